Background: an optimization exercise with open tools, aiming at small area, a short achievable clock period and few clock cycles per item. Do not read the settings as production practice. Only simulation tests tie the RTL to the original design; equivalence was not proved. The runs stand in the order in which they began. Some may have run side by side, so a run need not build on the results above it, and the first need not be the original design. The series may have gaps, and a smaller design here may also do less where the tests do not look. Power and IR drop assume default switching activity.

### flow/run.sh
#!/bin/bash
# synth_recipe.tcl (not shown) runs the flow's synth.tcl, then flattens the netlist and writes it again
# the make line also repeats each setting of config.mk as NAME=value (left out here)
make -C /OpenROAD-flow-scripts/flow DESIGN_CONFIG=/design/flow/config.mk WORK_HOME=/design/flow/orfs CLKGATE_MAP_FILE= SYNTH_SCRIPT=/design/flow/synth_recipe.tcl finish
### flow/config.mk
export PLATFORM = sky130hd
export DESIGN_NAME = fpadd
export DESIGN_NICKNAME = fpadd
export VERILOG_FILES = /design/flow/design.v
export SDC_FILE = /design/flow/constraint.sdc
export NUM_CORES = 4
export LEC_CHECK = 0
export CAP_MARGIN = 20
export CORE_MARGIN = 2
export CORE_UTILIZATION = 40
export PLACE_DENSITY = 0.6
export SLEW_MARGIN = 20
### flow/constraint.sdc
create_clock -name core_clock -period 8.0 [get_ports {clk}]
set_input_delay 1.6000 -clock core_clock [delete_from_list [all_inputs] [get_ports {clk}]]
set_output_delay 1.6000 -clock core_clock [all_outputs]
set_load 0.01 [all_outputs]
### flow/design.v
module fpadd (
    clk, reset, start,
    a, b,
    sum,
    done
);
    input clk, reset, start;
    input [31:0] a, b;
    output [31:0] sum;
    output done;
    reg        done;
    reg [31:0] sum;
    wire [31:0] res;
    fpadd_comb u_comb (.a(a), .b(b), .y(res));
    always @(posedge clk) begin
        if (reset)
            done <= 1'b0;
        else if (start)
            done <= 1'b1;
        if (start)
            sum <= res;
    end
endmodule
module fpadd_comb (
    input  [31:0] a,
    input  [31:0] b,
    output [31:0] y
);
    wire [7:0]  ea = a[30:23];
    wire [7:0]  eb = b[30:23];
    wire        a_inf  = &ea;
    wire        b_inf  = &eb;
    wire        a_zero = ~|a[30:0];
    wire        b_zero = ~|b[30:0];
    wire        a_ge = a[30:0] >= b[30:0];
    wire [31:0] L = a_ge ? a : b;
    wire [31:0] S = a_ge ? b : a;
    wire [7:0]  d  = L[30:23] - S[30:23];
    wire [4:0]  sh = (|d[7:5]) ? 5'd31 : d[4:0];
    wire [23:0] Ml = {1'b1, L[22:0]};
    wire [23:0] Ms = {1'b1, S[22:0]};
    wire [23:0] F  = Ms >> sh;
    wire [23:0] lost_mask = ~(24'hffffff << sh);
    wire        sticky = |(Ms & lost_mask);
    wire        sub = L[31] ^ S[31];
    wire        c   = S[31] & sticky;
    wire [24:0] Fx  = sub ? ~{1'b0, F} : {1'b0, F};
    wire [24:0] R   = {1'b0, Ml} + Fx + {24'd0, sub ^ c};
    reg  [4:0]  lz;
    integer i;
    always @* begin
        lz = 5'd0;
        for (i = 0; i <= 23; i = i + 1)
            if (R[i]) lz = 5'd23 - i[4:0];
    end
    wire [23:0] Rn = R[23:0] << lz;
    wire        r_zero = ~|R;
    wire [7:0]  e_n = R[24] ? L[30:23] + 8'd1 : L[30:23] - {3'd0, lz};
    wire [22:0] m_n = R[24] ? R[23:1] : Rn[22:0];
    wire [31:0] norm = r_zero ? 32'd0 : {L[31], e_n, m_n};
    assign y = a_inf  ? a :
               b_inf  ? b :
               b_zero ? a :
               a_zero ? b : norm;
endmodule
==> run notes, run 1 <==
SETUP PATH
------------------------------------------------------------------------------------------
Critical path endpoint category                                                       flop
Critical register-to-register path startpoint                                         done
Path type of the worst setup path                                                in -> reg
Crit path arrival time                                                            11.65 ns
Largest fanout on the critical path                                                      4
Required time at the endpoint of the critical path                                 8.13 ns
Depth of the worst register-to-register path                                             2
Maximum cell stage delay along the critical path                                   0.53 ns
Startpoint Class                                                                input port
Worst reg2reg setup slack                                                          7.38 ns
Reg-to-Reg End                                                                        done
Slowest stage cell, crit path                                                 sky130_fd_sc_hd__mux4_2

PLACED DESIGN
------------------------------------------------------------------------------------------
Cell count after placement                                                            2313
Dpl ws                                                                           -3.994 ns
Number of port buffers                                                                  99
HPWL after DPL                                                                    45710 µm
Placer congestion estimate                                                           1.069

STA
------------------------------------------------------------------------------------------
Post-route fraction of the period consumed by the critical path                      1.439
Slew Limit Fails                                                                         0
Actual slew at the worst max-slew pin                                            0.9757 ns
FMAX                                                                             86.85 MHz
Final setup slack of the worst path                                              -3.514 ns
Setup repair after global routing missed its margin                                   true
Setup clock skew after layout                                                         0 ns
Number of setup violations in the final report                                          32
Tightest slew margin relative to the limit                                          0.3427
Total count of hold-check failures in the final report                                   0
Fin Setup TNS                                                                    -91.20 ns
Final Critical Period                                                             11.51 ns

GLOBAL ROUTE
------------------------------------------------------------------------------------------
Number of global-route vias before repair                                           14.53k
Overall global routing resource usage                                               0.4232
Largest net degree at the start of global routing                                       45
Wire length of the first global-routing pass                                      86190 µm
Remaining global-route overflow                                                          0
Number of antenna violations at the first check in global routing                        2

YOSYS
------------------------------------------------------------------------------------------
Synthesis-stage register bit count                                                      33
Nets in the synthesized netlist                                                       1577
Syn Std Cell Area                                                                10130 µm²
Post-synth cell types                                                                   97
Sequential-to-total area share from yosys stat                                     0.09680
Share of synthesized flip-flops with an asynchronous set or reset                        0
Number of synthesized flops with an enable pin                                          32
Mean area per synthesized cell                                                   7.013 µm²
Predominant post-synthesis flop cell                                          sky130_fd_sc_hd__edfxtp_1
Synth warnings                                                                           2
Number of cells produced by synthesis                                                 1445

CLOCK TREE
------------------------------------------------------------------------------------------
# clock sinks                                                                           33
Number of buffers added by the clock tree synthesis step                                 5
Level count of the clock H-tree                                                          2
Clock tree buffer depth                                                                  2
Clock latency on the worst-skew pair                                               0.28 ns
Clock edge transition at the registers on the reported setup and hold paths        0.05 ns
Clock tree from TritonCTS                                                            built
Root Driver                                                                   sky130_fd_sc_hd__clkbuf_16
Number of buffers inserted for hold repair after clock tree synthesis                    0

FLOORPLANNING
------------------------------------------------------------------------------------------
Placeable core area                                                              25040 µm²
Die area                                                                         26620 µm²
Row count                                                                               58
Boundary pin count                                                                     100
Die X                                                                             163.2 µm
Die Y-Extent                                                                      163.2 µm
Effective utilization at floorplan                                                  0.4047

PWR
------------------------------------------------------------------------------------------
Cell Int Power                                                                    3.137 mW
Flop pwr share                                                                       0.059
Maximum resistive drop on vdd                                                  0.0002380 V
Post-route total power                                                            6.032 mW
Switching Power                                                                   2.895 mW
Clock network fraction of total power                                                0.041
Leakage power                                                                     7.969 nW
Power density over cell area                                                  330.4 nW/µm²
Switching Fraction                                                                  0.4800
Share of power burned in combinational logic                                         0.901

WORST HOLD PATH
------------------------------------------------------------------------------------------
Depth of the worst hold-timing path                                                      2
Class of the worst hold path                                                    reg -> reg
Hold Path Origin                                                                      done
Hold Crit Endpoint                                                                    done

FINAL LAYOUT
------------------------------------------------------------------------------------------
Filler Cells Inserted                                                                 1957
Number of nets in the layout                                                          2216
Count of non-filler cells in the finished layout                                      2417
Most common library cell in the layout ignoring fill and taps                 sky130_fd_sc_hd__buf_4
Commonest cells after routing, fill and taps aside                            sky130_fd_sc_hd__buf_4 (563), sky130_fd_sc_hd__nand2_1 (129), sky130_fd_sc_hd__nor2_1 (117)
Layout cell share with drive strength beyond 1                                      0.4916
Area grow syn2layout                                                                80.16%

DETAILED ROUTING
------------------------------------------------------------------------------------------
Detailed-route DRC error count                                                           0
Post-detailed-route wirelength per cell                                           24.89 µm
DRT Pass-1 Iters                                                                         7
Wirelength, routed                                                                60150 µm
Routed vias                                                                         15.57k
Drt first-iter violations                                                             2099
Number of antenna-violating nets in the routed design                                    0
DR vias/cell                                                                         6.441

OUTCOME
------------------------------------------------------------------------------------------
Failing Checks                                                                negative setup slack
Outcome                                                                       complete, but fails checks

FLOW RUN
------------------------------------------------------------------------------------------
Max-Cap Viols                                                                            0

-- area by class of cell --
class                   instances  area (µm²)  area share
inverters                      59       262.8     0.01439
clock buffers                   5       125.1    0.006854
flip-flops and latches         33       980.9     0.05373
repair buffers                724        5914      0.3240
well taps                     330       412.9     0.02262
multi-input cells            1261       10490      0.5746
diodes                          2       5.005   0.0002741
clock inverters                 3       65.06    0.003564
-- cells in the mapped netlist (all sizes together) (36+ instances only) --
library cell  instances  area, µm²
inv                  59      221.5
ha                   62      775.7
nor2                135      511.7
mux2i                74      740.7
a211oi               36      282.8
nor4                 36      225.2
xnor2                39      364.1
nand3                36      180.2
nand2               142      533.0
clkbuf               59      221.5
o21ai               120      604.3
a21oi               106      534.3
nor3                 45      267.8
-- how the worst max path moves through the flow --
stage	start	to	slack, ns	cells after the start
after floorplan	b[11]	sum[30]	-3.84	50
after global placement	b[8]	sum[30]	-3.88	48
after detailed placement	b[8]	sum[30]	-3.99	51
after CTS	b[11]	sum[29]	-3.02	48
after global routing	b[29]	sum[30]	-3.84	51
final	a[29]	sum[30]	-3.51	50
-- stage by stage --
step	instance area (µm²)	hold WS, ns	utilization
3_5_place_dp	15650	0.4813	0.6251
5_1_grt	18250	0.5686	0.7291
4_1_cts	17480	0.5422	0.6982
2_1_floorplan	10730	0.5028	-
3_3_place_gp	15650	0.4620	0.6250
6_report	18260	0.5310	0.7292
-- layer usage --
metal,up-vias,GRT usage,part of all wire
met3,270,0.07136,0.10
met4,0,0.1963,0.063
met1,7290,0.5558,0.39
met5,-,0,0
met2,1135,0.6759,0.44
li1,6874,-,-
-- sequential cells by signal (all words and copies together) (netlist names) --
| register | count |
|---|---|
| sum | 32 |
| done | 1 |
-- kinds of logic after synthesis --
group                      share of synthesized area
adders and majority gates                    0.08347
xor gates and xnor gates                     0.04630
muxes                                         0.1064
AOI/OAI and AO/OA                             0.3500
buffers and inverters                        0.06223
and+or+nand+nor                               0.2547
DFF                                          0.09680
-- critical path: cells and delay by family --
| kind | cells | cell delay [ns] |
|---|---|---|
| AO/OA/AOI/OAI | 17 | 3.16 |
| AND/OR/NAND/NOR | 16 | 2.79 |
| adder cells (fa/ha/maj) | 6 | 1.67 |
| XOR/XNOR | 2 | 0.35 |
| multiplexers | 4 | 1.17 |
| buffers and inverters | 5 | 0.88 |
-- what timing repair did --
action	CTS	global route
buffers inserted	69	45
pin swaps	86	113
cloned	5	0
gates resized for setup	370	182
setup endpoints to repair	32	32
-- power by group through the flow --
stage	clock network (mW)	logic, mW	registers [mW]
2_1_floorplan	0	2.12	0.405
3_3_place_gp	0	4.16	0.356
3_5_place_dp	0	4.18	0.359
4_1_cts	0.245	4.85	0.356
5_1_grt	0.254	5.65	0.360
6_report	0.245	5.43	0.354
Testbench counts, summed over its fixed seeds: cycles 2,408, items 2,400.
==> run 2: changes to the inputs <==
==> flow/design.v (replaced) <==
module fpadd (
    clk, reset, start,
    a, b,
    sum,
    done
);
    input clk, reset, start;
    input [31:0] a, b;
    output [31:0] sum;
    output done;
    reg        done;
    reg [31:0] sum;
    wire [31:0] res;
    fpadd_comb u_comb (.a(a), .b(b), .y(res));
    always @(posedge clk) begin
        if (reset)
            done <= 1'b0;
        else if (start)
            done <= 1'b1;
        if (start)
            sum <= res;
    end
endmodule
module pfx_add #(parameter W = 24) (
    input  [W-1:0] x,
    input  [W-1:0] y,
    input          cin,
    output [W-1:0] s,
    output         cout
);
    localparam L = (W >= 32) ? 6 : (W >= 16) ? 5 : (W >= 8) ? 4 : (W >= 4) ? 3 : (W >= 2) ? 2 : 1;
    wire [W:0] g [0:L];
    wire [W:0] p [0:L];
    assign g[0] = {x & y, cin};
    assign p[0] = {x ^ y, 1'b0};
    genvar l, i;
    generate
        for (l = 0; l < L; l = l + 1) begin : lev
            for (i = 0; i <= W; i = i + 1) begin : bt
                if ((i >> l) & 1) begin : comb
                    localparam integer J = ((i >> l) << l) - 1;
                    assign g[l+1][i] = g[l][i] | (p[l][i] & g[l][J]);
                    assign p[l+1][i] = p[l][i] & p[l][J];
                end else begin : pass
                    assign g[l+1][i] = g[l][i];
                    assign p[l+1][i] = p[l][i];
                end
            end
        end
    endgenerate
    assign s    = p[0][W:1] ^ g[L][W-1:0];
    assign cout = g[L][W];
endmodule
module fpadd_comb (
    input  [31:0] a,
    input  [31:0] b,
    output [31:0] y
);
    wire [7:0]  ea = a[30:23];
    wire [7:0]  eb = b[30:23];
    wire        sa = a[31];
    wire        sb = b[31];
    wire        sub = sa ^ sb;
    wire        a_inf  = &ea;
    wire        b_inf  = &eb;
    wire        a_zero = ~|a[30:0];
    wire        b_zero = ~|b[30:0];
    wire [7:0]  dab, dba;
    wire        a_ge, b_ge;
    pfx_add #(8) u_dab (.x(ea), .y(~eb), .cin(1'b1), .s(dab), .cout(a_ge));
    pfx_add #(8) u_dba (.x(eb), .y(~ea), .cin(1'b1), .s(dba), .cout(b_ge));
    wire        e_eq = (ea == eb);
    wire [22:0] m_unused;
    wire        m_age;
    pfx_add #(23) u_mcmp (.x(a[22:0]), .y(~b[22:0]), .cin(1'b1), .s(m_unused), .cout(m_age));
    wire        swap = e_eq ? ~m_age : ~a_ge;      
    wire [7:0]  d    = a_ge ? dab : dba;
    wire        near = sub & ~|d[7:1];
    wire [23:0] Ml = swap ? {1'b1, b[22:0]} : {1'b1, a[22:0]};
    wire [23:0] Ms = swap ? {1'b1, a[22:0]} : {1'b1, b[22:0]};
    wire        sL = swap ? sb : sa;
    wire        sS = swap ? sa : sb;
    wire [7:0]  eL = swap ? eb : ea;
    wire [4:0]  sh  = (|d[7:5]) ? 5'd31 : d[4:0];
    wire [23:0] F   = Ms >> sh;
    wire [23:0] lost_mask = ~(24'hffffff << sh);
    wire        sticky = |(Ms & lost_mask);
    wire        fc  = sS & sticky;
    wire [24:0] Fx  = sub ? ~{1'b0, F} : {1'b0, F};
    wire [24:0] Rf;
    wire        Rf_co;
    pfx_add #(25) u_far (.x({1'b0, Ml}), .y(Fx), .cin(sub ^ fc), .s(Rf), .cout(Rf_co));
    wire [7:0]  eL_p = eL + 8'd1;
    wire [7:0]  eL_m = eL - 8'd1;
    wire [7:0]  fe  = Rf[24] ? eL_p : Rf[23] ? eL : eL_m;
    wire [22:0] fm  = Rf[24] ? Rf[23:1] : Rf[23] ? Rf[22:0] : {Rf[21:0], 1'b0};
    wire        n_d1 = ea[0] ^ eb[0];              
    wire [23:0] nF  = n_d1 ? {1'b0, Ms[23:1]} : Ms;
    wire        nc  = n_d1 & sS & Ms[0];
    wire [23:0] Rn;
    wire        Rn_co;
    pfx_add #(24) u_near (.x(Ml), .y(~nF), .cin(~nc), .s(Rn), .cout(Rn_co));
    wire        z16 = ~|Rn[23:8];
    wire [23:0] s1  = z16 ? {Rn[7:0], 16'd0} : Rn;
    wire        z8  = ~|s1[23:16];
    wire [23:0] s2  = z8 ? {s1[15:0], 8'd0} : s1;
    wire        z4  = ~|s2[23:20];
    wire [23:0] s3  = z4 ? {s2[19:0], 4'd0} : s2;
    wire        z2  = ~|s3[23:22];
    wire [23:0] s4  = z2 ? {s3[21:0], 2'd0} : s3;
    wire        z1  = ~s4[23];
    wire [22:0] nm  = z1 ? {s4[21:0], 1'b0} : s4[22:0];
    wire [4:0]  lz  = {z16, z8, z4, z2, z1};
    wire        n_zero = ~|Rn;
    wire [7:0]  ne  = eL - {3'd0, lz};
    wire [30:0] norm = near ? {ne, nm} : {fe, fm};
    wire        sel_a = a_inf | (~b_inf & b_zero);
    wire        sel_b = ~a_inf & (b_inf | (~b_zero & a_zero));
    wire        sel_n = ~sel_a & ~sel_b & ~(near & n_zero);
    assign y = ({32{sel_a}} & a) | ({32{sel_b}} & b) | ({32{sel_n}} & {sL, norm});
endmodule
==> flow/flow/run.sh (new file) <==
#!/bin/bash
# The standard layout, with Yosys's full/half-adder extraction turned off
# (ADDER_MAP_FILE empty) so that ABC maps the adders and comparators as plain
# gates. Synthesis is otherwise the standard one, so the registers keep the
# standard synthesis's names and cell types.
set -euo pipefail
bash standard.sh ADDER_MAP_FILE= finish > make_finish.log 2>&1
==> flow/standard.sh (new file) <==
#!/bin/bash
# synth_recipe.tcl (not shown) runs the flow's synth.tcl, then flattens the netlist and writes it again
# the make line also repeats each setting of config.mk as NAME=value (left out here)
make -C /OpenROAD-flow-scripts/flow DESIGN_CONFIG=/design/flow/config.mk WORK_HOME=/design/flow/orfs CLKGATE_MAP_FILE= SYNTH_SCRIPT=/design/flow/synth_recipe.tcl "${@:-finish}"
--- a/flow/config.mk
+++ b/flow/config.mk
@@ -6,4 +6,5 @@
 export NUM_CORES = 4
 export LEC_CHECK = 0
+export ABC_AREA = 1
 export CAP_MARGIN = 20
 export CORE_MARGIN = 2
removed: flow/run.sh
==> run notes, run 2 <==
OUTCOME
------------------------------------------------------------------------------------------
Outcome                                                           timing/DRC/antenna clean

FINAL LAYOUT
------------------------------------------------------------------------------------------
Number of antenna cells inserted                                                         0   -2
Most common library cell in the layout ignoring fill and taps                 sky130_fd_sc_hd__nand2_1
Most flop-heavy register                                                               sum
Count of non-filler cells in the finished layout                                      2624   +8.6%
Number of nets in the layout                                                          2355   +6.3%
Layout cell share with drive strength beyond 1                                      0.1699   -0.3217
Max reg flops                                                                           32   unchanged
Final core utilization                                                              0.5243   -0.2049
Registers with the most flip-flops                                            sum (32), done (1)
Commonest cells after routing, fill and taps aside                            sky130_fd_sc_hd__nand2_1 (789), sky130_fd_sc_hd__nand3_1 (209), sky130_fd_sc_hd__inv_1 (204)
Area grow syn2layout                                                                29.54%

DETAILED ROUTING
------------------------------------------------------------------------------------------
Post-detailed-route wirelength per cell                                           19.31 µm   -22%
DR vias/cell                                                                         5.551   -14%
Detailed-route DRC error count                                                           0   unchanged
Routed wire length on met2                                                        22740 µm   -15%
Wire length on met3                                                                3905 µm   -38%
DRT Pass-1 Iters                                                                        12   +5
Number of antenna-violating nets in the routed design                                    0   unchanged
Routed vias                                                                         14.57k   -6.4%
Drt first-iter violations                                                             1584   -25%
Wirelength, routed                                                                50670 µm   -16%
Routed length on met1                                                             21340 µm   -9.2%
Uppermost layer routed                                                                met4

STA
------------------------------------------------------------------------------------------
Fin Setup TNS                                                                         0 ns   +91.20 ns
Total count of hold-check failures in the final report                                   0   unchanged
Setup clock skew after layout                                                         0 ns   unchanged
Post-route fraction of the period consumed by the critical path                     0.9533   -0.4860
Final Critical Period                                                             7.626 ns   -3.888 ns
Tightest slew margin relative to the limit                                          0.4025   +0.05986
Actual slew at the worst max-slew pin                                            0.8868 ns   -0.08885 ns
Number of setup violations in the final report                                           0   -100%
FMAX                                                                             131.1 MHz   +51%
Slew Limit Fails                                                                         0   unchanged
Final hold slack                                                                 0.4708 ns   -0.06021 ns

GLOBAL ROUTE
------------------------------------------------------------------------------------------
Remaining global-route overflow                                                          0   unchanged
Wire length of the first global-routing pass                                      75220 µm   -13%
Number of antenna violations at the first check in global routing                        0   -2
Overall global routing resource usage                                               0.3477   -0.07546
Largest net degree at the start of global routing                                       53   +18%
Number of global-route vias before repair                                           13.09k   -9.9%

YOSYS
------------------------------------------------------------------------------------------
Nets in the synthesized netlist                                                       2132   +35%
Synth warnings                                                                           5   +3
Syn Std Cell Area                                                                10490 µm²   +3.5%
Post-synth cell types                                                                   55   -43%
Predominant post-synthesis flop cell                                          sky130_fd_sc_hd__edfxtp_1
Area share of the leading cell type in the synthesized netlist                      0.2899   +0.1951
Share of synthesized flip-flops with an asynchronous set or reset                        0   unchanged
Most numerous cell types in the synthesized netlist                           sky130_fd_sc_hd__nand2_1 (810), sky130_fd_sc_hd__nand3_1 (216), sky130_fd_sc_hd__inv_1 (204)
Ranking of synthesized cells by area                                          sky130_fd_sc_hd__nand2_1 (29%), sky130_fd_sc_hd__nand3_1 (10%), sky130_fd_sc_hd__edfxtp_1 (9.2%)
Sequential-to-total area share from yosys stat                                     0.09353   -0.003268
Number of synthesized flops with an enable pin                                          32   unchanged
Number of cells produced by synthesis                                                 2065   +43%
Synthesis-stage register bit count                                                      33   unchanged
Mean area per synthesized cell                                                   5.079 µm²   -28%
Cell taking the most area after synthesis                                     sky130_fd_sc_hd__nand2_1
Top-count cell post-synth                                                     sky130_fd_sc_hd__nand2_1

FLOORPLANNING
------------------------------------------------------------------------------------------
Die X                                                                             165.9 µm   +1.7%
Row count                                                                               59   +1.7%
Die Y-Extent                                                                      165.9 µm   +1.7%
Boundary pin count                                                                     100   unchanged
Effective utilization at floorplan                                                  0.4048   about the same
Placeable core area                                                              25910 µm²   +3.5%
Die area                                                                         27530 µm²   +3.4%

CLOCK TREE
------------------------------------------------------------------------------------------
Clock latency on the worst-skew pair                                               0.28 ns   about the same
Clock tree buffer depth                                                                  2   unchanged
Level count of the clock H-tree                                                          2   unchanged
Clock tree from TritonCTS                                                            built
# clock sinks                                                                           33   unchanged
Number of buffers added by the clock tree synthesis step                                 5   unchanged
Clock edge transition at the registers on the reported setup and hold paths        0.06 ns   about the same
Root Driver                                                                   sky130_fd_sc_hd__clkbuf_16

SETUP PATH
------------------------------------------------------------------------------------------
Path type of the worst setup path                                                in -> reg
Slowest stage cell, crit path                                                 sky130_fd_sc_hd__clkdlybuf4s50_1
Crit path launch                                                                     b[28]
Largest fanout on the critical path                                                     13   +9
Top cell by count, worst path                                                 sky130_fd_sc_hd__nand2_1
Crit path arrival time                                                             7.63 ns   -4.02 ns
Critical path endpoint category                                                       flop
Startpoint Class                                                                input port
Maximum cell stage delay along the critical path                                   0.55 ns   +0.02 ns
Critical register-to-register path startpoint                                         done
Required time at the endpoint of the critical path                                 8.00 ns   -0.13 ns

PLACED DESIGN
------------------------------------------------------------------------------------------
Cell count after placement                                                            2604   +13%
Number of port buffers                                                                  99   unchanged
HPWL after DPL                                                                    41840 µm   -8.5%
Placer congestion estimate                                                          0.9823   -8.1%

PWR
------------------------------------------------------------------------------------------
Leakage power                                                                     7.064 nW   -11%
Maximum resistive drop on vdd                                                  0.0001339 V   -44%
Power density over cell area                                                  205.4 nW/µm²   -38%

WORST HOLD PATH
------------------------------------------------------------------------------------------
Hold Path Origin                                                                      done
Class of the worst hold path                                                    reg -> reg

FLOW RUN
------------------------------------------------------------------------------------------
Max-Cap Viols                                                                            0   unchanged

run 2: cell types whose count changed in the layout (fill, tap and decap cells not counted), moves of 33 or more:
cell,change
sky130_fd_sc_hd__nand2_2,+34
sky130_fd_sc_hd__clkdlybuf4s50_1,+57
sky130_fd_sc_hd__o21ai_1,+42
sky130_fd_sc_hd__buf_4,-391
sky130_fd_sc_hd__buf_6,-53
sky130_fd_sc_hd__inv_1,+180
sky130_fd_sc_hd__nand3_1,+181
sky130_fd_sc_hd__mux2i_1,-57
sky130_fd_sc_hd__ha_4,-33
sky130_fd_sc_hd__nand2_1,+660
run 2: cell families (layout without fill, tap and decap cells):
logic type | Yosys count | in the layout | share of synthesized area
muxes | 10 | 10 | 0.009545
buffers and inverters | 326 | 549 | 0.1328
DFF | 33 | 33 | 0.09353
and+or+nand+nor | 1306 | 1307 | 0.5339
AOI/OAI and AO/OA | 345 | 345 | 0.1927
xor gates and xnor gates | 45 | 45 | 0.03758
run 2: layer usage:
metal	track usage	vias to the layer above
li1	-	7150
met1	0.4583	6584
met2	0.5742	695
met3	0.03241	137
met4	0.1629	0
met5	0	-
run 2: worst max-delay path: cells and delay by family:
kind / cells / cell delay, ns
AOI/OAI and AO/OA: 4 / 0.64
buffers and inverters: 9 / 1.56
and+or+nand+nor: 34 / 3.78
run 2: path summary, 6_finish.rpt:
| path | endpoint | slack [ns] | cells after the start |
|---|---|---|---|
| max reg2reg | done | 7.45 | 2 |
| min | done | 0.47 | 2 |
| max | sum[6] | 0.37 | 47 |
| min reg2reg | done | 0.47 | 2 |
run 2: what timing repair did:
item / in CTS / in global routing
setup buffers: 0 / 6
gates resized for setup: 0 / 97
setup endpoints to repair: 0 / 31
hold buffers: 0 / 0
run 2: metrics by stage:
stage	total power, mW	cell area, µm²	setup WS (ns)
final	2.790	13590	0.3739
after global routing	3.007	13590	-0.01328
after CTS	2.663	13070	0.1577
after detailed placement	2.469	12930	-0.1301
after global placement	2.469	12930	-0.06976
after floorplan	1.603	10490	1.869
run 2: cell type report:
cell class,count,area [µm²]
Clock buffer,6,128.9
Clock inverter,2,10.01
Fill cell,2816,12330
Inverter,251,942.2
Multi-Input combinational cell,1707,8433
Sequential cell,33,980.9
Tap cell,335,419.2
Timing Repair Buffer,290,2671
run 2: power by group:
part | total (mW) | leakage (nW) | internal (mW) | switching (mW)
sequential | 0.286 | 0.322 | 0.264 | 0.0215
clock | 0.188 | 0.0706 | 0.114 | 0.0736
combinational | 2.32 | 6.67 | 0.867 | 1.45
total | 2.79 | 7.06 | 1.25 | 1.54
Testbench counts for the RTL of run 2, summed over its fixed seeds: cycles 2,408, items 2,400.
==> run 3: changes to the inputs <==
--- a/flow/config.mk
+++ b/flow/config.mk
@@ -9,5 +9,5 @@
 export CAP_MARGIN = 20
 export CORE_MARGIN = 2
-export CORE_UTILIZATION = 40
-export PLACE_DENSITY = 0.6
+export CORE_UTILIZATION = 65
+export PLACE_DENSITY = 0.8
 export SLEW_MARGIN = 20
==> run notes, run 3 <==
OUTCOME
------------------------------------------------------------------------------------------
Outcome                                                           timing/DRC/antenna clean

STA
------------------------------------------------------------------------------------------
Final setup slack of the worst path                                              0.2383 ns   -0.1356 ns
Post-route fraction of the period consumed by the critical path                     0.9702   +0.01695
Final Critical Period                                                             7.762 ns   +0.1356 ns
Fin Setup TNS                                                                         0 ns   unchanged
Total count of hold-check failures in the final report                                   0   unchanged
Number of setup violations in the final report                                           0   unchanged
Actual slew at the worst max-slew pin                                             1.032 ns   +0.1453 ns
Tightest slew margin relative to the limit                                          0.3046   -0.09789
FMAX                                                                             128.8 MHz   -1.7%
Slew Limit Fails                                                                         0   unchanged
Setup clock skew after layout                                                         0 ns   unchanged

GLOBAL ROUTE
------------------------------------------------------------------------------------------
Met2 Track Usage GR                                                                 0.7208   +0.1466
Overall global routing resource usage                                               0.4791   +0.1314
Wire length of the first global-routing pass                                      64100 µm   -15%
Number of global-route vias before repair                                           12.14k   -7.3%
Grt met3 use                                                                        0.1336   +0.1011
GR Util met1                                                                        0.6138   +0.1554
Layer carrying the most global-route usage                                            met2
Number of antenna violations at the first check in global routing                        0   unchanged
Remaining global-route overflow                                                          0   unchanged
Largest net degree at the start of global routing                                       71   +34%

YOSYS
------------------------------------------------------------------------------------------
Number of cells produced by synthesis                                                 2065   unchanged
Number of synthesized flops with an enable pin                                          32   unchanged
Synth warnings                                                                           5   unchanged
Cell taking the most area after synthesis                                     sky130_fd_sc_hd__nand2_1
Area share of the leading cell type in the synthesized netlist                      0.2899   unchanged
Ranking of synthesized cells by area                                          sky130_fd_sc_hd__nand2_1 (29%), sky130_fd_sc_hd__nand3_1 (10%), sky130_fd_sc_hd__edfxtp_1 (9.2%)
Syn Std Cell Area                                                                10490 µm²   unchanged
Most numerous cell types in the synthesized netlist                           sky130_fd_sc_hd__nand2_1 (810), sky130_fd_sc_hd__nand3_1 (216), sky130_fd_sc_hd__inv_1 (204)
Predominant post-synthesis flop cell                                          sky130_fd_sc_hd__edfxtp_1
Share of synthesized flip-flops with an asynchronous set or reset                        0   unchanged
Post-synth cell types                                                                   55   unchanged
Mean area per synthesized cell                                                   5.079 µm²   unchanged
Top-count cell post-synth                                                     sky130_fd_sc_hd__nand2_1
Sequential-to-total area share from yosys stat                                     0.09353   unchanged
Synthesis-stage register bit count                                                      33   unchanged
Nets in the synthesized netlist                                                       2132   unchanged

CLOCK TREE
------------------------------------------------------------------------------------------
# clock sinks                                                                           33   unchanged
Clock edge transition at the registers on the reported setup and hold paths        0.05 ns   about the same
Clock tree from TritonCTS                                                            built
Level count of the clock H-tree                                                          2   unchanged
Root Driver                                                                   sky130_fd_sc_hd__clkbuf_16
Clock latency on the worst-skew pair                                               0.28 ns   about the same
Number of buffers inserted for hold repair after clock tree synthesis                    0   unchanged
Clock tree buffer depth                                                                  2   unchanged
Number of buffers added by the clock tree synthesis step                                 5   unchanged

PWR
------------------------------------------------------------------------------------------
Maximum resistive drop on vdd                                                  0.0001117 V   -17%
Leakage power                                                                     6.490 nW   -8.1%
Power density over cell area                                                  209.8 nW/µm²   +2.2%
Post-route total power                                                            2.580 mW   -7.5%

SETUP PATH
------------------------------------------------------------------------------------------
Maximum cell stage delay along the critical path                                   0.53 ns   -0.02 ns
Path type of the worst setup path                                                in -> reg
Crit path launch                                                                     b[24]
Startpoint Class                                                                input port
Largest fanout on the critical path                                                     16   +3
Slowest stage cell, crit path                                                 sky130_fd_sc_hd__clkdlybuf4s50_1
Required time at the endpoint of the critical path                                 7.99 ns   about the same
Critical path endpoint category                                                       flop
Top cell by count, worst path                                                 sky130_fd_sc_hd__nand2_1
Crit path arrival time                                                             7.75 ns   +0.12 ns
Critical register-to-register path startpoint                                         done

FLOORPLANNING
------------------------------------------------------------------------------------------
Die X                                                                             131.0 µm   -21%
Placeable core area                                                              15830 µm²   -39%
Effective utilization at floorplan                                                  0.6626   +0.2579
Boundary pin count                                                                     100   unchanged
Die Y-Extent                                                                      131.0 µm   -21%
Row count                                                                               46   -22%
Die area                                                                         17170 µm²   -38%

DETAILED ROUTING
------------------------------------------------------------------------------------------
DR vias/cell                                                                         6.225   +12%
Post-detailed-route wirelength per cell                                           18.23 µm   -5.6%
Wirelength, routed                                                                43400 µm   -14%
Detailed-route DRC error count                                                           0   unchanged
Routed vias                                                                         14.82k   +1.8%
Number of antenna-violating nets in the routed design                                    0   unchanged
DRT Pass-1 Iters                                                                        10   -2
Drt first-iter violations                                                             2341   +48%

PLACED DESIGN
------------------------------------------------------------------------------------------
Post-placement cell area                                                         11750 µm²   -9.2%
Placer congestion estimate                                                           1.181   +20%
HPWL after DPL                                                                    33380 µm   -20%
Dpl ws                                                                          0.01518 ns   +0.1452 ns
Number of port buffers                                                                  99   unchanged

FINAL LAYOUT
------------------------------------------------------------------------------------------
Most flop-heavy register                                                               sum
Area grow syn2layout                                                                17.28%
Commonest cells after routing, fill and taps aside                            sky130_fd_sc_hd__nand2_1 (801), sky130_fd_sc_hd__nand3_1 (212), sky130_fd_sc_hd__inv_1 (202)
Number of nets in the layout                                                          2231   -5.3%
Fin area                                                                         12300 µm²   -9.5%
Most common library cell in the layout ignoring fill and taps                 sky130_fd_sc_hd__nand2_1
Registers with the most flip-flops                                            sum (32), done (1)
Max reg flops                                                                           32   unchanged
Layout cell share with drive strength beyond 1                                      0.1085   -0.06140
Number of antenna cells inserted                                                         0   unchanged
Final core utilization                                                              0.7771   +0.2528

WORST HOLD PATH
------------------------------------------------------------------------------------------
Hold Path Origin                                                                      done
Class of the worst hold path                                                    reg -> reg

FLOW RUN
------------------------------------------------------------------------------------------
Max-Cap Viols                                                                            0   unchanged

==> run 3: cell counts after synthesis <==
No cell type changed its count.
==> run 3: final timing paths <==
| path | to | slack, ns | depth (start not counted) |
|---|---|---|---|
| max | sum[8] | 0.24 | 43 |
| min | done | 0.48 | 2 |
| max reg2reg | done | 7.45 | 2 |
| min reg2reg | done | 0.48 | 2 |
==> run 3: per-stage QoR <==
| step | hold WS (ns) | instances |
|---|---|---|
| after global routing | 0.5118 | 2381 |
| after floorplan | 0.5028 | 2065 |
| final | 0.4798 | 2381 |
| after CTS | 0.4942 | 2365 |
| after detailed placement | 0.4818 | 2357 |
| after global placement | 0.4576 | 2357 |
==> run 3: power by group <==
| part | internal, mW | switching (mW) | total, mW |
|---|---|---|---|
| Sequential | 0.264 | 0.0207 | 0.285 |
| Clock | 0.146 | 0.0726 | 0.219 |
| Combinational | 0.702 | 1.37 | 2.08 |
==> run 3: cell type report <==
type	count	area (µm²)
well taps	216	270.3
flip-flops and latches	33	980.9
clock inverters	2	33.78
fillers	1357	3528
repair buffers	166	1653
multi-input cells	1707	8278
clock buffers	6	128.9
inverters	251	954.7
==> run 3: critical path: cells and delay by family <==
family | cells | cell delay (ns)
AND/OR/NAND/NOR | 34 | 4.02
buffers and inverters | 5 | 1.10
AO/OA/AOI/OAI | 4 | 1.00
==> run 3: repair_timing <==
action	in CTS	in global routing
resized for setup	0	70
setup endpoints to repair	0	31
setup buffers	0	13
==> run 3: kinds of logic (layout without fill, tap and decap cells) <==
logic type | count (synthesis) | in the layout | synth area share
compound gates | 345 | 345 | 0.1927
xor+xnor | 45 | 45 | 0.03758
buf+inv | 326 | 425 | 0.1328
flops | 33 | 33 | 0.09353
mux | 10 | 10 | 0.009545
simple gates | 1306 | 1307 | 0.5339
==> run 3: routing by layer <==
| metal | wire length [µm] | up-vias |
|---|---|---|
| met5 | 0 | - |
| met4 | 3289 | 0 |
| met3 | 6827 | 271 |
| met2 | 17820 | 1316 |
| met1 | 15460 | 6331 |
| li1 | - | 6903 |
==> run 4: changes to the inputs <==
==> flow/flow/run.sh (replaced) <==
#!/bin/bash
# The standard layout, with two changes:
# - Yosys's full/half-adder extraction is turned off (ADDER_MAP_FILE empty) so
#   that ABC maps the adders and comparators as plain gates. Synthesis is
#   otherwise the standard one, so the registers keep the standard
#   synthesis's names and cell types.
# - every input and output port still gets a buffer, but a plain buf_2 rather
#   than the default pick (a slow delay buffer).
set -euo pipefail
bash standard.sh ADDER_MAP_FILE= "BUFFER_PORTS_ARGS=-buffer_cell sky130_fd_sc_hd__buf_2" finish > make_finish.log 2>&1
==> run notes, run 4 <==
DETAILED ROUTING
------------------------------------------------------------------------------------------
Wirelength, routed                                                                41460 µm   -4.4%
Routed vias                                                                         14.74k   -0.55%
Number of antenna-violating nets in the routed design                                    0   unchanged
Drt first-iter violations                                                             2242   -4.2%
Detailed-route DRC error count                                                           0   unchanged
DR vias/cell                                                                         6.251   +0.42%
DRT Pass-1 Iters                                                                        14   +4
Post-detailed-route wirelength per cell                                           17.58 µm   -3.5%

FINAL LAYOUT
------------------------------------------------------------------------------------------
Commonest cells after routing, fill and taps aside                            sky130_fd_sc_hd__nand2_1 (808), sky130_fd_sc_hd__nand3_1 (214), sky130_fd_sc_hd__inv_1 (201)
Filler Cells Inserted                                                                 1443   +6.3%
Most flop-heavy register                                                               sum
Registers with the most flip-flops                                            sum (32), done (1)
Max reg flops                                                                           32   unchanged
Number of nets in the layout                                                          2208   -1.0%
Most common library cell in the layout ignoring fill and taps                 sky130_fd_sc_hd__nand2_1
Layout cell share with drive strength beyond 1                                      0.1391   +0.03058
Area grow syn2layout                                                                9.366%
Final core utilization                                                              0.7247   -0.05241
Number of antenna cells inserted                                                         0   unchanged

YOSYS
------------------------------------------------------------------------------------------
Share of synthesized flip-flops with an asynchronous set or reset                        0   unchanged
Nets in the synthesized netlist                                                       2132   unchanged
Mean area per synthesized cell                                                   5.079 µm²   unchanged
Ranking of synthesized cells by area                                          sky130_fd_sc_hd__nand2_1 (29%), sky130_fd_sc_hd__nand3_1 (10%), sky130_fd_sc_hd__edfxtp_1 (9.2%)
Sequential-to-total area share from yosys stat                                     0.09353   unchanged
Most numerous cell types in the synthesized netlist                           sky130_fd_sc_hd__nand2_1 (810), sky130_fd_sc_hd__nand3_1 (216), sky130_fd_sc_hd__inv_1 (204)
Number of cells produced by synthesis                                                 2065   unchanged
Top-count cell post-synth                                                     sky130_fd_sc_hd__nand2_1
Syn Std Cell Area                                                                10490 µm²   unchanged
Cell taking the most area after synthesis                                     sky130_fd_sc_hd__nand2_1
Synthesis-stage register bit count                                                      33   unchanged
Predominant post-synthesis flop cell                                          sky130_fd_sc_hd__edfxtp_1
Post-synth cell types                                                                   55   unchanged
Number of synthesized flops with an enable pin                                          32   unchanged
Area share of the leading cell type in the synthesized netlist                      0.2899   unchanged
Synth warnings                                                                           5   unchanged

GLOBAL ROUTE
------------------------------------------------------------------------------------------
Remaining global-route overflow                                                          0   unchanged
Number of global-route vias before repair                                           12.21k   +0.61%
Wire length of the first global-routing pass                                      62530 µm   -2.4%
Number of antenna violations at the first check in global routing                        0   unchanged
Largest net degree at the start of global routing                                       44   -38%
Overall global routing resource usage                                               0.4701   -0.008998

PLACED DESIGN
------------------------------------------------------------------------------------------
HPWL after DPL                                                                    32730 µm   -1.9%
Number of port buffers                                                                  99   unchanged
Placer congestion estimate                                                           1.149   -2.7%
Dpl ws                                                                          0.08620 ns   +0.07102 ns

FLOORPLANNING
------------------------------------------------------------------------------------------
Placeable core area                                                              15830 µm²   unchanged
Boundary pin count                                                                     100   unchanged
Row count                                                                               46   unchanged
Die area                                                                         17170 µm²   unchanged
Die Y-Extent                                                                      131.0 µm   unchanged
Die X                                                                             131.0 µm   unchanged
Effective utilization at floorplan                                                  0.6626   unchanged

WORST HOLD PATH
------------------------------------------------------------------------------------------
Class of the worst hold path                                                    reg -> reg

PWR
------------------------------------------------------------------------------------------
Leakage power                                                                     6.213 nW   -4.3%
Maximum resistive drop on vdd                                                  0.0001316 V   +18%
Post-route total power                                                            2.448 mW   -5.1%
Power density over cell area                                                  213.4 nW/µm²   +1.7%

STA
------------------------------------------------------------------------------------------
Number of setup violations in the final report                                           0   unchanged
Setup clock skew after layout                                                         0 ns   unchanged
Total count of hold-check failures in the final report                                   0   unchanged
Final setup slack of the worst path                                              0.3626 ns   +0.1244 ns
Slew Limit Fails                                                                         0   unchanged
Tightest slew margin relative to the limit                                          0.1472   -0.1575
Actual slew at the worst max-slew pin                                             1.271 ns   +0.2386 ns
Final Critical Period                                                             7.637 ns   -0.1244 ns
FMAX                                                                             130.9 MHz   +1.6%
Post-route fraction of the period consumed by the critical path                     0.9547   -0.01555

SETUP PATH
------------------------------------------------------------------------------------------
Required time at the endpoint of the critical path                                 8.00 ns   about the same
Startpoint Class                                                                input port
Largest fanout on the critical path                                                     16   unchanged
Crit path arrival time                                                             7.64 ns   -0.11 ns
Path type of the worst setup path                                                in -> reg
Top cell by count, worst path                                                 sky130_fd_sc_hd__nand2_1
Maximum cell stage delay along the critical path                                   0.33 ns   -0.20 ns
Critical path endpoint category                                                       flop
Slowest stage cell, crit path                                                 sky130_fd_sc_hd__a21oi_1

CLOCK TREE
------------------------------------------------------------------------------------------
Number of buffers added by the clock tree synthesis step                                 5   unchanged
Clock tree buffer depth                                                                  2   unchanged
Number of buffers inserted for hold repair after clock tree synthesis                    0   unchanged
Root Driver                                                                   sky130_fd_sc_hd__clkbuf_16
Clock latency on the worst-skew pair                                               0.28 ns   about the same
Clock edge transition at the registers on the reported setup and hold paths        0.05 ns   about the same
Clock tree from TritonCTS                                                            built
Level count of the clock H-tree                                                          2   unchanged
# clock sinks                                                                           33   unchanged

OUTCOME
------------------------------------------------------------------------------------------
Outcome                                                           timing/DRC/antenna clean

FLOW RUN
------------------------------------------------------------------------------------------
Max-Cap Viols                                                                            0   unchanged

[run 4: changes by cell type in the layout (fill, tap and decap cells not counted), sizes merged]
cell / change
clkinvlp: +2
buf: +79
bufinv: -1
inv: -1
dlymetal6s2s: -15
clkdlybuf4s50: -84
clkbuf: -3
[run 4: layout make-up]
type | instances | area (µm²) | area share
Clock inverter | 2 | 10.01 | 0.0008727
Inverter | 251 | 960.9 | 0.08378
Clock buffer | 6 | 128.9 | 0.01124
Timing Repair Buffer | 143 | 870.8 | 0.07592
Sequential cell | 33 | 980.9 | 0.08552
Multi-Input combinational cell | 1707 | 8248 | 0.7191
Tap cell | 216 | 270.3 | 0.02356
[run 4: stage by stage]
stage	TNS [ns]	hold WS, ns	std cells	cell area (µm²)
after floorplan	0	0.5028	2065	10490
after global placement	0	0.4549	2333	11040
after detailed placement	0	0.4689	2333	11040
after CTS	0	0.4821	2341	11170
after global routing	-0.1403	0.5209	2358	11470
final	0	0.4700	2358	11470
[run 4: power breakdown]
part           internal, mW  switching [mW]  total (mW)
logic                 0.608            1.38        1.98
registers             0.264          0.0147       0.278
clock network         0.114          0.0717       0.186
total                 0.986            1.46        2.45
[run 4: path summary, 6_finish.rpt]
path / start / endpoint / slack, ns / cells past startpoint
worst max-delay path: b[24] / sum[1] / 0.36 / 47
worst min register to register: done / done / 0.47 / 2
worst min-delay path: done / done / 0.47 / 2
worst max register to register: done / done / 7.44 / 2
[run 4: timing repair]
item / CTS / global route
endpoints found under the hold margin: 0 / 0
resized for setup: 0 / 39
endpoints found under the setup margin: 0 / 31
buffers inserted: 0 / 16
[run 4: per-layer routing]
metal / vias to the layer above / part of all wire / routed length (µm) / track usage
met2: 1243 / 0.40 / 16450 / 0.6925
met5: - / 0 / 0 / 0
li1: 6862 / - / - / -
met1: 6324 / 0.35 / 14470 / 0.5824
met4: 0 / 0.087 / 3589 / 0.3116
met3: 311 / 0.17 / 6950 / 0.1568
[run 4: kinds of logic (layout without fill, tap and decap cells)]
family	after synthesis	after routing	share of synthesized area
AO/OA/AOI/OAI	345	345	0.1927
XOR/XNOR	45	45	0.03758
buffers and inverters	326	402	0.1328
flip-flops	33	33	0.09353
multiplexers	10	10	0.009545
AND/OR/NAND/NOR	1306	1307	0.5339
[run 4: critical path, delay by kind of cell]
kind                      cells  cell delay [ns]
xor gates and xnor gates      1             0.16
buffers and inverters         8             1.01
AOI/OAI and AO/OA             6             1.06
and+or+nand+nor              32             3.77
==> run 5: changes to the inputs <==
--- a/flow/config.mk
+++ b/flow/config.mk
@@ -11,3 +11,4 @@
 export CORE_UTILIZATION = 65
 export PLACE_DENSITY = 0.8
+export SETUP_SLACK_MARGIN = 1.5
 export SLEW_MARGIN = 20
==> run notes, run 5 <==
YOSYS
------------------------------------------------------------------------------------
Area share of the leading cell type in the synthesized netlist                0.2899   unchanged
Predominant post-synthesis flop cell                                    sky130_fd_sc_hd__edfxtp_1
Xor/xnor cell area share of the yosys netlist                                0.03758   unchanged
Ranking of synthesized cells by area                                    sky130_fd_sc_hd__nand2_1 (29%), sky130_fd_sc_hd__nand3_1 (10%), sky130_fd_sc_hd__edfxtp_1 (9.2%)
Syn Std Cell Area                                                          10490 µm²   unchanged
Synthesis-stage register bit count                                                33   unchanged
Simple-gate share of the synthesized area                                     0.5339   unchanged
Number of synthesized flops with an enable pin                                    32   unchanged
Multiplexer share of the synthesized area                                   0.009544   unchanged
Nets in the synthesized netlist                                                 2132   unchanged
Most numerous cell types in the synthesized netlist                     sky130_fd_sc_hd__nand2_1 (810), sky130_fd_sc_hd__nand3_1 (216), sky130_fd_sc_hd__inv_1 (204)
Compound-cell area share of the yosys netlist                                 0.1927   unchanged
Post-Synth Adder-Cell Area                                                         0   unchanged
Mean area per synthesized cell                                             5.079 µm²   unchanged
Top-count cell post-synth                                               sky130_fd_sc_hd__nand2_1
Cell taking the most area after synthesis                               sky130_fd_sc_hd__nand2_1
Synth warnings                                                                     5   unchanged
Share of synthesized flip-flops with an asynchronous set or reset                  0   unchanged
Number of cells produced by synthesis                                           2065   unchanged
Combinational family with the most area after synthesis                 simple AND/OR/NAND/NOR gates
Sequential-to-total area share from yosys stat                               0.09353   unchanged
Post-synth cell types                                                             55   unchanged

PLACED DESIGN
------------------------------------------------------------------------------------
Placer congestion estimate                                                     1.149   unchanged
Number of port buffers                                                            99   unchanged
HPWL after DPL                                                              32730 µm   unchanged
Post-placement cell area                                                   11040 µm²   unchanged

CLOCK TREE
------------------------------------------------------------------------------------
# clock sinks                                                                     33   unchanged
Number of buffers inserted for hold repair after clock tree synthesis              0   unchanged
Level count of the clock H-tree                                                    2   unchanged
Number of buffers added by the clock tree synthesis step                           5   unchanged
Clock tree buffer depth                                                            2   unchanged
Root Driver                                                             sky130_fd_sc_hd__clkbuf_16

STA
------------------------------------------------------------------------------------
Kind of endpoint with the least setup slack                             register input
Last worst endpoint in the global-route repair_timing                   sum[30]$_DFFE_PP_/D

FLOORPLANNING
------------------------------------------------------------------------------------
Row count                                                                         46   unchanged
Effective utilization at floorplan                                            0.6626   unchanged
Die Y-Extent                                                                131.0 µm   unchanged
Boundary pin count                                                               100   unchanged
Die X                                                                       131.0 µm   unchanged

OUTCOME
------------------------------------------------------------------------------------
Outcome                                                                 aborted with a tool error
Step where the flow halted                                                   5_1_grt
Err                                                                     [ERROR GRT-0232] Routing congestion too high. Check the congestion heatmap in the GUI.

GLOBAL ROUTE
------------------------------------------------------------------------------------
Overall global routing resource usage                                         0.9648
Largest net degree at the start of global routing                                 44
Remaining global-route overflow                                                  872

run 5: cell counts after synthesis:
Identical to the previous run, type by type.
run 5: worst max-delay path by stage:
stage / from / endpoint / slack (ns) / cells after the start
CTS: b[24] / sum[30] / 1.25 / 48
detailed placement: b[24] / sum[12] / 0.09 / 47
global placement: a[27] / sum[8] / 0.24 / 43
floorplan: b[24] / sum[9] / 1.87 / 48
run 5: logic make-up after synthesis:
| kind of cell | after synthesis |
|---|---|
| xor gates and xnor gates | 45 |
| buffers and inverters | 326 |
| muxes | 10 |
| and+or+nand+nor | 1306 |
| AOI/OAI and AO/OA | 345 |
| DFF | 33 |
run 5: through the flow:
step	hold WS [ns]	setup slack, ns	std cells	utilization
4_1_cts	0.4821	1.254	2438	0.8253
3_5_place_dp	0.4689	0.08620	2333	0.6972
3_3_place_gp	0.4549	0.2432	2333	0.6972
2_1_floorplan	0.5028	1.869	2065	-
run 5: power groups by stage:
stage               logic (mW)  registers (mW)  clock network (mW)
floorplan                 1.30           0.307                   0
global placement          1.78           0.281                   0
detailed placement        1.81           0.281                   0
CTS                       2.19           0.278               0.185
run 5: what timing repair did:
| item | CTS |
|---|---|
| resized for setup | 270 |
| cloned | 18 |
| setup endpoints to repair | 32 |
| buffers inserted | 79 |
| pin swaps | 85 |
run 5: routing by layer:
| metal | overflow | GRT usage |
|---|---|---|
| met4 | 236 | 1.109 |
| met1 | 17 | 0.8809 |
| met5 | 4 | 0.5912 |
| met2 | 584 | 1.165 |
| met3 | 31 | 0.7928 |
==> run 6: changes to the inputs <==
--- a/flow/design.v
+++ b/flow/design.v
@@ -52,4 +52,45 @@
     assign cout = g[L][W];
 endmodule
+module lzc32 (
+    input  [31:0] x,
+    output [4:0]  cnt,
+    output        nz
+);
+    wire [15:0] v1;
+    wire [15:0] c1;
+    genvar i;
+    generate
+        for (i = 0; i < 16; i = i + 1) begin : l1
+            assign v1[i] = x[2*i+1] | x[2*i];
+            assign c1[i] = ~x[2*i+1];
+        end
+    endgenerate
+    wire [7:0]  v2;
+    wire [15:0] c2;
+    generate
+        for (i = 0; i < 8; i = i + 1) begin : l2
+            assign v2[i] = v1[2*i+1] | v1[2*i];
+            assign c2[2*i+1:2*i] = v1[2*i+1] ? {1'b0, c1[2*i+1]} : {1'b1, c1[2*i]};
+        end
+    endgenerate
+    wire [3:0]  v3;
+    wire [11:0] c3;
+    generate
+        for (i = 0; i < 4; i = i + 1) begin : l3
+            assign v3[i] = v2[2*i+1] | v2[2*i];
+            assign c3[3*i+2:3*i] = v2[2*i+1] ? {1'b0, c2[4*i+3:4*i+2]} : {1'b1, c2[4*i+1:4*i]};
+        end
+    endgenerate
+    wire [1:0]  v4;
+    wire [7:0]  c4;
+    generate
+        for (i = 0; i < 2; i = i + 1) begin : l4
+            assign v4[i] = v3[2*i+1] | v3[2*i];
+            assign c4[4*i+3:4*i] = v3[2*i+1] ? {1'b0, c3[6*i+5:6*i+3]} : {1'b1, c3[6*i+2:6*i]};
+        end
+    endgenerate
+    assign nz  = v4[1] | v4[0];
+    assign cnt = v4[1] ? {1'b0, c4[7:4]} : {1'b1, c4[3:0]};
+endmodule
 module fpadd_comb (
     input  [31:0] a,
@@ -101,16 +142,13 @@
     wire        Rn_co;
     pfx_add #(24) u_near (.x(Ml), .y(~nF), .cin(~nc), .s(Rn), .cout(Rn_co));
-    wire        z16 = ~|Rn[23:8];
-    wire [23:0] s1  = z16 ? {Rn[7:0], 16'd0} : Rn;
-    wire        z8  = ~|s1[23:16];
-    wire [23:0] s2  = z8 ? {s1[15:0], 8'd0} : s1;
-    wire        z4  = ~|s2[23:20];
-    wire [23:0] s3  = z4 ? {s2[19:0], 4'd0} : s2;
-    wire        z2  = ~|s3[23:22];
-    wire [23:0] s4  = z2 ? {s3[21:0], 2'd0} : s3;
-    wire        z1  = ~s4[23];
-    wire [22:0] nm  = z1 ? {s4[21:0], 1'b0} : s4[22:0];
-    wire [4:0]  lz  = {z16, z8, z4, z2, z1};
-    wire        n_zero = ~|Rn;
+    wire [4:0]  lz;
+    wire        n_nz;
+    lzc32 u_lzc (.x({Rn, 8'd0}), .cnt(lz), .nz(n_nz));
+    wire [23:0] s1  = lz[4] ? {Rn[7:0], 16'd0} : Rn;
+    wire [23:0] s2  = lz[3] ? {s1[15:0], 8'd0} : s1;
+    wire [23:0] s3  = lz[2] ? {s2[19:0], 4'd0} : s2;
+    wire [23:0] s4  = lz[1] ? {s3[21:0], 2'd0} : s3;
+    wire [22:0] nm  = lz[0] ? {s4[21:0], 1'b0} : s4[22:0];
+    wire        n_zero = ~n_nz;
     wire [7:0]  ne  = eL - {3'd0, lz};
     wire [30:0] norm = near ? {ne, nm} : {fe, fm};
--- a/flow/config.mk
+++ b/flow/config.mk
@@ -11,4 +11,3 @@
 export CORE_UTILIZATION = 65
 export PLACE_DENSITY = 0.8
-export SETUP_SLACK_MARGIN = 1.5
 export SLEW_MARGIN = 20
==> run notes, run 6 <==
CLOCK TREE
------------------------------------------------------------------------------------------
Number of buffers inserted for hold repair after clock tree synthesis                    0   unchanged
Clock edge transition at the registers on the reported setup and hold paths        0.06 ns
Clock tree from TritonCTS                                                            built
Number of buffers added by the clock tree synthesis step                                 5   unchanged
Clock latency on the worst-skew pair                                               0.28 ns
Root Driver                                                                   sky130_fd_sc_hd__clkbuf_16
# clock sinks                                                                           33   unchanged
Post-cts resize count                                                                    0   -100%
Clock tree buffer depth                                                                  2   unchanged
Post-CTS setup-driven buffer insertion count                                             0   -100%
Level count of the clock H-tree                                                          2   unchanged

FINAL LAYOUT
------------------------------------------------------------------------------------------
Layout cell share with drive strength beyond 1                                      0.1313
Area grow syn2layout                                                                5.558%
Number of nets in the layout                                                          2434
Most common library cell in the layout ignoring fill and taps                 sky130_fd_sc_hd__nand2_1
Commonest cells after routing, fill and taps aside                            sky130_fd_sc_hd__nand2_1 (956), sky130_fd_sc_hd__nand3_1 (330), sky130_fd_sc_hd__inv_1 (225)
Max reg flops                                                                           32
Final core utilization                                                              0.7068
Most flop-heavy register                                                               sum
Registers with the most flip-flops                                            sum (32), done (1)

SETUP PATH
------------------------------------------------------------------------------------------
Depth of the worst register-to-register path                                             2
Crit path arrival time                                                             7.62 ns
Critical path endpoint category                                                       flop
Maximum cell stage delay along the critical path                                   0.43 ns
Path type of the worst setup path                                                in -> reg
Startpoint Class                                                                input port
Largest fanout on the critical path                                                     80
Required time at the endpoint of the critical path                                 8.03 ns
Slowest stage cell, crit path                                                 sky130_fd_sc_hd__nand2_8
Top cell by count, worst path                                                 sky130_fd_sc_hd__nand2_1

PLACED DESIGN
------------------------------------------------------------------------------------------
Placer congestion estimate                                                           1.146   -0.25%
Dpl ws                                                                           0.5517 ns   +0.4655 ns
HPWL after DPL                                                                    38840 µm   +19%
Number of port buffers                                                                  99   unchanged

WORST HOLD PATH
------------------------------------------------------------------------------------------
Class of the worst hold path                                                    reg -> reg
Depth of the worst hold-timing path                                                      2

GLOBAL ROUTE
------------------------------------------------------------------------------------------
Overall global routing resource usage                                               0.5046
Largest net degree at the start of global routing                                       81
Grt met3 use                                                                        0.2131
GR Util met1                                                                        0.5929
Remaining global-route overflow                                                          0
Number of antenna violations at the first check in global routing                        4
Met2 Track Usage GR                                                                 0.7415
Number of global-route vias before repair                                           14.18k
Layer carrying the most global-route usage                                            met2
Wire length of the first global-routing pass                                      74040 µm

PWR
------------------------------------------------------------------------------------------
Post-route total power                                                            2.807 mW
Leakage power                                                                     6.946 nW
Power density over cell area                                                  228.0 nW/µm²
Maximum resistive drop on vdd                                                  0.0001809 V

YOSYS
------------------------------------------------------------------------------------------
Number of cells produced by synthesis                                                 2311   +12%
Ranking of synthesized cells by area                                          sky130_fd_sc_hd__nand2_1 (31%), sky130_fd_sc_hd__nand3_1 (14%), sky130_fd_sc_hd__edfxtp_1 (8.2%)
Share of synthesized flip-flops with an asynchronous set or reset                        0   unchanged
Most numerous cell types in the synthesized netlist                           sky130_fd_sc_hd__nand2_1 (956), sky130_fd_sc_hd__nand3_1 (330), sky130_fd_sc_hd__inv_1 (225)
Area share of the leading cell type in the synthesized netlist                      0.3077   +0.01779
Synth warnings                                                                           5   unchanged
Mean area per synthesized cell                                                   5.046 µm²   -0.63%
Syn Std Cell Area                                                                11660 µm²   +11%
Nets in the synthesized netlist                                                       2378   +12%
Top-count cell post-synth                                                     sky130_fd_sc_hd__nand2_1
Sequential-to-total area share from yosys stat                                     0.08411   -0.009423
Number of synthesized flops with an enable pin                                          32   unchanged
Cell taking the most area after synthesis                                     sky130_fd_sc_hd__nand2_1
Predominant post-synthesis flop cell                                          sky130_fd_sc_hd__edfxtp_1
Post-synth cell types                                                                   54   -1.8%
Synthesis-stage register bit count                                                      33   unchanged

FLOORPLANNING
------------------------------------------------------------------------------------------
Placeable core area                                                              17420 µm²
Row count                                                                               48   +4.3%
Die Y-Extent                                                                      138.0 µm   +5.3%
Effective utilization at floorplan                                                  0.6696   +0.007003
Die area                                                                         19030 µm²
Boundary pin count                                                                     100   unchanged
Die X                                                                             138.0 µm   +5.3%

DETAILED ROUTING
------------------------------------------------------------------------------------------
Detailed-route DRC error count                                                           0
DR vias/cell                                                                         6.350
Number of antenna-violating nets in the routed design                                    0
Routed vias                                                                         16.48k
Post-detailed-route wirelength per cell                                           18.94 µm
Wirelength, routed                                                                49170 µm
DRT Pass-1 Iters                                                                         9
Drt first-iter violations                                                             2388

STA
------------------------------------------------------------------------------------------
Tightest slew margin relative to the limit                                          0.2721
Fin Setup TNS                                                                         0 ns
Final setup slack of the worst path                                              0.4126 ns
Number of setup violations in the final report                                           0
Total count of hold-check failures in the final report                                   0
Slew Limit Fails                                                                         0
FMAX                                                                             131.8 MHz
Setup repair after global routing missed its margin                                  false
Post-route fraction of the period consumed by the critical path                     0.9484
Final Critical Period                                                             7.587 ns
Actual slew at the worst max-slew pin                                             1.091 ns
Setup clock skew after layout                                                         0 ns
Final hold slack                                                                 0.4774 ns

FLOW RUN
------------------------------------------------------------------------------------------
Max-Cap Viols                                                                            0

OUTCOME
------------------------------------------------------------------------------------------
Outcome                                                           timing/DRC/antenna clean

## run 6: cell types whose count changed after synthesis, sizes merged, moves of 7 or more
| cell | change |
|---|---|
| nand2 | +174 |
| nand3 | +122 |
| o21ai | -55 |
| nor2 | +40 |
| inv | +30 |
| or2 | -23 |
| o211ai | -18 |
| o22ai | +12 |
| mux2i | -10 |
| a21oi | -9 |
| nand4 | +9 |
| nor3 | +7 |
| o21a | -7 |
## run 6: stage by stage
step           instance area, µm²  std cells
2_1_floorplan               11660       2311
3_5_place_dp                12100       2584
3_3_place_gp                12100       2584
4_1_cts                     12280       2592
6_report                    12310       2596
5_1_grt                     12300       2593
## run 6: final timing paths
kind	from	end	slack (ns)
setup / recovery	a[27]	sum[15]	0.41
hold / removal	done	done	0.48
setup reg to reg	done	done	7.44
hold reg to reg	done	done	0.48
## run 6: routing by layer
layer,vias to the layer above,wire (µm)
met2,1424,19610
met4,2,4373
li1,7549,-
met5,-,13
met1,7142,16970
met3,367,8200
## run 6: power by group
group | internal (mW) | leakage [nW] | switching (mW) | total, mW
registers | 0.283 | 0.323 | 0.0268 | 0.310
clock network | 0.156 | 0.0841 | 0.0776 | 0.233
logic | 0.650 | 6.54 | 1.61 | 2.26
total | 1.09 | 6.95 | 1.72 | 2.81
## run 6: area by class of cell
type | instances | area [µm²]
fill | 1671 | 5106
sequential | 33 | 980.9
multi-input combinational | 1926 | 9131
clock buffer | 7 | 142.6
tap | 225 | 281.5
timing repair buffer | 121 | 680.7
inverter | 280 | 1056
clock inverter | 1 | 30.03
antenna | 3 | 7.507
## run 6: cells by family (layout without fill, tap and decap cells)
family          Yosys count  count (layout)  share of synthesized area
xor+xnor                 42              42                    0.03154
fa+ha+maj                 1               1                  0.0008583
buf+inv                 352             409                     0.1341
flops                    33              33                    0.08411
other cells               0               3                          0
compound gates          251             251                     0.1264
simple gates           1632            1632                     0.6230
## run 6: critical path: cells and delay by family
kind	cells	cell delay (ns)
AND/OR/NAND/NOR	30	4.93
buffers and inverters	5	0.63
AO/OA/AOI/OAI	1	0.42
Testbench counts for the RTL of run 6, summed over its fixed seeds: cycles 2,408, items 2,400.
==> run 7: changes to the inputs <==
--- a/flow/design.v
+++ b/flow/design.v
@@ -117,5 +117,6 @@
     wire        swap = e_eq ? ~m_age : ~a_ge;      
     wire [7:0]  d    = a_ge ? dab : dba;
-    wire        near = sub & ~|d[7:1];
+    wire        d01  = e_eq | (dab == 8'd1) | (dba == 8'd1);
+    wire        near = sub & d01;
     wire [23:0] Ml = swap ? {1'b1, b[22:0]} : {1'b1, a[22:0]};
     wire [23:0] Ms = swap ? {1'b1, a[22:0]} : {1'b1, b[22:0]};
@@ -123,27 +124,25 @@
     wire        sS = swap ? sa : sb;
     wire [7:0]  eL = swap ? eb : ea;
-    wire [4:0]  sh  = (|d[7:5]) ? 5'd31 : d[4:0];
-    wire [23:0] F   = Ms >> sh;
-    wire [23:0] lost_mask = ~(24'hffffff << sh);
-    wire        sticky = |(Ms & lost_mask);
-    wire        fc  = sS & sticky;
+    wire        big = (|d[7:5]) | (d[4] & d[3]);    
+    wire [23:0] Fs  = Ms >> d[4:0];
+    wire [23:0] lost_mask = ~(24'hffffff << d[4:0]);
+    wire        st_f = big | (|(Ms & lost_mask));
+    wire        n_d1 = ea[0] ^ eb[0];              
+    wire [23:0] nF  = n_d1 ? {1'b0, Ms[23:1]} : Ms;
+    wire        st_n = n_d1 & Ms[0];
+    wire [23:0] F   = near ? nF : (big ? 24'd0 : Fs);
+    wire        c   = sS & (near ? st_n : st_f);
     wire [24:0] Fx  = sub ? ~{1'b0, F} : {1'b0, F};
-    wire [24:0] Rf;
-    wire        Rf_co;
-    pfx_add #(25) u_far (.x({1'b0, Ml}), .y(Fx), .cin(sub ^ fc), .s(Rf), .cout(Rf_co));
+    wire [24:0] R;
+    wire        R_co;
+    pfx_add #(25) u_add (.x({1'b0, Ml}), .y(Fx), .cin(sub ^ c), .s(R), .cout(R_co));
     wire [7:0]  eL_p = eL + 8'd1;
     wire [7:0]  eL_m = eL - 8'd1;
-    wire [7:0]  fe  = Rf[24] ? eL_p : Rf[23] ? eL : eL_m;
-    wire [22:0] fm  = Rf[24] ? Rf[23:1] : Rf[23] ? Rf[22:0] : {Rf[21:0], 1'b0};
-    wire        n_d1 = ea[0] ^ eb[0];              
-    wire [23:0] nF  = n_d1 ? {1'b0, Ms[23:1]} : Ms;
-    wire        nc  = n_d1 & sS & Ms[0];
-    wire [23:0] Rn;
-    wire        Rn_co;
-    pfx_add #(24) u_near (.x(Ml), .y(~nF), .cin(~nc), .s(Rn), .cout(Rn_co));
+    wire [7:0]  fe  = R[24] ? eL_p : R[23] ? eL : eL_m;
+    wire [22:0] fm  = R[24] ? R[23:1] : R[23] ? R[22:0] : {R[21:0], 1'b0};
     wire [4:0]  lz;
     wire        n_nz;
-    lzc32 u_lzc (.x({Rn, 8'd0}), .cnt(lz), .nz(n_nz));
-    wire [23:0] s1  = lz[4] ? {Rn[7:0], 16'd0} : Rn;
+    lzc32 u_lzc (.x({R[23:0], 8'd0}), .cnt(lz), .nz(n_nz));
+    wire [23:0] s1  = lz[4] ? {R[7:0], 16'd0} : R[23:0];
     wire [23:0] s2  = lz[3] ? {s1[15:0], 8'd0} : s1;
     wire [23:0] s3  = lz[2] ? {s2[19:0], 4'd0} : s2;
==> run notes, run 7 <==
FINAL LAYOUT
------------------------------------------------------------------------------------------
Most common library cell in the layout ignoring fill and taps                 sky130_fd_sc_hd__nand2_1
Number of nets in the layout                                                          2009   -17%
Area grow syn2layout                                                                7.969%
Most flop-heavy register                                                               sum
Fin area                                                                         10600 µm²   -14%
Commonest cells after routing, fill and taps aside                            sky130_fd_sc_hd__nand2_1 (706), sky130_fd_sc_hd__nand3_1 (312), sky130_fd_sc_hd__inv_1 (172)
Max reg flops                                                                           32   unchanged
Filler Cells Inserted                                                                 1394   -17%
Registers with the most flip-flops                                            sum (32), done (1)
Layout cell share with drive strength beyond 1                                      0.1395   +0.008141

CLOCK TREE
------------------------------------------------------------------------------------------
Clock tree from TritonCTS                                                            built
Clock edge transition at the registers on the reported setup and hold paths        0.06 ns   about the same
Level count of the clock H-tree                                                          2   unchanged
Clock latency on the worst-skew pair                                               0.28 ns   about the same
Number of buffers inserted for hold repair after clock tree synthesis                    0   unchanged
# clock sinks                                                                           33   unchanged
Root Driver                                                                   sky130_fd_sc_hd__clkbuf_16
Number of buffers added by the clock tree synthesis step                                 5   unchanged
Clock tree buffer depth                                                                  2   unchanged

GLOBAL ROUTE
------------------------------------------------------------------------------------------
Wire length of the first global-routing pass                                      63080 µm   -15%
Overall global routing resource usage                                               0.4924   -0.01224
Largest net degree at the start of global routing                                       59   -27%
Number of antenna violations at the first check in global routing                        3   -1
Number of global-route vias before repair                                           11.93k   -16%
Remaining global-route overflow                                                          0   unchanged

SETUP PATH
------------------------------------------------------------------------------------------
Crit path launch                                                                     b[28]
Startpoint Class                                                                input port
Top cell by count, worst path                                                 sky130_fd_sc_hd__nand2_1
Worst setup path end                                                                sum[3]
Worst reg2reg setup slack                                                          7.42 ns   -0.02 ns
Path type of the worst setup path                                                in -> reg
Slowest stage cell, crit path                                                 sky130_fd_sc_hd__inv_2
Required time at the endpoint of the critical path                                 7.97 ns   -0.06 ns
Reg-to-Reg End                                                                        done
Largest fanout on the critical path                                                     27   -66%
Critical path endpoint category                                                       flop
Critical register-to-register path startpoint                                         done
Depth of the worst register-to-register path                                             2   unchanged
Maximum cell stage delay along the critical path                                   0.37 ns   -0.06 ns
Crit path arrival time                                                             7.42 ns   -0.20 ns

OUTCOME
------------------------------------------------------------------------------------------
Outcome                                                           timing/DRC/antenna clean

YOSYS
------------------------------------------------------------------------------------------
Synth warnings                                                                           4   -1
Number of synthesized flops with an enable pin                                          32   unchanged
Cell taking the most area after synthesis                                     sky130_fd_sc_hd__nand2_1
Syn Std Cell Area                                                                 9813 µm²   -16%
Ranking of synthesized cells by area                                          sky130_fd_sc_hd__nand2_1 (27%), sky130_fd_sc_hd__nand3_1 (16%), sky130_fd_sc_hd__edfxtp_1 (9.8%)
Most numerous cell types in the synthesized netlist                           sky130_fd_sc_hd__nand2_1 (706), sky130_fd_sc_hd__nand3_1 (313), sky130_fd_sc_hd__inv_1 (172)
Top-count cell post-synth                                                     sky130_fd_sc_hd__nand2_1
Sequential-to-total area share from yosys stat                                     0.09996   +0.01585
Predominant post-synthesis flop cell                                          sky130_fd_sc_hd__edfxtp_1
Post-synth cell types                                                                   58   +7.4%
Mean area per synthesized cell                                                   5.234 µm²   +3.7%
Number of cells produced by synthesis                                                 1875   -19%
Share of synthesized flip-flops with an asynchronous set or reset                        0   unchanged
Synthesis-stage register bit count                                                      33   unchanged
Area share of the leading cell type in the synthesized netlist                      0.2700   -0.03764
Nets in the synthesized netlist                                                       1942   -18%

PWR
------------------------------------------------------------------------------------------
Maximum resistive drop on vdd                                                  0.0001363 V   -25%
Cell Int Power                                                                   0.9998 mW   -8.2%
Share of power burned in combinational logic                                         0.794   -0.012
Flop pwr share                                                                       0.115   +0.005
Power density over cell area                                                  234.7 nW/µm²   +2.9%
Leakage power                                                                     5.610 nW   -19%
Switching Power                                                                   1.487 mW   -13%
Clock network fraction of total power                                                0.091   +0.008
Switching Fraction                                                                  0.5979   -0.01406

STA
------------------------------------------------------------------------------------------
Post-route fraction of the period consumed by the critical path                     0.9312   -0.01721
Setup clock skew after layout                                                         0 ns   unchanged
Total count of hold-check failures in the final report                                   0   unchanged
Slew Limit Fails                                                                         0   unchanged
Actual slew at the worst max-slew pin                                             1.036 ns   -0.05463 ns
Number of setup violations in the final report                                           0   unchanged
Final setup slack of the worst path                                              0.5502 ns   +0.1377 ns
Tightest slew margin relative to the limit                                          0.3021   +0.02992
Fin Setup TNS                                                                         0 ns   unchanged
Setup repair after global routing missed its margin                                  false
Final Critical Period                                                             7.450 ns   -0.1377 ns
FMAX                                                                             134.2 MHz   +1.8%

FLOORPLANNING
------------------------------------------------------------------------------------------
Die X                                                                             126.9 µm   -8.0%
Row count                                                                               44   -8.3%
Effective utilization at floorplan                                                  0.6701   about the same
Boundary pin count                                                                     100   unchanged
Die Y-Extent                                                                      126.9 µm   -8.0%
Die area                                                                         16100 µm²   -15%
Placeable core area                                                              14640 µm²   -16%

PLACED DESIGN
------------------------------------------------------------------------------------------
Post-placement cell area                                                         10350 µm²   -15%
Placer congestion estimate                                                           1.146   about the same
HPWL after DPL                                                                    32400 µm   -17%
Dpl ws                                                                           0.4297 ns   -0.1220 ns
Number of port buffers                                                                  99   unchanged

WORST HOLD PATH
------------------------------------------------------------------------------------------
Class of the worst hold path                                                    reg -> reg

DETAILED ROUTING
------------------------------------------------------------------------------------------
Post-detailed-route wirelength per cell                                           19.24 µm   +1.6%
DR vias/cell                                                                         6.486   +2.1%
Routed vias                                                                         13.81k   -16%
Wirelength, routed                                                                40950 µm   -17%
Drt first-iter violations                                                             2759   +16%
Detailed-route DRC error count                                                           0   unchanged
Number of antenna-violating nets in the routed design                                    0   unchanged
DRT Pass-1 Iters                                                                        12   +3

FLOW RUN
------------------------------------------------------------------------------------------
Max-Cap Viols                                                                            0   unchanged

[run 7: cell count changes after synthesis, moves of 12 or more]
cell / previous run / this run
sky130_fd_sc_hd__o22ai_1: 28 / 10
sky130_fd_sc_hd__o21ai_0: 53 / 68
sky130_fd_sc_hd__o21ai_2: 17 / 0
sky130_fd_sc_hd__o21ai_1: 60 / 33
sky130_fd_sc_hd__nand3_1: 330 / 313
sky130_fd_sc_hd__buf_6: 19 / 7
sky130_fd_sc_hd__xor2_1: 33 / 15
sky130_fd_sc_hd__o211ai_1: 10 / 38
sky130_fd_sc_hd__nand2_1: 956 / 706
sky130_fd_sc_hd__inv_2: 50 / 28
sky130_fd_sc_hd__o221ai_1: 2 / 21
sky130_fd_sc_hd__nor2_1: 170 / 100
sky130_fd_sc_hd__inv_1: 225 / 172
[run 7: cell type report]
class	count	area, µm²	share of cell area
inverters	206	783.3	0.07393
clock buffers	5	125.1	0.01181
clock inverters	3	46.29	0.004369
repair buffers	126	705.7	0.06660
well taps	184	230.2	0.02173
diodes	2	5.005	0.0004724
flip-flops and latches	33	980.9	0.09258
multi-input cells	1570	7719	0.7285
[run 7: power by group through the flow]
stage | sequential (mW) | clock, mW | combinational [mW]
2_1_floorplan | 0.314 | 0 | 1.29
3_5_place_dp | 0.288 | 0 | 1.84
4_1_cts | 0.285 | 0.223 | 1.84
5_1_grt | 0.288 | 0.233 | 2.12
3_3_place_gp | 0.286 | 0 | 1.82
6_report | 0.286 | 0.226 | 1.97
[run 7: metrics by stage]
step / hold slack (ns) / total power, mW / std cells / utilization
2_1_floorplan: 0.5028 / 1.601 / 1875 / -
3_3_place_gp: 0.4435 / 2.103 / 2115 / 0.7066
3_5_place_dp: 0.5030 / 2.124 / 2115 / 0.7066
4_1_cts: 0.5105 / 2.353 / 2123 / 0.7183
5_1_grt: 0.5642 / 2.641 / 2129 / 0.7235
6_report: 0.5089 / 2.486 / 2129 / 0.7235
[run 7: worst min-delay path by stage]
| stage | startpoint | endpoint | slack (ns) | cells after the start |
|---|---|---|---|---|
| 3_3_place_gp | done | done | 0.44 | 2 |
| 2_1_floorplan | done | done | 0.50 | 2 |
| 6_report | done | done | 0.51 | 2 |
| 4_1_cts | done | done | 0.51 | 2 |
| 5_1_grt | done | done | 0.56 | 2 |
| 3_5_place_dp | done | done | 0.50 | 2 |
[run 7: repair_timing]
| item | CTS | global route |
|---|---|---|
| hold endpoints to repair | 0 | 0 |
| gates resized for setup | 0 | 11 |
| setup endpoints to repair | 0 | 24 |
| setup buffers | 0 | 3 |
[run 7: cells by family after synthesis]
| family | count (synthesis) | synth area share |
|---|---|---|
| AND/OR/NAND/NOR | 1273 | 0.5854 |
| AO/OA/AOI/OAI | 276 | 0.1788 |
| buffers and inverters | 273 | 0.1181 |
| flip-flops | 33 | 0.09996 |
| XOR/XNOR | 20 | 0.01785 |
[run 7: critical path: cells and delay by family]
| family | cells | cell delay [ns] |
|---|---|---|
| AO/OA/AOI/OAI | 6 | 1.04 |
| buffers and inverters | 5 | 0.98 |
| AND/OR/NAND/NOR | 31 | 3.78 |
[run 7: metal layers]
layer	global-route usage	wire, µm	up-vias
li1	-	-	6376
met1	0.6464	14510	5908
met2	0.7217	16350	1239
met3	0.1295	6477	285
met4	0.2986	3620	0
met5	0	0	-
Testbench counts for the RTL of run 7, summed over its fixed seeds: cycles 2,408, items 2,400.
==> run 8: changes to the inputs <==
--- a/flow/design.v
+++ b/flow/design.v
@@ -112,8 +112,8 @@
     pfx_add #(8) u_dba (.x(eb), .y(~ea), .cin(1'b1), .s(dba), .cout(b_ge));
     wire        e_eq = (ea == eb);
-    wire [22:0] m_unused;
-    wire        m_age;
-    pfx_add #(23) u_mcmp (.x(a[22:0]), .y(~b[22:0]), .cin(1'b1), .s(m_unused), .cout(m_age));
-    wire        swap = e_eq ? ~m_age : ~a_ge;      
+    wire [30:0] c_unused;
+    wire        mag_ge;
+    pfx_add #(31) u_cmp (.x(a[30:0]), .y(~b[30:0]), .cin(1'b1), .s(c_unused), .cout(mag_ge));
+    wire        swap = ~mag_ge;                    
     wire [7:0]  d    = a_ge ? dab : dba;
     wire        d01  = e_eq | (dab == 8'd1) | (dba == 8'd1);
==> flow/flow/run.sh (replaced) <==
#!/bin/bash
# The standard layout, with three changes:
# - Yosys's full/half-adder extraction is turned off (ADDER_MAP_FILE empty) so
#   that ABC maps the adders and comparators as plain gates.
# - ABC maps for area without its own buffering and upsizing (the layout's
#   repair sizes the gates with real wire loads instead). This uses a copy of
#   ORFS's scripts folder in which only abc_area.script differs.
# - every input and output port still gets a buffer, but a plain buf_2 rather
#   than the default pick (a slow delay buffer).
# Synthesis is otherwise the standard one, so the registers keep the standard
# synthesis's names and cell types.
set -euo pipefail
here=$(pwd)
cp -r "$FLOW_HOME/scripts" "$here/scripts_mod"
cp "$here/flow/abc_area.script" "$here/scripts_mod/abc_area.script"
bash standard.sh SCRIPTS_DIR="$here/scripts_mod" ADDER_MAP_FILE= \
  "BUFFER_PORTS_ARGS=-buffer_cell sky130_fd_sc_hd__buf_2" finish > make_finish.log 2>&1
==> flow/flow/abc_area.script (new file) <==
strash
dch
map -B 0.9
topo
stime -c
dnsize -c
==> run notes, run 8 <==
FINAL LAYOUT
------------------------------------------------------------------------------------------
Final core utilization                                                              0.7736   +0.05013
Count of non-filler cells in the finished layout                                      2191   +2.9%
Area grow syn2layout                                                                17.40%
Most flop-heavy register                                                               sum
Registers with the most flip-flops                                            sum (32), done (1)
Number of nets in the layout                                                          2077   +3.4%
Commonest cells after routing, fill and taps aside                            sky130_fd_sc_hd__nand2_1 (729), sky130_fd_sc_hd__nand3_1 (354), sky130_fd_sc_hd__clkinv_1 (208)
Filler Cells Inserted                                                                 1263   -9.4%
Sequential Area                                                                  980.9 µm²   unchanged
Number of antenna cells inserted                                                         0   -2
Multi-input combinational cell area                                               7432 µm²   -3.7%
Layout cell share with drive strength beyond 1                                      0.1094   -0.03008
Max reg flops                                                                           32   unchanged
Most common library cell in the layout ignoring fill and taps                 sky130_fd_sc_hd__nand2_1

SETUP PATH
------------------------------------------------------------------------------------------
Top cell by count, worst path                                                 sky130_fd_sc_hd__nand2_1
Depth of the worst register-to-register path                                             2   unchanged
Slowest stage cell, crit path                                                 sky130_fd_sc_hd__clkinvlp_4
Critical register-to-register path startpoint                                         done
Startpoint Class                                                                input port
Critical path endpoint category                                                       flop
Crit path launch                                                                      b[1]
Reg-to-Reg End                                                                        done
Worst setup path end                                                                sum[6]
Maximum cell stage delay along the critical path                                   0.30 ns   -0.07 ns
Required time at the endpoint of the critical path                                 7.99 ns   +0.02 ns
Path type of the worst setup path                                                in -> reg
Crit path arrival time                                                             7.63 ns   +0.21 ns
Worst reg2reg setup slack                                                          7.43 ns   about the same
Largest fanout on the critical path                                                     25   -7.4%

GLOBAL ROUTE
------------------------------------------------------------------------------------------
Number of global-route vias before repair                                           11.86k   -0.60%
Wire length of the first global-routing pass                                      59620 µm   -5.5%
Largest net degree at the start of global routing                                       52   -12%
Remaining global-route overflow                                                          0   unchanged
Overall global routing resource usage                                               0.5066   +0.01419
Number of antenna violations at the first check in global routing                        0   -3

YOSYS
------------------------------------------------------------------------------------------
Most numerous cell types in the synthesized netlist                           sky130_fd_sc_hd__nand2_1 (748), sky130_fd_sc_hd__nand3_1 (356), sky130_fd_sc_hd__clkinv_1 (216)
Post-Synth Adder-Cell Area                                                               0   unchanged
Xor/xnor cell area share of the yosys netlist                                      0.02034   +0.002493
Post-synth cell types                                                                   27   -53%
Simple-gate share of the synthesized area                                           0.6180   +0.03268
Top-count cell post-synth                                                     sky130_fd_sc_hd__nand2_1
Combinational family with the most area after synthesis                       simple AND/OR/NAND/NOR gates
Synth warnings                                                                           4   unchanged
Area share of the leading cell type in the synthesized netlist                      0.3105   +0.04050
Mean area per synthesized cell                                                   4.914 µm²   -6.1%
Ranking of synthesized cells by area                                          sky130_fd_sc_hd__nand2_1 (31%), sky130_fd_sc_hd__nand3_1 (20%), sky130_fd_sc_hd__edfxtp_1 (11%)
Nets in the synthesized netlist                                                       1907   -1.8%
Number of synthesized flops with an enable pin                                          32   unchanged
Multiplexer share of the synthesized area                                         0.002214   +0.002214
Synthesis-stage register bit count                                                      33   unchanged
Number of cells produced by synthesis                                                 1840   -1.9%
Predominant post-synthesis flop cell                                          sky130_fd_sc_hd__edfxtp_1
Cell taking the most area after synthesis                                     sky130_fd_sc_hd__nand2_1
Syn Std Cell Area                                                                 9041 µm²   -7.9%
Compound-cell area share of the yosys netlist                                       0.1612   -0.01753
Share of synthesized flip-flops with an asynchronous set or reset                        0   unchanged
Sequential-to-total area share from yosys stat                                      0.1085   +0.008535

PLACED DESIGN
------------------------------------------------------------------------------------------
Cell count after placement                                                            2177   +2.9%
HPWL after DPL                                                                    29890 µm   -7.8%
Dpl ws                                                                          -0.1135 ns   -0.5432 ns
Number of port buffers                                                                  99   unchanged
Placer congestion estimate                                                           1.206   +5.2%

STA
------------------------------------------------------------------------------------------
Final setup slack of the worst path                                              0.3516 ns   -0.1986 ns
Slew Limit Fails                                                                         0   unchanged
Final Critical Period                                                             7.648 ns   +0.1986 ns
Actual slew at the worst max-slew pin                                            0.8986 ns   -0.1373 ns
Post-route fraction of the period consumed by the critical path                     0.9560   +0.02483
Setup clock skew after layout                                                         0 ns   unchanged
FMAX                                                                             130.7 MHz   -2.6%
Tightest slew margin relative to the limit                                          0.3946   +0.09252
Total count of hold-check failures in the final report                                   0   unchanged
Final hold slack                                                                 0.4982 ns   -0.01065 ns
Number of setup violations in the final report                                           0   unchanged

FLOORPLANNING
------------------------------------------------------------------------------------------
Die X                                                                             121.9 µm   -3.9%
Row count                                                                               43   -2.3%
Placeable core area                                                              13720 µm²   -6.3%
Die Y-Extent                                                                      121.9 µm   -3.9%
Effective utilization at floorplan                                                  0.6590   -0.01111
Die area                                                                         14870 µm²   -7.6%
Boundary pin count                                                                     100   unchanged

DETAILED ROUTING
------------------------------------------------------------------------------------------
DRT Pass-1 Iters                                                                        12   unchanged
Drt first-iter violations                                                             3001   +8.8%
DR vias/cell                                                                         6.457   -0.44%
Routed vias                                                                         14.15k   +2.5%
Detailed-route DRC error count                                                           0   unchanged
Number of antenna-violating nets in the routed design                                    0   unchanged
Post-detailed-route wirelength per cell                                           17.74 µm   -7.8%
Wirelength, routed                                                                38880 µm   -5.1%

CLOCK TREE
------------------------------------------------------------------------------------------
Clock tree from TritonCTS                                                            built
Number of buffers added by the clock tree synthesis step                                 5   unchanged
Number of buffers inserted for hold repair after clock tree synthesis                    0   unchanged
Clock edge transition at the registers on the reported setup and hold paths        0.06 ns   about the same
# clock sinks                                                                           33   unchanged
Level count of the clock H-tree                                                          2   unchanged
Root Driver                                                                   sky130_fd_sc_hd__clkbuf_16
Clock latency on the worst-skew pair                                               0.29 ns   about the same
Clock tree buffer depth                                                                  2   unchanged

WORST HOLD PATH
------------------------------------------------------------------------------------------
Class of the worst hold path                                                    reg -> reg

OUTCOME
------------------------------------------------------------------------------------------
Outcome                                                           timing/DRC/antenna clean

PWR
------------------------------------------------------------------------------------------
Post-route total power                                                            2.208 mW   -11%
Maximum resistive drop on vdd                                                  0.0001079 V   -21%
Power density over cell area                                                  208.1 nW/µm²   -11%
Leakage power                                                                     4.996 nW   -11%

FLOW RUN
------------------------------------------------------------------------------------------
Max-Cap Viols                                                                            0   unchanged

run 8: cell types whose count changed in the layout (fill, tap and decap cells not counted), sizes merged, moves of 6 or more:
| cell | change |
|---|---|
| o21ai | +7 |
| a22oi | -6 |
| clkinv | +207 |
| nand3 | +32 |
| o211ai | -21 |
| inv | -199 |
| nand2 | -6 |
| nand4 | +6 |
| buf | +34 |
| a31oi | +8 |
run 8: per-layer routing:
metal / track usage / part of all wire / up-vias
met5: 0 / 0 / -
met4: 0.2385 / 0.072 / 0
met3: 0.1742 / 0.17 / 328
met2: 0.7256 / 0.40 / 1283
met1: 0.6796 / 0.36 / 5964
li1: - / - / 6572
run 8: kinds of logic (layout without fill, tap and decap cells):
family / after synthesis / count (layout)
AND/OR/NAND/NOR: 1315 / 1317
AO/OA/AOI/OAI: 253 / 253
flip-flops: 33 / 33
buffers and inverters: 216 / 385
multiplexers: 2 / 2
XOR/XNOR: 21 / 21
run 8: worst min path at each step:
stage	slack, ns	endpoint	cells past startpoint	from
detailed placement	0.49	done	2	done
CTS	0.50	done	2	done
finish	0.50	done	2	done
floorplan	0.50	done	2	done
global route	0.55	done	2	done
global placement	0.46	done	2	done
run 8: power breakdown:
part	leakage, nW	internal [mW]	switching (mW)
combinational	4.60	0.550	1.19
clock	0.0706	0.114	0.0801
sequential	0.322	0.262	0.0160
total	5.00	0.927	1.28
run 8: worst max-delay path, delay by kind of cell:
family / cells / cell delay [ns]
buffers and inverters: 7 / 1.20
AOI/OAI and AO/OA: 5 / 0.93
and+or+nand+nor: 32 / 3.87
run 8: through the flow:
stage	TNS, ns	area (µm²)
after floorplan	0	9095
after global placement	0	10270
after detailed placement	-0.3343	10270
after CTS	0	10410
after global routing	-3.019	10610
final	0	10610
run 8: area by class of cell:
class	instances	area share
clock buffers	6	0.01214
clock inverters	2	0.0009431
repair buffers	160	0.09407
repair inverters	1	0.0007073
flip-flops and latches	33	0.09242
multi-input cells	1593	0.7002
well taps	180	0.02122
inverters	216	0.07827
run 8: what timing repair did:
item / CTS / global route
gates resized for setup: 0 / 44
endpoints found under the setup margin: 0 / 32
setup buffers: 0 / 3
hold endpoints to repair: 0 / 0
Testbench counts for the RTL of run 8, summed over its fixed seeds: cycles 2,408, items 2,400.
==> run 9: changes to the inputs <==
--- a/flow/design.v
+++ b/flow/design.v
@@ -102,9 +102,11 @@
     wire        sa = a[31];
     wire        sb = b[31];
-    wire        sub = sa ^ sb;
     wire        a_inf  = &ea;
     wire        b_inf  = &eb;
     wire        a_zero = ~|a[30:0];
     wire        b_zero = ~|b[30:0];
+    wire        pick_a = a_inf | (~b_inf & b_zero);
+    wire        pick_b = ~a_inf & (b_inf | (~b_zero & a_zero));
+    wire        pick   = pick_a | pick_b;
     wire [7:0]  dab, dba;
     wire        a_ge, b_ge;
@@ -115,6 +117,7 @@
     wire        mag_ge;
     pfx_add #(31) u_cmp (.x(a[30:0]), .y(~b[30:0]), .cin(1'b1), .s(c_unused), .cout(mag_ge));
-    wire        swap = ~mag_ge;                    
+    wire        swap = pick ? pick_b : ~mag_ge;    
     wire [7:0]  d    = a_ge ? dab : dba;
+    wire        sub  = (sa ^ sb) & ~pick;
     wire        d01  = e_eq | (dab == 8'd1) | (dba == 8'd1);
     wire        near = sub & d01;
@@ -125,4 +128,5 @@
     wire [7:0]  eL = swap ? eb : ea;
     wire        big = (|d[7:5]) | (d[4] & d[3]);    
+    wire        kill = big | pick;
     wire [23:0] Fs  = Ms >> d[4:0];
     wire [23:0] lost_mask = ~(24'hffffff << d[4:0]);
@@ -131,6 +135,6 @@
     wire [23:0] nF  = n_d1 ? {1'b0, Ms[23:1]} : Ms;
     wire        st_n = n_d1 & Ms[0];
-    wire [23:0] F   = near ? nF : (big ? 24'd0 : Fs);
-    wire        c   = sS & (near ? st_n : st_f);
+    wire [23:0] F   = near ? nF : (kill ? 24'd0 : Fs);
+    wire        c   = sS & ~pick & (near ? st_n : st_f);
     wire [24:0] Fx  = sub ? ~{1'b0, F} : {1'b0, F};
     wire [24:0] R;
@@ -149,10 +153,5 @@
     wire [23:0] s4  = lz[1] ? {s3[21:0], 2'd0} : s3;
     wire [22:0] nm  = lz[0] ? {s4[21:0], 1'b0} : s4[22:0];
-    wire        n_zero = ~n_nz;
-    wire [7:0]  ne  = eL - {3'd0, lz};
-    wire [30:0] norm = near ? {ne, nm} : {fe, fm};
-    wire        sel_a = a_inf | (~b_inf & b_zero);
-    wire        sel_b = ~a_inf & (b_inf | (~b_zero & a_zero));
-    wire        sel_n = ~sel_a & ~sel_b & ~(near & n_zero);
-    assign y = ({32{sel_a}} & a) | ({32{sel_b}} & b) | ({32{sel_n}} & {sL, norm});
+    wire [7:0]  ne  = n_nz ? eL - {3'd0, lz} : 8'd0;
+    assign y = near ? {sL & n_nz, ne, nm} : {sL, fe, fm};
 endmodule
==> flow/flow/run.sh (replaced) <==
#!/bin/bash
# The standard layout, with two changes:
# - Yosys's full/half-adder extraction is turned off (ADDER_MAP_FILE empty) so
#   that ABC maps the adders and comparators as plain gates. Synthesis is
#   otherwise the standard one, so the registers keep the standard
#   synthesis's names and cell types.
# - every input and output port still gets a buffer, but a plain buf_2 rather
#   than the default pick (a slow delay buffer).
set -euo pipefail
bash standard.sh ADDER_MAP_FILE= "BUFFER_PORTS_ARGS=-buffer_cell sky130_fd_sc_hd__buf_2" finish > make_finish.log 2>&1
removed: flow/flow/abc_area.script
==> run notes, run 9 <==
SETUP PATH
------------------------------------------------------------------------------------------
Crit path launch                                                                     b[30]
Path type of the worst setup path                                                in -> reg
Worst reg2reg setup slack                                                          7.45 ns   +0.02 ns
Critical path endpoint category                                                       flop
Depth of the worst register-to-register path                                             2   unchanged
Largest fanout on the critical path                                                     61   +140%
Top cell by count, worst path                                                 sky130_fd_sc_hd__nand2_1
Crit path arrival time                                                             7.44 ns   -0.19 ns
Startpoint Class                                                                input port
Reg-to-Reg End                                                                        done
Maximum cell stage delay along the critical path                                   0.51 ns   +0.21 ns
Critical register-to-register path startpoint                                         done
Slowest stage cell, crit path                                                 sky130_fd_sc_hd__inv_1
Required time at the endpoint of the critical path                                 8.02 ns   +0.03 ns

YOSYS
------------------------------------------------------------------------------------------
Area share of the leading cell type in the synthesized netlist                      0.2498   -0.06074
Post-synth cell types                                                                   60   +120%
Synth warnings                                                                           4   unchanged
Ranking of synthesized cells by area                                          sky130_fd_sc_hd__nand2_1 (25%), sky130_fd_sc_hd__nand3_1 (17%), sky130_fd_sc_hd__edfxtp_1 (10%)
Share of synthesized flip-flops with an asynchronous set or reset                        0   unchanged
Sequential-to-total area share from yosys stat                                      0.1040   -0.004546
Synthesis-stage register bit count                                                      33   unchanged
Most numerous cell types in the synthesized netlist                           sky130_fd_sc_hd__nand2_1 (628), sky130_fd_sc_hd__nand3_1 (317), sky130_fd_sc_hd__inv_1 (164)
Mean area per synthesized cell                                                   5.248 µm²   +6.8%
Nets in the synthesized netlist                                                       1865   -2.2%
Top-count cell post-synth                                                     sky130_fd_sc_hd__nand2_1
Number of cells produced by synthesis                                                 1798   -2.3%
Syn Std Cell Area                                                                 9437 µm²   +4.4%
Number of synthesized flops with an enable pin                                          32   unchanged
Cell taking the most area after synthesis                                     sky130_fd_sc_hd__nand2_1
Predominant post-synthesis flop cell                                          sky130_fd_sc_hd__edfxtp_1

FINAL LAYOUT
------------------------------------------------------------------------------------------
Registers with the most flip-flops                                            sum (32), done (1)
Layout cell share with drive strength beyond 1                                      0.1381   +0.02870
Filler Cells Inserted                                                                 1332   +5.5%
Max reg flops                                                                           32   unchanged
Number of antenna cells inserted                                                         0   unchanged
Most common library cell in the layout ignoring fill and taps                 sky130_fd_sc_hd__nand2_1
Most flop-heavy register                                                               sum
Count of non-filler cells in the finished layout                                      2045   -6.7%
Number of nets in the layout                                                          1927   -7.2%
Area grow syn2layout                                                                6.497%
Final core utilization                                                              0.6994   -0.07423
Commonest cells after routing, fill and taps aside                            sky130_fd_sc_hd__nand2_1 (628), sky130_fd_sc_hd__nand3_1 (317), sky130_fd_sc_hd__inv_1 (164)

OUTCOME
------------------------------------------------------------------------------------------
Outcome                                                           timing/DRC/antenna clean

PWR
------------------------------------------------------------------------------------------
Leakage power                                                                     5.381 nW   +7.7%
Maximum resistive drop on vdd                                                  0.0001365 V   +26%
Power density over cell area                                                  215.1 nW/µm²   +3.4%
Flop pwr share                                                                       0.128   +0.002
Switching Fraction                                                                  0.5765   -0.003874
Clock network fraction of total power                                                0.105   +0.017
Share of power burned in combinational logic                                         0.767   -0.019
Cell Int Power                                                                   0.9154 mW   -1.2%
Switching Power                                                                   1.246 mW   -2.8%

GLOBAL ROUTE
------------------------------------------------------------------------------------------
Number of antenna violations at the first check in global routing                        0   unchanged
Wire length of the first global-routing pass                                      51550 µm   -14%
Largest net degree at the start of global routing                                       62   +19%
Remaining global-route overflow                                                          0   unchanged
Number of global-route vias before repair                                           10.98k   -7.4%
Overall global routing resource usage                                               0.3937   -0.1129

CLOCK TREE
------------------------------------------------------------------------------------------
Post-CTS setup-driven buffer insertion count                                             0   unchanged
Number of buffers added by the clock tree synthesis step                                 5   unchanged
# clock sinks                                                                           33   unchanged
Number of buffers inserted for hold repair after clock tree synthesis                    0   unchanged
Post-cts resize count                                                                    0   unchanged
Clock tree buffer depth                                                                  2   unchanged
Root Driver                                                                   sky130_fd_sc_hd__clkbuf_16
Clock tree from TritonCTS                                                            built
Level count of the clock H-tree                                                          2   unchanged
Clock edge transition at the registers on the reported setup and hold paths        0.05 ns   about the same
Clock latency on the worst-skew pair                                               0.28 ns   about the same

FLOW RUN
------------------------------------------------------------------------------------------
Max-Cap Viols                                                                            0   unchanged

STA
------------------------------------------------------------------------------------------
Setup clock skew after layout                                                         0 ns   unchanged
Fin Setup TNS                                                                         0 ns   unchanged
Actual slew at the worst max-slew pin                                            0.9510 ns   +0.05235 ns
Tightest slew margin relative to the limit                                          0.3593   -0.03527
Number of setup violations in the final report                                           0   unchanged
Setup repair after global routing missed its margin                                  false
FMAX                                                                             134.9 MHz   +3.2%
Post-route fraction of the period consumed by the critical path                     0.9265   -0.02954
Final Critical Period                                                             7.412 ns   -0.2363 ns
Final setup slack of the worst path                                              0.5879 ns   +0.2363 ns
Slew Limit Fails                                                                         0   unchanged
Total count of hold-check failures in the final report                                   0   unchanged

DETAILED ROUTING
------------------------------------------------------------------------------------------
DRT Pass-1 Iters                                                                         6   -6
Wirelength, routed                                                                31900 µm   -18%
Post-detailed-route wirelength per cell                                           15.60 µm   -12%
Number of antenna-violating nets in the routed design                                    0   unchanged
Drt first-iter violations                                                             1487   -50%
DR vias/cell                                                                         5.978   -7.4%
Routed vias                                                                         12.23k   -14%
Detailed-route DRC error count                                                           0   unchanged

FLOORPLANNING
------------------------------------------------------------------------------------------
Die Y-Extent                                                                      124.5 µm   +2.1%
Die area                                                                         15500 µm²   +4.2%
Boundary pin count                                                                     100   unchanged
Die X                                                                             124.5 µm   +2.1%
Effective utilization at floorplan                                                  0.6567   -0.002266
Placeable core area                                                              14370 µm²   +4.7%
Row count                                                                               44   +2.3%

PLACED DESIGN
------------------------------------------------------------------------------------------
HPWL after DPL                                                                    25880 µm   -13%
Cell count after placement                                                            2037   -6.4%
Placer congestion estimate                                                           1.020   -15%
Dpl ws                                                                           0.5180 ns   +0.6315 ns
Number of port buffers                                                                  99   unchanged

WORST HOLD PATH
------------------------------------------------------------------------------------------
Hold Path Origin                                                                      done
Depth of the worst hold-timing path                                                      2   unchanged
Class of the worst hold path                                                    reg -> reg
Hold Crit Endpoint                                                                    done

run 9: cell count changes after synthesis, sizes merged, moves of 7 or more:
cell / change
a21oi: -7
a31oi: -7
buf: +51
clkbuf: +10
clkinv: -211
inv: +192
nand2: -56
nand3: -32
nor2: +21
nor4: -9
o211ai: -7
o21ai: +21
o221ai: -14
o22ai: -9
run 9: how the worst max path moves through the flow:
stage | to | depth (start not counted)
floorplan | sum[16] | 40
global placement | sum[11] | 42
detailed placement | sum[11] | 41
CTS | sum[11] | 41
global route | sum[11] | 41
finish | sum[11] | 42
run 9: critical path, delay by kind of cell:
kind / cells / cell delay (ns)
buf+inv: 3 / 0.72
simple gates: 39 / 5.05
run 9: cell families after synthesis:
kind of cell	count (synthesis)	synth area share
DFF	33	0.1040
buffers and inverters	260	0.1241
AOI/OAI and AO/OA	228	0.1356
muxes	5	0.005304
xor gates and xnor gates	23	0.02135
and+or+nand+nor	1249	0.6097
run 9: routing by layer:
metal  wire (µm)  GRT usage  up-vias
met5           0          0        -
met4        1602     0.1818        0
met3        2734    0.03866      148
met2       14890     0.6860      704
met1       12660     0.4887     5339
li1            -          -     6035
run 9: final cells by class:
| type | instances | area (µm²) | area share |
|---|---|---|---|
| clock inverters | 1 | 30.03 | 0.002988 |
| multi-input cells | 1505 | 7284 | 0.7249 |
| inverters | 197 | 743.2 | 0.07395 |
| well taps | 184 | 230.2 | 0.02291 |
| repair buffers | 118 | 638.1 | 0.06350 |
| flip-flops and latches | 33 | 980.9 | 0.09761 |
| clock buffers | 7 | 142.6 | 0.01419 |
run 9: stage by stage:
step           instance area [µm²]  total power [mW]  hold WS (ns)
3_3_place_gp                  9877             1.843        0.4459
3_5_place_dp                  9877             1.872        0.4526
5_1_grt                      10050             2.333        0.5299
4_1_cts                      10050             2.106        0.4644
2_1_floorplan                 9437             1.486        0.5028
6_report                     10050             2.161        0.4589
run 9: power by group through the flow:
| stage | Sequential (mW) | Clock, mW | Combinational [mW] |
|---|---|---|---|
| 4_1_cts | 0.277 | 0.223 | 1.61 |
| 3_5_place_dp | 0.279 | 0 | 1.59 |
| 2_1_floorplan | 0.309 | 0 | 1.18 |
| 3_3_place_gp | 0.277 | 0 | 1.57 |
| 6_report | 0.276 | 0.226 | 1.66 |
| 5_1_grt | 0.279 | 0.233 | 1.82 |
Testbench counts for the RTL of run 9, summed over its fixed seeds: cycles 2,408, items 2,400.
==> run 10: changes to the inputs <==
--- a/flow/design.v
+++ b/flow/design.v
@@ -118,5 +118,5 @@
     pfx_add #(31) u_cmp (.x(a[30:0]), .y(~b[30:0]), .cin(1'b1), .s(c_unused), .cout(mag_ge));
     wire        swap = pick ? pick_b : ~mag_ge;    
-    wire [7:0]  d    = a_ge ? dab : dba;
+    wire [7:0]  d    = mag_ge ? dab : dba;
     wire        sub  = (sa ^ sb) & ~pick;
     wire        d01  = e_eq | (dab == 8'd1) | (dba == 8'd1);
@@ -127,9 +127,17 @@
     wire        sS = swap ? sa : sb;
     wire [7:0]  eL = swap ? eb : ea;
-    wire        big = (|d[7:5]) | (d[4] & d[3]);    
+    wire        big = |d[7:5];                     
     wire        kill = big | pick;
-    wire [23:0] Fs  = Ms >> d[4:0];
-    wire [23:0] lost_mask = ~(24'hffffff << d[4:0]);
-    wire        st_f = big | (|(Ms & lost_mask));
+    wire [23:0] r4  = d[4] ? {16'd0, Ms[23:16]} : Ms;
+    wire        k4  = d[4] & (|Ms[15:0]);
+    wire [23:0] r3  = d[3] ? {8'd0, r4[23:8]} : r4;
+    wire        k3  = d[3] & (|r4[7:0]);
+    wire [23:0] r2  = d[2] ? {4'd0, r3[23:4]} : r3;
+    wire        k2  = d[2] & (|r3[3:0]);
+    wire [23:0] r1  = d[1] ? {2'd0, r2[23:2]} : r2;
+    wire        k1  = d[1] & (|r2[1:0]);
+    wire [23:0] Fs  = d[0] ? {1'd0, r1[23:1]} : r1;
+    wire        k0  = d[0] & r1[0];
+    wire        st_f = big | k4 | k3 | k2 | k1 | k0;
     wire        n_d1 = ea[0] ^ eb[0];              
     wire [23:0] nF  = n_d1 ? {1'b0, Ms[23:1]} : Ms;
==> run notes, run 10 <==
GLOBAL ROUTE
------------------------------------------------------------------------------------------
Largest net degree at the start of global routing                                       51   -18%
Number of global-route vias before repair                                           10.40k   -5.3%
Remaining global-route overflow                                                          0   unchanged
Wire length of the first global-routing pass                                      48350 µm   -6.2%
Overall global routing resource usage                                               0.4058   +0.01210
Number of antenna violations at the first check in global routing                        0   unchanged

STA
------------------------------------------------------------------------------------------
FMAX                                                                             134.3 MHz   -0.46%
Number of setup violations in the final report                                           0   unchanged
Tightest slew margin relative to the limit                                          0.4319   +0.07256
Final Critical Period                                                             7.446 ns   +0.03435 ns
Slew Limit Fails                                                                         0   unchanged
Total count of hold-check failures in the final report                                   0   unchanged
Setup repair after global routing missed its margin                                  false
Post-route fraction of the period consumed by the critical path                     0.9308   +0.004294
Setup clock skew after layout                                                         0 ns   unchanged
Actual slew at the worst max-slew pin                                            0.8513 ns   -0.09972 ns
Final setup slack of the worst path                                              0.5536 ns   -0.03435 ns
Fin Setup TNS                                                                         0 ns   unchanged

YOSYS
------------------------------------------------------------------------------------------
Top-count cell post-synth                                                     sky130_fd_sc_hd__nand2_1
Post-synth cell types                                                                   50   -17%
Mean area per synthesized cell                                                   5.163 µm²   -1.6%
Most numerous cell types in the synthesized netlist                           sky130_fd_sc_hd__nand2_1 (614), sky130_fd_sc_hd__nand3_1 (263), sky130_fd_sc_hd__inv_1 (174)
Syn Std Cell Area                                                                 8761 µm²   -7.2%
Sequential-to-total area share from yosys stat                                      0.1120   +0.008017
Area share of the leading cell type in the synthesized netlist                      0.2631   +0.01327
Number of cells produced by synthesis                                                 1697   -5.6%
Nets in the synthesized netlist                                                       1764   -5.4%
Synthesis-stage register bit count                                                      33   unchanged
Number of synthesized flops with an enable pin                                          32   unchanged
Predominant post-synthesis flop cell                                          sky130_fd_sc_hd__edfxtp_1
Synth warnings                                                                           4   unchanged
Cell taking the most area after synthesis                                     sky130_fd_sc_hd__nand2_1
Ranking of synthesized cells by area                                          sky130_fd_sc_hd__nand2_1 (26%), sky130_fd_sc_hd__nand3_1 (15%), sky130_fd_sc_hd__edfxtp_1 (11%)
Share of synthesized flip-flops with an asynchronous set or reset                        0   unchanged

SETUP PATH
------------------------------------------------------------------------------------------
Critical path endpoint category                                                       flop
Crit path arrival time                                                             7.46 ns   +0.02 ns
Path type of the worst setup path                                                in -> reg
Maximum cell stage delay along the critical path                                   0.36 ns   -0.15 ns
Top cell by count, worst path                                                 sky130_fd_sc_hd__nand2_1
Slowest stage cell, crit path                                                 sky130_fd_sc_hd__buf_4
Startpoint Class                                                                input port
Required time at the endpoint of the critical path                                 8.01 ns   about the same
Largest fanout on the critical path                                                     50   -18%

PWR
------------------------------------------------------------------------------------------
Power density over cell area                                                  230.2 nW/µm²   +7.0%
Post-route total power                                                            2.185 mW   +1.1%
Maximum resistive drop on vdd                                                  0.0001295 V   -5.1%
Switching Fraction                                                                  0.5837   +0.007284
Leakage power                                                                     5.082 nW   -5.5%
Cell Int Power                                                                   0.9095 mW   -0.64%
Clock network fraction of total power                                                0.087   -0.018
Share of power burned in combinational logic                                         0.786   +0.019
Flop pwr share                                                                       0.127   about the same
Switching Power                                                                   1.275 mW   +2.4%

CLOCK TREE
------------------------------------------------------------------------------------------
Clock latency on the worst-skew pair                                               0.28 ns   about the same
# clock sinks                                                                           33   unchanged
Level count of the clock H-tree                                                          2   unchanged
Clock tree buffer depth                                                                  2   unchanged
Number of buffers inserted for hold repair after clock tree synthesis                    0   unchanged
Clock tree from TritonCTS                                                            built
Clock edge transition at the registers on the reported setup and hold paths        0.06 ns   about the same
Number of buffers added by the clock tree synthesis step                                 5   unchanged
Root Driver                                                                   sky130_fd_sc_hd__clkbuf_16

WORST HOLD PATH
------------------------------------------------------------------------------------------
Class of the worst hold path                                                    reg -> reg

DETAILED ROUTING
------------------------------------------------------------------------------------------
Routed vias                                                                         11.78k   -3.6%
Number of antenna-violating nets in the routed design                                    0   unchanged
Drt first-iter violations                                                             1513   +1.7%
Wirelength, routed                                                                29360 µm   -7.9%
DR vias/cell                                                                         6.061   +1.4%
DRT Pass-1 Iters                                                                         8   +2
Post-detailed-route wirelength per cell                                           15.10 µm   -3.2%
Detailed-route DRC error count                                                           0   unchanged

PLACED DESIGN
------------------------------------------------------------------------------------------
Post-placement cell area                                                          9324 µm²   -5.6%
Number of port buffers                                                                  99   unchanged
Placer congestion estimate                                                           1.063   +4.2%
HPWL after DPL                                                                    23820 µm   -8.0%
Dpl ws                                                                           0.1834 ns   -0.3346 ns

FLOORPLANNING
------------------------------------------------------------------------------------------
Boundary pin count                                                                     100   unchanged
Die area                                                                         14420 µm²   -6.9%
Row count                                                                               42   -4.5%
Effective utilization at floorplan                                                  0.6642   +0.007461
Die Y-Extent                                                                      120.1 µm   -3.5%
Placeable core area                                                              13190 µm²   -8.2%
Die X                                                                             120.1 µm   -3.5%

FINAL LAYOUT
------------------------------------------------------------------------------------------
Layout cell share with drive strength beyond 1                                      0.1278   -0.01027
Most common library cell in the layout ignoring fill and taps                 sky130_fd_sc_hd__nand2_1
Fin area                                                                          9492 µm²   -5.6%
Number of antenna cells inserted                                                         0   unchanged
Commonest cells after routing, fill and taps aside                            sky130_fd_sc_hd__nand2_1 (612), sky130_fd_sc_hd__nand3_1 (263), sky130_fd_sc_hd__inv_1 (174)
Area grow syn2layout                                                                8.340%
Most flop-heavy register                                                               sum
Registers with the most flip-flops                                            sum (32), done (1)
Filler Cells Inserted                                                                 1218   -8.6%
Max reg flops                                                                           32   unchanged
Number of nets in the layout                                                          1834   -4.8%

OUTCOME
------------------------------------------------------------------------------------------
Outcome                                                           timing/DRC/antenna clean

FLOW RUN
------------------------------------------------------------------------------------------
Max-Cap Viols                                                                            0   unchanged

## run 10: power groups by stage
stage | combinational (mW) | clock [mW] | sequential [mW]
after floorplan | 1.20 | 0 | 0.313
final | 1.72 | 0.190 | 0.278
after global routing | 1.90 | 0.197 | 0.283
after global placement | 1.63 | 0 | 0.279
after CTS | 1.65 | 0.189 | 0.279
after detailed placement | 1.65 | 0 | 0.282
## run 10: timing repair
item,CTS,global route
buffers inserted,0,0
endpoints found under the setup margin,0,27
gates resized for setup,0,6
## run 10: kinds of logic after synthesis
kind of cell,after synthesis,synth area share
AO/OA/AOI/OAI,243,0.1571
multiplexers,1,0.001143
buffers and inverters,259,0.1241
AND/OR/NAND/NOR,1132,0.5767
flip-flops,33,0.1120
XOR/XNOR,29,0.02899
## run 10: cell type report
type,instances,area [µm²],area share
repair buffers,120,665.6,0.07013
well taps,176,220.2,0.02320
clock buffers,5,125.1,0.01318
inverters,202,764.5,0.08054
multi-input cells,1405,6718,0.7078
flip-flops and latches,33,980.9,0.1033
clock inverters,3,17.52,0.001846
## run 10: per-layer routing
| metal | GRT usage | up-vias | wire length (µm) | part of all wire |
|---|---|---|---|---|
| li1 | - | 5758 | - | - |
| met5 | 0 | - | 0 | 0 |
| met4 | 0.2515 | 0 | 2020 | 0.069 |
| met2 | 0.6761 | 749 | 13370 | 0.46 |
| met3 | 0.04610 | 170 | 2593 | 0.088 |
| met1 | 0.4980 | 5106 | 11380 | 0.39 |
## run 10: worst max-delay path: cells and delay by family
kind	cells	cell delay (ns)
compound gates	5	0.83
buf+inv	7	1.31
simple gates	31	3.71
## run 10: final timing paths
path / cells past startpoint / to / from / slack (ns)
max reg2reg: 2 / done / done / 7.42
max: 43 / sum[6] / b[14] / 0.55
min reg2reg: 2 / done / done / 0.48
min: 2 / done / done / 0.48
## run 10: stage by stage
step / utilization / cells / hold WS, ns
detailed placement: 0.7069 / 1936 / 0.4788
finish: 0.7196 / 1944 / 0.4811
CTS: 0.7177 / 1944 / 0.4921
floorplan: - / 1697 / 0.5028
global route: 0.7196 / 1944 / 0.5156
global placement: 0.7063 / 1935 / 0.4445
Testbench counts for the RTL of run 10, summed over its fixed seeds: cycles 2,408, items 2,400.
==> run 11: changes to the inputs <==
--- a/flow/config.mk
+++ b/flow/config.mk
@@ -11,3 +11,4 @@
 export CORE_UTILIZATION = 65
 export PLACE_DENSITY = 0.8
+export SETUP_SLACK_MARGIN = 0.5
 export SLEW_MARGIN = 20
==> run notes, run 11 <==
OUTCOME
------------------------------------------------------------------------------------------
Outcome                                                           timing/DRC/antenna clean

FLOORPLANNING
------------------------------------------------------------------------------------------
Row count                                                                               42   unchanged
Boundary pin count                                                                     100   unchanged
Die area                                                                         14420 µm²   unchanged
Effective utilization at floorplan                                                  0.6642   unchanged
Die X                                                                             120.1 µm   unchanged
Die Y-Extent                                                                      120.1 µm   unchanged
Placeable core area                                                              13190 µm²   unchanged

STA
------------------------------------------------------------------------------------------
Post-route fraction of the period consumed by the critical path                     0.8895   -0.04132
Final hold slack                                                                 0.4813 ns   +0.0002390 ns
FMAX                                                                             140.5 MHz   +4.6%
Slew Limit Fails                                                                         0   unchanged
Setup repair after global routing missed its margin                                  false
Final Critical Period                                                             7.116 ns   -0.3305 ns
Fin Setup TNS                                                                         0 ns   unchanged
Number of setup violations in the final report                                           0   unchanged
Tightest slew margin relative to the limit                                          0.4247   -0.007189
Actual slew at the worst max-slew pin                                            0.8621 ns   +0.01077 ns
Total count of hold-check failures in the final report                                   0   unchanged
Setup clock skew after layout                                                         0 ns   unchanged

SETUP PATH
------------------------------------------------------------------------------------------
Top cell by count, worst path                                                 sky130_fd_sc_hd__nand2_1
Reg-to-Reg End                                                                        done
Depth of the worst register-to-register path                                             2   unchanged
Required time at the endpoint of the critical path                                 8.11 ns   +0.10 ns
Slowest stage cell, crit path                                                 sky130_fd_sc_hd__nor4_1
Worst setup path end                                                                sum[1]
Worst reg2reg setup slack                                                          7.42 ns   about the same
Crit path launch                                                                      b[6]
Path type of the worst setup path                                                in -> reg
Maximum cell stage delay along the critical path                                   0.56 ns   +0.20 ns
Largest fanout on the critical path                                                     40   -20%
Critical path endpoint category                                                       flop
Startpoint Class                                                                input port
Critical register-to-register path startpoint                                         done
Crit path arrival time                                                             7.22 ns   -0.24 ns

YOSYS
------------------------------------------------------------------------------------------
Number of synthesized flops with an enable pin                                          32   unchanged
Synth warnings                                                                           4   unchanged
Share of synthesized flip-flops with an asynchronous set or reset                        0   unchanged
Area share of the leading cell type in the synthesized netlist                      0.2631   unchanged
Ranking of synthesized cells by area                                          sky130_fd_sc_hd__nand2_1 (26%), sky130_fd_sc_hd__nand3_1 (15%), sky130_fd_sc_hd__edfxtp_1 (11%)
Mean area per synthesized cell                                                   5.163 µm²   unchanged
Top-count cell post-synth                                                     sky130_fd_sc_hd__nand2_1
Predominant post-synthesis flop cell                                          sky130_fd_sc_hd__edfxtp_1
Post-synth cell types                                                                   50   unchanged
Number of cells produced by synthesis                                                 1697   unchanged
Nets in the synthesized netlist                                                       1764   unchanged
Most numerous cell types in the synthesized netlist                           sky130_fd_sc_hd__nand2_1 (614), sky130_fd_sc_hd__nand3_1 (263), sky130_fd_sc_hd__inv_1 (174)
Sequential-to-total area share from yosys stat                                      0.1120   unchanged
Cell taking the most area after synthesis                                     sky130_fd_sc_hd__nand2_1
Syn Std Cell Area                                                                 8761 µm²   unchanged
Synthesis-stage register bit count                                                      33   unchanged

CLOCK TREE
------------------------------------------------------------------------------------------
Level count of the clock H-tree                                                          2   unchanged
Clock edge transition at the registers on the reported setup and hold paths        0.05 ns   about the same
Clock tree buffer depth                                                                  2   unchanged
# clock sinks                                                                           33   unchanged
Clock latency on the worst-skew pair                                               0.29 ns   about the same
Number of buffers inserted for hold repair after clock tree synthesis                    0   unchanged
Clock tree from TritonCTS                                                            built
Number of buffers added by the clock tree synthesis step                                 5   unchanged
Root Driver                                                                   sky130_fd_sc_hd__clkbuf_16

PLACED DESIGN
------------------------------------------------------------------------------------------
HPWL after DPL                                                                    23820 µm   unchanged
Number of port buffers                                                                  99   unchanged
Placer congestion estimate                                                           1.063   unchanged

PWR
------------------------------------------------------------------------------------------
Power density over cell area                                                  228.9 nW/µm²   -0.56%
Maximum resistive drop on vdd                                                  0.0001310 V   +1.1%
Leakage power                                                                     5.194 nW   +2.2%
Post-route total power                                                            2.243 mW   +2.6%

FINAL LAYOUT
------------------------------------------------------------------------------------------
Number of nets in the layout                                                          1851   +0.93%
Commonest cells after routing, fill and taps aside                            sky130_fd_sc_hd__nand2_1 (606), sky130_fd_sc_hd__nand3_1 (260), sky130_fd_sc_hd__inv_1 (173)
Most flop-heavy register                                                               sum
Max reg flops                                                                           32   unchanged
Layout cell share with drive strength beyond 1                                      0.1445   +0.01671
Area grow syn2layout                                                                11.84%
Registers with the most flip-flops                                            sum (32), done (1)
Number of antenna cells inserted                                                         0   unchanged
Most common library cell in the layout ignoring fill and taps                 sky130_fd_sc_hd__nand2_1

DETAILED ROUTING
------------------------------------------------------------------------------------------
Wirelength, routed                                                                30530 µm   +4.0%
Routed vias                                                                         11.92k   +1.2%
Number of antenna-violating nets in the routed design                                    0   unchanged
DR vias/cell                                                                         6.080   +0.30%
Detailed-route DRC error count                                                           0   unchanged
DRT Pass-1 Iters                                                                         9   +1
Drt first-iter violations                                                             1616   +6.8%
Post-detailed-route wirelength per cell                                           15.57 µm   +3.1%

GLOBAL ROUTE
------------------------------------------------------------------------------------------
Layer carrying the most global-route usage                                            met2
GR Util met1                                                                        0.4980   unchanged
Overall global routing resource usage                                               0.4058   unchanged
Wire length of the first global-routing pass                                      48350 µm   unchanged
Largest net degree at the start of global routing                                       51   unchanged
Met2 Track Usage GR                                                                 0.6761   unchanged
Number of global-route vias before repair                                           10.40k   unchanged
Number of antenna violations at the first check in global routing                        0   unchanged
Remaining global-route overflow                                                          0   unchanged
Grt met3 use                                                                       0.04610   unchanged

WORST HOLD PATH
------------------------------------------------------------------------------------------
Class of the worst hold path                                                    reg -> reg

FLOW RUN
------------------------------------------------------------------------------------------
Max-Cap Viols                                                                            0   unchanged

==> run 11: cell counts after synthesis <==
Identical to the previous run, type by type.
==> run 11: metrics by stage <==
step                      cell area, µm²  std cells  setup WS (ns)  utilization
after CTS                           9472       1944         0.6211       0.7181
final                               9798       1961         0.8841       0.7428
after floorplan                     8761       1697          2.029            -
after detailed placement            9324       1936         0.1834       0.7069
after global routing                9798       1961         0.4083       0.7428
after global placement              9316       1935         0.2368       0.7063
==> run 11: timing repair <==
action | CTS | global route
endpoints found under the setup margin | 4 | 30
pin swaps | 0 | 10
endpoints found under the hold margin | 0 | 0
setup buffers | 0 | 14
gates cloned | 0 | 3
gates resized for setup | 1 | 39
==> run 11: worst min-delay path by stage <==
stage	startpoint	to	slack [ns]	depth (start not counted)
finish	done	done	0.48	2
global route	done	done	0.52	2
CTS	done	done	0.49	2
detailed placement	done	done	0.48	2
global placement	done	done	0.44	2
floorplan	done	done	0.50	2
==> run 11: cells by family after synthesis <==
group / Yosys count / share of synthesized area
flip-flops: 33 / 0.1120
AND/OR/NAND/NOR: 1132 / 0.5767
multiplexers: 1 / 0.001143
AO/OA/AOI/OAI: 243 / 0.1571
XOR/XNOR: 29 / 0.02899
buffers and inverters: 259 / 0.1241
==> run 11: cell type report <==
| class | instances | area, µm² |
|---|---|---|
| flip-flops and latches | 33 | 980.9 |
| inverters | 202 | 774.5 |
| clock inverters | 3 | 17.52 |
| well taps | 176 | 220.2 |
| repair inverters | 1 | 7.507 |
| repair buffers | 135 | 832.0 |
| clock buffers | 5 | 125.1 |
| multi-input cells | 1406 | 6840 |
| fillers | 1174 | 3392 |
==> run 11: report_power, final <==
group | switching (mW) | total [mW] | internal (mW)
clock network | 0.0770 | 0.191 | 0.114
logic | 1.22 | 1.77 | 0.556
registers | 0.0114 | 0.278 | 0.267
total | 1.31 | 2.24 | 0.937
==> run 11: worst max-delay path, delay by kind of cell <==
kind                   cells  cell delay, ns
and+or+nand+nor           28            4.06
buffers and inverters      5            0.87
AOI/OAI and AO/OA          4            0.67
==> run 11: per-layer routing <==
metal / part of all wire / vias up / wire, µm
met5: 0 / - / 0
met4: 0.071 / 0 / 2170
met3: 0.097 / 187 / 2951
met2: 0.46 / 803 / 13970
met1: 0.37 / 5147 / 11440
li1: - / 5785 / -
==> run 12: changes to the inputs <==
--- a/flow/config.mk
+++ b/flow/config.mk
@@ -11,4 +11,4 @@
 export CORE_UTILIZATION = 65
 export PLACE_DENSITY = 0.8
-export SETUP_SLACK_MARGIN = 0.5
+export SETUP_SLACK_MARGIN = 1.0
 export SLEW_MARGIN = 20
==> run notes, run 12 <==
PWR
------------------------------------------------------------------------------------------
Maximum resistive drop on vdd                                                  0.0001176 V   -10%
Clock network fraction of total power                                                0.076   -0.009
Flop pwr share                                                                       0.107   -0.017
Switching Fraction                                                                  0.5859   +0.003591
Share of power burned in combinational logic                                         0.817   +0.026
Power density over cell area                                                  234.3 nW/µm²   +2.3%
Leakage power                                                                     5.671 nW   +9.2%
Cell Int Power                                                                    1.072 mW   +14%
Switching Power                                                                   1.517 mW   +16%

DETAILED ROUTING
------------------------------------------------------------------------------------------
Detailed-route DRC error count                                                           0   unchanged
Routed vias                                                                         13.42k   +13%
DRT Pass-1 Iters                                                                        17   +8
Wirelength, routed                                                                37140 µm   +22%
Drt first-iter violations                                                             2422   +50%
Number of antenna-violating nets in the routed design                                    0   unchanged
Post-detailed-route wirelength per cell                                           18.40 µm   +18%
DR vias/cell                                                                         6.652   +9.4%

FINAL LAYOUT
------------------------------------------------------------------------------------------
Commonest cells after routing, fill and taps aside                            sky130_fd_sc_hd__nand2_1 (540), sky130_fd_sc_hd__nand3_1 (228), sky130_fd_sc_hd__inv_1 (167)
Most common library cell in the layout ignoring fill and taps                 sky130_fd_sc_hd__nand2_1
Most flop-heavy register                                                               sum
Registers with the most flip-flops                                            sum (32), done (1)
Layout cell share with drive strength beyond 1                                      0.2470   +0.1025
Filler Cells Inserted                                                                  895   -24%
Number of nets in the layout                                                          1908   +3.1%
Area grow syn2layout                                                                26.16%
Max reg flops                                                                           32   unchanged
Count of non-filler cells in the finished layout                                      2018   +2.9%
Number of antenna cells inserted                                                         0   unchanged

YOSYS
------------------------------------------------------------------------------------------
Area share of the leading cell type in the synthesized netlist                      0.2631   unchanged
Predominant post-synthesis flop cell                                          sky130_fd_sc_hd__edfxtp_1
Combinational family with the most area after synthesis                       simple AND/OR/NAND/NOR gates
Multiplexer share of the synthesized area                                         0.001143   unchanged
Synth warnings                                                                           4   unchanged
Synthesis-stage register bit count                                                      33   unchanged
Top-count cell post-synth                                                     sky130_fd_sc_hd__nand2_1
Syn Std Cell Area                                                                 8761 µm²   unchanged
Number of cells produced by synthesis                                                 1697   unchanged
Simple-gate share of the synthesized area                                           0.5767   unchanged
Cell taking the most area after synthesis                                     sky130_fd_sc_hd__nand2_1
Ranking of synthesized cells by area                                          sky130_fd_sc_hd__nand2_1 (26%), sky130_fd_sc_hd__nand3_1 (15%), sky130_fd_sc_hd__edfxtp_1 (11%)
Post-synth cell types                                                                   50   unchanged
Mean area per synthesized cell                                                   5.163 µm²   unchanged
Xor/xnor cell area share of the yosys netlist                                      0.02899   unchanged
Most numerous cell types in the synthesized netlist                           sky130_fd_sc_hd__nand2_1 (614), sky130_fd_sc_hd__nand3_1 (263), sky130_fd_sc_hd__inv_1 (174)
Share of synthesized flip-flops with an asynchronous set or reset                        0   unchanged
Number of synthesized flops with an enable pin                                          32   unchanged
Nets in the synthesized netlist                                                       1764   unchanged
Sequential-to-total area share from yosys stat                                      0.1120   unchanged
Compound-cell area share of the yosys netlist                                       0.1571   unchanged
Post-Synth Adder-Cell Area                                                               0   unchanged

OUTCOME
------------------------------------------------------------------------------------------
Outcome                                                           timing/DRC/antenna clean

SETUP PATH
------------------------------------------------------------------------------------------
Path type of the worst setup path                                                in -> reg
Top cell by count, worst path                                                 sky130_fd_sc_hd__nand2_1
Worst reg2reg setup slack                                                          7.42 ns   about the same
Largest fanout on the critical path                                                     18   -55%
Required time at the endpoint of the critical path                                 8.03 ns   -0.08 ns
Reg-to-Reg End                                                                        done
Critical path endpoint category                                                       flop
Slowest stage cell, crit path                                                 sky130_fd_sc_hd__mux2i_1
Number of buffer and inverter stages on the critical path                                8   +3
Critical register-to-register path startpoint                                         done
Family with the most delay on the worst path                                  simple AND/OR/NAND/NOR gates
Maximum cell stage delay along the critical path                                   0.23 ns   -0.33 ns
Crit path arrival time                                                             7.22 ns   about the same
Startpoint Class                                                                input port
Depth of the worst register-to-register path                                             2   unchanged

PLACED DESIGN
------------------------------------------------------------------------------------------
Cell count after placement                                                            1936   unchanged
HPWL after DPL                                                                    23820 µm   unchanged
Number of port buffers                                                                  99   unchanged
Placer congestion estimate                                                           1.063   unchanged

CLOCK TREE
------------------------------------------------------------------------------------------
Number of buffers added by the clock tree synthesis step                                 5   unchanged
Level count of the clock H-tree                                                          2   unchanged
Clock latency on the worst-skew pair                                               0.30 ns   about the same
Clock edge transition at the registers on the reported setup and hold paths        0.06 ns   about the same
Root Driver                                                                   sky130_fd_sc_hd__clkbuf_16
Number of buffers inserted for hold repair after clock tree synthesis                    0   unchanged
# clock sinks                                                                           33   unchanged
Clock tree buffer depth                                                                  2   unchanged
Clock tree from TritonCTS                                                            built

GLOBAL ROUTE
------------------------------------------------------------------------------------------
Number of antenna violations at the first check in global routing                        0   unchanged
Largest net degree at the start of global routing                                       51   unchanged
Wire length of the first global-routing pass                                      48690 µm   +0.71%
Overall global routing resource usage                                               0.4085   +0.002706
Number of global-route vias before repair                                           10.47k   +0.71%
Remaining global-route overflow                                                          0   unchanged

WORST HOLD PATH
------------------------------------------------------------------------------------------
Depth of the worst hold-timing path                                                      2   unchanged
Class of the worst hold path                                                    reg -> reg
Hold Crit Endpoint                                                                    done
Hold Path Origin                                                                      done

FLOORPLANNING
------------------------------------------------------------------------------------------
Boundary pin count                                                                     100   unchanged
Die X                                                                             120.1 µm   unchanged
Die area                                                                         14420 µm²   unchanged
Effective utilization at floorplan                                                  0.6642   unchanged
Row count                                                                               42   unchanged
Die Y-Extent                                                                      120.1 µm   unchanged
Placeable core area                                                              13190 µm²   unchanged

FLOW RUN
------------------------------------------------------------------------------------------
Max-Cap Viols                                                                            0   unchanged

STA
------------------------------------------------------------------------------------------
Total count of hold-check failures in the final report                                   0   unchanged
FMAX                                                                             139.2 MHz   -0.93%
Number of setup violations in the final report                                           0   unchanged
Actual slew at the worst max-slew pin                                            0.8931 ns   +0.03105 ns
Final Critical Period                                                             7.183 ns   +0.06662 ns
Tightest slew margin relative to the limit                                          0.3983   -0.02636
Fin Setup TNS                                                                         0 ns   unchanged
Post-route fraction of the period consumed by the critical path                     0.8978   +0.008328
Setup clock skew after layout                                                         0 ns   unchanged
Setup repair after global routing missed its margin                                  false
Slew Limit Fails                                                                         0   unchanged

## run 12: cell counts after synthesis
No cell type changed its count.
## run 12: through the flow
stage	area (µm²)	util	total power [mW]	worst slack [ns]	hold slack (ns)
CTS	9570	0.7256	2.132	1.001	0.4921
global route	11050	0.8380	2.762	0.3846	0.5156
global placement	9316	0.7063	1.905	0.2368	0.4445
floorplan	8761	-	1.512	2.029	0.5028
finish	11050	0.8380	2.589	0.8175	0.4839
detailed placement	9324	0.7069	1.929	0.1834	0.4788
## run 12: cell type report
type	instances	area (µm²)	share of cell area
inverter	202	798.3	0.07222
timing repair buffer	189	1380	0.1249
clock inverter	3	17.52	0.001585
multi-input combinational	1408	7516	0.6800
sequential	33	980.9	0.08875
timing repair inverter	2	15.01	0.001358
clock buffer	5	125.1	0.01132
tap	176	220.2	0.01992
## run 12: per-layer routing
layer | vias up | track usage | routed length [µm]
met2 | 1310 | 0.6797 | 16270
met1 | 5728 | 0.4997 | 12280
li1 | 5915 | - | -
met5 | - | 0 | 0
met3 | 471 | 0.04183 | 4626
met4 | 0 | 0.2662 | 3960
## run 12: worst max path at each step
stage	start	endpoint	slack (ns)	depth (start not counted)
6_report	b[28]	sum[22]	0.82	48
5_1_grt	a[24]	sum[22]	0.38	46
4_1_cts	b[29]	sum[28]	1.00	46
3_5_place_dp	b[14]	sum[22]	0.18	47
3_3_place_gp	b[5]	sum[21]	0.24	43
2_1_floorplan	b[27]	sum[28]	2.03	43
## run 12: kinds of logic after synthesis
kind of cell | count (synthesis)
AO/OA/AOI/OAI | 243
XOR/XNOR | 29
buffers and inverters | 259
flip-flops | 33
multiplexers | 1
AND/OR/NAND/NOR | 1132
## run 12: worst reg2reg max path, cell delays in order, from the launching register on
cell and delay, ns:
sky130_fd_sc_hd__dfxtp_1 0.30, sky130_fd_sc_hd__nor2_1 0.11, sky130_fd_sc_hd__nor2_1 0.06
## run 12: power by group through the flow
stage	sequential, mW	combinational (mW)	clock (mW)
2_1_floorplan	0.313	1.20	0
3_3_place_gp	0.279	1.63	0
3_5_place_dp	0.282	1.65	0
4_1_cts	0.279	1.66	0.189
5_1_grt	0.283	2.28	0.202
6_report	0.278	2.12	0.196
## run 12: what timing repair did
item                       4_1_cts  5_1_grt
pin swaps                        3       65
setup endpoints to repair       30       31
gates cloned                     1       11
gates resized for setup         16      225
buffers inserted                 3       59
==> run 13: changes to the inputs <==
--- a/flow/design.v
+++ b/flow/design.v
@@ -10,7 +10,12 @@
     output done;
     reg        done;
-    reg [31:0] sum;
-    wire [31:0] res;
-    fpadd_comb u_comb (.a(a), .b(b), .y(res));
+    wire [24:0] R_d;
+    wire [7:0]  eL_d;
+    wire        sL_d, near_d;
+    reg  [24:0] R_q;
+    reg  [7:0]  eL_q;
+    reg         sL_q, near_q;
+    fpadd_front u_front (.a(a), .b(b), .R(R_d), .eL(eL_d), .sL(sL_d), .near(near_d));
+    fpadd_back  u_back  (.R(R_q), .eL(eL_q), .sL(sL_q), .near(near_q), .y(sum));
     always @(posedge clk) begin
         if (reset)
@@ -18,6 +23,10 @@
         else if (start)
             done <= 1'b1;
-        if (start)
-            sum <= res;
+        if (start) begin
+            R_q    <= R_d;
+            eL_q   <= eL_d;
+            sL_q   <= sL_d;
+            near_q <= near_d;
+        end
     end
 endmodule
@@ -93,8 +102,11 @@
     assign cnt = v4[1] ? {1'b0, c4[7:4]} : {1'b1, c4[3:0]};
 endmodule
-module fpadd_comb (
+module fpadd_front (
     input  [31:0] a,
     input  [31:0] b,
-    output [31:0] y
+    output [24:0] R,
+    output [7:0]  eL,
+    output        sL,
+    output        near
 );
     wire [7:0]  ea = a[30:23];
@@ -121,10 +133,10 @@
     wire        sub  = (sa ^ sb) & ~pick;
     wire        d01  = e_eq | (dab == 8'd1) | (dba == 8'd1);
-    wire        near = sub & d01;
+    assign      near = sub & d01;
     wire [23:0] Ml = swap ? {1'b1, b[22:0]} : {1'b1, a[22:0]};
     wire [23:0] Ms = swap ? {1'b1, a[22:0]} : {1'b1, b[22:0]};
-    wire        sL = swap ? sb : sa;
+    assign      sL = swap ? sb : sa;
     wire        sS = swap ? sa : sb;
-    wire [7:0]  eL = swap ? eb : ea;
+    assign      eL = swap ? eb : ea;
     wire        big = |d[7:5];                     
     wire        kill = big | pick;
@@ -146,7 +158,14 @@
     wire        c   = sS & ~pick & (near ? st_n : st_f);
     wire [24:0] Fx  = sub ? ~{1'b0, F} : {1'b0, F};
-    wire [24:0] R;
     wire        R_co;
     pfx_add #(25) u_add (.x({1'b0, Ml}), .y(Fx), .cin(sub ^ c), .s(R), .cout(R_co));
+endmodule
+module fpadd_back (
+    input  [24:0] R,
+    input  [7:0]  eL,
+    input         sL,
+    input         near,
+    output [31:0] y
+);
     wire [7:0]  eL_p = eL + 8'd1;
     wire [7:0]  eL_m = eL - 8'd1;
--- a/flow/config.mk
+++ b/flow/config.mk
@@ -11,4 +11,3 @@
 export CORE_UTILIZATION = 65
 export PLACE_DENSITY = 0.8
-export SETUP_SLACK_MARGIN = 1.0
 export SLEW_MARGIN = 20
==> run notes, run 13 <==
OUTCOME
------------------------------------------------------------------------------------------
Outcome                                                           timing/DRC/antenna clean

PLACED DESIGN
------------------------------------------------------------------------------------------
Dpl ws                                                                            1.150 ns   +0.9663 ns
Number of port buffers                                                                  99   unchanged
Placer congestion estimate                                                           1.029   -3.2%
HPWL after DPL                                                                    20960 µm   -12%
Cell count after placement                                                            1777   -8.2%

CLOCK TREE
------------------------------------------------------------------------------------------
Clock tree buffer depth                                                                  2   unchanged
Clock edge transition at the registers on the reported setup and hold paths        0.06 ns   about the same
Root Driver                                                                   sky130_fd_sc_hd__clkbuf_16
Clock tree from TritonCTS                                                            built
Post-CTS setup-driven buffer insertion count                                             0   -3
Number of buffers added by the clock tree synthesis step                                 5   unchanged
Level count of the clock H-tree                                                          2   unchanged
Clock latency on the worst-skew pair                                               0.28 ns   -0.02 ns
Number of buffers inserted for hold repair after clock tree synthesis                    0   unchanged
Post-cts resize count                                                                    0   -16
# clock sinks                                                                           36   +9.1%

YOSYS
------------------------------------------------------------------------------------------
Area share of the leading cell type in the synthesized netlist                      0.2458   -0.01727
Synth warnings                                                                           4   unchanged
Share of synthesized flip-flops with an asynchronous set or reset                        0   unchanged
Xor/xnor cell area share of the yosys netlist                                      0.03392   +0.004932
Top-count cell post-synth                                                     sky130_fd_sc_hd__nand2_1
Sequential-to-total area share from yosys stat                                      0.1296   +0.01767
Predominant post-synthesis flop cell                                          sky130_fd_sc_hd__edfxtp_1
Post-Synth Adder-Cell Area                                                               0   unchanged
Number of cells produced by synthesis                                                 1554   -8.4%
Ranking of synthesized cells by area                                          sky130_fd_sc_hd__nand2_1 (25%), sky130_fd_sc_hd__edfxtp_1 (13%), sky130_fd_sc_hd__nand3_1 (9.8%)
Combinational family with the most area after synthesis                       simple AND/OR/NAND/NOR gates
Simple-gate share of the synthesized area                                           0.5043   -0.07238
Syn Std Cell Area                                                                 8262 µm²   -5.7%
Most numerous cell types in the synthesized netlist                           sky130_fd_sc_hd__nand2_1 (541), sky130_fd_sc_hd__inv_1 (180), sky130_fd_sc_hd__nand3_1 (161)
Post-synth cell types                                                                   58   +16%
Cell taking the most area after synthesis                                     sky130_fd_sc_hd__nand2_1
Synthesis-stage register bit count                                                      36   +9.1%
Number of synthesized flops with an enable pin                                          35   +9.4%
Multiplexer share of the synthesized area                                         0.002423   +0.001281
Nets in the synthesized netlist                                                       1621   -8.1%
Mean area per synthesized cell                                                   5.316 µm²   +3.0%
Compound-cell area share of the yosys netlist                                       0.2057   +0.04857

WORST HOLD PATH
------------------------------------------------------------------------------------------
Class of the worst hold path                                                    reg -> reg
Depth of the worst hold-timing path                                                      2   unchanged
Hold Crit Endpoint                                                                    done
Hold Path Origin                                                                      done

PWR
------------------------------------------------------------------------------------------
Leakage power                                                                     4.687 nW   -17%
Maximum resistive drop on vdd                                                 0.00008914 V   -24%
Power density over cell area                                                  216.4 nW/µm²   -7.6%

FINAL LAYOUT
------------------------------------------------------------------------------------------
Count of non-filler cells in the finished layout                                      1785   -12%
Layout cell share with drive strength beyond 1                                      0.1141   -0.1329
Commonest cells after routing, fill and taps aside                            sky130_fd_sc_hd__nand2_1 (541), sky130_fd_sc_hd__inv_1 (180), sky130_fd_sc_hd__nand3_1 (160)
Most common library cell in the layout ignoring fill and taps                 sky130_fd_sc_hd__nand2_1
Registers with the most flip-flops                                            R_q (25), eL_q (8)
Area grow syn2layout                                                                8.087%
Max reg flops                                                                           25   -22%
Number of antenna cells inserted                                                         0   unchanged
Number of nets in the layout                                                          1679   -12%
Most flop-heavy register                                                               R_q

FLOORPLANNING
------------------------------------------------------------------------------------------
Effective utilization at floorplan                                                  0.6600   -0.004164
Boundary pin count                                                                     100   unchanged
Die area                                                                         13630 µm²   -5.5%
Die Y-Extent                                                                      116.7 µm   -2.8%
Placeable core area                                                              12520 µm²   -5.1%
Row count                                                                               41   -2.4%
Die X                                                                             116.7 µm   -2.8%

STA
------------------------------------------------------------------------------------------
Slew Limit Fails                                                                         0   unchanged
Total count of hold-check failures in the final report                                   0   unchanged
Setup repair after global routing missed its margin                                  false
Tightest slew margin relative to the limit                                          0.2890   -0.1093
Final hold slack                                                                 0.4862 ns   +0.002319 ns
FMAX                                                                             147.5 MHz   +5.9%
Post-route fraction of the period consumed by the critical path                     0.8476   -0.05018
Final setup slack of the worst path                                               1.219 ns   +0.4015 ns
Fin Setup TNS                                                                         0 ns   unchanged
Final Critical Period                                                             6.781 ns   -0.4015 ns
Setup clock skew after layout                                                         0 ns   unchanged
Number of setup violations in the final report                                           0   unchanged
Actual slew at the worst max-slew pin                                             1.063 ns   +0.1694 ns

GLOBAL ROUTE
------------------------------------------------------------------------------------------
Number of antenna violations at the first check in global routing                        0   unchanged
Overall global routing resource usage                                               0.3779   -0.03055
Largest net degree at the start of global routing                                       46   -9.8%
Remaining global-route overflow                                                          0   unchanged
Number of global-route vias before repair                                             9216   -12%
Wire length of the first global-routing pass                                      42030 µm   -14%

SETUP PATH
------------------------------------------------------------------------------------------
Reg-to-Reg End                                                                        done
Number of buffer and inverter stages on the critical path                                9   +1
Number of stages on the worst setup path                                                26   -46%
Family with the most delay on the worst path                                  simple AND/OR/NAND/NOR gates
Startpoint Class                                                                      flop
Top cell by count, worst path                                                 sky130_fd_sc_hd__nand2_1
Depth of the worst register-to-register path                                             2   unchanged
Critical register-to-register path startpoint                                         done
Required time at the endpoint of the critical path                                 6.40 ns   -1.63 ns
Worst reg2reg setup slack                                                          7.44 ns   +0.02 ns
Crit path arrival time                                                             5.18 ns   -2.04 ns
Largest fanout on the critical path                                                     23   +5
Critical path endpoint category                                               primary output
Maximum cell stage delay along the critical path                                   0.53 ns   +0.30 ns
Slowest stage cell, crit path                                                 sky130_fd_sc_hd__edfxtp_1
Path type of the worst setup path                                               reg -> out

FLOW RUN
------------------------------------------------------------------------------------------
Max-Cap Viols                                                                            0   unchanged

DETAILED ROUTING
------------------------------------------------------------------------------------------
Post-detailed-route wirelength per cell                                           14.67 µm   -20%
Number of antenna-violating nets in the routed design                                    0   unchanged
Detailed-route DRC error count                                                           0   unchanged
Drt first-iter violations                                                             1247   -49%
Wirelength, routed                                                                26190 µm   -29%
DR vias/cell                                                                         5.958   -10%
Routed vias                                                                         10.64k   -21%
DRT Pass-1 Iters                                                                         6   -11

-- run 13: cell types whose count changed in the layout (fill, tap and decap cells not counted), sizes merged, moves of 6 or more --
cell	change
nor2	+11
nand3	-105
nand2	-84
o221ai	+21
o211ai	-12
a21o	+11
buf	-82
xnor2	+6
a22oi	+11
nor4	+9
-- run 13: final cells by class --
| class | count | area (µm²) |
|---|---|---|
| inverter | 201 | 762.0 |
| clock buffer | 5 | 125.1 |
| fill | 1256 | 3587 |
| clock inverter | 3 | 42.54 |
| multi-input combinational | 1265 | 6188 |
| tap | 172 | 215.2 |
| sequential | 36 | 1071 |
| timing repair buffer | 103 | 525.5 |
-- run 13: worst max-delay path by stage --
| stage | to | slack [ns] | from |
|---|---|---|---|
| global route | sum[30] | 0.54 | R_q[23] |
| finish | sum[30] | 1.22 | R_q[23] |
| floorplan | R_q[21] | 3.18 | b[24] |
| detailed placement | R_q[19] | 1.15 | b[24] |
| CTS | sum[30] | 1.31 | R_q[23] |
| global placement | R_q[21] | 1.25 | b[24] |
-- run 13: kinds of logic after synthesis --
family                 after synthesis
AND/OR/NAND/NOR                    955
AO/OA/AOI/OAI                      276
buffers and inverters              253
flip-flops                          36
XOR/XNOR                            32
multiplexers                         2
-- run 13: layer usage --
| metal | GRT usage | share of wire | up-vias |
|---|---|---|---|
| met5 | 0 | 0 | - |
| met2 | 0.6624 | 0.47 | 533 |
| met3 | 0.04411 | 0.069 | 111 |
| met4 | 0.1945 | 0.048 | 0 |
| met1 | 0.4547 | 0.41 | 4713 |
| li1 | - | - | 5278 |
-- run 13: worst register-to-register path: stages (launching register included) --
cell,delay [ns]
sky130_fd_sc_hd__dfxtp_1,0.31
sky130_fd_sc_hd__nor2_1,0.09
sky130_fd_sc_hd__nor2_1,0.06
-- run 13: through the flow --
stage            util  total power, mW  area (µm²)
2_1_floorplan       -            1.340        8262
3_5_place_dp   0.6992            1.663        8752
6_report       0.7134            1.932        8930
3_3_place_gp   0.6992            1.635        8752
5_1_grt        0.7134            2.103        8930
4_1_cts        0.7126            1.891        8920
-- run 13: report_power, final --
| part | total, mW | switching (mW) | internal, mW |
|---|---|---|---|
| clock | 0.225 | 0.0783 | 0.146 |
| sequential | 0.356 | 0.0709 | 0.285 |
| combinational | 1.35 | 0.902 | 0.449 |
Testbench counts for the RTL of run 13, summed over its fixed seeds: cycles 2,408, items 2,400.
==> run 14: changes to the inputs <==
--- a/flow/config.mk
+++ b/flow/config.mk
@@ -9,5 +9,6 @@
 export CAP_MARGIN = 20
 export CORE_MARGIN = 2
-export CORE_UTILIZATION = 65
-export PLACE_DENSITY = 0.8
+export CORE_UTILIZATION = 60
+export PLACE_DENSITY = 0.75
+export SETUP_SLACK_MARGIN = 2.0
 export SLEW_MARGIN = 20
==> run notes, run 14 <==
PWR
------------------------------------------------------------------------------------------
Power density over cell area                                                  208.9 nW/µm²   -3.5%
Post-route total power                                                            1.915 mW   -0.90%
Leakage power                                                                     4.805 nW   +2.5%
Maximum resistive drop on vdd                                                 0.00008454 V   -5.2%

GLOBAL ROUTE
------------------------------------------------------------------------------------------
Wire length of the first global-routing pass                                      41830 µm   -0.46%
Overall global routing resource usage                                               0.3447   -0.03325
Number of global-route vias before repair                                             8985   -2.5%
Largest net degree at the start of global routing                                       45   -2.2%
Number of antenna violations at the first check in global routing                        0   unchanged
Remaining global-route overflow                                                          0   unchanged

SETUP PATH
------------------------------------------------------------------------------------------
Crit path launch                                                                   R_q[19]
Maximum cell stage delay along the critical path                                   0.48 ns   -0.05 ns
Family with the most delay on the worst path                                  simple AND/OR/NAND/NOR gates
Critical path endpoint category                                               primary output
Largest fanout on the critical path                                                     23   unchanged
Critical register-to-register path startpoint                                         done
Required time at the endpoint of the critical path                                 6.40 ns   about the same
Path type of the worst setup path                                               reg -> out
Slowest stage cell, crit path                                                 sky130_fd_sc_hd__edfxtp_1
Crit path arrival time                                                             4.15 ns   -1.03 ns
Startpoint Class                                                                      flop
Number of buffer and inverter stages on the critical path                                9   unchanged

YOSYS
------------------------------------------------------------------------------------------
Number of cells produced by synthesis                                                 1554   unchanged
Sequential-to-total area share from yosys stat                                      0.1296   unchanged
Ranking of synthesized cells by area                                          sky130_fd_sc_hd__nand2_1 (25%), sky130_fd_sc_hd__edfxtp_1 (13%), sky130_fd_sc_hd__nand3_1 (9.8%)
Syn Std Cell Area                                                                 8262 µm²   unchanged
Most numerous cell types in the synthesized netlist                           sky130_fd_sc_hd__nand2_1 (541), sky130_fd_sc_hd__inv_1 (180), sky130_fd_sc_hd__nand3_1 (161)
Predominant post-synthesis flop cell                                          sky130_fd_sc_hd__edfxtp_1
Mean area per synthesized cell                                                   5.316 µm²   unchanged
Synth warnings                                                                           4   unchanged
Share of synthesized flip-flops with an asynchronous set or reset                        0   unchanged
Cell taking the most area after synthesis                                     sky130_fd_sc_hd__nand2_1
Area share of the leading cell type in the synthesized netlist                      0.2458   unchanged
Nets in the synthesized netlist                                                       1621   unchanged
Top-count cell post-synth                                                     sky130_fd_sc_hd__nand2_1
Number of synthesized flops with an enable pin                                          35   unchanged
Post-synth cell types                                                                   58   unchanged
Synthesis-stage register bit count                                                      36   unchanged

WORST HOLD PATH
------------------------------------------------------------------------------------------
Hold Path Origin                                                                      done
Class of the worst hold path                                                    reg -> reg

FINAL LAYOUT
------------------------------------------------------------------------------------------
Commonest cells after routing, fill and taps aside                            sky130_fd_sc_hd__nand2_1 (539), sky130_fd_sc_hd__inv_1 (178), sky130_fd_sc_hd__nand3_1 (160)
Number of antenna cells inserted                                                         0   unchanged
Most flop-heavy register                                                               R_q
Filler Cells Inserted                                                                 1303   +3.7%
Count of non-filler cells in the finished layout                                      1812   +1.5%
Number of nets in the layout                                                          1703   +1.4%
Multi-input combinational cell area                                               6265 µm²   +1.2%
Layout cell share with drive strength beyond 1                                      0.1314   +0.01734
Registers with the most flip-flops                                            R_q (25), eL_q (8)
Area grow syn2layout                                                                10.96%
Max reg flops                                                                           25   unchanged
Sequential Area                                                                   1071 µm²   unchanged
Final core utilization                                                              0.6868   -0.02660
Most common library cell in the layout ignoring fill and taps                 sky130_fd_sc_hd__nand2_1

FLOW RUN
------------------------------------------------------------------------------------------
Max-Cap Viols                                                                            0   unchanged

STA
------------------------------------------------------------------------------------------
Post-route fraction of the period consumed by the critical path                     0.7189   -0.1288
Setup repair after global routing missed its margin                                  false
Final hold slack                                                                 0.4611 ns   -0.02505 ns
Final Critical Period                                                             5.751 ns   -1.030 ns
Tightest slew margin relative to the limit                                          0.4859   +0.1969
Setup clock skew after layout                                                         0 ns   unchanged
FMAX                                                                             173.9 MHz   +18%
Slew Limit Fails                                                                         0   unchanged
Total count of hold-check failures in the final report                                   0   unchanged
Fin Setup TNS                                                                         0 ns   unchanged
Actual slew at the worst max-slew pin                                            0.7711 ns   -0.2914 ns
Number of setup violations in the final report                                           0   unchanged

FLOORPLANNING
------------------------------------------------------------------------------------------
Row count                                                                               42   +2.4%
Die X                                                                             121.3 µm   +3.9%
Die Y-Extent                                                                      121.3 µm   +3.9%
Placeable core area                                                              13350 µm²   +6.6%
Die area                                                                         14720 µm²   +8.0%
Boundary pin count                                                                     100   unchanged
Effective utilization at floorplan                                                  0.6190   -0.04108

CLOCK TREE
------------------------------------------------------------------------------------------
# clock sinks                                                                           36   unchanged
Number of buffers added by the clock tree synthesis step                                 5   unchanged
Clock tree buffer depth                                                                  2   unchanged
Root Driver                                                                   sky130_fd_sc_hd__clkbuf_16
Level count of the clock H-tree                                                          2   unchanged
Clock edge transition at the registers on the reported setup and hold paths        0.05 ns   about the same
Number of buffers inserted for hold repair after clock tree synthesis                    0   unchanged
Clock tree from TritonCTS                                                            built
Clock latency on the worst-skew pair                                               0.28 ns   about the same

OUTCOME
------------------------------------------------------------------------------------------
Outcome                                                           timing/DRC/antenna clean

DETAILED ROUTING
------------------------------------------------------------------------------------------
Number of antenna-violating nets in the routed design                                    0   unchanged
Detailed-route DRC error count                                                           0   unchanged
DR vias/cell                                                                         5.847   -1.9%
Post-detailed-route wirelength per cell                                           14.56 µm   -0.75%
Wirelength, routed                                                                26390 µm   +0.76%
Routed vias                                                                         10.59k   -0.39%
DRT Pass-1 Iters                                                                         6   unchanged
Drt first-iter violations                                                             1220   -2.2%

PLACED DESIGN
------------------------------------------------------------------------------------------
Placer congestion estimate                                                          0.9982   -2.9%
HPWL after DPL                                                                    21010 µm   +0.26%
Number of port buffers                                                                  99   unchanged
Cell count after placement                                                            1784   +0.39%

[run 14: path summary, 6_finish.rpt]
| check | endpoint | slack [ns] | cells past startpoint |
|---|---|---|---|
| setup / recovery | sum[30] | 2.25 | 26 |
| hold / removal | done | 0.46 | 2 |
| hold reg to reg | done | 0.46 | 2 |
| setup reg to reg | done | 7.45 | 2 |
[run 14: per-stage QoR]
stage	setup WS [ns]	instance area, µm²
2_1_floorplan	3.180	8262
3_3_place_gp	1.617	8780
3_5_place_dp	1.516	8780
4_1_cts	1.992	8935
5_1_grt	2.003	9168
6_report	2.249	9168
[run 14: kinds of logic (layout without fill, tap and decap cells)]
family	after synthesis	after routing	synth area share
flip-flops	36	36	0.1296
multiplexers	2	2	0.002423
AND/OR/NAND/NOR	955	957	0.5043
AO/OA/AOI/OAI	276	277	0.2057
XOR/XNOR	32	32	0.03392
buffers and inverters	253	332	0.1240
[run 14: final cells by class]
type,instances,share of cell area
sequential,36,0.1168
clock inverter,2,0.0008189
tap,176,0.02402
multi-input combinational,1268,0.6834
inverter,201,0.08407
timing repair buffer,124,0.07725
clock buffer,5,0.01365
[run 14: what timing repair did]
action | 4_1_cts | 5_1_grt
buffers inserted | 0 | 17
pin swaps | 0 | 3
gates cloned | 0 | 3
endpoints found under the setup margin | 17 | 24
gates resized for setup | 7 | 14
[run 14: power by group]
part	total [mW]	internal, mW	switching (mW)
Combinational	1.38	0.478	0.904
Sequential	0.355	0.286	0.0691
Clock	0.178	0.111	0.0670
[run 14: routing by layer]
metal | routed length (µm) | global-route usage
met1 | 11040 | 0.4384
met2 | 12300 | 0.5962
met3 | 1862 | 0.02773
met4 | 1187 | 0.1501
met5 | 0 | 0
[run 14: worst min-delay path: stages (launching register included)]
cell	delay, ns
sky130_fd_sc_hd__dfxtp_1	0.32
sky130_fd_sc_hd__nor2_1	0.04
sky130_fd_sc_hd__nor2_1	0.06
==> run 15: changes to the inputs <==
--- a/flow/design.v
+++ b/flow/design.v
@@ -12,10 +12,10 @@
     wire [24:0] R_d;
     wire [7:0]  eL_d;
-    wire        sL_d, near_d;
+    wire        sL_d;
     reg  [24:0] R_q;
     reg  [7:0]  eL_q;
-    reg         sL_q, near_q;
-    fpadd_front u_front (.a(a), .b(b), .R(R_d), .eL(eL_d), .sL(sL_d), .near(near_d));
-    fpadd_back  u_back  (.R(R_q), .eL(eL_q), .sL(sL_q), .near(near_q), .y(sum));
+    reg         sL_q;
+    fpadd_front u_front (.a(a), .b(b), .R(R_d), .eL(eL_d), .sL(sL_d));
+    fpadd_back  u_back  (.R(R_q), .eL(eL_q), .sL(sL_q), .y(sum));
     always @(posedge clk) begin
         if (reset)
@@ -27,5 +27,4 @@
             eL_q   <= eL_d;
             sL_q   <= sL_d;
-            near_q <= near_d;
         end
     end
@@ -107,6 +106,5 @@
     output [24:0] R,
     output [7:0]  eL,
-    output        sL,
-    output        near
+    output        sL
 );
     wire [7:0]  ea = a[30:23];
@@ -133,5 +131,5 @@
     wire        sub  = (sa ^ sb) & ~pick;
     wire        d01  = e_eq | (dab == 8'd1) | (dba == 8'd1);
-    assign      near = sub & d01;
+    wire        near = sub & d01;
     wire [23:0] Ml = swap ? {1'b1, b[22:0]} : {1'b1, a[22:0]};
     wire [23:0] Ms = swap ? {1'b1, a[22:0]} : {1'b1, b[22:0]};
@@ -165,20 +163,15 @@
     input  [7:0]  eL,
     input         sL,
-    input         near,
     output [31:0] y
 );
-    wire [7:0]  eL_p = eL + 8'd1;
-    wire [7:0]  eL_m = eL - 8'd1;
-    wire [7:0]  fe  = R[24] ? eL_p : R[23] ? eL : eL_m;
-    wire [22:0] fm  = R[24] ? R[23:1] : R[23] ? R[22:0] : {R[21:0], 1'b0};
     wire [4:0]  lz;
-    wire        n_nz;
-    lzc32 u_lzc (.x({R[23:0], 8'd0}), .cnt(lz), .nz(n_nz));
-    wire [23:0] s1  = lz[4] ? {R[7:0], 16'd0} : R[23:0];
-    wire [23:0] s2  = lz[3] ? {s1[15:0], 8'd0} : s1;
-    wire [23:0] s3  = lz[2] ? {s2[19:0], 4'd0} : s2;
-    wire [23:0] s4  = lz[1] ? {s3[21:0], 2'd0} : s3;
-    wire [22:0] nm  = lz[0] ? {s4[21:0], 1'b0} : s4[22:0];
-    wire [7:0]  ne  = n_nz ? eL - {3'd0, lz} : 8'd0;
-    assign y = near ? {sL & n_nz, ne, nm} : {sL, fe, fm};
+    wire        nz;
+    lzc32 u_lzc (.x({R, 7'd0}), .cnt(lz), .nz(nz));
+    wire [24:0] s1  = lz[4] ? {R[8:0], 16'd0} : R;
+    wire [24:0] s2  = lz[3] ? {s1[16:0], 8'd0} : s1;
+    wire [24:0] s3  = lz[2] ? {s2[20:0], 4'd0} : s2;
+    wire [24:0] s4  = lz[1] ? {s3[22:0], 2'd0} : s3;
+    wire [22:0] m   = lz[0] ? s4[22:0] : s4[23:1];
+    wire [7:0]  e   = eL + 8'd1 - {3'd0, lz};
+    assign y = nz ? {sL, e, m} : 32'd0;
 endmodule
==> run notes, run 15 <==
OUTCOME
------------------------------------------------------------------------------------------
Outcome                                                           timing/DRC/antenna clean

YOSYS
------------------------------------------------------------------------------------------
Top-count cell post-synth                                                     sky130_fd_sc_hd__nand2_1
Ranking of synthesized cells by area                                          sky130_fd_sc_hd__nand2_1 (27%), sky130_fd_sc_hd__edfxtp_1 (13%), sky130_fd_sc_hd__nand3_1 (9.1%)
Mean area per synthesized cell                                                   5.276 µm²   -0.76%
Syn Std Cell Area                                                                 7893 µm²   -4.5%
Share of synthesized flip-flops with an asynchronous set or reset                        0   unchanged
Post-synth cell types                                                                   58   unchanged
Sequential-to-total area share from yosys stat                                      0.1319   +0.002258
Cell taking the most area after synthesis                                     sky130_fd_sc_hd__nand2_1
Most numerous cell types in the synthesized netlist                           sky130_fd_sc_hd__nand2_1 (571), sky130_fd_sc_hd__inv_1 (169), sky130_fd_sc_hd__nand3_1 (143)
Area share of the leading cell type in the synthesized netlist                      0.2716   +0.02576
Nets in the synthesized netlist                                                       1563   -3.6%
Synthesis-stage register bit count                                                      35   -2.8%
Number of synthesized flops with an enable pin                                          34   -2.9%
Predominant post-synthesis flop cell                                          sky130_fd_sc_hd__edfxtp_1
Number of cells produced by synthesis                                                 1496   -3.7%
Synth warnings                                                                           4   unchanged

PWR
------------------------------------------------------------------------------------------
Switching Power                                                                  0.9783 mW   -5.9%
Clock network fraction of total power                                                0.120   +0.027
Leakage power                                                                     4.662 nW   -3.0%
Share of power burned in combinational logic                                         0.700   -0.022
Switching Fraction                                                                  0.5342   -0.008904
Cell Int Power                                                                   0.8530 mW   -2.5%
Maximum resistive drop on vdd                                                 0.00008677 V   +2.6%
Power density over cell area                                                  212.3 nW/µm²   +1.7%
Flop pwr share                                                                       0.180   -0.005

FLOORPLANNING
------------------------------------------------------------------------------------------
Boundary pin count                                                                     100   unchanged
Row count                                                                               41   -2.4%
Die X                                                                             118.7 µm   -2.2%
Die Y-Extent                                                                      118.7 µm   -2.2%
Effective utilization at floorplan                                                  0.6204   +0.001424
Placeable core area                                                              12720 µm²   -4.7%
Die area                                                                         14090 µm²   -4.3%

STA
------------------------------------------------------------------------------------------
Setup clock skew after layout                                                         0 ns   unchanged
Number of setup violations in the final report                                           0   unchanged
Post-route fraction of the period consumed by the critical path                     0.7020   -0.01686
Slew Limit Fails                                                                         0   unchanged
Tightest slew margin relative to the limit                                          0.3859   -0.1000
Actual slew at the worst max-slew pin                                            0.9211 ns   +0.1500 ns
Fin Setup TNS                                                                         0 ns   unchanged
FMAX                                                                             178.1 MHz   +2.4%
Setup repair after global routing missed its margin                                  false
Total count of hold-check failures in the final report                                   0   unchanged
Final setup slack of the worst path                                               2.384 ns   +0.1349 ns
Final Critical Period                                                             5.616 ns   -0.1349 ns

PLACED DESIGN
------------------------------------------------------------------------------------------
Post-placement cell area                                                          8409 µm²   -4.2%
Cell count after placement                                                            1726   -3.3%
Number of port buffers                                                                  99   unchanged
Dpl ws                                                                            1.691 ns   +0.1752 ns
Placer congestion estimate                                                          0.9810   -1.7%
HPWL after DPL                                                                    19260 µm   -8.3%

SETUP PATH
------------------------------------------------------------------------------------------
Path type of the worst setup path                                                in -> reg
Number of buffer and inverter stages on the critical path                                4   -5
Required time at the endpoint of the critical path                                 8.04 ns   +1.64 ns
Largest fanout on the critical path                                                     27   +17%
Maximum cell stage delay along the critical path                                   0.32 ns   -0.16 ns
Startpoint Class                                                                input port
Family with the most delay on the worst path                                  simple AND/OR/NAND/NOR gates
Top cell by count, worst path                                                 sky130_fd_sc_hd__nand2_1
Critical path endpoint category                                                       flop
Crit path arrival time                                                             5.66 ns   +1.51 ns
Slowest stage cell, crit path                                                 sky130_fd_sc_hd__buf_4

DETAILED ROUTING
------------------------------------------------------------------------------------------
Wirelength, routed                                                                24060 µm   -8.8%
Post-detailed-route wirelength per cell                                           13.85 µm   -4.9%
DRT Pass-1 Iters                                                                         8   +2
DR vias/cell                                                                         5.580   -4.6%
Routed vias                                                                           9693   -8.5%
Detailed-route DRC error count                                                           0   unchanged
Drt first-iter violations                                                              860   -30%
Number of antenna-violating nets in the routed design                                    0   unchanged

CLOCK TREE
------------------------------------------------------------------------------------------
Clock tree buffer depth                                                                  2   unchanged
# clock sinks                                                                           35   -2.8%
Clock latency on the worst-skew pair                                               0.28 ns   about the same
Root Driver                                                                   sky130_fd_sc_hd__clkbuf_16
Clock tree from TritonCTS                                                            built
Post-CTS setup-driven buffer insertion count                                             0   unchanged
Level count of the clock H-tree                                                          2   unchanged
Clock edge transition at the registers on the reported setup and hold paths        0.05 ns   about the same
Number of buffers inserted for hold repair after clock tree synthesis                    0   unchanged
Number of buffers added by the clock tree synthesis step                                 5   unchanged

FINAL LAYOUT
------------------------------------------------------------------------------------------
Layout cell share with drive strength beyond 1                                      0.1431   +0.01171
Number of antenna cells inserted                                                         0   unchanged
Commonest cells after routing, fill and taps aside                            sky130_fd_sc_hd__nand2_1 (569), sky130_fd_sc_hd__inv_1 (169), sky130_fd_sc_hd__nand3_1 (143)
Area grow syn2layout                                                                9.274%
Registers with the most flip-flops                                            R_q (25), eL_q (8)
Count of non-filler cells in the finished layout                                      1737   -4.1%
Fin area                                                                          8625 µm²   -5.9%
Max reg flops                                                                           25   unchanged
Most common library cell in the layout ignoring fill and taps                 sky130_fd_sc_hd__nand2_1
Number of nets in the layout                                                          1631   -4.2%
Most flop-heavy register                                                               R_q
Final core utilization                                                              0.6779   -0.008909

FLOW RUN
------------------------------------------------------------------------------------------
Max-Cap Viols                                                                            0   unchanged

GLOBAL ROUTE
------------------------------------------------------------------------------------------
Largest net degree at the start of global routing                                       54   +20%
Number of global-route vias before repair                                             8414   -6.4%
Wire length of the first global-routing pass                                      38790 µm   -7.3%
Remaining global-route overflow                                                          0   unchanged
Overall global routing resource usage                                               0.3279   -0.01682
Number of antenna violations at the first check in global routing                        0   unchanged

WORST HOLD PATH
------------------------------------------------------------------------------------------
Class of the worst hold path                                                    reg -> reg

[run 15: changes by cell type after synthesis, moves of 9 or more]
cell and change:
sky130_fd_sc_hd__o221ai_1 -23, sky130_fd_sc_hd__o21ai_1 -16, sky130_fd_sc_hd__a22oi_1 -10, sky130_fd_sc_hd__nand2_1 +30, sky130_fd_sc_hd__nor4_1 -10, sky130_fd_sc_hd__o22ai_1 -12
sky130_fd_sc_hd__inv_1 -11, sky130_fd_sc_hd__nand3_1 -18, sky130_fd_sc_hd__nand2_2 +9
[run 15: final timing paths]
path	startpoint	endpoint	slack, ns	cells past startpoint
max	b[26]	R_q[20]	2.38	33
min	done	done	0.47	2
max reg2reg	done	done	7.45	2
min reg2reg	done	done	0.47	2
[run 15: through the flow]
step | total power, mW | hold slack [ns]
global placement | 1.562 | 0.4512
CTS | 1.800 | 0.4808
finish | 1.831 | 0.4729
global route | 2.002 | 0.5231
detailed placement | 1.577 | 0.4691
floorplan | 1.267 | 0.5028
[run 15: area by class of cell]
class	instances	area, µm²
multi-input cells	1227	5938
fillers	1257	4098
flip-flops and latches	35	1041
inverters	190	725.7
repair buffers	105	540.5
well taps	172	215.2
clock buffers	5	125.1
clock inverters	3	38.79
[run 15: logic make-up after synthesis]
group,Yosys count,synth area share
DFF,35,0.1319
AOI/OAI and AO/OA,216,0.1592
muxes,1,0.001268
xor gates and xnor gates,35,0.04058
and+or+nand+nor,972,0.5444
buffers and inverters,237,0.1227
[run 15: per-layer routing]
metal | GRT usage | vias to the layer above | routed length (µm)
met5 | 0 | - | 0
met1 | 0.4173 | 4239 | 10270
met4 | 0.1243 | 0 | 831
li1 | - | 4970 | -
met3 | 0.01882 | 63 | 1477
met2 | 0.5801 | 421 | 11480
[run 15: power by group through the flow]
stage               Clock, mW  Combinational (mW)  Sequential [mW]
finish                  0.220                1.28            0.329
global route            0.225                1.44            0.335
CTS                     0.219                1.25            0.328
detailed placement          0                1.24            0.332
global placement            0                1.23            0.333
floorplan                   0               0.960            0.308
[run 15: what timing repair did]
item	CTS	global route
gates cloned	0	3
resized for setup	1	4
setup endpoints to repair	8	35
pin swaps	0	2
[run 15: worst register-to-register path, stage by stage (launching register included)]
cell and delay, ns:
sky130_fd_sc_hd__dfxtp_1 0.30, sky130_fd_sc_hd__nor2_1 0.09, sky130_fd_sc_hd__nor2_1 0.05
Testbench counts for the RTL of run 15, summed over its fixed seeds: cycles 2,408, items 2,400.
==> run 16: changes to the inputs <==
--- a/flow/design.v
+++ b/flow/design.v
@@ -123,5 +123,4 @@
     pfx_add #(8) u_dab (.x(ea), .y(~eb), .cin(1'b1), .s(dab), .cout(a_ge));
     pfx_add #(8) u_dba (.x(eb), .y(~ea), .cin(1'b1), .s(dba), .cout(b_ge));
-    wire        e_eq = (ea == eb);
     wire [30:0] c_unused;
     wire        mag_ge;
@@ -130,6 +129,4 @@
     wire [7:0]  d    = mag_ge ? dab : dba;
     wire        sub  = (sa ^ sb) & ~pick;
-    wire        d01  = e_eq | (dab == 8'd1) | (dba == 8'd1);
-    wire        near = sub & d01;
     wire [23:0] Ml = swap ? {1'b1, b[22:0]} : {1'b1, a[22:0]};
     wire [23:0] Ms = swap ? {1'b1, a[22:0]} : {1'b1, b[22:0]};
@@ -150,9 +147,6 @@
     wire        k0  = d[0] & r1[0];
     wire        st_f = big | k4 | k3 | k2 | k1 | k0;
-    wire        n_d1 = ea[0] ^ eb[0];              
-    wire [23:0] nF  = n_d1 ? {1'b0, Ms[23:1]} : Ms;
-    wire        st_n = n_d1 & Ms[0];
-    wire [23:0] F   = near ? nF : (kill ? 24'd0 : Fs);
-    wire        c   = sS & ~pick & (near ? st_n : st_f);
+    wire [23:0] F   = kill ? 24'd0 : Fs;
+    wire        c   = sS & ~pick & st_f;
     wire [24:0] Fx  = sub ? ~{1'b0, F} : {1'b0, F};
     wire        R_co;
--- a/flow/config.mk
+++ b/flow/config.mk
@@ -11,4 +11,4 @@
 export CORE_UTILIZATION = 60
 export PLACE_DENSITY = 0.75
-export SETUP_SLACK_MARGIN = 2.0
+export SETUP_SLACK_MARGIN = 3.0
 export SLEW_MARGIN = 20
==> run notes, run 16 <==
YOSYS
------------------------------------------------------------------------------------
Synth warnings                                                                     4   unchanged
Most numerous cell types in the synthesized netlist                     sky130_fd_sc_hd__nand2_1 (622), sky130_fd_sc_hd__inv_1 (165), sky130_fd_sc_hd__nand3_1 (136)
Share of synthesized flip-flops with an asynchronous set or reset                  0   unchanged
Ranking of synthesized cells by area                                    sky130_fd_sc_hd__nand2_1 (30%), sky130_fd_sc_hd__edfxtp_1 (13%), sky130_fd_sc_hd__nand3_1 (8.8%)
Sequential-to-total area share from yosys stat                                0.1343   +0.002363
Syn Std Cell Area                                                           7754 µm²   -1.8%
Post-synth cell types                                                             51   -12%
Mean area per synthesized cell                                             5.159 µm²   -2.2%
Number of synthesized flops with an enable pin                                    34   unchanged
Nets in the synthesized netlist                                                 1570   +0.45%
Number of cells produced by synthesis                                           1503   +0.47%
Top-count cell post-synth                                               sky130_fd_sc_hd__nand2_1
Cell taking the most area after synthesis                               sky130_fd_sc_hd__nand2_1
Area share of the leading cell type in the synthesized netlist                0.3011   +0.02955
Synthesis-stage register bit count                                                35   unchanged
Predominant post-synthesis flop cell                                    sky130_fd_sc_hd__edfxtp_1

PLACED DESIGN
------------------------------------------------------------------------------------
Cell count after placement                                                      1733   +0.41%
Placer congestion estimate                                                     1.060   +8.1%
HPWL after DPL                                                              18810 µm   -2.3%
Number of port buffers                                                            99   unchanged
Dpl ws                                                                      1.623 ns   -0.06805 ns
Post-placement cell area                                                    8275 µm²   -1.6%

FLOORPLANNING
------------------------------------------------------------------------------------
Boundary pin count                                                               100   unchanged
Die Y-Extent                                                                117.7 µm   -0.85%
Die X                                                                       117.7 µm   -0.85%
Effective utilization at floorplan                                            0.6144   -0.005962
Row count                                                                         41   unchanged

GLOBAL ROUTE
------------------------------------------------------------------------------------
Largest net degree at the start of global routing                                 36
Remaining global-route overflow                                                   15
Overall global routing resource usage                                         0.7089

STA
------------------------------------------------------------------------------------
Kind of endpoint with the least setup slack                             register input
Last worst endpoint in the global-route repair_timing                   R_q[23]$_DFFE_PP_/D

CLOCK TREE
------------------------------------------------------------------------------------
Level count of the clock H-tree                                                    2   unchanged
Number of buffers inserted for hold repair after clock tree synthesis              0   unchanged
Number of buffers added by the clock tree synthesis step                           5   unchanged
# clock sinks                                                                     35   unchanged
Root Driver                                                             sky130_fd_sc_hd__clkbuf_16
Clock tree buffer depth                                                            2   unchanged

OUTCOME
------------------------------------------------------------------------------------
Err                                                                     [ERROR GRT-0232] Routing congestion too high. Check the congestion heatmap in the GUI.
Step where the flow halted                                                   5_1_grt
Outcome                                                                 aborted with a tool error

run 16: worst max-delay path by stage:
stage               slack [ns]       to  start
floorplan                 3.22  R_q[18]  b[28]
CTS                       3.00  R_q[17]  a[25]
detailed placement        1.62  R_q[21]  b[23]
global placement          1.70  R_q[18]  a[23]
run 16: kinds of logic after synthesis:
kind of cell,Yosys count,share of synthesized area
mux,2,0.002582
xor+xnor,43,0.05035
flops,35,0.1343
compound gates,207,0.1522
buf+inv,234,0.1228
simple gates,982,0.5378
run 16: routing by layer:
| metal | GRT overflow | global-route usage |
|---|---|---|
| met2 | 4 | 0.8997 |
| met4 | 10 | 0.6792 |
| met3 | 1 | 0.5339 |
| met5 | 0 | 0.1875 |
| met1 | 0 | 0.7140 |
run 16: power groups by stage:
stage | logic (mW) | registers [mW] | clock network [mW]
floorplan | 0.933 | 0.303 | 0
global placement | 1.20 | 0.323 | 0
CTS | 1.39 | 0.323 | 0.224
detailed placement | 1.21 | 0.322 | 0
run 16: repair_timing:
item,CTS
cloned,17
setup buffers,52
resized for setup,155
endpoints found under the setup margin,53
pin swaps,38
Testbench counts for the RTL of run 16, summed over its fixed seeds: cycles 2,408, items 2,400.
==> run 17: changes to the inputs <==
--- a/flow/config.mk
+++ b/flow/config.mk
@@ -11,4 +11,4 @@
 export CORE_UTILIZATION = 60
 export PLACE_DENSITY = 0.75
-export SETUP_SLACK_MARGIN = 3.0
+export SETUP_SLACK_MARGIN = 2.5
 export SLEW_MARGIN = 20
==> run notes, run 17 <==
YOSYS
------------------------------------------------------------------------------------------
Sequential-to-total area share from yosys stat                                      0.1343   unchanged
Predominant post-synthesis flop cell                                          sky130_fd_sc_hd__edfxtp_1
Top-count cell post-synth                                                     sky130_fd_sc_hd__nand2_1
Nets in the synthesized netlist                                                       1570   unchanged
Most numerous cell types in the synthesized netlist                           sky130_fd_sc_hd__nand2_1 (622), sky130_fd_sc_hd__inv_1 (165), sky130_fd_sc_hd__nand3_1 (136)
Area share of the leading cell type in the synthesized netlist                      0.3011   unchanged
Synthesis-stage register bit count                                                      35   unchanged
Number of synthesized flops with an enable pin                                          34   unchanged
Share of synthesized flip-flops with an asynchronous set or reset                        0   unchanged
Post-synth cell types                                                                   51   unchanged
Mean area per synthesized cell                                                   5.159 µm²   unchanged
Syn Std Cell Area                                                                 7754 µm²   unchanged
Synth warnings                                                                           4   unchanged
Number of cells produced by synthesis                                                 1503   unchanged
Cell taking the most area after synthesis                                     sky130_fd_sc_hd__nand2_1
Ranking of synthesized cells by area                                          sky130_fd_sc_hd__nand2_1 (30%), sky130_fd_sc_hd__edfxtp_1 (13%), sky130_fd_sc_hd__nand3_1 (8.8%)

FLOORPLANNING
------------------------------------------------------------------------------------------
Boundary pin count                                                                     100   unchanged
Row count                                                                               41   unchanged
Die area                                                                         13850 µm²
Placeable core area                                                              12620 µm²
Die X                                                                             117.7 µm   unchanged
Die Y-Extent                                                                      117.7 µm   unchanged
Effective utilization at floorplan                                                  0.6144   unchanged

SETUP PATH
------------------------------------------------------------------------------------------
Required time at the endpoint of the critical path                                 8.02 ns
Family with the most delay on the worst path                                  simple AND/OR/NAND/NOR gates
Depth of the worst register-to-register path                                             2
Slowest stage cell, crit path                                                 sky130_fd_sc_hd__o31ai_1
Critical register-to-register path startpoint                                         done
Critical path endpoint category                                                       flop
Startpoint Class                                                                input port
Number of stages on the worst setup path                                                30
Largest fanout on the critical path                                                      8
Top cell by count, worst path                                                 sky130_fd_sc_hd__nand2_1
Number of buffer and inverter stages on the critical path                                7
Crit path arrival time                                                             5.34 ns
Maximum cell stage delay along the critical path                                   0.38 ns
Reg-to-Reg End                                                                        done
Path type of the worst setup path                                                in -> reg
Worst reg2reg setup slack                                                          7.43 ns

FINAL LAYOUT
------------------------------------------------------------------------------------------
Number of nets in the layout                                                          1678
Most common library cell in the layout ignoring fill and taps                 sky130_fd_sc_hd__nand2_1
Max reg flops                                                                           25
Most flop-heavy register                                                               R_q
Area grow syn2layout                                                                18.85%
Final core utilization                                                              0.7302
Layout cell share with drive strength beyond 1                                      0.1725
Commonest cells after routing, fill and taps aside                            sky130_fd_sc_hd__nand2_1 (607), sky130_fd_sc_hd__inv_1 (161), sky130_fd_sc_hd__nand3_1 (132)
Number of antenna cells inserted                                                         0
Registers with the most flip-flops                                            R_q (25), eL_q (8)

PWR
------------------------------------------------------------------------------------------
Leakage power                                                                     4.952 nW
Post-route total power                                                            1.910 mW
Power density over cell area                                                  207.2 nW/µm²
Maximum resistive drop on vdd                                                 0.00009300 V

CLOCK TREE
------------------------------------------------------------------------------------------
Root Driver                                                                   sky130_fd_sc_hd__clkbuf_16
Clock tree buffer depth                                                                  2   unchanged
Clock tree from TritonCTS                                                            built
Clock edge transition at the registers on the reported setup and hold paths        0.06 ns
# clock sinks                                                                           35   unchanged
Number of buffers inserted for hold repair after clock tree synthesis                    0   unchanged
Level count of the clock H-tree                                                          2   unchanged
Clock latency on the worst-skew pair                                               0.28 ns
Number of buffers added by the clock tree synthesis step                                 5   unchanged

DETAILED ROUTING
------------------------------------------------------------------------------------------
Post-detailed-route wirelength per cell                                           14.50 µm
Number of antenna-violating nets in the routed design                                    0
Drt first-iter violations                                                             1258
Detailed-route DRC error count                                                           0
Wirelength, routed                                                                25860 µm
Routed vias                                                                         10.22k
DR vias/cell                                                                         5.729
DRT Pass-1 Iters                                                                         6

GLOBAL ROUTE
------------------------------------------------------------------------------------------
Number of global-route vias before repair                                             8522
Remaining global-route overflow                                                          0
Number of antenna violations at the first check in global routing                        0
Wire length of the first global-routing pass                                      39630 µm
Largest net degree at the start of global routing                                       43
Overall global routing resource usage                                               0.3381

OUTCOME
------------------------------------------------------------------------------------------
Outcome                                                           timing/DRC/antenna clean

STA
------------------------------------------------------------------------------------------
Number of setup violations in the final report                                           0
Final Critical Period                                                             5.322 ns
Setup clock skew after layout                                                         0 ns
Total count of hold-check failures in the final report                                   0
Tightest slew margin relative to the limit                                          0.4872
Fin Setup TNS                                                                         0 ns
Post-route fraction of the period consumed by the critical path                     0.6653
Actual slew at the worst max-slew pin                                            0.7622 ns
Setup repair after global routing missed its margin                                  false
Slew Limit Fails                                                                         0
Final setup slack of the worst path                                               2.678 ns
FMAX                                                                             187.9 MHz

WORST HOLD PATH
------------------------------------------------------------------------------------------
Hold Crit Endpoint                                                                    done
Class of the worst hold path                                                    reg -> reg
Hold Path Origin                                                                      done
Depth of the worst hold-timing path                                                      2

PLACED DESIGN
------------------------------------------------------------------------------------------
Dpl ws                                                                            1.623 ns   unchanged
Placer congestion estimate                                                           1.060   unchanged
HPWL after DPL                                                                    18810 µm   unchanged
Number of port buffers                                                                  99   unchanged

FLOW RUN
------------------------------------------------------------------------------------------
Max-Cap Viols                                                                            0

run 17: cell counts after synthesis:
Identical to the previous run, type by type.
run 17: metal layers:
metal,up-vias,routed length (µm),global-route usage
met1,4458,10270,0.4367
met2,566,11970,0.5680
met5,-,0,0
met3,139,1993,0.02471
li1,5057,-,-
met4,0,1630,0.1709
run 17: kinds of logic (layout without fill, tap and decap cells):
| kind of cell | Yosys count | in the layout | synth area share |
|---|---|---|---|
| simple gates | 982 | 988 | 0.5378 |
| mux | 2 | 2 | 0.002582 |
| flops | 35 | 35 | 0.1343 |
| compound gates | 207 | 208 | 0.1522 |
| buf+inv | 234 | 336 | 0.1228 |
| xor+xnor | 43 | 43 | 0.05035 |
run 17: worst reg2reg max path, delay by kind of cell, from the launching register on:
family	cells	cell delay [ns]
AND/OR/NAND/NOR	2	0.16
flip-flops	1	0.31
run 17: per-stage QoR:
step	hold WS, ns	cell area [µm²]	std cells
2_1_floorplan	0.5028	7754	1503
3_3_place_gp	0.4504	8275	1733
3_5_place_dp	0.4906	8275	1733
4_1_cts	0.4984	8637	1753
5_1_grt	0.5194	9215	1784
6_report	0.4959	9215	1784
run 17: how the worst max path moves through the flow:
stage,start,endpoint,slack (ns)
finish,b[22],R_q[24],2.68
global route,b[24],R_q[17],2.41
CTS,a[27],R_q[23],2.48
detailed placement,b[23],R_q[21],1.62
global placement,a[23],R_q[18],1.70
floorplan,b[28],R_q[18],3.22
run 17: final cells by class:
cell class                      instances  area (µm²)
Clock buffer                            5       125.1
Clock inverter                          3       47.55
Fill cell                            1147        3405
Inverter                              185       724.4
Multi-Input combinational cell       1241        6140
Sequential cell                        35        1041
Tap cell                              172       215.2
Timing Repair Buffer                  140       899.6
Timing Repair inverter                  3       22.52
run 17: where the power goes:
group | total, mW | switching, mW | internal (mW)
registers | 0.323 | 0.0481 | 0.275
clock network | 0.222 | 0.0741 | 0.148
logic | 1.36 | 0.890 | 0.474
total | 1.91 | 1.01 | 0.897
run 17: what timing repair did:
item	in CTS	in global routing
cloned	5	8
setup endpoints to repair	48	42
setup buffers	7	23
pin swaps	4	17
resized for setup	22	84
==> run 18: changes to the inputs <==
==> flow/run.sh (new file) <==
#!/bin/bash
# synth_recipe.tcl (not shown) runs the flow's synth.tcl, then flattens the netlist and writes it again
# the make line also repeats each setting of config.mk as NAME=value (left out here)
make -C /OpenROAD-flow-scripts/flow DESIGN_CONFIG=/design/flow/config.mk WORK_HOME=/design/flow/orfs CLKGATE_MAP_FILE= SYNTH_SCRIPT=/design/flow/synth_recipe.tcl finish
--- a/flow/config.mk
+++ b/flow/config.mk
@@ -11,4 +11,4 @@
 export CORE_UTILIZATION = 60
 export PLACE_DENSITY = 0.75
-export SETUP_SLACK_MARGIN = 2.5
+export SETUP_SLACK_MARGIN = 2.0
 export SLEW_MARGIN = 20
removed: flow/flow/run.sh
removed: flow/standard.sh
==> run notes, run 18 <==
OUTCOME
------------------------------------------------------------------------------------------
Outcome                                                           timing/DRC/antenna clean

GLOBAL ROUTE
------------------------------------------------------------------------------------------
Wire length of the first global-routing pass                                      42720 µm   +7.8%
Number of global-route vias before repair                                             8809   +3.4%
Remaining global-route overflow                                                          0   unchanged
Number of antenna violations at the first check in global routing                        0   unchanged
Overall global routing resource usage                                               0.3776   +0.03948
Largest net degree at the start of global routing                                       36   -16%

CLOCK TREE
------------------------------------------------------------------------------------------
Number of buffers added by the clock tree synthesis step                                 5   unchanged
Number of buffers inserted for hold repair after clock tree synthesis                    0   unchanged
Clock tree buffer depth                                                                  2   unchanged
Clock latency on the worst-skew pair                                               0.30 ns   +0.02 ns
Level count of the clock H-tree                                                          2   unchanged
# clock sinks                                                                           35   unchanged
Clock edge transition at the registers on the reported setup and hold paths        0.07 ns   about the same
Clock tree from TritonCTS                                                            built
Root Driver                                                                   sky130_fd_sc_hd__clkbuf_16

FLOORPLANNING
------------------------------------------------------------------------------------------
Die area                                                                         13800 µm²   -0.37%
Boundary pin count                                                                     100   unchanged
Row count                                                                               41   unchanged
Placeable core area                                                              12620 µm²   unchanged
Effective utilization at floorplan                                                  0.6121   -0.002280
Die Y-Extent                                                                      117.5 µm   -0.18%
Die X                                                                             117.5 µm   -0.18%

SETUP PATH
------------------------------------------------------------------------------------------
Startpoint Class                                                                input port
Crit path arrival time                                                             6.74 ns   +1.40 ns
Critical path endpoint category                                                       flop
Maximum cell stage delay along the critical path                                   0.36 ns   -0.02 ns
Depth of the worst register-to-register path                                             2   unchanged
Worst reg2reg setup slack                                                          7.45 ns   +0.02 ns
Required time at the endpoint of the critical path                                 8.05 ns   +0.03 ns
Path type of the worst setup path                                                in -> reg
Top cell by count, worst path                                                 sky130_fd_sc_hd__nand2_1
Reg-to-Reg End                                                                        done
Largest fanout on the critical path                                                      8   unchanged
Critical register-to-register path startpoint                                         done
Slowest stage cell, crit path                                                 sky130_fd_sc_hd__fa_2

YOSYS
------------------------------------------------------------------------------------------
Nets in the synthesized netlist                                                       1455   -7.3%
Number of synthesized flops with an enable pin                                          34   unchanged
Area share of the leading cell type in the synthesized netlist                      0.1992   -0.1019
Ranking of synthesized cells by area                                          sky130_fd_sc_hd__nand2_1 (20%), sky130_fd_sc_hd__edfxtp_1 (13%), sky130_fd_sc_hd__ha_1 (11%)
Sequential-to-total area share from yosys stat                                      0.1348   +0.0005002
Share of synthesized flip-flops with an asynchronous set or reset                        0   unchanged
Mean area per synthesized cell                                                   5.906 µm²   +14%
Post-synth cell types                                                                   52   +2.0%
Syn Std Cell Area                                                                 7725 µm²   -0.37%
Predominant post-synthesis flop cell                                          sky130_fd_sc_hd__edfxtp_1
Cell taking the most area after synthesis                                     sky130_fd_sc_hd__nand2_1
Most numerous cell types in the synthesized netlist                           sky130_fd_sc_hd__nand2_1 (410), sky130_fd_sc_hd__inv_1 (159), sky130_fd_sc_hd__nand3_1 (127)
Number of cells produced by synthesis                                                 1308   -13%
Synthesis-stage register bit count                                                      35   unchanged
Top-count cell post-synth                                                     sky130_fd_sc_hd__nand2_1
Synth warnings                                                                           4   unchanged

PWR
------------------------------------------------------------------------------------------
Power density over cell area                                                  236.5 nW/µm²   +14%
Post-route total power                                                            2.541 mW   +33%
Flop pwr share                                                                       0.141   -0.028
Maximum resistive drop on vdd                                                  0.0001617 V   +74%
Switching Fraction                                                                  0.5145   -0.01560
Share of power burned in combinational logic                                         0.778   +0.064
Clock network fraction of total power                                                0.081   -0.035
Cell Int Power                                                                    1.233 mW   +37%
Leakage power                                                                     5.354 nW   +8.1%
Switching Power                                                                   1.307 mW   +29%

DETAILED ROUTING
------------------------------------------------------------------------------------------
Routed length on met1                                                             10850 µm   +5.6%
Wirelength, routed                                                                31600 µm   +22%
Routed wire length on met2                                                        14030 µm   +17%
Uppermost layer routed                                                                met4
Number of antenna-violating nets in the routed design                                    0   unchanged
Wire length on met3                                                                3720 µm   +87%
DR vias/cell                                                                         6.307   +10%
Detailed-route DRC error count                                                           0   unchanged
Post-detailed-route wirelength per cell                                           19.34 µm   +33%
Routed vias                                                                         10.31k   +0.84%
DRT Pass-1 Iters                                                                         9   +3
Drt first-iter violations                                                             1605   +28%

STA
------------------------------------------------------------------------------------------
Tightest slew margin relative to the limit                                          0.2694   -0.2177
Slew Limit Fails                                                                         0   unchanged
Setup clock skew after layout                                                         0 ns   unchanged
Final setup slack of the worst path                                               1.313 ns   -1.365 ns
Number of setup violations in the final report                                           0   unchanged
Final Critical Period                                                             6.687 ns   +1.365 ns
Setup repair after global routing missed its margin                                   true
Total count of hold-check failures in the final report                                   0   unchanged
Final hold slack                                                                 0.4794 ns   -0.01653 ns
FMAX                                                                             149.5 MHz   -20%
Post-route fraction of the period consumed by the critical path                     0.8359   +0.1706
Actual slew at the worst max-slew pin                                             1.084 ns   +0.3222 ns
Fin Setup TNS                                                                         0 ns   unchanged

PLACED DESIGN
------------------------------------------------------------------------------------------
Number of port buffers                                                                  99   unchanged
Post-placement cell area                                                          8830 µm²   +6.7%
Placer congestion estimate                                                          0.9579   -9.6%
HPWL after DPL                                                                    18430 µm   -2.0%
Dpl ws                                                                           0.5879 ns   -1.035 ns

FINAL LAYOUT
------------------------------------------------------------------------------------------
Most flop-heavy register                                                               R_q
Number of nets in the layout                                                          1608   -4.2%
Commonest cells after routing, fill and taps aside                            sky130_fd_sc_hd__nand2_1 (359), sky130_fd_sc_hd__inv_1 (134), sky130_fd_sc_hd__nor2_1 (101)
Most common library cell in the layout ignoring fill and taps                 sky130_fd_sc_hd__nand2_1
Layout cell share with drive strength beyond 1                                      0.2756   +0.1032
Registers with the most flip-flops                                            R_q (25), eL_q (8)
Max reg flops                                                                           25   unchanged
Number of antenna cells inserted                                                         0   unchanged
Fin area                                                                         10740 µm²   +17%
Area grow syn2layout                                                                39.08%

WORST HOLD PATH
------------------------------------------------------------------------------------------
Class of the worst hold path                                                    reg -> reg
Depth of the worst hold-timing path                                                      2   unchanged
Hold Path Origin                                                                      done
Hold Crit Endpoint                                                                    done

FLOW RUN
------------------------------------------------------------------------------------------
Max-Cap Viols                                                                            0   unchanged

run 18: changes by cell type after synthesis, sizes merged, moves of 7 or more:
cell	delta
clkbuf	-10
nand3b	-7
fa	+9
nand4	-25
nand2	-220
ha	+71
nand3	-8
buf	+11
nor4	-8
a21oi	+20
inv	-11
o21ai	-17
run 18: logic make-up after synthesis:
logic type | count (synthesis) | share of synthesized area
adders and majority gates | 80 | 0.1383
and+or+nand+nor | 708 | 0.3903
muxes | 5 | 0.006479
xor gates and xnor gates | 47 | 0.05329
DFF | 35 | 0.1348
buffers and inverters | 221 | 0.1195
AOI/OAI and AO/OA | 212 | 0.1573
run 18: final cells by class:
| class | instances | area (µm²) |
|---|---|---|
| timing repair buffer | 192 | 1788 |
| clock buffer | 5 | 125.1 |
| timing repair inverter | 1 | 6.256 |
| inverter | 171 | 696.9 |
| fill | 758 | 1876 |
| tap | 172 | 215.2 |
| multi-input combinational | 1055 | 6848 |
| sequential | 35 | 1041 |
| clock inverter | 3 | 23.77 |
run 18: through the flow:
stage,utilization,instances
floorplan,-,1308
global placement,0.6997,1539
detailed placement,0.6997,1539
CTS,0.7966,1608
global route,0.8514,1634
finish,0.8514,1634
run 18: what timing repair did:
action	in CTS	in global routing
setup buffers	50	24
gates cloned	11	2
pin swaps	93	88
endpoints found under the setup margin	20	22
gates resized for setup	314	176
run 18: how the worst max path moves through the flow:
| stage | from | to | slack (ns) | depth (start not counted) |
|---|---|---|---|---|
| after CTS | b[2] | R_q[18] | 2.00 | 42 |
| after floorplan | a[25] | R_q[24] | 1.96 | 34 |
| after detailed placement | a[26] | R_q[24] | 0.59 | 33 |
| after global routing | b[1] | R_q[13] | 0.92 | 43 |
| final | a[29] | R_q[20] | 1.31 | 41 |
| after global placement | a[25] | R_q[24] | 0.74 | 34 |
run 18: metal layers:
layer | up-vias | GRT usage
met3 | 298 | 0.05572
li1 | 4564 | -
met4 | 0 | 0.2440
met5 | - | 0
met2 | 877 | 0.6257
met1 | 4567 | 0.4580
run 18: critical path: cells and delay by family:
kind                       cells  cell delay (ns)
and+or+nand+nor               27             2.76
AOI/OAI and AO/OA              6             1.01
adders and majority gates      2             0.65
buffers and inverters          5             0.55
xor gates and xnor gates       1             0.14
run 18: power by group through the flow:
stage	registers (mW)	logic [mW]	clock network (mW)
after floorplan	0.326	1.06	0
after global placement	0.353	1.48	0
after detailed placement	0.354	1.51	0
after CTS	0.351	1.70	0.203
after global routing	0.360	2.13	0.214
final	0.357	1.98	0.207
==> run 19: changes to the inputs <==
==> flow/flow/run.sh (new file) <==
#!/bin/bash
# The standard layout, with two changes:
# - Yosys's full/half-adder extraction is turned off (ADDER_MAP_FILE empty) so
#   that ABC maps the adders and comparators as plain gates. Synthesis is
#   otherwise the standard one, so the registers keep the standard
#   synthesis's names and cell types.
# - every input and output port still gets a buffer, but a plain buf_1 rather
#   than the default pick (a slow delay buffer).
set -euo pipefail
bash standard.sh ADDER_MAP_FILE= "BUFFER_PORTS_ARGS=-buffer_cell sky130_fd_sc_hd__buf_1" finish > make_finish.log 2>&1
==> flow/standard.sh (new file) <==
#!/bin/bash
# synth_recipe.tcl (not shown) runs the flow's synth.tcl, then flattens the netlist and writes it again
# the make line also repeats each setting of config.mk as NAME=value (left out here)
make -C /OpenROAD-flow-scripts/flow DESIGN_CONFIG=/design/flow/config.mk WORK_HOME=/design/flow/orfs CLKGATE_MAP_FILE= SYNTH_SCRIPT=/design/flow/synth_recipe.tcl "${@:-finish}"
--- a/flow/config.mk
+++ b/flow/config.mk
@@ -11,4 +11,4 @@
 export CORE_UTILIZATION = 60
 export PLACE_DENSITY = 0.75
-export SETUP_SLACK_MARGIN = 2.0
+export SETUP_SLACK_MARGIN = 2.5
 export SLEW_MARGIN = 20
removed: flow/run.sh
==> run notes, run 19 <==
YOSYS
------------------------------------------------------------------------------------------
Syn Std Cell Area                                                                 7754 µm²   +0.37%
Most numerous cell types in the synthesized netlist                           sky130_fd_sc_hd__nand2_1 (622), sky130_fd_sc_hd__inv_1 (165), sky130_fd_sc_hd__nand3_1 (136)
Predominant post-synthesis flop cell                                          sky130_fd_sc_hd__edfxtp_1
Post-synth cell types                                                                   51   -1.9%
Number of cells produced by synthesis                                                 1503   +15%
Number of synthesized flops with an enable pin                                          34   unchanged
Nets in the synthesized netlist                                                       1570   +7.9%
Mean area per synthesized cell                                                   5.159 µm²   -13%
Sequential-to-total area share from yosys stat                                      0.1343   -0.0005002
Synth warnings                                                                           4   unchanged
Cell taking the most area after synthesis                                     sky130_fd_sc_hd__nand2_1
Top-count cell post-synth                                                     sky130_fd_sc_hd__nand2_1
Share of synthesized flip-flops with an asynchronous set or reset                        0   unchanged
Ranking of synthesized cells by area                                          sky130_fd_sc_hd__nand2_1 (30%), sky130_fd_sc_hd__edfxtp_1 (13%), sky130_fd_sc_hd__nand3_1 (8.8%)
Synthesis-stage register bit count                                                      35   unchanged
Area share of the leading cell type in the synthesized netlist                      0.3011   +0.1019

STA
------------------------------------------------------------------------------------------
Tightest slew margin relative to the limit                                          0.4591   +0.1896
Post-route fraction of the period consumed by the critical path                     0.6602   -0.1757
Final hold slack                                                                 0.5389 ns   +0.05950 ns
Total count of hold-check failures in the final report                                   0   unchanged
Final Critical Period                                                             5.282 ns   -1.406 ns
Fin Setup TNS                                                                         0 ns   unchanged
FMAX                                                                             189.3 MHz   +27%
Actual slew at the worst max-slew pin                                            0.8114 ns   -0.2730 ns
Number of setup violations in the final report                                           0   unchanged
Setup clock skew after layout                                                         0 ns   unchanged
Slew Limit Fails                                                                         0   unchanged
Setup repair after global routing missed its margin                                  false

FLOORPLANNING
------------------------------------------------------------------------------------------
Die X                                                                             117.7 µm   +0.18%
Row count                                                                               41   unchanged
Placeable core area                                                              12620 µm²   unchanged
Die Y-Extent                                                                      117.7 µm   +0.18%
Effective utilization at floorplan                                                  0.6144   +0.002280
Die area                                                                         13850 µm²   +0.37%
Boundary pin count                                                                     100   unchanged

SETUP PATH
------------------------------------------------------------------------------------------
Crit path launch                                                                     a[23]
Critical path endpoint category                                                       flop
Critical register-to-register path startpoint                                         done
Startpoint Class                                                                input port
Crit path arrival time                                                             5.32 ns   -1.42 ns
Required time at the endpoint of the critical path                                 8.03 ns   -0.02 ns
Depth of the worst register-to-register path                                             2   unchanged
Top cell by count, worst path                                                 sky130_fd_sc_hd__nand2_1
Reg-to-Reg End                                                                        done
Largest fanout on the critical path                                                     15   +7
Maximum cell stage delay along the critical path                                   0.30 ns   -0.06 ns
Worst setup path end                                                               R_q[23]
Worst reg2reg setup slack                                                          7.36 ns   -0.09 ns
Slowest stage cell, crit path                                                 sky130_fd_sc_hd__o21ai_1
Path type of the worst setup path                                                in -> reg

DETAILED ROUTING
------------------------------------------------------------------------------------------
DRT Pass-1 Iters                                                                         7   -2
Number of antenna-violating nets in the routed design                                    0   unchanged
Post-detailed-route wirelength per cell                                           14.03 µm   -27%
DR vias/cell                                                                         5.679   -10%
Routed vias                                                                         10.13k   -1.7%
Drt first-iter violations                                                             1195   -26%
Detailed-route DRC error count                                                           0   unchanged
Wirelength, routed                                                                25030 µm   -21%

PLACED DESIGN
------------------------------------------------------------------------------------------
HPWL after DPL                                                                    18580 µm   +0.79%
Number of port buffers                                                                  99   unchanged
Placer congestion estimate                                                           1.007   +5.1%

CLOCK TREE
------------------------------------------------------------------------------------------
Clock tree buffer depth                                                                  2   unchanged
Clock tree from TritonCTS                                                            built
Root Driver                                                                   sky130_fd_sc_hd__clkbuf_16
Level count of the clock H-tree                                                          2   unchanged
Number of buffers added by the clock tree synthesis step                                 5   unchanged
# clock sinks                                                                           35   unchanged
Clock latency on the worst-skew pair                                               0.28 ns   -0.02 ns
Clock edge transition at the registers on the reported setup and hold paths        0.05 ns   -0.02 ns

GLOBAL ROUTE
------------------------------------------------------------------------------------------
Number of antenna violations at the first check in global routing                        0   unchanged
Wire length of the first global-routing pass                                      37940 µm   -11%
Remaining global-route overflow                                                          0   unchanged
Number of global-route vias before repair                                             8313   -5.6%
Largest net degree at the start of global routing                                       36   unchanged
Overall global routing resource usage                                               0.3253   -0.05233

PWR
------------------------------------------------------------------------------------------
Switching Fraction                                                                  0.5364   +0.02186
Switching Power                                                                   1.003 mW   -23%
Maximum resistive drop on vdd                                                 0.00007791 V   -52%
Leakage power                                                                     4.709 nW   -12%
Power density over cell area                                                  206.1 nW/µm²   -13%
Flop pwr share                                                                       0.176   +0.035
Clock network fraction of total power                                                0.114   +0.033
Share of power burned in combinational logic                                         0.710   -0.068
Cell Int Power                                                                   0.8670 mW   -30%

WORST HOLD PATH
------------------------------------------------------------------------------------------
Class of the worst hold path                                                    reg -> reg

FINAL LAYOUT
------------------------------------------------------------------------------------------
Number of antenna cells inserted                                                         0   unchanged
Layout cell share with drive strength beyond 1                                      0.1123   -0.1634
Commonest cells after routing, fill and taps aside                            sky130_fd_sc_hd__nand2_1 (605), sky130_fd_sc_hd__inv_1 (160), sky130_fd_sc_hd__nand3_1 (133)
Number of nets in the layout                                                          1678   +4.4%
Registers with the most flip-flops                                            R_q (25), eL_q (8)
Area grow syn2layout                                                                17.02%
Most flop-heavy register                                                               R_q
Most common library cell in the layout ignoring fill and taps                 sky130_fd_sc_hd__nand2_1
Max reg flops                                                                           25   unchanged

FLOW RUN
------------------------------------------------------------------------------------------
Max-Cap Viols                                                                            0   unchanged

OUTCOME
------------------------------------------------------------------------------------------
Outcome                                                           timing/DRC/antenna clean

## run 19: cell count changes in the layout (fill, tap and decap cells not counted), sizes merged, moves of 12 or more
cell,delta
a21oi,-20
buf,+12
o21ai,+16
nand2,+222
clkdlybuf4s50,-36
clkbuf,-13
ha,-71
nand4,+25
## run 19: cells by family after synthesis
family | after synthesis | synth area share
buffers and inverters | 234 | 0.1228
AND/OR/NAND/NOR | 982 | 0.5378
AO/OA/AOI/OAI | 207 | 0.1522
flip-flops | 35 | 0.1343
XOR/XNOR | 43 | 0.05035
multiplexers | 2 | 0.002582
## run 19: area by class of cell
cell class                      instances  area (µm²)
Timing Repair Buffer                  141       805.8
Clock inverter                          3       38.79
Inverter                              185       734.5
Multi-Input combinational cell       1241        6098
Tap cell                              172       215.2
Clock buffer                            5       125.1
Fill cell                            1178        3546
Sequential cell                        35        1041
Timing Repair inverter                  2       15.01
## run 19: routing by layer
layer | track usage | share of wire | up-vias | wire, µm
li1 | - | - | 5066 | -
met1 | 0.4191 | 0.40 | 4421 | 10120
met2 | 0.5469 | 0.47 | 536 | 11850
met3 | 0.02568 | 0.074 | 108 | 1853
met4 | 0.1627 | 0.048 | 0 | 1204
met5 | 0 | 0 | - | 0
## run 19: worst min path at each step
stage / from / end / slack, ns / cells past startpoint
finish: done / done / 0.54 / 2
global route: done / done / 0.57 / 2
CTS: done / done / 0.57 / 2
detailed placement: done / done / 0.51 / 2
global placement: done / done / 0.46 / 2
floorplan: done / done / 0.50 / 2
## run 19: repair_timing
action | 4_1_cts | 5_1_grt
setup endpoints to repair | 50 | 44
pin swaps | 4 | 13
hold buffers | 0 | 0
cloned | 3 | 7
setup buffers | 5 | 28
resized for setup | 21 | 81
## run 19: through the flow
step	utilization	power [mW]	instances	instance area, µm²	setup slack [ns]
6_report	0.7190	1.870	1784	9074	2.718
5_1_grt	0.7190	2.034	1784	9074	2.435
4_1_cts	0.6693	1.750	1749	8447	2.514
3_5_place_dp	0.6460	1.512	1733	8153	1.357
3_3_place_gp	0.6460	1.495	1733	8153	1.427
2_1_floorplan	-	1.236	1503	7754	3.224
## run 19: power groups by stage
stage	clock network, mW	registers (mW)	logic, mW
final	0.214	0.329	1.33
after global routing	0.223	0.334	1.48
after CTS	0.215	0.322	1.21
after detailed placement	0	0.326	1.19
after global placement	0	0.328	1.17
after floorplan	0	0.303	0.933
## run 19: worst max-delay path, delay by kind of cell
kind,cells,cell delay (ns)
buffers and inverters,5,0.57
and+or+nand+nor,20,2.36
xor gates and xnor gates,1,0.23
AOI/OAI and AO/OA,3,0.51
==> run 20: changes to the inputs <==
==> flow/flow/run.sh (replaced) <==
#!/bin/bash
# The standard layout, with two changes:
# - Yosys's full/half-adder extraction is turned off (ADDER_MAP_FILE empty) so
#   that ABC maps the adders and comparators as plain gates. Synthesis is
#   otherwise the standard one, so the registers keep the standard
#   synthesis's names and cell types.
# - every input and output port still gets a buffer, but a plain buf_2 rather
#   than the default pick (a slow delay buffer).
set -euo pipefail
bash standard.sh ADDER_MAP_FILE= "BUFFER_PORTS_ARGS=-buffer_cell sky130_fd_sc_hd__buf_2" finish > make_finish.log 2>&1
--- a/flow/config.mk
+++ b/flow/config.mk
@@ -9,6 +9,6 @@
 export CAP_MARGIN = 20
 export CORE_MARGIN = 2
-export CORE_UTILIZATION = 60
-export PLACE_DENSITY = 0.75
-export SETUP_SLACK_MARGIN = 2.5
+export CORE_UTILIZATION = 65
+export PLACE_DENSITY = 0.8
+export SETUP_SLACK_MARGIN = 2.0
 export SLEW_MARGIN = 20
==> run notes, run 20 <==
FLOORPLANNING
------------------------------------------------------------------------------------------
Die X                                                                             113.2 µm   -3.8%
Effective utilization at floorplan                                                  0.6733   +0.05888
Placeable core area                                                              11520 µm²   -8.7%
Boundary pin count                                                                     100   unchanged
Die Y-Extent                                                                      113.2 µm   -3.8%
Row count                                                                               39   -4.9%
Die area                                                                         12820 µm²   -7.4%

STA
------------------------------------------------------------------------------------------
Slew Limit Fails                                                                         0   unchanged
Setup clock skew after layout                                                         0 ns   unchanged
Final Critical Period                                                             5.643 ns   +0.3618 ns
Total count of hold-check failures in the final report                                   0   unchanged
Setup repair after global routing missed its margin                                  false
Fin Setup TNS                                                                         0 ns   unchanged
Post-route fraction of the period consumed by the critical path                     0.7054   +0.04523
Number of setup violations in the final report                                           0   unchanged
Actual slew at the worst max-slew pin                                            0.7220 ns   -0.08945 ns
Tightest slew margin relative to the limit                                          0.5182   +0.05910
FMAX                                                                             177.2 MHz   -6.4%

YOSYS
------------------------------------------------------------------------------------------
Synthesis-stage register bit count                                                      35   unchanged
Mean area per synthesized cell                                                   5.159 µm²   unchanged
Area share of the leading cell type in the synthesized netlist                      0.3011   unchanged
Most numerous cell types in the synthesized netlist                           sky130_fd_sc_hd__nand2_1 (622), sky130_fd_sc_hd__inv_1 (165), sky130_fd_sc_hd__nand3_1 (136)
Number of synthesized flops with an enable pin                                          34   unchanged
Syn Std Cell Area                                                                 7754 µm²   unchanged
Cell taking the most area after synthesis                                     sky130_fd_sc_hd__nand2_1
Post-synth cell types                                                                   51   unchanged
Number of cells produced by synthesis                                                 1503   unchanged
Ranking of synthesized cells by area                                          sky130_fd_sc_hd__nand2_1 (30%), sky130_fd_sc_hd__edfxtp_1 (13%), sky130_fd_sc_hd__nand3_1 (8.8%)
Top-count cell post-synth                                                     sky130_fd_sc_hd__nand2_1
Synth warnings                                                                           4   unchanged
Share of synthesized flip-flops with an asynchronous set or reset                        0   unchanged
Nets in the synthesized netlist                                                       1570   unchanged
Predominant post-synthesis flop cell                                          sky130_fd_sc_hd__edfxtp_1
Sequential-to-total area share from yosys stat                                      0.1343   unchanged

SETUP PATH
------------------------------------------------------------------------------------------
Worst reg2reg setup slack                                                          7.44 ns   +0.08 ns
Startpoint Class                                                                input port
Crit path launch                                                                     b[23]
Crit path arrival time                                                             5.68 ns   +0.36 ns
Required time at the endpoint of the critical path                                 8.03 ns   about the same
Reg-to-Reg End                                                                        done
Path type of the worst setup path                                                in -> reg
Critical path endpoint category                                                       flop
Critical register-to-register path startpoint                                         done
Largest fanout on the critical path                                                     26   +11
Worst setup path end                                                               R_q[18]
Depth of the worst register-to-register path                                             2   unchanged

GLOBAL ROUTE
------------------------------------------------------------------------------------------
Remaining global-route overflow                                                          0   unchanged
Wire length of the first global-routing pass                                      38470 µm   +1.4%
Number of global-route vias before repair                                             8526   +2.6%
Overall global routing resource usage                                               0.3587   +0.03347
Largest net degree at the start of global routing                                       58   +61%
Number of antenna violations at the first check in global routing                        0   unchanged

DETAILED ROUTING
------------------------------------------------------------------------------------------
Wire length on met3                                                                1686 µm   -9.0%
Uppermost layer routed                                                                met4
Drt first-iter violations                                                              948   -21%
Routed vias                                                                           9869   -2.6%
Number of antenna-violating nets in the routed design                                    0   unchanged
Post-detailed-route wirelength per cell                                           13.72 µm   -2.2%
DR vias/cell                                                                         5.728   +0.86%
Detailed-route DRC error count                                                           0   unchanged
Routed wire length on met2                                                        11380 µm   -4.0%
DRT Pass-1 Iters                                                                        25   +18
Wirelength, routed                                                                23640 µm   -5.6%
Routed length on met1                                                              9763 µm   -3.5%

PWR
------------------------------------------------------------------------------------------
Share of power burned in combinational logic                                         0.702   -0.008
Switching Fraction                                                                  0.5295   -0.006867
Cell Int Power                                                                   0.8485 mW   -2.1%
Power density over cell area                                                  210.7 nW/µm²   +2.2%
Switching Power                                                                  0.9551 mW   -4.8%
Leakage power                                                                     4.736 nW   +0.58%
Post-route total power                                                            1.804 mW   -3.6%
Flop pwr share                                                                       0.180   +0.004
Maximum resistive drop on vdd                                                 0.00008551 V   +9.8%
Clock network fraction of total power                                                0.119   +0.005

FINAL LAYOUT
------------------------------------------------------------------------------------------
Fin area                                                                          8562 µm²   -5.6%
Most common library cell in the layout ignoring fill and taps                 sky130_fd_sc_hd__nand2_1
Most flop-heavy register                                                               R_q
Number of nets in the layout                                                          1646   -1.9%
Commonest cells after routing, fill and taps aside                            sky130_fd_sc_hd__nand2_1 (620), sky130_fd_sc_hd__inv_1 (164), sky130_fd_sc_hd__nand3_1 (134)
Layout cell share with drive strength beyond 1                                      0.1291   +0.01683
Filler Cells Inserted                                                                 1046   -11%
Area grow syn2layout                                                                10.42%
Final core utilization                                                              0.7435   +0.02446
Registers with the most flip-flops                                            R_q (25), eL_q (8)
Max reg flops                                                                           25   unchanged
Number of antenna cells inserted                                                         0   unchanged

CLOCK TREE
------------------------------------------------------------------------------------------
Root Driver                                                                   sky130_fd_sc_hd__clkbuf_16
Clock latency on the worst-skew pair                                               0.28 ns   about the same
# clock sinks                                                                           35   unchanged
Number of buffers added by the clock tree synthesis step                                 5   unchanged
Clock edge transition at the registers on the reported setup and hold paths        0.05 ns   about the same
Clock tree from TritonCTS                                                            built
Level count of the clock H-tree                                                          2   unchanged
Clock tree buffer depth                                                                  2   unchanged

WORST HOLD PATH
------------------------------------------------------------------------------------------
Class of the worst hold path                                                    reg -> reg

PLACED DESIGN
------------------------------------------------------------------------------------------
HPWL after DPL                                                                    18770 µm   +1.0%
Number of port buffers                                                                  99   unchanged
Placer congestion estimate                                                           1.023   +1.6%
Post-placement cell area                                                          8247 µm²   +1.2%

OUTCOME
------------------------------------------------------------------------------------------
Outcome                                                           timing/DRC/antenna clean

FLOW RUN
------------------------------------------------------------------------------------------
Max-Cap Viols                                                                            0   unchanged

[run 20: stage by stage]
stage | setup slack (ns) | hold slack [ns] | instances
final | 2.357 | 0.4823 | 1723
after global routing | 2.049 | 0.4955 | 1723
after CTS | 2.053 | 0.4927 | 1713
after detailed placement | 1.395 | 0.4828 | 1705
after global placement | 1.527 | 0.4605 | 1705
after floorplan | 3.224 | 0.5028 | 1503
[run 20: worst min-delay path by stage]
stage          from    to  slack (ns)  depth (start not counted)
2_1_floorplan  done  done        0.50                          2
3_3_place_gp   done  done        0.46                          2
3_5_place_dp   done  done        0.48                          2
4_1_cts        done  done        0.49                          2
5_1_grt        done  done        0.50                          2
6_report       done  done        0.48                          2
[run 20: cells by family after synthesis]
| logic type | Yosys count | synth area share |
|---|---|---|
| flops | 35 | 0.1343 |
| xor+xnor | 43 | 0.05035 |
| simple gates | 982 | 0.5378 |
| buf+inv | 234 | 0.1228 |
| compound gates | 207 | 0.1522 |
| mux | 2 | 0.002582 |
[run 20: layout make-up]
type / count / area, µm² / share of cell area
Clock inverter: 3 / 43.79 / 0.005115
Clock buffer: 5 / 125.1 / 0.01461
Timing Repair Buffer: 116 / 623.1 / 0.07278
Inverter: 185 / 710.7 / 0.08300
Tap cell: 143 / 178.9 / 0.02090
Multi-Input combinational cell: 1236 / 5839 / 0.6820
Sequential cell: 35 / 1041 / 0.1216
[run 20: timing repair]
item                                    CTS  global route
endpoints found under the setup margin   13            46
hold buffers                              0             0
buffers inserted                          0             8
pin swaps                                 0             3
cloned                                    0             2
gates resized for setup                   1            20
[run 20: per-layer routing]
layer  vias to the layer above  track usage
met5                         -            0
met2                       485       0.6212
met1                      4301       0.4647
met4                         0       0.1407
li1                       4996            -
met3                        87      0.02839
[run 20: power by group through the flow]
stage | Combinational [mW] | Clock (mW) | Sequential, mW
after CTS | 1.22 | 0.215 | 0.322
after floorplan | 0.933 | 0 | 0.303
final | 1.27 | 0.214 | 0.324
after detailed placement | 1.21 | 0 | 0.325
after global placement | 1.19 | 0 | 0.324
after global routing | 1.42 | 0.222 | 0.328
[run 20: critical path, cell delays in order]
cell and delay [ns]:
sky130_fd_sc_hd__buf_2 0.10, sky130_fd_sc_hd__inv_1 0.07, sky130_fd_sc_hd__nand2_1 0.12, sky130_fd_sc_hd__nand2_1 0.19
sky130_fd_sc_hd__nor2_1 0.22, sky130_fd_sc_hd__nand3_1 0.12, sky130_fd_sc_hd__nor2_1 0.27, sky130_fd_sc_hd__nand2_4 0.22
sky130_fd_sc_hd__nand2_4 0.16, sky130_fd_sc_hd__nand2_1 0.13, sky130_fd_sc_hd__nand2_4 0.26, sky130_fd_sc_hd__clkinv_2 0.29
sky130_fd_sc_hd__a21oi_1 0.37, sky130_fd_sc_hd__o21ai_1 0.19, sky130_fd_sc_hd__nand2_1 0.11, sky130_fd_sc_hd__nand3_1 0.10
sky130_fd_sc_hd__a21o_1 0.22, sky130_fd_sc_hd__nand2_1 0.11, sky130_fd_sc_hd__nor2_1 0.07, sky130_fd_sc_hd__nand2_1 0.08
sky130_fd_sc_hd__inv_1 0.07, sky130_fd_sc_hd__a21oi_4 0.20, sky130_fd_sc_hd__nand2_8 0.11, sky130_fd_sc_hd__nand2_2 0.09
sky130_fd_sc_hd__nand2_1 0.07, sky130_fd_sc_hd__nand2_1 0.08, sky130_fd_sc_hd__nand2_1 0.05
==> run 21: changes to the inputs <==
==> flow/flow/run.sh (replaced) <==
#!/bin/bash
# The standard layout, with two changes:
# - Yosys's full/half-adder extraction is turned off (ADDER_MAP_FILE empty) so
#   that ABC maps the adders and comparators as plain gates. Synthesis is
#   otherwise the standard one, so the registers keep the standard
#   synthesis's names and cell types.
# - every input and output port still gets a buffer, but a plain buf_1 rather
#   than the default pick (a slow delay buffer).
set -euo pipefail
bash standard.sh ADDER_MAP_FILE= "BUFFER_PORTS_ARGS=-buffer_cell sky130_fd_sc_hd__buf_1" finish > make_finish.log 2>&1
==> flow/config.mk (replaced) <==
export PLATFORM = sky130hd
export DESIGN_NAME = fpadd
export DESIGN_NICKNAME = fpadd
export VERILOG_FILES = /design/flow/design.v
export SDC_FILE = /design/flow/constraint.sdc
export NUM_CORES = 4
export LEC_CHECK = 0
export ABC_AREA = 1
export CAP_MARGIN = 10
export CORE_MARGIN = 2
export CORE_UTILIZATION = 60
export PLACE_DENSITY = 0.75
export SETUP_SLACK_MARGIN = 2.5
export SLEW_MARGIN = 10
==> run notes, run 21 <==
OUTCOME
------------------------------------------------------------------------------------------
Outcome                                                           timing/DRC/antenna clean

STA
------------------------------------------------------------------------------------------
Actual slew at the worst max-slew pin                                            0.8114 ns   +0.08945 ns
Final setup slack of the worst path                                               2.718 ns   +0.3618 ns
Number of setup violations in the final report                                           0   unchanged
Post-route fraction of the period consumed by the critical path                     0.6602   -0.04523
Total count of hold-check failures in the final report                                   0   unchanged
Setup clock skew after layout                                                         0 ns   unchanged
Final hold slack                                                                 0.5389 ns   +0.05663 ns
Slew Limit Fails                                                                         0   unchanged
Tightest slew margin relative to the limit                                          0.4591   -0.05910
Setup repair after global routing missed its margin                                  false
FMAX                                                                             189.3 MHz   +6.9%
Fin Setup TNS                                                                         0 ns   unchanged
Final Critical Period                                                             5.282 ns   -0.3618 ns

FINAL LAYOUT
------------------------------------------------------------------------------------------
Most flop-heavy register                                                               R_q
Filler Cells Inserted                                                                 1178   +13%
Fin area                                                                          9074 µm²   +6.0%
Max reg flops                                                                           25   unchanged
Sequential Area                                                                   1041 µm²   unchanged
Multi-input combinational cell area                                               6098 µm²   +4.4%
Registers with the most flip-flops                                            R_q (25), eL_q (8)
Most common library cell in the layout ignoring fill and taps                 sky130_fd_sc_hd__nand2_1
Area grow syn2layout                                                                17.02%
Commonest cells after routing, fill and taps aside                            sky130_fd_sc_hd__nand2_1 (605), sky130_fd_sc_hd__inv_1 (160), sky130_fd_sc_hd__nand3_1 (133)
Layout cell share with drive strength beyond 1                                      0.1123   -0.01683
Final core utilization                                                              0.7190   -0.02446
Number of nets in the layout                                                          1678   +1.9%
Number of antenna cells inserted                                                         0   unchanged
Count of non-filler cells in the finished layout                                      1784   +3.5%

CLOCK TREE
------------------------------------------------------------------------------------------
Clock latency on the worst-skew pair                                               0.28 ns   about the same
Clock tree buffer depth                                                                  2   unchanged
Clock edge transition at the registers on the reported setup and hold paths        0.05 ns   about the same
Clock tree from TritonCTS                                                            built
Number of buffers added by the clock tree synthesis step                                 5   unchanged
# clock sinks                                                                           35   unchanged
Root Driver                                                                   sky130_fd_sc_hd__clkbuf_16
Level count of the clock H-tree                                                          2   unchanged
Number of buffers inserted for hold repair after clock tree synthesis                    0   unchanged

GLOBAL ROUTE
------------------------------------------------------------------------------------------
Wire length of the first global-routing pass                                      37940 µm   -1.4%
Number of antenna violations at the first check in global routing                        0   unchanged
Number of global-route vias before repair                                             8313   -2.5%
Largest net degree at the start of global routing                                       36   -38%
Overall global routing resource usage                                               0.3253   -0.03347
Remaining global-route overflow                                                          0   unchanged

DETAILED ROUTING
------------------------------------------------------------------------------------------
Wirelength, routed                                                                25030 µm   +5.9%
DR vias/cell                                                                         5.679   -0.86%
Routed vias                                                                         10.13k   +2.7%
Post-detailed-route wirelength per cell                                           14.03 µm   +2.3%
Drt first-iter violations                                                             1195   +26%
DRT Pass-1 Iters                                                                         7   -72%
Detailed-route DRC error count                                                           0   unchanged
Number of antenna-violating nets in the routed design                                    0   unchanged

PLACED DESIGN
------------------------------------------------------------------------------------------
Cell count after placement                                                            1733   +1.6%
Post-placement cell area                                                          8153 µm²   -1.1%
Dpl ws                                                                            1.357 ns   -0.03736 ns
Number of port buffers                                                                  99   unchanged
Placer congestion estimate                                                           1.007   -1.6%
HPWL after DPL                                                                    18580 µm   -1.0%

YOSYS
------------------------------------------------------------------------------------------
Area share of the leading cell type in the synthesized netlist                      0.3011   unchanged
Most numerous cell types in the synthesized netlist                           sky130_fd_sc_hd__nand2_1 (622), sky130_fd_sc_hd__inv_1 (165), sky130_fd_sc_hd__nand3_1 (136)
Synth warnings                                                                           4   unchanged
Number of synthesized flops with an enable pin                                          34   unchanged
Mean area per synthesized cell                                                   5.159 µm²   unchanged
Number of cells produced by synthesis                                                 1503   unchanged
Synthesis-stage register bit count                                                      35   unchanged
Sequential-to-total area share from yosys stat                                      0.1343   unchanged
Post-synth cell types                                                                   51   unchanged
Share of synthesized flip-flops with an asynchronous set or reset                        0   unchanged
Cell taking the most area after synthesis                                     sky130_fd_sc_hd__nand2_1
Top-count cell post-synth                                                     sky130_fd_sc_hd__nand2_1
Ranking of synthesized cells by area                                          sky130_fd_sc_hd__nand2_1 (30%), sky130_fd_sc_hd__edfxtp_1 (13%), sky130_fd_sc_hd__nand3_1 (8.8%)
Nets in the synthesized netlist                                                       1570   unchanged
Syn Std Cell Area                                                                 7754 µm²   unchanged
Predominant post-synthesis flop cell                                          sky130_fd_sc_hd__edfxtp_1

SETUP PATH
------------------------------------------------------------------------------------------
Top cell by count, worst path                                                 sky130_fd_sc_hd__nand2_1
Critical path endpoint category                                                       flop
Startpoint Class                                                                input port
Largest fanout on the critical path                                                     15   -42%
Maximum cell stage delay along the critical path                                   0.30 ns   -0.07 ns
Slowest stage cell, crit path                                                 sky130_fd_sc_hd__o21ai_1
Crit path arrival time                                                             5.32 ns   -0.36 ns
Path type of the worst setup path                                                in -> reg
Required time at the endpoint of the critical path                                 8.03 ns   about the same

PWR
------------------------------------------------------------------------------------------
Post-route total power                                                            1.870 mW   +3.7%
Power density over cell area                                                  206.1 nW/µm²   -2.2%
Leakage power                                                                     4.709 nW   -0.58%
Maximum resistive drop on vdd                                                 0.00007791 V   -8.9%

FLOORPLANNING
------------------------------------------------------------------------------------------
Placeable core area                                                              12620 µm²   +9.6%
Die Y-Extent                                                                      117.7 µm   +3.9%
Row count                                                                               41   +5.1%
Effective utilization at floorplan                                                  0.6144   -0.05888
Die X                                                                             117.7 µm   +3.9%
Boundary pin count                                                                     100   unchanged
Die area                                                                         13850 µm²   +8.0%

WORST HOLD PATH
------------------------------------------------------------------------------------------
Class of the worst hold path                                                    reg -> reg

FLOW RUN
------------------------------------------------------------------------------------------
Max-Cap Viols                                                                            0   unchanged

-- run 21: what timing repair did --
item	in CTS	in global routing
cloned	3	7
pin swaps	4	13
buffers inserted	5	28
gates resized for setup	21	81
setup endpoints to repair	50	44
-- run 21: where the power goes --
| part | switching (mW) | internal [mW] | leakage [nW] |
|---|---|---|---|
| combinational | 0.881 | 0.447 | 4.29 |
| sequential | 0.0537 | 0.276 | 0.341 |
| clock | 0.0687 | 0.145 | 0.0812 |
| total | 1.00 | 0.867 | 4.71 |
-- run 21: cells by family (layout without fill, tap and decap cells) --
logic type,after synthesis,count (layout),share of synthesized area
multiplexers,2,2,0.002582
buffers and inverters,234,336,0.1228
AND/OR/NAND/NOR,982,989,0.5378
XOR/XNOR,43,43,0.05035
AO/OA/AOI/OAI,207,207,0.1522
flip-flops,35,35,0.1343
-- run 21: layout make-up --
cell class | count | area share
Clock buffer | 5 | 0.01379
Clock inverter | 3 | 0.004275
Inverter | 185 | 0.08094
Multi-Input combinational cell | 1241 | 0.6721
Sequential cell | 35 | 0.1147
Tap cell | 172 | 0.02372
Timing Repair Buffer | 141 | 0.08880
Timing Repair inverter | 2 | 0.001655
-- run 21: path summary, 6_finish.rpt --
path	from	end	slack, ns	cells after the start
setup / recovery	a[23]	R_q[23]	2.72	29
hold / removal	done	done	0.54	2
setup reg to reg	done	done	7.36	2
hold reg to reg	done	done	0.54	2
-- run 21: worst max-delay path: cells and delay by family --
kind,cells,cell delay (ns)
compound gates,3,0.51
simple gates,20,2.36
buf+inv,5,0.57
xor+xnor,1,0.23
-- run 21: routing by layer --
layer / track usage / up-vias / share of wire / routed length, µm
met4: 0.1627 / 0 / 0.048 / 1204
li1: - / 5066 / - / -
met3: 0.02568 / 108 / 0.074 / 1853
met2: 0.5469 / 536 / 0.47 / 11850
met1: 0.4191 / 4421 / 0.40 / 10120
met5: 0 / - / 0 / 0
==> run 22: changes to the inputs <==
--- a/flow/config.mk
+++ b/flow/config.mk
@@ -6,9 +6,9 @@
 export NUM_CORES = 4
 export LEC_CHECK = 0
-export ABC_AREA = 1
-export CAP_MARGIN = 10
+export ABC_AREA = 0
+export CAP_MARGIN = 20
 export CORE_MARGIN = 2
 export CORE_UTILIZATION = 60
 export PLACE_DENSITY = 0.75
 export SETUP_SLACK_MARGIN = 2.5
-export SLEW_MARGIN = 10
+export SLEW_MARGIN = 20
==> run notes, run 22 <==
OUTCOME
------------------------------------------------------------------------------------------
Outcome                                                           timing/DRC/antenna clean

FLOORPLANNING
------------------------------------------------------------------------------------------
Effective utilization at floorplan                                                  0.6121   -0.002360
Die area                                                                         14450 µm²   +4.4%
Die X                                                                             120.2 µm   +2.2%
Boundary pin count                                                                     100   unchanged
Row count                                                                               42   +2.4%
Die Y-Extent                                                                      120.2 µm   +2.2%
Placeable core area                                                              13240 µm²   +4.9%

STA
------------------------------------------------------------------------------------------
Tightest slew margin relative to the limit                                          0.2535   -0.2056
FMAX                                                                             135.5 MHz   -28%
Actual slew at the worst max-slew pin                                             1.120 ns   +0.3084 ns
Final Critical Period                                                             7.381 ns   +2.100 ns
Total count of hold-check failures in the final report                                   0   unchanged
Number of setup violations in the final report                                           0   unchanged
Slew Limit Fails                                                                         0   unchanged
Final setup slack of the worst path                                              0.6188 ns   -2.100 ns
Setup repair after global routing missed its margin                                   true
Final hold slack                                                                 0.4935 ns   -0.04543 ns
Post-route fraction of the period consumed by the critical path                     0.9226   +0.2624
Setup clock skew after layout                                                         0 ns   unchanged
Fin Setup TNS                                                                         0 ns   unchanged

PWR
------------------------------------------------------------------------------------------
Share of power burned in combinational logic                                         0.751   +0.041
Power density over cell area                                                  217.5 nW/µm²   +5.5%
Cell Int Power                                                                    1.195 mW   +38%
Maximum resistive drop on vdd                                                  0.0001394 V   +79%
Switching Power                                                                   1.195 mW   +19%
Flop pwr share                                                                       0.150   -0.026
Clock network fraction of total power                                                0.098   -0.016
Switching Fraction                                                                  0.5000   -0.03640
Leakage power                                                                     4.228 nW   -10%

FINAL LAYOUT
------------------------------------------------------------------------------------------
Sequential Area                                                                   1041 µm²   unchanged
Most flop-heavy register                                                               R_q
Number of nets in the layout                                                          1430   -15%
Commonest cells after routing, fill and taps aside                            sky130_fd_sc_hd__buf_4 (140), sky130_fd_sc_hd__nand2_1 (111), sky130_fd_sc_hd__nor2_1 (110)
Area grow syn2layout                                                                35.57%
Most common library cell in the layout ignoring fill and taps                 sky130_fd_sc_hd__buf_4
Multi-input combinational cell area                                               7525 µm²   +23%
Layout cell share with drive strength beyond 1                                      0.2764   +0.1641
Count of non-filler cells in the finished layout                                      1540   -14%
Number of antenna cells inserted                                                         0   unchanged
Registers with the most flip-flops                                            R_q (25), eL_q (8)
Max reg flops                                                                           25   unchanged
Filler Cells Inserted                                                                  847   -28%

WORST HOLD PATH
------------------------------------------------------------------------------------------
Depth of the worst hold-timing path                                                      2   unchanged
Hold Path Origin                                                                      done
Class of the worst hold path                                                    reg -> reg
Hold Crit Endpoint                                                                    done

SETUP PATH
------------------------------------------------------------------------------------------
Startpoint Class                                                                input port
Worst reg2reg setup slack                                                          7.43 ns   +0.07 ns
Cells traversed along the worst timing path                                   buf_1 -> xor2_1 -> nor4_4 -> a211o_1 -> o2111a_2 -> buf_4 -> buf_4 -> a211o_4 -> buf_4 -> a22oi_2 -> o21ai_0 -> a32oi_1 -> buf_4 -> a211oi_1 -> a311oi_1 -> xnor2_1 -> or2_1 -> a2111o_1 -> a211oi_2 -> nor4_4 -> o221a_1 -> or3_4 -> maj3_2 -> xor2_1
Maximum cell stage delay along the critical path                                   0.50 ns   +0.20 ns
Reg-to-Reg End                                                                        done
Critical register-to-register path startpoint                                         done
Number of buffer and inverter stages on the critical path                                5   unchanged
Largest fanout on the critical path                                                      6   -9
Required time at the endpoint of the critical path                                 8.02 ns   about the same
Family with the most delay on the worst path                                  compound AO/OA/AOI/OAI gates
Path type of the worst setup path                                                in -> reg
Top cell by count, worst path                                                 sky130_fd_sc_hd__buf_4
Critical path endpoint category                                                       flop
Slowest stage cell, crit path                                                 sky130_fd_sc_hd__a2111o_1
Depth of the worst register-to-register path                                             2   unchanged
Crit path arrival time                                                             7.40 ns   +2.08 ns

DETAILED ROUTING
------------------------------------------------------------------------------------------
Drt first-iter violations                                                             1898   +59%
Number of antenna-violating nets in the routed design                                    0   unchanged
DRT Pass-1 Iters                                                                         7   unchanged
Detailed-route DRC error count                                                           0   unchanged
Post-detailed-route wirelength per cell                                           22.20 µm   +58%
DR vias/cell                                                                         7.054   +24%
Routed vias                                                                         10.86k   +7.2%
Wirelength, routed                                                                34190 µm   +37%

CLOCK TREE
------------------------------------------------------------------------------------------
Clock latency on the worst-skew pair                                               0.28 ns   about the same
Clock tree from TritonCTS                                                            built
# clock sinks                                                                           35   unchanged
Number of buffers added by the clock tree synthesis step                                 5   unchanged
Number of buffers inserted for hold repair after clock tree synthesis                    0   unchanged
Level count of the clock H-tree                                                          2   unchanged
Clock edge transition at the registers on the reported setup and hold paths        0.06 ns   about the same
Clock tree buffer depth                                                                  2   unchanged
Root Driver                                                                   sky130_fd_sc_hd__clkbuf_16

YOSYS
------------------------------------------------------------------------------------------
Ranking of synthesized cells by area                                          sky130_fd_sc_hd__edfxtp_1 (13%), sky130_fd_sc_hd__xnor2_1 (7.1%), sky130_fd_sc_hd__mux2i_1 (6.2%)
Area share of the leading cell type in the synthesized netlist                      0.1260   -0.1751
Post-synth cell types                                                                   91   +78%
Sequential-to-total area share from yosys stat                                      0.1284   -0.005824
Number of cells produced by synthesis                                                 1165   -22%
Share of synthesized flip-flops with an asynchronous set or reset                        0   unchanged
Most numerous cell types in the synthesized netlist                           sky130_fd_sc_hd__nand2_1 (117), sky130_fd_sc_hd__nor2_1 (115), sky130_fd_sc_hd__a21oi_1 (91)
Synth warnings                                                                           4   unchanged
Top-count cell post-synth                                                     sky130_fd_sc_hd__nand2_1
Mean area per synthesized cell                                                   6.957 µm²   +35%
Nets in the synthesized netlist                                                       1232   -22%
Predominant post-synthesis flop cell                                          sky130_fd_sc_hd__edfxtp_1
Synthesis-stage register bit count                                                      35   unchanged
Number of synthesized flops with an enable pin                                          34   unchanged
Syn Std Cell Area                                                                 8105 µm²   +4.5%
Cell taking the most area after synthesis                                     sky130_fd_sc_hd__edfxtp_1

GLOBAL ROUTE
------------------------------------------------------------------------------------------
Number of antenna violations at the first check in global routing                        1   +1
Overall global routing resource usage                                               0.4344   +0.1091
Wire length of the first global-routing pass                                      50250 µm   +32%
Largest net degree at the start of global routing                                       38   +5.6%
Number of global-route vias before repair                                             9587   +15%
Remaining global-route overflow                                                          0   unchanged

PLACED DESIGN
------------------------------------------------------------------------------------------
Cell count after placement                                                            1439   -17%
Number of port buffers                                                                  99   unchanged
Placer congestion estimate                                                           1.040   +3.3%
HPWL after DPL                                                                    23160 µm   +25%
Dpl ws                                                                         -0.04538 ns   -1.403 ns

FLOW RUN
------------------------------------------------------------------------------------------
Max-Cap Viols                                                                            0   unchanged

-- run 22: cell families (layout without fill, tap and decap cells) --
family | Yosys count | after routing | share of synthesized area
AO/OA/AOI/OAI | 389 | 391 | 0.3290
XOR/XNOR | 97 | 97 | 0.1048
adder cells (fa/ha/maj) | 27 | 27 | 0.03350
buffers and inverters | 112 | 309 | 0.05696
flip-flops | 35 | 35 | 0.1284
multiplexers | 66 | 66 | 0.08537
AND/OR/NAND/NOR | 439 | 439 | 0.2620
-- run 22: power groups by stage --
stage               Combinational (mW)  Sequential [mW]  Clock [mW]
finish                            1.80            0.359       0.235
global route                      1.90            0.364       0.241
global placement                  1.35            0.376           0
floorplan                         1.02            0.327           0
detailed placement                1.38            0.376           0
CTS                               1.59            0.349       0.234
-- run 22: metrics by stage --
step	power [mW]	area, µm²	utilization
after floorplan	1.349	8379	-
after global placement	1.728	9195	0.6944
after detailed placement	1.751	9195	0.6944
after CTS	2.170	10280	0.7763
after global routing	2.506	10990	0.8297
final	2.390	10990	0.8297
-- run 22: worst reg2reg max path, delay by kind of cell (launching register included) --
family,cells,cell delay (ns)
simple gates,2,0.15
flops,1,0.32
-- run 22: worst max path at each step --
stage	start	to	slack, ns	depth (start not counted)
after floorplan	a[25]	R_q[20]	0.93	24
after global placement	b[0]	R_q[20]	0.07	22
after detailed placement	b[14]	R_q[20]	-0.05	22
after CTS	b[24]	R_q[20]	0.78	25
after global routing	a[10]	R_q[20]	0.42	24
final	a[10]	R_q[20]	0.62	24
-- run 22: layer usage --
metal | routed length (µm) | part of all wire | vias up | global-route usage
li1 | - | - | 4775 | -
met1 | 12680 | 0.37 | 4981 | 0.5613
met2 | 15390 | 0.45 | 890 | 0.7092
met3 | 3768 | 0.11 | 217 | 0.05896
met4 | 2349 | 0.069 | 0 | 0.2238
met5 | 0 | 0 | - | 0
-- run 22: area by class of cell --
cell class	count	area share
repair buffers	265	0.1719
flip-flops and latches	35	0.09474
multi-input cells	1020	0.6848
well taps	176	0.02004
clock inverters	2	0.003188
inverters	36	0.01264
clock buffers	6	0.01264
-- run 22: timing repair --
action,4_1_cts,5_1_grt
gates cloned,4,1
pin swaps,58,54
resized for setup,99,106
setup endpoints to repair,33,31
setup buffers,57,31

[separate check: timing with driven ports]
How much do the figures lean on ideal ports? The routed layouts below were timed once more, with nothing changed but the port constraints. Step 1 sets driving cells, clkbuf_16 on the clock port and buf_2 on the other inputs (assumed; they add their load-dependent delay and slew). Step 2 adds t to the input delays and takes it off the output delays; t is the mean of the earliest and latest rising clock arrival at the registers after step 1. Input paths then give back, and output paths get back, about the clock's delay inside the block. a / b / c = ideal ports / drivers / drivers and shift; a / b = the first two.
run	t (ns)	slack for setup (ns)	hold WS [ns]	worst setup path at the end	latest minus earliest clock arrival (ns)
run 1	0.308	-3.514 / -3.525 / -3.833	0.531 / 0.531 / 0.531	input to register	0.007 / 0.006
run 2	0.321	0.374 / 0.378 / 0.058	0.471 / 0.471 / 0.471	input to register	0.009 / 0.009
run 3	0.321	0.238 / 0.246 / -0.075	0.480 / 0.480 / 0.480	input to register	0.005 / 0.005
run 4	0.322	0.363 / 0.380 / 0.058	0.470 / 0.470 / 0.470	input to register	0.004 / 0.004
run 6	0.316	0.413 / 0.417 / 0.101	0.477 / 0.477 / 0.477	input to register	0.014 / 0.014
run 7	0.309	0.550 / 0.555 / 0.246	0.509 / 0.509 / 0.509	input to register	0.005 / 0.005
run 8	0.329	0.352 / 0.370 / 0.041	0.498 / 0.498 / 0.498	input to register	0.006 / 0.006
run 9	0.310	0.588 / 0.598 / 0.288	0.459 / 0.459 / 0.459	input to register	0.005 / 0.005
run 10	0.320	0.554 / 0.568 / 0.248	0.481 / 0.481 / 0.481	input to register	0.007 / 0.008
run 11	0.325	0.884 / 0.905 / 0.580	0.481 / 0.481 / 0.481	input to register	0.007 / 0.007
run 12	0.339	0.817 / 0.841 / 0.502	0.484 / 0.484 / 0.484	input to register	0.010 / 0.010
run 13	0.320	1.219 / 1.184 / 1.000	0.486 / 0.486 / 0.486	input to register	0.004 / 0.005
run 14	0.310	2.249 / 2.216 / 2.116	0.461 / 0.461 / 0.461	input to register	0.003 / 0.003
run 15	0.321	2.384 / 2.382 / 2.075	0.473 / 0.473 / 0.473	input to register	0.010 / 0.009
run 17	0.314	2.678 / 2.683 / 2.369	0.496 / 0.496 / 0.496	input to register	0.009 / 0.008
run 18	0.340	1.313 / 1.318 / 0.978	0.479 / 0.479 / 0.479	input to register	0.009 / 0.008
run 19	0.309	2.718 / 2.723 / 2.415	0.539 / 0.539 / 0.539	input to register	0.007 / 0.007
run 20	0.317	2.357 / 2.372 / 2.056	0.482 / 0.482 / 0.482	input to register	0.003 / 0.003
run 21	0.309	2.718 / 2.723 / 2.415	0.539 / 0.539 / 0.539	input to register	0.007 / 0.007
run 22	0.310	0.619 / 0.629 / 0.318	0.493 / 0.493 / 0.493	input to register	0.008 / 0.009
With both steps, setup timing fails in run 3, where it was met with ideal ports. For run 18, which loses most, drivers alone change the setup slack by +0.005 ns; drivers and shift together by -0.335 ns.
